What follows belongs to an exercise in optimizing a design on an open flow for small area and a short achievable clock period; a production flow would make more cautious choices.
Where RTL was checked, it was by simulation tests only, not by an equivalence proof against the original.
Runs are listed by start time; runs that overlapped did not see each other's results, and the first one shown may already differ from the original design.
Not every run is shown, and edits may drop behaviour that the tests do not exercise.
The RTL of runs 1 and 2 was laid out without a check of its function.
No activity file was given, so power comes from the tool's default toggle rates.

<file path="design/flow/run.sh">
#!/bin/bash
# synth_recipe.tcl (not shown) runs the flow's synth.tcl, then flattens the netlist and writes it again
# the make line also repeats each setting of config.mk as NAME=value (left out here)
make -C /OpenROAD-flow-scripts/flow DESIGN_CONFIG=/design/flow/config.mk WORK_HOME=/design/flow/orfs CLKGATE_MAP_FILE= SYNTH_SCRIPT=/design/flow/synth_recipe.tcl finish
</file>
<file path="design/flow/config.mk">
export PLATFORM = sky130hd
export DESIGN_NAME = RV32I
export DESIGN_NICKNAME = RV32I
export VERILOG_FILES = /design/flow/design.v
export SDC_FILE = /design/flow/constraint.sdc
export NUM_CORES = 8
export LEC_CHECK = 0
export CAP_MARGIN = 20
export CORE_MARGIN = 2
export CORE_UTILIZATION = 40
export SLEW_MARGIN = 20
</file>
<file path="design/flow/constraint.sdc">
create_clock -name core_clock -period 22.0 [get_ports {clk}]
set_input_delay 4.4000 -clock core_clock [delete_from_list [all_inputs] [get_ports {clk}]]
set_output_delay 4.4000 -clock core_clock [all_outputs]
set_load 0.01 [all_outputs]
</file>
<file path="design/flow/design.v">
module mux2 #(parameter WIDTH = 8)
                      (output [WIDTH-1:0] y,
                       input [WIDTH-1:0] d0, d1,
                       input              s);
     assign y[WIDTH-1:0] = s ? d1 : d0;
endmodule
module mux3 #(parameter WIDTH = 8)
                     (output [WIDTH-1:0] y,
                         input  [WIDTH-1:0] d0, d1, d2,
                         input  [1:0]       s);
     assign y = s[1] ? d2 : (s[0] ? d1 : d0);
endmodule
module adder(output  [31:0] y,input   [31:0] a, b);
     assign y = a + b;
endmodule
module pc(output reg [31:0] PC, input clk, reset, en, input [31:0] PCNext);
    always @(posedge clk or posedge reset) begin
        if (reset) begin
            PC<=0;
        end
        else if (en) begin
            PC <= PCNext;
        end
    end
endmodule
module instruction_fetch(
		output [6:0] opcode, 
		output [11:7] rd, 
		output [14:12] funct3,
		output [19:15] rs1,
		output [24:20] rs2,
		output [31:25] funct7,
		output [31:7] imm,
		input [31:0] Instr);
	assign opcode=Instr[6:0];
	assign rd=Instr[11:7];
	assign funct3=Instr[14:12];
	assign rs1=Instr[19:15];
	assign rs2=Instr[24:20];
	assign funct7=Instr[31:25];
	assign imm=Instr[31:7];
endmodule
module extend(output reg 	[31:0] immext,
               input  		[31:7] instr,
               input  		[2:0]  immsrc);
    always@(*) begin
        case(immsrc)
            3'b000:     immext = {{20{instr[31]}}, instr[31:20]}; 
            3'b001:     immext = {{20{instr[31]}}, instr[31:25], instr[11:7]}; 
            3'b010:     immext = {{20{instr[31]}}, instr[7], instr[30:25], instr[11:8], 1'b0}; 
            3'b011:     immext = {instr[31:12], 12'b0}; 
            3'b100:     immext = {{12{instr[31]}}, instr[19:12],  instr[20], instr[30:21], 1'b0}; 
            default:   immext = 32'b0;  
        endcase
    end
endmodule
module register_file(output reg [31:0] RD1,RD2, input clk, WE3, rst, input [4:0] A1,A2,A3, input [31:0] WD3);
    reg [31:0] reg_file [31:0];
    integer i;
    always @(posedge clk or posedge rst ) begin  
        if(rst)begin  
            for(i=0;i<32;i=i+1)begin
                reg_file[i]<=32'd0;
            end
        end
        else if(!rst && WE3 && (A3!=0))begin  
            reg_file[A3]<=WD3;
        end
    end
    always @(*) begin
        RD1=reg_file[A1];
        RD2=reg_file[A2];
    end
endmodule
module branch_cond(output reg br_taken, input [0:2] br_type, input [0:31] A, B);
	always @(*) begin	
		case (br_type)
			3'b000: br_taken = (A==B)? 1:0;	 
			3'b001: br_taken = (A!=B)? 1:0;	 
			3'b010: br_taken = 0;	 
			3'b011: br_taken = 1;	 
			3'b100: br_taken = ($signed(A) < $signed(B))?  1:0;	 
			3'b101: br_taken = ($signed(A) >= $signed(B))? 1:0;	 
			3'b110: br_taken = (A<B)?  1:0;	 
			3'b111: br_taken = (A>=B)? 1:0;	 
			default: br_taken = 0;
		endcase
	end
endmodule
module alu(input [31:0] A,B,   
           input [3:0] ALU_Sel, 
           output [31:0] ALU_Out,  
           output reg zero,over_load);
    reg [31:0] ALU_Result;
    wire [32:0] tmp;
    assign ALU_Out = ALU_Result;  
    always @(*)begin
      over_load = 0;
      case(ALU_Sel)
      4'b0000:  
      begin
        ALU_Result = A + B ;
                if ((A[31] == B[31])&&(ALU_Result[31] != B[31])) over_load = 1;
                else over_load =0;
      end
      4'b0001:
      begin  
        ALU_Result = A - B ;
                if ((A[31]!=B[31])&&(ALU_Result[31] == B[31])) over_load = 1;
                else over_load =0;
      end
      4'b0100:  
        ALU_Result = A<<B[4:0]; 
      4'b0101:  
        ALU_Result = A>>B[4:0]; 
      4'b0110:  
        ALU_Result = $signed(A)>>>B[4:0];
      4'b1000:  
        ALU_Result = A & B;
      4'b1001:  
        ALU_Result = A | B;
      4'b1010:  
        ALU_Result = A ^ B;
      4'b1100:  
        ALU_Result = B;
      4'b1101:  
        ALU_Result = (A < B)?32'd1:32'd0 ;
      4'b1110:  
        ALU_Result = ($signed(A) < $signed(B))?32'd1:32'd0 ;
      default: ALU_Result = 32'b0 ;
      endcase
      if (ALU_Result == 0) zero =1;
                else zero = 0;
    end
endmodule
module data_memory(output reg [31:0] ReadData,input clk,rst, input [2:0] ReadControl, WriteControl, input [7:0] Address, input [31:0] WriteData);
    reg [31:0] data_mem_file [63:0];     
    reg [31:0] store_intermediate, load_intermediate1;
    reg signed [31:0] load_intermediate2;
    integer i;
    always @(posedge clk or posedge rst) begin  
        if(rst)
        begin
            for(i=0;i<=63;i=i+1)begin     
                data_mem_file[i]<=32'd0;
            end
        end
        else 
        begin
            case(WriteControl) 
                3'b000:begin
                    data_mem_file[Address>>2] <= ( (data_mem_file[Address>>2]) & ~(32'h000000ff<< ({3'd0,Address[1:0]}<<3) ) ) | ({24'h000000,WriteData[7:0]}<<({3'd0,Address[1:0]}<<3));
                 end             
                3'b001:begin
                    data_mem_file[Address>>2] <= ( (data_mem_file[Address>>2]) & ~(32'h0000ffff<< ({3'd0,(Address[1]),1'd0}<<3) )) | ({16'h0000,WriteData[15:0]}<<({3'd0,(Address[1]),1'd0}<<3)); 
                 end
                3'b010: data_mem_file[Address>>2] <= WriteData; 
                default: ; 
            endcase
        end
    end
    always @(*) begin
        load_intermediate1 = 0;
        load_intermediate2 = 0;
        case (ReadControl) 
            3'b000:begin
                load_intermediate1=((3-{3'd0,Address[1:0]})<<3);
                load_intermediate2=data_mem_file[Address >> 2]<<load_intermediate1;
                ReadData = load_intermediate2>>>24; 
            end
            3'b001:begin
                load_intermediate1=(2-{3'd0,(Address[1]),1'd0})<<3; 
                load_intermediate2=data_mem_file[Address >> 2]<<load_intermediate1;
                ReadData = load_intermediate2>>>16; 
            end
            3'b010: ReadData =  data_mem_file[Address >> 2]; 
            3'b100:begin
                load_intermediate1=((3-{3'd0,(Address[1:0])})<<3);
                load_intermediate2=data_mem_file[Address >> 2]<<load_intermediate1;
                ReadData = load_intermediate2>>24; 
            end
            3'b101:begin
                load_intermediate1=((2-{3'd0,(Address[1]),1'd0})<<3);
                load_intermediate2=data_mem_file[Address >> 2]<<load_intermediate1;
                ReadData = load_intermediate2>>16; 
            end
            default: begin
            ReadData = 0;
            end
        endcase
    end
endmodule
module result2 #(parameter WIDTH = 32)
                      (output [WIDTH-1:0] result2,
                       input clk, rst, en,
                       input [WIDTH-1:0] result,
                       input [1:0] s);
     reg [WIDTH-1:0] temp;
     assign result2 = (s[1]^s[0]) ? result : temp;
     always @(posedge clk or posedge rst)
        begin
          if (rst)
            temp <= 0;
          else if (en && (s[1]^s[0]))
            temp <= result;
        end
endmodule
module datapath(output [6:0] opcode,
                output [14:12] funct3, 
                output [31:25] funct7, 
                output [31:0] Result,output [31:0] Result2,
                input rst,clk, reg_wr,sel_A,sel_B,
                input [1:0] wb_sel,
                input [2:0] ImmSrc,input [3:0] alu_op, input [2:0] br_type, ReadControl, WriteControl,input test,input [7:0]test_addr,
                output zero,over_load,
                input [31:0] Instr, output [31:0] PC);
	wire [31:0] PCNext, PCPlus4, ImmExt, SrcA, RD1, RD2, SrcB, rdata, ALUResult;
	wire [24:20] rs2;
	wire [19:15] rs1;
	wire [11:7] rd;
    wire [31:7] imm;
    wire br_taken;
    wire [31:0] inpaddr_t;
    wire [31:0] Result2_t;
	assign inpaddr_t = test? test_addr:ALUResult[7:0];
	assign Result2 = test?rdata:Result2_t;
	mux2 #(32) pcnext(PCNext,PCPlus4,ALUResult,br_taken);
	pc pc_inst(PC,clk,rst,!test,PCNext);
	adder pc_plus4(PCPlus4,PC,32'd4);
	instruction_fetch ins_fetch(opcode,rd,funct3,rs1,rs2,funct7,imm,Instr);
	extend ext(ImmExt,Instr[31:7],ImmSrc);
	register_file reg_file(RD1,RD2,clk, reg_wr && !test, rst, rs1,rs2,rd, Result);
	branch_cond Br_taken(br_taken,br_type,RD1,RD2);
	mux2 #(32) srcA(SrcA,PC,RD1,sel_A);
	mux2 #(32) srcB(SrcB,RD2,ImmExt,sel_B);
	alu aalu(SrcA,SrcB,alu_op, ALUResult,zero,over_load);
	data_memory data_mem(rdata,clk,rst,ReadControl,test ? 3'b111 : WriteControl,inpaddr_t,RD2);
	mux3 #(32) result(Result,PCPlus4,ALUResult,rdata,wb_sel);
	result2 #(32) r2(Result2_t,clk,rst,!test,Result,wb_sel);
endmodule
module controller(output reg [2:0] ImmSrc, output reg [3:0] alu_op, output reg [2:0] br_type,ReadControl,WriteControl,
                    output reg reg_wr, sel_A, sel_B,
                    output reg [1:0] wb_sel,
                    input[6:0] opcode,     
                    input [14:12] funct3,  
                    input [31:25] funct7,  
                    input rst);
        reg R,Ii,S,L,B,auipc,lui,jal,jalr;
    always@(*)begin    
        if (rst)
        begin
            {R,Ii,S,L,B,auipc,lui,jal,jalr}<=0;
        end    
        else 
        begin  
            case(opcode) 
                3: {R,Ii,S,L,B,auipc,lui,jal,jalr}<= 'b000100000;                          
                19:{R,Ii,S,L,B,auipc,lui,jal,jalr}<= 'b010000000;                          
                23:{R,Ii,S,L,B,auipc,lui,jal,jalr}<= 'b000001000;                          
                35:{R,Ii,S,L,B,auipc,lui,jal,jalr}<= 'b001000000;                          
                51:{R,Ii,S,L,B,auipc,lui,jal,jalr}<= 'b100000000;                          
                55:{R,Ii,S,L,B,auipc,lui,jal,jalr}<= 'b000000100;                          
                99:{R,Ii,S,L,B,auipc,lui,jal,jalr}<= 'b000010000;                          
                103:{R,Ii,S,L,B,auipc,lui,jal,jalr}<='b000000001;                          
                111:{R,Ii,S,L,B,auipc,lui,jal,jalr}<='b000000010;                          
                default:{R,Ii,S,L,B,auipc,lui,jal,jalr}<='b000000000;
            endcase    
        end
    end
    always @(*) begin
        if (R||Ii) begin     
            casex({R,funct7[30] & (R | (funct3 == 3'b101)),funct7[25] & R,funct3}) 
                6'b100000:alu_op<=0; 
                6'b110000:alu_op<=1; 
                6'b000000:alu_op<=0; 
                6'b100001:alu_op<=4; 
                6'b000001:alu_op<=4; 
                6'b100010:alu_op<=14; 
                6'b000010:alu_op<=14; 
                6'b100011:alu_op<=13; 
                6'b000011:alu_op<=13; 
                6'b100100:alu_op<=10; 
                6'b000100:alu_op<=10; 
                6'b100101:alu_op<=5; 
                6'b000101:alu_op<=5; 
                6'b110101:alu_op<=6; 
                6'b010101:alu_op<=6; 
                6'b100110:alu_op<=9; 
                6'b000110:alu_op<=9; 
                6'b100111:alu_op<=8; 
                6'b000111:alu_op<=8; 
                default:alu_op<=0;
            endcase    
        end
        else if(lui)begin
            alu_op<=4'b1100; 
        end
        else begin
            alu_op<=0; 
        end            
    end
    always @(*) begin 
        case ({S})
            1: WriteControl<=funct3;
            default: WriteControl<=7; 
        endcase
    end
    always @(*) begin 
        case ({L})
            1: ReadControl<=funct3;
            default: ReadControl<=7; 
        endcase
    end
    always @(*) begin 
        casex({jal,jalr,B})
            3'b100: br_type <= 3 ;
            3'b010: br_type <= 3 ; 
            3'b001: br_type <= funct3 ;
            default: br_type<= 2;  
        endcase
    end
    always@(*)begin
        case({R,Ii,S,L,B,auipc,lui,jal,jalr}) 
            10'b100000000:{ImmSrc,sel_A, sel_B,wb_sel,reg_wr}<=8'b00010011; 
            10'b010000000:{ImmSrc,sel_A, sel_B,wb_sel,reg_wr}<=8'b00011011; 
            10'b001000000:{ImmSrc,sel_A, sel_B,wb_sel,reg_wr}<=8'b00111000; 
            10'b000100000:{ImmSrc,sel_A, sel_B,wb_sel,reg_wr}<=8'b00011101; 
            10'b000010000:{ImmSrc,sel_A, sel_B,wb_sel,reg_wr}<=8'b01001000; 
            10'b000001000:{ImmSrc,sel_A, sel_B,wb_sel,reg_wr}<=8'b01101011; 
            10'b000000100:{ImmSrc,sel_A, sel_B,wb_sel,reg_wr}<=8'b01111011; 
            10'b000000010:{ImmSrc,sel_A, sel_B,wb_sel,reg_wr}<=8'b10001001; 
            10'b000000001:{ImmSrc,sel_A, sel_B,wb_sel,reg_wr}<=8'b00011001; 
            default: {ImmSrc,sel_A, sel_B,wb_sel,reg_wr}<=0;
        endcase
    end
endmodule
module RV32I(output [31:0] Result,output [31:0] Result2,input clk,rst,input test,input [7:0] test_addr,output zero,overload,
             input [31:0] instr, output [31:0] pc);
wire [6:0] opcode;
wire [14:12] funct3; 
wire [31:25] funct7; 
wire br_taken,ResultSrc,reg_wr,sel_A,sel_B; 
wire [3:0] alu_op;
wire [2:0] ImmSrc, br_type, ReadControl,WriteControl;
wire [1:0] wb_sel;
wire [2:0] ReadControl_t;
assign ReadControl_t = test ? 3'b010:ReadControl;
datapath dp(opcode, funct3, funct7, Result,Result2, rst,clk,reg_wr,sel_A,sel_B, wb_sel, ImmSrc, alu_op,br_type,ReadControl_t,WriteControl,test,test_addr,zero,overload,instr,pc);
controller con(ImmSrc,alu_op,br_type,ReadControl,WriteControl, reg_wr, sel_A, sel_B, wb_sel, opcode, funct3, funct7,rst);
endmodule
</file>
==> results by group, run 1 <==
GRT
  – Largest net degree at the start of global routing: 180
  – Global-route wire length before repair: 1170000 um
  – Grt total ovfl: 0
  – Antenna violations before repair: 78
  – Tot GR Track Use: 41.9%
  – Vias in the first global route: 142000

Timing
  – Final Cycle Share: 98.8%
  – RSZ-0062 raised after global routing: no
  – Final TNS setup: 0 ps
  – Clk_skew: 112 ps
  – Least-Margin Pin Slew: 1300 ps
  – Endpoints failing setup: 0
  – Fmax: 46.0 MHz
  – Final Max Slew Viols: 0
  – Max transition margin: 12.8%
  – Post-route minimum period: 21740 ps
  – Final hold vios: 0

Routing
  – Final WL: 852000 um
  – DRC: 0
  – DR iter-0 viols: approximately 26000
  – Vias/cell: approximately 6.9
  – Routed vias: 154000
  – ANT nets after route: 0
  – Drt first pass iters: 17
  – Wire per inst: 37.9 um

Critical path
  – WS Path Type: in -> out
  – WP data required: 17600 ps
  – Startpoint Class: input port
  – Slowest-stage cell, CP: nor4_1
  – Buf+Inv Stages, Crit Path: 10
  – CP top delay family: compound AO/OA/AOI/OAI gates
  – Crit path arrival time: 17340 ps
  – Critical path fanouts, max: 33
  – Crit-path max cell delay: 1000 ps
  – CP Capture Type: primary output
  – Crit-path most repeated cell: buf_4

Clocking
  – Clock sink count: 3136
  – CTS tree: yes
  – Post-CTS Resized: 0
  – Clock latency (worst-skew pair): between 1000 and 1500 ps
  – # H-tree levels: 5
  – Root Buffer: clkbuf_16
  – Hold-fix buffers, CTS: 0
  – Clock tree buffer depth: 4
  – Worst-path clk slew: 50 ps
  – Post-CTS Setup Bufs: 0
  – Cts bufs inserted: 352

Finish
  – Register Area: 0.0785 sq mm
  – Multi-input gate area: 0.0718 sq mm
  – Fillcell total: about 38000
  – Nets: ~17000
  – Fin util: between 40% and 50%
  – Layout cells sized above 1: a little under an eighth
  – Commonest non-fill, non-tap cell in the layout: nand2_1
  – Commonest cells after routing, fill and taps aside: nand2_1, dfrtp_1, o21ai_0, a22oi_1, nor2_1
  – Synthesis-to-layout area growth: 14.2%

Power
  – P_int: approximately 10000 uW
  – Sequential power share: 40.0%
  – IR drop worst, VDD: around 77 uV
  – P per Cell Area: around 80 mW/mm^2
  – Total power: 14700 uW
  – Switching Share: 31.7%
  – Static Leakage: 0.0774 uW
  – Comb power frac: 16.9%
  – P_sw: approximately 4700 uW
  – Clk pwr share: between 40% and 50%

Die
  – Rows: 229
  – CORE AREA: between 0.3 and 0.4 sq mm
  – Die height: around 630 um
  – Die ar.: 0.395 sq mm
  – Initial Util: roughly two fifths
  – Top Ports: 141
  – Die Wd: around 630 um

Yosys
  – Post-synth EDFFs: 0
  – Mapped Area: 0.156 sq mm
  – Synthesis Warnings: 11
  – Syn avg cell area: 8.98 sq um
  – Async S/R FF share, synth: 100%
  – Register area share after synthesis: 50.3%
  – Synthesized flop and latch total: 3136
  – Dominant synthesized flop cell: dfrtp_1
  – Post-synth top area share: 50.3%
  – Leading area contributor after synthesis: dfrtp_1
  – Post-Synthesis Cells: 17400
  – Number of distinct library cells after synthesis: 111
  – Top cells by area, synth: dfrtp_1, nand2_1, o21ai_0, a22oi_1, clkbuf_1

Run
  – Max cap viols: 0

Placement
  – Port Buffer Count: 140
  – RePlAce Congestion: 1.12
  – Post-DP HPWL: 556000 um

Run status
  – Status: timing/DRC/antenna clean

Min path
  – Hold Crit Class: reg -> reg
path summary, 6_finish.rpt:
| path | cells past startpoint | startpoint | slack [ps] | endpoint |
|---|---|---|---|---|
| min in group asynchronous | 2 | rst | 3980 | dp.pc_inst.PC[30] |
| hold / removal | 0 | dp.reg_file.reg_file[0][15] | 410 | dp.reg_file.reg_file[0][15] |
| max in group asynchronous | 7 | rst | 13650 | dp.data_mem.data_mem_file[51][29] |
| setup / recovery | 36 | instr[24] | 260 | Result[2] |
| setup reg to reg | 33 | dp.reg_file.reg_file[26][1] | 9690 | dp.data_mem.data_mem_file[4][20] |
| hold reg to reg | 0 | dp.reg_file.reg_file[0][15] | 410 | dp.reg_file.reg_file[0][15] |
state kept, by name, indices dropped and copies added (netlist names):
signal / cells
dp.reg_file.reg_file: 1024
dp.data_mem.data_mem_file: 2048
dp.pc_inst.PC: 32
dp.r2.temp: 32
logic make-up after synthesis:
logic type	share of synthesized area (%)
AOI/OAI and AO/OA	22.9
xor gates and xnor gates	0.180
adders and majority gates	1.10
buffers and inverters	4.97
DFF	50.3
muxes	3.04
and+or+nand+nor	17.4
routing by layer:
layer	GRT usage (%)	part of all wire, %	vias up
li1	-	-	61900
met1	53.9	37	75500
met2	56.7	39	13100
met3	16.2	15	3760
met4	30.7	9.3	42
met5	0.0121	0.032	-
Yosys cell counts (22+ instances only):
cell / instances
nor3_2: 22
o2111ai_1: 47
nand4_1: 488
a22oi_1: 1011
o22a_1: 22
clkbuf_1: 1299
a21oi_1: 632
o32ai_1: 31
nor3_1: 179
nand3_1: 407
o21a_1: 25
nor3b_1: 23
and2_1: 25
mux2i_1: 257
inv_1: 226
and4_1: 74
a221oi_1: 144
dfrtp_1: 3136
xnor2_1: 29
ha_1: 134
buf_4: 26
nor4_1: 96
nand2_1: 3249
o221ai_1: 23
a2111oi_0: 99
nor2_1: 827
o21ai_0: 2314
o22ai_1: 84
o211ai_1: 33
a21o_1: 38
o31ai_1: 137
mux2_2: 185
nand2b_1: 28
buf_2: 246
a221o_1: 28
buf_1: 106
and3_1: 375
o21ai_1: 340
a211oi_1: 59
a22o_1: 217
nor2b_1: 39
or4_1: 36
a31oi_1: 98
a222oi_1: 56
or3_1: 38
stage by stage:
step | instance area [sq um] | hold WS, ps | instances | worst slack, ps
floorplan | 156000 | 441 | 17400 | -30730
global placement | 165000 | 388 | 21800 | 1300
detailed placement | 165000 | 393 | 21800 | 1150
CTS | 178000 | 405 | 22400 | 1110
global route | 178000 | 417 | 22400 | 464
finish | 178000 | 407 | 22500 | 260
worst register-to-register path: cells and delay by family, from the launching register on:
family | cells | cell delay [ps]
DFF | 1 | 460
and+or+nand+nor | 9 | 2520
adders and majority gates | 1 | 430
xor gates and xnor gates | 1 | 160
AOI/OAI and AO/OA | 15 | 5840
buffers and inverters | 7 | 2660
power by group through the flow:
stage                     combinational, uW  clock, uW  sequential (uW)
final                                  2470       6330             5860
after global routing                   2470       6550             5860
after CTS                              2320       6310             5850
after detailed placement               2320          0             5960
after global placement                 2320          0             5960
after floorplan                        1110          0             5980
layout make-up:
type                    instances  share of cell area, %
flip-flops and latches       3136                   44.1
repair buffers                923                   4.45
well taps                    5197                   3.65
multi-input cells           12300                   40.4
diodes                         71                 0.0998
clock inverters               138                   1.11
inverters                     231                  0.490
clock buffers                 492                   5.73
==> run 2: changes to the inputs <==
==> design/flow/design.v (replaced) <==
module register_file(output reg [31:0] RD1, RD2,
                     input clk, rst, WE,
                     input [4:0] A1, A2, A3,
                     input [31:0] WD3);
    reg [31*32-1:0] r;    
    reg [31:1] v;
    wire [31:0] wsel = (32'd1 << A3) & {{31{WE}}, 1'b0};
    wire [31:0] s1 = (32'd1 << A1) & {v, 1'b0};
    wire [31:0] s2 = (32'd1 << A2) & {v, 1'b0};
    genvar g;
    generate
        for (g = 1; g < 32; g = g + 1) begin : regs
            always @(posedge clk)
                if (wsel[g])
                    r[(g-1)*32 +: 32] <= WD3;
            always @(posedge clk or posedge rst)
                if (rst)
                    v[g] <= 1'b0;
                else if (wsel[g])
                    v[g] <= 1'b1;
        end
    endgenerate
    integer i;
    always @(*) begin
        RD1 = 32'd0;
        RD2 = 32'd0;
        for (i = 1; i < 32; i = i + 1) begin
            RD1 = RD1 | (r[(i-1)*32 +: 32] & {32{s1[i]}});
            RD2 = RD2 | (r[(i-1)*32 +: 32] & {32{s2[i]}});
        end
    end
endmodule
module alu(input [31:0] A, B,
           input SUB,
           input F_ADD, F_SLL, F_SR, F_ARITH, F_SLT, F_SLTU, F_XOR, F_OR, F_AND, F_COPY,
           output [31:0] Y,
           output [31:0] SUM,
           output zero, over_load);
    wire [31:0] bx = B ^ {32{SUB}};
    wire [32:0] s = {1'b0, A} + {1'b0, bx} + {32'd0, SUB};
    assign SUM = s[31:0];
    wire ltu = ~s[32];
    wire lt  = (A[31] ^ B[31]) ? A[31] : s[31];
    wire [4:0] sh = B[4:0];
    wire [31:0] arev, srev;
    wire [31:0] sin = F_SLL ? arev : A;
    wire [31:0] sr = $signed({F_SR & F_ARITH & A[31], sin}) >>> sh;
    genvar k;
    generate
        for (k = 0; k < 32; k = k + 1) begin : rev
            assign arev[k] = A[31-k];
            assign srev[k] = sr[31-k];
        end
    endgenerate
    assign Y = ({32{F_ADD}}  & s[31:0])
             | ({32{F_SLL}}  & srev)
             | ({32{F_SR}}   & sr)
             | ({32{F_XOR}}  & (A ^ B))
             | ({32{F_OR}}   & (A | B))
             | ({32{F_AND}}  & (A & B))
             | ({32{F_COPY}} & B)
             | {31'd0, (F_SLT & lt) | (F_SLTU & ltu)};
    wire z_add = ~|((A ^ B) ^ {A[30:0] | B[30:0], 1'b0});    
    wire z_eq  = (A == B);                                   
    assign zero = (F_ADD & ~SUB & z_add)
                | ((F_ADD & SUB | F_XOR) & z_eq)
                | (F_SLL & ~|srev)
                | (F_SR & ~|sr)
                | (F_OR & ~|(A | B))
                | (F_AND & ~|(A & B))
                | (F_COPY & ~|B)
                | (F_SLT & ~lt)
                | (F_SLTU & ~ltu);
    assign over_load = F_ADD & (A[31] == bx[31]) & (s[31] != A[31]);
endmodule
module data_memory(output reg [31:0] RD,
                   input clk, rst, WE,
                   input [3:0] LE,
                   input [5:0] WA,
                   input [31:0] WD,
                   input [63:0] RSEL);
    reg [64*32-1:0] m;
    reg [63:0] v;
    wire [63:0] wsel = (64'd1 << WA) & {64{WE}};
    wire [31:0] wd = WD & {{8{LE[3]}}, {8{LE[2]}}, {8{LE[1]}}, {8{LE[0]}}};
    genvar g, l;
    generate
        for (g = 0; g < 64; g = g + 1) begin : words
            for (l = 0; l < 4; l = l + 1) begin : lanes
                always @(posedge clk)
                    if (wsel[g] & (LE[l] | ~v[g]))
                        m[g*32 + l*8 +: 8] <= wd[l*8 +: 8];
            end
            always @(posedge clk or posedge rst)
                if (rst)
                    v[g] <= 1'b0;
                else if (wsel[g])
                    v[g] <= 1'b1;
        end
    endgenerate
    wire [63:0] rs = RSEL & v;
    integer i;
    always @(*) begin
        RD = 32'd0;
        for (i = 0; i < 64; i = i + 1)
            RD = RD | (m[i*32 +: 32] & {32{rs[i]}});
    end
endmodule
module RV32I(output [31:0] Result, output [31:0] Result2, input clk, rst, input test, input [7:0] test_addr,
             output zero, overload,
             input [31:0] instr, output [31:0] pc);
    wire [6:0] op = instr[6:0];
    wire [2:0] f3 = instr[14:12];
    wire f30 = instr[30];
    wire f25 = instr[25];
    wire [4:0] rd  = instr[11:7];
    wire [4:0] ra1 = instr[19:15];
    wire [4:0] ra2 = instr[24:20];
    wire isL   = ~rst & (op == 7'h03);
    wire isI   = ~rst & (op == 7'h13);
    wire isAUI = ~rst & (op == 7'h17);
    wire isS   = ~rst & (op == 7'h23);
    wire isR   = ~rst & (op == 7'h33);
    wire isLUI = ~rst & (op == 7'h37);
    wire isB   = ~rst & (op == 7'h63);
    wire isJR  = ~rst & (op == 7'h67);
    wire isJ   = ~rst & (op == 7'h6f);
    wire wb_alu = isR | isI | isAUI | isLUI;           
    wire wb_pc4 = ~(wb_alu | isL);                     
    wire reg_wr = wb_alu | isL | isJ | isJR;
    reg  [31:0] PC;
    reg  [31:0] hold2;
    assign pc = PC;
    wire [31:0] pc4 = PC + 32'd4;
    wire [31:0] rs1, rs2;
    wire selA_rs1 = isR | isI | isS | isL | isLUI | isJR;
    wire selB_rs2 = ~(isI | isS | isL | isB | isAUI | isLUI | isJ | isJR);
    wire [31:0] immI = {{20{instr[31]}}, instr[31:20]};
    wire [31:0] immS = {{20{instr[31]}}, instr[31:25], instr[11:7]};
    wire [31:0] immB = {{20{instr[31]}}, instr[7], instr[30:25], instr[11:8], 1'b0};
    wire [31:0] immU = {instr[31:12], 12'd0};
    wire [31:0] immJ = {{12{instr[31]}}, instr[19:12], instr[20], instr[30:21], 1'b0};
    wire [31:0] imm = ({32{isI | isL | isJR}} & immI)
                    | ({32{isS}} & immS)
                    | ({32{isB}} & immB)
                    | ({32{isAUI | isLUI}} & immU)
                    | ({32{isJ}} & immJ);
    wire [31:0] A = selA_rs1 ? rs1 : PC;
    wire [31:0] B = selB_rs2 ? rs2 : imm;
    wire f3_000 = (f3 == 3'b000);
    wire f3_101 = (f3 == 3'b101);
    wire use_f3 = isI | (isR & ~f25 & (~f30 | f3_000 | f3_101));
    wire do_sub = isR & ~f25 & f30 & f3_000;
    wire F_SLL  = use_f3 & (f3 == 3'b001);
    wire F_SLT  = use_f3 & (f3 == 3'b010);
    wire F_SLTU = use_f3 & (f3 == 3'b011);
    wire F_XOR  = use_f3 & (f3 == 3'b100);
    wire F_SR   = use_f3 & f3_101;
    wire F_OR   = use_f3 & (f3 == 3'b110);
    wire F_AND  = use_f3 & (f3 == 3'b111);
    wire F_COPY = isLUI;
    wire F_ADD  = ~(F_SLL | F_SLT | F_SLTU | F_XOR | F_SR | F_OR | F_AND | F_COPY);
    wire SUB    = do_sub | F_SLT | F_SLTU;
    wire [31:0] alu_y, sum;
    alu u_alu(.A(A), .B(B), .SUB(SUB),
              .F_ADD(F_ADD), .F_SLL(F_SLL), .F_SR(F_SR), .F_ARITH(f30), .F_SLT(F_SLT), .F_SLTU(F_SLTU),
              .F_XOR(F_XOR), .F_OR(F_OR), .F_AND(F_AND), .F_COPY(F_COPY),
              .Y(alu_y), .SUM(sum), .zero(zero), .over_load(overload));
    wire beq  = (rs1 == rs2);
    wire bltu = (rs1 < rs2);
    wire blt  = ($signed(rs1) < $signed(rs2));
    reg  cond;
    always @(*)
        case (f3)
            3'b000: cond = beq;
            3'b001: cond = ~beq;
            3'b010: cond = 1'b0;
            3'b011: cond = 1'b1;
            3'b100: cond = blt;
            3'b101: cond = ~blt;
            3'b110: cond = bltu;
            default: cond = ~bltu;
        endcase
    wire taken = isJ | isJR | (isB & cond);
    wire [7:0] la = rs1[7:0];
    wire [7:0] lb = instr[27:20];
    wire c2 = (la[1] & lb[1]) | ((la[1] | lb[1]) & la[0] & lb[0]);
    wire [1:0] lsum10 = la[1:0] + lb[1:0];
    function sdec_f(input [7:0] a, input [7:0] b, input c, input [5:0] wa);
        reg [7:0] k;
        reg ok;
        integer i;
        begin
            k = {wa, 2'b00};
            ok = ~(a[2] ^ b[2] ^ k[2] ^ c);
            for (i = 3; i < 8; i = i + 1)
                ok = ok & ~(a[i] ^ b[i] ^ k[i] ^ ((a[i-1] & b[i-1]) | ((a[i-1] | b[i-1]) & ~k[i-1])));
            sdec_f = ok;
        end
    endfunction
    wire [63:0] sdec;
    genvar gw;
    generate
        for (gw = 0; gw < 64; gw = gw + 1) begin : sdecs
            assign sdec[gw] = sdec_f(la, lb, c2, gw);
        end
    endgenerate
    wire [63:0] tdec = 64'd1 << test_addr[7:2];
    wire [63:0] rsel = test ? tdec : sdec;
    wire [31:0] word;
    wire [7:0]  sa = rs1[7:0] + immS[7:0];
    wire st = isS & ~test;
    wire [3:0] le = (f3 == 3'b000) ? (4'b0001 << sa[1:0]) :
                    (f3 == 3'b001) ? (sa[1] ? 4'b1100 : 4'b0011) : 4'b1111;
    wire st_we = st & (f3 == 3'b000 | f3 == 3'b001 | f3 == 3'b010);
    wire [31:0] wdata = (f3[1:0] == 2'b00) ? {4{rs2[7:0]}} :
                        (f3[1:0] == 2'b01) ? {2{rs2[15:0]}} : rs2;
    data_memory u_dmem(.RD(word), .clk(clk), .rst(rst), .WE(st_we), .LE(le), .WA(sa[7:2]), .WD(wdata), .RSEL(rsel));
    wire [7:0]  byte_ = (lsum10 == 2'd0) ? word[7:0] :
                        (lsum10 == 2'd1) ? word[15:8] :
                        (lsum10 == 2'd2) ? word[23:16] : word[31:24];
    wire [15:0] half = lsum10[1] ? word[31:16] : word[15:0];
    reg  [31:0] ld;
    always @(*) begin
        if (test)
            ld = word;
        else
            case (f3)
                3'b000: ld = {{24{byte_[7]}}, byte_};
                3'b001: ld = {{16{half[15]}}, half};
                3'b010: ld = word;
                3'b100: ld = {24'd0, byte_};
                3'b101: ld = {16'd0, half};
                default: ld = 32'd0;
            endcase
    end
    assign Result  = isL ? ld : (wb_alu ? alu_y : pc4);
    assign Result2 = (isL & ~test) ? ld : ((wb_alu & ~test) ? alu_y : (test ? word : hold2));
    register_file u_rf(.RD1(rs1), .RD2(rs2), .clk(clk), .rst(rst), .WE(reg_wr & ~test),
                       .A1(ra1), .A2(ra2), .A3(rd), .WD3(Result));
    always @(posedge clk or posedge rst) begin
        if (rst) begin
            PC <= 32'd0;
            hold2 <= 32'd0;
        end else if (~test) begin
            PC <= taken ? sum : pc4;
            if (wb_alu | isL)
                hold2 <= Result;
        end
    end
endmodule
--- a/design/flow/config.mk
+++ b/design/flow/config.mk
@@ -8,4 +8,5 @@
 export CAP_MARGIN = 20
 export CORE_MARGIN = 2
 export CORE_UTILIZATION = 40
+export SETUP_SLACK_MARGIN = 5
 export SLEW_MARGIN = 20
==> run 2 against run 1 <==
Still clean. Combinational power decreased by 22%. Clock skew is 2.2 ps lower. Sequential power increased by 18%. Clock power decreased by 2%. Area after synthesis fell by 7.2%. Utilization up 2.7 points. Worst setup slack gained 4400 ps. Count of clock-buffer cells in the layout is 65 lower. Wire length increased by 18%. Highest routed layer unchanged.
==> results by group, run 2 <==
Critical path
  – Slowest-stage cell, CP: a222oi_1
  – WS Path Type: in -> out
  – CP Capture Type: primary output
  – Crit-path most repeated cell: buf_4
  – Startpoint Class: input port
  – Crit path arrival time: 12970 ps (-4370 ps)
  – Critical path fanouts, max: 14 (-58%)
  – Crit-path max cell delay: 680 ps (-320 ps)
  – WP data required: 17600 ps (about the same)

Clocking
  – Clock tree buffer depth: 4 (unchanged)
  – CTS tree: yes
  – Clock latency (worst-skew pair): 1050 ps (about the same)
  – # H-tree levels: 5 (unchanged)
  – Clock sink count: 3199 (+2.0%)
  – Root Buffer: clkbuf_16
  – Worst-path clk slew: 60 ps (about the same)
  – Cts bufs inserted: 343 (-2.6%)

GRT
  – Global-route wire length before repair: 1260000 um (+7.4%)
  – Vias in the first global route: 120000 (-15%)
  – Tot GR Track Use: 53.3% (+11 points)
  – Largest net degree at the start of global routing: 68 (-62%)
  – Grt total ovfl: 0 (unchanged)
  – Antenna violations before repair: 150 (+92%)

Yosys
  – Most frequent cells after synthesis: edfxtp_1, nand3_1, nand2_1
  – Async S/R FF share, synth: 4.97% (-95 points)
  – Register area share after synthesis: 65.9% (+16 points)
  – Syn avg cell area: 13.0 sq um (+45%)
  – Synthesized flop and latch total: 3199 (+2.0%)
  – Synthesis Warnings: 3 (-8)
  – Top cells by area, synth: edfxtp_1, nand3_1, a22oi_1, dfrtp_1, nand2_1
  – Mapped Area: 0.145 sq mm (-7.2%)
  – Post-synth top area share: 63.1% (+13 points)
  – Count leader, synth: edfxtp_1
  – Number of distinct library cells after synthesis: 125 (+13%)
  – Leading area contributor after synthesis: edfxtp_1
  – Dominant synthesized flop cell: edfxtp_1
  – Post-Synthesis Cells: 11100 (-36%)
  – Post-synth EDFFs: 3040 (+3040)

Timing
  – Final Max Slew Viols: 0 (unchanged)
  – Final TNS setup: 0 ps (unchanged)
  – Least-Margin Pin Slew: 1390 ps (+96.9 ps)
  – Max transition margin: 6.80% (-6.0 points)
  – RSZ-0062 raised after global routing: no
  – Clk_skew: 110 ps (-2.21 ps)
  – Fmax: 57.6 MHz (+25%)
  – Post-route minimum period: 17370 ps (-4370 ps)
  – Endpoints failing setup: 0 (unchanged)
  – Final hold vios: 0 (unchanged)
  – Final Cycle Share: 78.9% (-20 points)

Power
  – P_int: 10800 uW (+8.1%)
  – IR drop worst, VDD: 99.6 uV (+30%)
  – P_sw: 4230 uW (-9.0%)
  – Clk pwr share: 41.2% (-2.0 points)
  – Switching Share: 28.1% (-3.6 points)
  – Comb power frac: 12.9% (-4.0 points)
  – Sequential power share: 46.0% (+6.0 points)
  – Static Leakage: 0.0593 uW (-23%)
  – P per Cell Area: 86.3 mW/mm^2 (+4.8%)

Finish
  – Layout cells sized above 1: 19.9% (+8.2 points)
  – Top Registers: u_dmem.m x2048, u_rf.r x992, u_dmem.v x64
  – Synthesis-to-layout area growth: 20.5%
  – Nets: 12100 (-29%)
  – Max FFs per register: 2048 (unchanged)
  – Commonest cells after routing, fill and taps aside: edfxtp_1, buf_4, nand3_1, nand2_1, a22oi_1
  – Fin cells: 17100 (-24%)
  – Fin util: 48.5% (+2.7 points)
  – Top reg by flops: u_dmem.m
  – Commonest non-fill, non-tap cell in the layout: edfxtp_1

Die
  – Die height: 605 um (-3.6%)
  – Top Ports: 141 (unchanged)
  – Die ar.: 0.366 sq mm (-7.1%)
  – Rows: 220 (-3.9%)
  – Die Wd: 605 um (-3.6%)
  – CORE AREA: 0.359 sq mm (-7.5%)
  – Initial Util: 40.2% (+0.12 points)

Routing
  – DR iter-0 viols: 33300 (+27%)
  – Routed vias: 135000 (-12%)
  – Wire per inst: 58.7 um (+55%)
  – Final WL: 1000000 um (+18%)
  – Vias/cell: 7.92 (+15%)
  – DRC: 0 (unchanged)
  – ANT nets after route: 0 (unchanged)
  – Drt first pass iters: 17 (unchanged)

Run status
  – Status: timing/DRC/antenna clean

Run
  – Max cap viols: 0 (unchanged)

Placement
  – Post-DP HPWL: 694000 um (+25%)
  – RePlAce Congestion: 1.17 (+3.9%)
  – Port Buffer Count: 138 (-1.4%)
  – Cells after DPL: 16200 (-26%)

Min path
  – Hold Crit Class: reg -> reg
[run 2: cell count changes in the layout (fill, tap and decap cells not counted), sizes merged, moves of 166 or more]
cell,previous run,this run
a22oi,1011,570
and3,375,179
buf,793,1122
dfrtp,3136,159
edfxtp,0,3040
mux2i,260,94
nand2,3249,723
nand3,407,943
nor2,832,404
o21ai,2656,183
[run 2: layer usage]
| metal | up-vias | track usage (%) | wire length, um |
|---|---|---|---|
| met5 | - | 2.22 | 2530 |
| met4 | 80 | 38.5 | 91900 |
| met3 | 4089 | 31.8 | 190000 |
| met2 | 16400 | 66.9 | 369000 |
| met1 | 67800 | 66.1 | 351000 |
| li1 | 47000 | - | - |
[run 2: layout make-up]
class / instances / area, sq um
Sequential cell: 3199 / 95300
Tap cell: 4773 / 5970
Fill cell: 31600 / 185000
Multi-Input combinational cell: 6914 / 49700
Timing Repair Buffer: 1255 / 10600
Clock buffer: 427 / 9060
Antenna cell: 135 / 338
Inverter: 183 / 697
Clock inverter: 210 / 2690
[run 2: logic make-up (layout without fill, tap and decap cells)]
group / after synthesis / count (layout) / share of synthesized area, %
flops: 3199 / 3199 / 65.9
compound gates: 2955 / 2955 / 15.5
fa+ha+maj: 149 / 149 / 1.30
buf+inv: 980 / 2075 / 2.64
simple gates: 3531 / 3533 / 12.8
other cells: 0 / 135 / 0
xor+xnor: 147 / 147 / 0.909
mux: 130 / 130 / 0.954
[run 2: path summary, 6_finish.rpt]
kind                            depth (start not counted)  slack [ps]       from      endpoint
min in group asynchronous                               3        3930        rst      hold2[7]
worst max-delay path                                   35        4630  instr[16]     Result[4]
worst max register to register                         32       12830  u_rf.v[8]   u_rf.r[740]
worst min register to register                          2         490  hold2[28]     hold2[28]
max in group asynchronous                               5       15790        rst  u_dmem.v[23]
worst min-delay path                                    2         490  hold2[28]     hold2[28]
[run 2: power by group through the flow]
stage | clock, uW | combinational, uW | sequential (uW)
3_3_place_gp | 0 | 1760 | 7040
5_1_grt | 6350 | 1910 | 6920
3_5_place_dp | 0 | 1760 | 7040
6_report | 6190 | 1930 | 6920
2_1_floorplan | 0 | 691 | 7020
4_1_cts | 6130 | 1800 | 6910
[run 2: stage by stage]
stage               cell area (sq um)  worst slack [ps]  power [uW]  hold slack [ps]
global route                   174000              4970       15200              521
finish                         174000              4630       15000              487
detailed placement             159000              2030        8800              471
global placement               158000              1390        8800              468
floorplan                      145000              5300        7710              445
CTS                            173000              4970       14800              486
[run 2: timing repair]
| action | in CTS | in global routing |
|---|---|---|
| setup buffers | 106 | 54 |
| gates resized for setup | 295 | 123 |
| setup endpoints to repair | 66 | 61 |
| pin swaps | 51 | 32 |
| cloned | 3 | 1 |
| hold buffers | 0 | 0 |
[run 2: critical path: cells and delay by family]
kind | cells | cell delay, ps
xor gates and xnor gates | 1 | 160
buffers and inverters | 13 | 3050
AOI/OAI and AO/OA | 5 | 1530
muxes | 1 | 340
and+or+nand+nor | 14 | 2920
adders and majority gates | 1 | 440
==> run 3: changes to the inputs <==
--- a/design/flow/design.v
+++ b/design/flow/design.v
@@ -184,29 +184,44 @@
     wire taken = isJ | isJR | (isB & cond);
     wire [7:0] la = rs1[7:0];
     wire [7:0] lb = instr[27:20];
-    wire c2 = (la[1] & lb[1]) | ((la[1] | lb[1]) & la[0] & lb[0]);
-    wire [1:0] lsum10 = la[1:0] + lb[1:0];
-    function sdec_f(input [7:0] a, input [7:0] b, input c, input [5:0] wa);
-        reg [7:0] k;
-        reg ok;
-        integer i;
-        begin
-            k = {wa, 2'b00};
-            ok = ~(a[2] ^ b[2] ^ k[2] ^ c);
-            for (i = 3; i < 8; i = i + 1)
-                ok = ok & ~(a[i] ^ b[i] ^ k[i] ^ ((a[i-1] & b[i-1]) | ((a[i-1] | b[i-1]) & ~k[i-1])));
-            sdec_f = ok;
-        end
+    wire [7:0] le_ = la ^ lb;
+    wire [7:0] lg = la & lb;
+    wire [7:0] lp = la | lb;
+    wire c2 = lg[1] | (lp[1] & lg[0]);
+    wire [1:0] m2 = {~(le_[2] ^ ~c2), ~(le_[2] ^ c2)};
+    function [3:0] mt(input e, input g, input p);
+        mt = {~(e ^ ~g), ~(e ^ ~p), ~(e ^ g), ~(e ^ p)};    
     endfunction
-    wire [63:0] sdec;
-    genvar gw;
-    generate
-        for (gw = 0; gw < 64; gw = gw + 1) begin : sdecs
-            assign sdec[gw] = sdec_f(la, lb, c2, gw);
-        end
-    endgenerate
-    wire [63:0] tdec = 64'd1 << test_addr[7:2];
-    wire [63:0] rsel = test ? tdec : sdec;
+    wire [3:0] m3 = mt(le_[3], lg[2], lp[2]);
+    wire [3:0] m4 = mt(le_[4], lg[3], lp[3]);
+    wire [3:0] m5 = mt(le_[5], lg[4], lp[4]);
+    wire [3:0] m6 = mt(le_[6], lg[5], lp[5]);
+    wire [3:0] m7 = mt(le_[7], lg[6], lp[6]);
+    reg [7:0]  ga;
+    reg [15:0] gb;
+    integer j;
+    always @(*) begin
+        for (j = 0; j < 8; j = j + 1)
+            ga[j] = m2[j & 1] & m3[(j >> 0) & 3] & m4[(j >> 1) & 3];
+        for (j = 0; j < 16; j = j + 1)
+            gb[j] = m5[(j >> 0) & 3] & m6[(j >> 1) & 3] & m7[(j >> 2) & 3];
+    end
+    wire [7:0]  ta = 8'd1 << test_addr[4:2];
+    wire [7:0]  tb8 = 8'd1 << test_addr[7:5];
+    wire [7:0]  sa_ = test ? ta : ga;
+    wire [15:0] sb_;
+    genvar gj;
+    generate
+        for (gj = 0; gj < 16; gj = gj + 1) begin : gbt
+            assign sb_[gj] = test ? tb8[gj >> 1] : gb[gj];
+        end
+    endgenerate
+    wire [63:0] rsel;
+    generate
+        for (gj = 0; gj < 64; gj = gj + 1) begin : wls
+            assign rsel[gj] = sa_[gj & 7] & sb_[gj >> 2];
+        end
+    endgenerate
     wire [31:0] word;
     wire [7:0]  sa = rs1[7:0] + immS[7:0];
     wire st = isS & ~test;
@@ -216,24 +231,27 @@
     wire [31:0] wdata = (f3[1:0] == 2'b00) ? {4{rs2[7:0]}} :
                         (f3[1:0] == 2'b01) ? {2{rs2[15:0]}} : rs2;
     data_memory u_dmem(.RD(word), .clk(clk), .rst(rst), .WE(st_we), .LE(le), .WA(sa[7:2]), .WD(wdata), .RSEL(rsel));
-    wire [7:0]  byte_ = (lsum10 == 2'd0) ? word[7:0] :
-                        (lsum10 == 2'd1) ? word[15:8] :
-                        (lsum10 == 2'd2) ? word[23:16] : word[31:24];
-    wire [15:0] half = lsum10[1] ? word[31:16] : word[15:0];
-    reg  [31:0] ld;
-    always @(*) begin
-        if (test)
-            ld = word;
-        else
-            case (f3)
-                3'b000: ld = {{24{byte_[7]}}, byte_};
-                3'b001: ld = {{16{half[15]}}, half};
-                3'b010: ld = word;
-                3'b100: ld = {24'd0, byte_};
-                3'b101: ld = {16'd0, half};
-                default: ld = 32'd0;
-            endcase
-    end
+    wire a0 = le_[0];
+    wire a1 = le_[1] ^ lg[0];
+    wire isw = test | (f3 == 3'b010);
+    wire ish = ~test & (f3[1:0] == 2'b01);
+    wire isb = ~test & (f3[1:0] == 2'b00);
+    wire sgn = ~f3[2];
+    wire sel0 = isw | (ish & ~a1) | (isb & ~a1 & ~a0);
+    wire sel1 = isb & ~a1 & a0;
+    wire sel2 = (ish & a1) | (isb & a1 & ~a0);
+    wire sel3 = isb & a1 & a0;
+    wire hi1  = isw | (ish & ~a1);                  
+    wire hi3  = ish & a1;                           
+    wire bsign = (sel0 & word[7]) | (sel1 & word[15]) | (sel2 & word[23]) | (sel3 & word[31]);
+    wire hsign = a1 ? word[31] : word[15];
+    wire ext8  = isb & sgn & bsign;                 
+    wire ext16 = ext8 | (ish & sgn & hsign);        
+    wire [31:0] ld;
+    assign ld[7:0]   = ({8{sel0}} & word[7:0]) | ({8{sel1}} & word[15:8])
+                     | ({8{sel2}} & word[23:16]) | ({8{sel3}} & word[31:24]);
+    assign ld[15:8]  = ({8{hi1}} & word[15:8]) | ({8{hi3}} & word[31:24]) | {8{ext8}};
+    assign ld[31:16] = ({16{isw}} & word[31:16]) | {16{ext16}};
     assign Result  = isL ? ld : (wb_alu ? alu_y : pc4);
     assign Result2 = (isL & ~test) ? ld : ((wb_alu & ~test) ? alu_y : (test ? word : hold2));
     register_file u_rf(.RD1(rs1), .RD2(rs2), .clk(clk), .rst(rst), .WE(reg_wr & ~test),
--- a/design/flow/config.mk
+++ b/design/flow/config.mk
@@ -8,5 +8,7 @@
 export CAP_MARGIN = 20
 export CORE_MARGIN = 2
 export CORE_UTILIZATION = 40
+export CTS_CLUSTER_DIAMETER = 100
+export CTS_CLUSTER_SIZE = 25
 export SETUP_SLACK_MARGIN = 5
 export SLEW_MARGIN = 20
==> run 3 against run 2 <==
Utilization shrank 2.1 points. Synthesized cell count down 0.91%. Power shrank 18%. Worst setup slack better by 6.8 ps. Combinational power down about 10%. Critical path type unchanged. Non-clock buffer count down 178. Final cell count is 3.8% lower. Design area decreased by 4.5%. Sequential cell count did not move. Via count shrank 4.2%. Still clean on timing, DRC and antenna. Sequential power is essentially flat. Area after synthesis fell by 0.20%.
==> results by group, run 3 <==
Die
  – CORE AREA: 0.359 sq mm (about the same)
  – Die Wd: 605 um (-0.10%)
  – Top Ports: 141 (unchanged)
  – Initial Util: 40.2% (-0.051 points)
  – Die height: 605 um (-0.10%)
  – Die ar.: 0.366 sq mm (-0.20%)
  – Rows: 220 (unchanged)

Clocking
  – Cts bufs inserted: 166 (-52%)
  – Worst-path clk slew: 90 ps (+30 ps)
  – CTS tree: yes
  – Clock latency (worst-skew pair): 1020 ps (-30 ps)
  – Root Buffer: clkbuf_16
  – # H-tree levels: 4 (-1)
  – Clock sink count: 3199 (unchanged)
  – Clock tree buffer depth: 4 (unchanged)

Timing
  – Clk_skew: 76.1 ps (-33.8 ps)
  – Fmax: 57.6 MHz (about the same)
  – RSZ-0062 raised after global routing: yes
  – Post-route minimum period: 17360 ps (-6.81 ps)
  – Final Cycle Share: 78.9% (about the same)
  – Final hold vios: 0 (unchanged)
  – Endpoints failing setup: 0 (unchanged)
  – Least-Margin Pin Slew: 1330 ps (-68.4 ps)
  – Max transition margin: 11.6% (+4.8 points)
  – Final TNS setup: 0 ps (unchanged)
  – Hold WS: 481 ps (-5.89 ps)
  – Final Max Slew Viols: 0 (unchanged)

Run status
  – Status: timing/DRC/antenna clean

Yosys
  – Dominant synthesized flop cell: edfxtp_1
  – Async S/R FF share, synth: 4.97% (unchanged)
  – Synthesis Warnings: 3 (unchanged)
  – Post-synth top area share: 63.2% (+0.13 points)
  – Register area share after synthesis: 66.0% (+0.13 points)
  – Top cells by area, synth: edfxtp_1, a22oi_1, dfrtp_1, nand2_1, clkbuf_1
  – Post-synth EDFFs: 3040 (unchanged)
  – Post-Synthesis Cells: 11000 (-0.91%)
  – Synthesized flop and latch total: 3199 (unchanged)
  – Most frequent cells after synthesis: edfxtp_1, a22oi_1, nand2_1
  – Number of distinct library cells after synthesis: 110 (-12%)
  – Mapped Area: 0.144 sq mm (-0.20%)
  – Count leader, synth: edfxtp_1
  – Leading area contributor after synthesis: edfxtp_1
  – Syn avg cell area: 13.1 sq um (+0.71%)

GRT
  – Tot GR Track Use: 47.9% (-5.4 points)
  – Grt total ovfl: 0 (unchanged)
  – Vias in the first global route: 115000 (-4.4%)
  – Antenna violations before repair: 129 (-14%)
  – Largest net degree at the start of global routing: 65 (-4.4%)
  – Global-route wire length before repair: 1150000 um (-8.8%)

Placement
  – Post-DP HPWL: 604000 um (-13%)
  – RePlAce Congestion: 1.11 (-5.0%)
  – Port Buffer Count: 138 (unchanged)
  – Cells after DPL: 15900 (-1.8%)

Finish
  – Max FFs per register: 2048 (unchanged)
  – Fillcell total: 31900 (+1.0%)
  – Multi-input gate area: 0.0498 sq mm (+0.32%)
  – Layout cells sized above 1: 17.4% (-2.6 points)
  – Register Area: 0.0953 sq mm (about the same)
  – Fin cells: 16400 (-3.8%)
  – Top reg by flops: u_dmem.m
  – Synthesis-to-layout area growth: 15.3%
  – Nets: 11600 (-3.8%)
  – Top Registers: u_dmem.m x2048, u_rf.r x992, u_dmem.v x64
  – Commonest cells after routing, fill and taps aside: edfxtp_1, a22oi_1, buf_4, nand2_1, nand4_1
  – Commonest non-fill, non-tap cell in the layout: edfxtp_1

Critical path
  – Critical path fanouts, max: 14 (unchanged)
  – CP Capture Type: primary output
  – WS Path Type: in -> out
  – Crit path arrival time: 12960 ps (about the same)
  – WP data required: 17600 ps (about the same)
  – Startpoint Class: input port

Routing
  – DR iter-0 viols: 31000 (-6.9%)
  – Drt first pass iters: 13 (-4)
  – ANT nets after route: 0 (unchanged)
  – Vias/cell: 7.88 (-0.44%)
  – Final WL: 905000 um (-9.8%)
  – DRC: 0 (unchanged)
  – Wire per inst: 55.1 um (-6.3%)
  – Routed vias: 130000 (-4.2%)

Run
  – Max cap viols: 0 (unchanged)

Power
  – Static Leakage: 0.0560 uW (-5.6%)
  – IR drop worst, VDD: 84.0 uV (-16%)
  – P per Cell Area: 73.9 mW/mm^2 (-14%)

Min path
  – Hold Crit Class: reg -> reg
## run 3: cell types whose count changed in the layout (fill, tap and decap cells not counted), moves of 56 or more
cell and change:
a2111oi_0 +114, a22o_1 -86, a22oi_1 +340, a32o_1 -77, a32oi_1 -56, and3_1 +195
and4_1 +97, buf_4 -172, clkbuf_16 -177, nand3_1 -618, nor3_1 +95, o21ai_0 +61
## run 3: through the flow
stage	power [uW]	instance area, sq um	setup WS (ps)	utilization (%)
floorplan	7630	144000	4820	-
global placement	8560	157000	2210	43.7
detailed placement	8560	157000	2260	43.8
CTS	12100	165000	4900	45.9
global route	12400	166000	4870	46.3
finish	12300	166000	4640	46.3
## run 3: what timing repair did
item | in CTS | in global routing
gates cloned | 2 | 5
resized for setup | 322 | 162
pin swaps | 63 | 36
endpoints found under the setup margin | 66 | 64
hold buffers | 0 | 0
buffers inserted | 114 | 55
## run 3: layer usage
metal | share of wire [%] | vias to the layer above | track usage (%)
li1 | - | 45700 | -
met1 | 33 | 64400 | 57.2
met2 | 40 | 15100 | 66.2
met3 | 17 | 4325 | 22.0
met4 | 10 | 95 | 38.0
met5 | 0.14 | - | 1.10
## run 3: worst paths after layout
kind,startpoint,to,slack [ps],cells past startpoint
worst max-delay path,instr[16],Result[0],4640,25
min in group asynchronous,rst,u_dmem.v[20],4380,2
worst min-delay path,hold2[4],hold2[4],480,2
worst max register to register,u_rf.v[14],u_rf.r[735],13050,29
worst min register to register,hold2[4],hold2[4],480,2
max in group asynchronous,rst,u_rf.v[18],15400,4
## run 3: area by class of cell
type                    instances  area share [%]
well taps                    4773            3.59
flip-flops and latches       3199            57.2
multi-input cells            6823            29.9
clock inverters                47           0.410
clock buffers                 209            2.62
repair buffers               1077            5.62
diodes                        151           0.227
inverters                     168           0.382
## run 3: critical path, stage by stage
cell and delay [ps]:
buf_6 270, buf_4 380, nor3b_4 170, buf_4 250
and3_1 200, a2111oi_0 830, and3_1 340, and3_4 260
ha_4 240, nand2_1 120, nand2_1 200, nand4_1 380
buf_4 360, nand3_1 420, a21oi_4 180, buf_4 310
a22oi_1 330, nand4_1 220, or4b_1 690, or4_4 710
nor2_1 280, o2111ai_2 330, a21boi_4 280, buf_12 170
clkdlybuf4s50_1 500
## run 3: power breakdown
group	internal, uW	switching, uW	leakage (uW)	total [uW]
Sequential	6810	79.8	0.0301	6890
Combinational	433	1290	0.0235	1730
Clock	1480	2210	0.00242	3680
## run 3: cells by family after synthesis
| kind of cell | Yosys count | synth area share, % |
|---|---|---|
| AO/OA/AOI/OAI | 3189 | 16.4 |
| XOR/XNOR | 146 | 0.886 |
| adder cells (fa/ha/maj) | 148 | 1.30 |
| buffers and inverters | 970 | 2.55 |
| flip-flops | 3199 | 66.0 |
| multiplexers | 72 | 0.522 |
| AND/OR/NAND/NOR | 3266 | 12.3 |
==> run 4: changes to the inputs <==
--- a/design/flow/design.v
+++ b/design/flow/design.v
@@ -1,13 +1,129 @@
-module register_file(output reg [31:0] RD1, RD2,
+module g_inv(output y, input a);
+    assign y = ~a;
+endmodule
+module g_nand2(output y, input a, b);
+    assign y = ~(a & b);
+endmodule
+module g_nand3(output y, input a, b, c);
+    assign y = ~(a & b & c);
+endmodule
+module g_nand4(output y, input a, b, c, d);
+    assign y = ~(a & b & c & d);
+endmodule
+module g_nor2(output y, input a, b);
+    assign y = ~(a | b);
+endmodule
+module g_nor3(output y, input a, b, c);
+    assign y = ~(a | b | c);
+endmodule
+module g_xor2(output y, input a, b);
+    assign y = a ^ b;
+endmodule
+module g_xnor2(output y, input a, b);
+    assign y = ~(a ^ b);
+endmodule
+module g_mux2i(output y, input a0, a1, s);
+    assign y = ~(s ? a1 : a0);
+endmodule
+module g_a21oi(output y, input a1, a2, b1);
+    assign y = ~((a1 & a2) | b1);
+endmodule
+module g_a22oi(output y, input a1, a2, b1, b2);
+    assign y = ~((a1 & a2) | (b1 & b2));
+endmodule
+module g_aoi222(output y, input a0, b0, a1, b1, a2, b2);
+    assign y = ~((a0 & b0) | (a1 & b1) | (a2 & b2));
+endmodule
+module rd64(output y, input [63:0] s, input [63:0] d);
+    wire [21:0] t;       
+    genvar k;
+    generate
+        for (k = 0; k < 21; k = k + 1) begin : l1
+            g_aoi222 u(t[k], s[3*k], d[3*k], s[3*k+1], d[3*k+1], s[3*k+2], d[3*k+2]);
+        end
+    endgenerate
+    g_nand2 u63(t[21], s[63], d[63]);
+    wire [5:0] u;        
+    g_nand4 n0(u[0], t[0], t[1], t[2], t[3]);
+    g_nand4 n1(u[1], t[4], t[5], t[6], t[7]);
+    g_nand4 n2(u[2], t[8], t[9], t[10], t[11]);
+    g_nand4 n3(u[3], t[12], t[13], t[14], t[15]);
+    g_nand3 n4(u[4], t[16], t[17], t[18]);
+    g_nand3 n5(u[5], t[19], t[20], t[21]);
+    wire [2:0] v;        
+    g_nor2 o0(v[0], u[0], u[1]);
+    g_nor2 o1(v[1], u[2], u[3]);
+    g_nor2 o2(v[2], u[4], u[5]);
+    g_nand3 f(y, v[0], v[1], v[2]);
+endmodule
+module rd31n(output yn, input [31:1] s, input [31:1] d);
+    wire [10:0] t;       
+    genvar k;
+    generate
+        for (k = 0; k < 10; k = k + 1) begin : l1
+            g_aoi222 u(t[k], s[3*k+1], d[3*k+1], s[3*k+2], d[3*k+2], s[3*k+3], d[3*k+3]);
+        end
+    endgenerate
+    g_nand2 u31(t[10], s[31], d[31]);
+    wire [2:0] u;        
+    g_nand4 n0(u[0], t[0], t[1], t[2], t[3]);
+    g_nand4 n1(u[1], t[4], t[5], t[6], t[7]);
+    g_nand3 n2(u[2], t[8], t[9], t[10]);
+    g_nor3 f(yn, u[0], u[1], u[2]);
+endmodule
+module sumdec(output [7:0] SA, output [15:0] SB,
+              input [7:0] an,           
+              input [7:0] b,            
+              input test,
+              input [7:0] tan,          
+              input [7:0] tbn);         
+    wire [7:0] bn = ~b;
+    wire [7:0] e, en, g, p;
+    genvar i, j;
+    generate
+        for (i = 0; i < 8; i = i + 1) begin : pg
+            g_xnor2 ue(e[i], an[i], b[i]);       
+            g_xor2  un(en[i], an[i], b[i]);      
+            g_nor2  ug(g[i], an[i], bn[i]);      
+            g_nand2 up(p[i], an[i], bn[i]);      
+        end
+    endgenerate
+    wire c2n;
+    g_a21oi uc(c2n, p[1], g[0], g[1]);
+    wire [1:0] m2;
+    g_xor2 um20(m2[0], e[2], c2n);
+    g_xor2 um21(m2[1], en[2], c2n);
+    wire [19:0] mm;    
+    generate
+        for (i = 3; i < 8; i = i + 1) begin : mt
+            g_xnor2 u0(mm[(i-3)*4+0], e[i],  p[i-1]);
+            g_xnor2 u1(mm[(i-3)*4+1], e[i],  g[i-1]);
+            g_xnor2 u2(mm[(i-3)*4+2], en[i], p[i-1]);
+            g_xnor2 u3(mm[(i-3)*4+3], en[i], g[i-1]);
+        end
+        for (j = 0; j < 8; j = j + 1) begin : ga
+            wire gn;
+            g_nand3 u(gn, m2[j & 1], mm[0 + (j & 3)], mm[4 + ((j >> 1) & 3)]);
+            g_mux2i t(SA[j], gn, tan[j], test);
+        end
+        for (j = 0; j < 16; j = j + 1) begin : gb
+            wire gn;
+            g_nand3 u(gn, mm[8 + (j & 3)], mm[12 + ((j >> 1) & 3)], mm[16 + ((j >> 2) & 3)]);
+            g_mux2i t(SB[j], gn, tbn[j >> 1], test);
+        end
+    endgenerate
+endmodule
+module register_file(output [31:0] RD1n, RD2n,
                      input clk, rst, WE,
                      input [4:0] A1, A2, A3,
                      input [31:0] WD3);
     reg [31*32-1:0] r;    
     reg [31:1] v;
     wire [31:0] wsel = (32'd1 << A3) & {{31{WE}}, 1'b0};
-    wire [31:0] s1 = (32'd1 << A1) & {v, 1'b0};
-    wire [31:0] s2 = (32'd1 << A2) & {v, 1'b0};
-    genvar g;
+    wire [31:1] s1, s2;
+    rdec d1(s1, A1, v);
+    rdec d2(s2, A2, v);
+    genvar g, b;
     generate
         for (g = 1; g < 32; g = g + 1) begin : regs
             always @(posedge clk)
@@ -19,16 +135,37 @@
                 else if (wsel[g])
                     v[g] <= 1'b1;
         end
+        for (b = 0; b < 32; b = b + 1) begin : bits
+            wire [31:1] col;
+            for (g = 1; g < 32; g = g + 1) begin : c
+                assign col[g] = r[(g-1)*32 + b];
+            end
+            rd31n p1(RD1n[b], s1[31:1], col);
+            rd31n p2(RD2n[b], s2[31:1], col);
+        end
     endgenerate
-    integer i;
-    always @(*) begin
-        RD1 = 32'd0;
-        RD2 = 32'd0;
-        for (i = 1; i < 32; i = i + 1) begin
-            RD1 = RD1 | (r[(i-1)*32 +: 32] & {32{s1[i]}});
-            RD2 = RD2 | (r[(i-1)*32 +: 32] & {32{s2[i]}});
+endmodule
+module rdec(output [31:1] s, input [4:0] A, input [31:1] v);
+    wire [4:0] An;
+    wire [3:0] pa;       
+    wire [7:0] pb;       
+    genvar i;
+    generate
+        for (i = 0; i < 5; i = i + 1) begin : iv
+            g_inv u(An[i], A[i]);
+        end
+        for (i = 0; i < 4; i = i + 1) begin : da
+            g_nor2 u(pa[i], (i & 1) ? An[0] : A[0], (i & 2) ? An[1] : A[1]);
+        end
+        for (i = 0; i < 8; i = i + 1) begin : db
+            g_nor3 u(pb[i], (i & 1) ? An[2] : A[2], (i & 2) ? An[3] : A[3], (i & 4) ? An[4] : A[4]);
+        end
+        for (i = 1; i < 32; i = i + 1) begin : w
+            wire sn;
+            g_nand3 u(sn, pa[i & 3], pb[i >> 2], v[i]);
+            g_inv   d(s[i], sn);
         end
-    end
+    endgenerate
 endmodule
 module alu(input [31:0] A, B,
            input SUB,
@@ -73,17 +210,19 @@
                 | (F_SLTU & ~ltu);
     assign over_load = F_ADD & (A[31] == bx[31]) & (s[31] != A[31]);
 endmodule
-module data_memory(output reg [31:0] RD,
+module data_memory(output [31:0] RD,
                    input clk, rst, WE,
                    input [3:0] LE,
                    input [5:0] WA,
                    input [31:0] WD,
-                   input [63:0] RSEL);
+                   input [7:0] SA,
+                   input [15:0] SB);
     reg [64*32-1:0] m;
     reg [63:0] v;
     wire [63:0] wsel = (64'd1 << WA) & {64{WE}};
     wire [31:0] wd = WD & {{8{LE[3]}}, {8{LE[2]}}, {8{LE[1]}}, {8{LE[0]}}};
-    genvar g, l;
+    wire [63:0] rs;
+    genvar g, l, b;
     generate
         for (g = 0; g < 64; g = g + 1) begin : words
             for (l = 0; l < 4; l = l + 1) begin : lanes
@@ -97,14 +236,53 @@
                 else if (wsel[g])
                     v[g] <= 1'b1;
         end
+        for (g = 0; g < 64; g = g + 1) begin : sel
+            wire rsn;
+            g_nand3 u(rsn, SA[g % 8], SB[g / 4], v[g]);
+            g_inv   d(rs[g], rsn);
+        end
+        for (b = 0; b < 32; b = b + 1) begin : bits
+            wire [63:0] col;
+            for (g = 0; g < 64; g = g + 1) begin : c
+                assign col[g] = m[g*32 + b];
+            end
+            rd64 p(RD[b], rs, col);
+        end
+    endgenerate
+endmodule
+module wbmux(output [31:0] Y,
+             input [31:0] W, ALU, OTH,
+             input L0, L1, L2, L3, H1, H3, LW,
+             input Q7, Q15B, Q15, Q23, Q31B, Q31,
+             input SA, SO);
+    wire x0, x1, x2, x3, ext8, ext16;
+    g_a22oi s0(x0, Q7, W[7], Q15B, W[15]);
+    g_a22oi s1(x1, Q23, W[23], Q31B, W[31]);
+    g_nand2 s2(ext8, x0, x1);
+    g_a22oi s3(x2, Q7, W[7], Q15, W[15]);
+    g_a22oi s4(x3, Q23, W[23], Q31, W[31]);
+    g_nand2 s5(ext16, x2, x3);
+    genvar j;
+    generate
+        for (j = 0; j < 8; j = j + 1) begin : b0
+            wire t0, t1;
+            g_aoi222 u0(t0, L0, W[j], L1, W[j+8], L2, W[j+16]);
+            g_aoi222 u1(t1, L3, W[j+24], SA, ALU[j], SO, OTH[j]);
+            g_nand2  u2(Y[j], t0, t1);
+        end
+        for (j = 8; j < 16; j = j + 1) begin : b1
+            wire t0, t1;
+            g_aoi222 u0(t0, H1, W[j], H3, W[j+16], SA, ALU[j]);
+            g_a21oi  u1(t1, SO, OTH[j], ext8);
+            g_nand2  u2(Y[j], t0, t1);
+        end
+        for (j = 16; j < 32; j = j + 1) begin : b2
+            wire t0, t1;
+            g_a22oi  u0(t0, LW, W[j], SA, ALU[j]);
+            g_a21oi  u1(t1, SO, OTH[j], ext16);
+            g_nand2  u2(Y[j], t0, t1);
+        end
     endgenerate
-    wire [63:0] rs = RSEL & v;
-    integer i;
-    always @(*) begin
-        RD = 32'd0;
-        for (i = 0; i < 64; i = i + 1)
-            RD = RD | (m[i*32 +: 32] & {32{rs[i]}});
-    end
 endmodule
 module RV32I(output [31:0] Result, output [31:0] Result2, input clk, rst, input test, input [7:0] test_addr,
              output zero, overload,
@@ -132,7 +310,9 @@
     reg  [31:0] hold2;
     assign pc = PC;
     wire [31:0] pc4 = PC + 32'd4;
-    wire [31:0] rs1, rs2;
+    wire [31:0] rs1n, rs2n;
+    wire [31:0] rs1 = ~rs1n;
+    wire [31:0] rs2 = ~rs2n;
     wire selA_rs1 = isR | isI | isS | isL | isLUI | isJR;
     wire selB_rs2 = ~(isI | isS | isL | isB | isAUI | isLUI | isJ | isJR);
     wire [31:0] immI = {{20{instr[31]}}, instr[31:20]};
@@ -182,46 +362,12 @@
             default: cond = ~bltu;
         endcase
     wire taken = isJ | isJR | (isB & cond);
-    wire [7:0] la = rs1[7:0];
     wire [7:0] lb = instr[27:20];
-    wire [7:0] le_ = la ^ lb;
-    wire [7:0] lg = la & lb;
-    wire [7:0] lp = la | lb;
-    wire c2 = lg[1] | (lp[1] & lg[0]);
-    wire [1:0] m2 = {~(le_[2] ^ ~c2), ~(le_[2] ^ c2)};
-    function [3:0] mt(input e, input g, input p);
-        mt = {~(e ^ ~g), ~(e ^ ~p), ~(e ^ g), ~(e ^ p)};    
-    endfunction
-    wire [3:0] m3 = mt(le_[3], lg[2], lp[2]);
-    wire [3:0] m4 = mt(le_[4], lg[3], lp[3]);
-    wire [3:0] m5 = mt(le_[5], lg[4], lp[4]);
-    wire [3:0] m6 = mt(le_[6], lg[5], lp[5]);
-    wire [3:0] m7 = mt(le_[7], lg[6], lp[6]);
-    reg [7:0]  ga;
-    reg [15:0] gb;
-    integer j;
-    always @(*) begin
-        for (j = 0; j < 8; j = j + 1)
-            ga[j] = m2[j & 1] & m3[(j >> 0) & 3] & m4[(j >> 1) & 3];
-        for (j = 0; j < 16; j = j + 1)
-            gb[j] = m5[(j >> 0) & 3] & m6[(j >> 1) & 3] & m7[(j >> 2) & 3];
-    end
-    wire [7:0]  ta = 8'd1 << test_addr[4:2];
-    wire [7:0]  tb8 = 8'd1 << test_addr[7:5];
-    wire [7:0]  sa_ = test ? ta : ga;
+    wire [7:0] tan = ~(8'd1 << test_addr[4:2]);
+    wire [7:0] tbn = ~(8'd1 << test_addr[7:5]);
+    wire [7:0]  sa_;
     wire [15:0] sb_;
-    genvar gj;
-    generate
-        for (gj = 0; gj < 16; gj = gj + 1) begin : gbt
-            assign sb_[gj] = test ? tb8[gj >> 1] : gb[gj];
-        end
-    endgenerate
-    wire [63:0] rsel;
-    generate
-        for (gj = 0; gj < 64; gj = gj + 1) begin : wls
-            assign rsel[gj] = sa_[gj & 7] & sb_[gj >> 2];
-        end
-    endgenerate
+    sumdec u_sd(.SA(sa_), .SB(sb_), .an(rs1n[7:0]), .b(lb), .test(test), .tan(tan), .tbn(tbn));
     wire [31:0] word;
     wire [7:0]  sa = rs1[7:0] + immS[7:0];
     wire st = isS & ~test;
@@ -230,9 +376,9 @@
     wire st_we = st & (f3 == 3'b000 | f3 == 3'b001 | f3 == 3'b010);
     wire [31:0] wdata = (f3[1:0] == 2'b00) ? {4{rs2[7:0]}} :
                         (f3[1:0] == 2'b01) ? {2{rs2[15:0]}} : rs2;
-    data_memory u_dmem(.RD(word), .clk(clk), .rst(rst), .WE(st_we), .LE(le), .WA(sa[7:2]), .WD(wdata), .RSEL(rsel));
-    wire a0 = le_[0];
-    wire a1 = le_[1] ^ lg[0];
+    data_memory u_dmem(.RD(word), .clk(clk), .rst(rst), .WE(st_we), .LE(le), .WA(sa[7:2]), .WD(wdata), .SA(sa_), .SB(sb_));
+    wire a0 = rs1[0] ^ lb[0];
+    wire a1 = rs1[1] ^ lb[1] ^ (rs1[0] & lb[0]);
     wire isw = test | (f3 == 3'b010);
     wire ish = ~test & (f3[1:0] == 2'b01);
     wire isb = ~test & (f3[1:0] == 2'b00);
@@ -241,20 +387,30 @@
     wire sel1 = isb & ~a1 & a0;
     wire sel2 = (ish & a1) | (isb & a1 & ~a0);
     wire sel3 = isb & a1 & a0;
-    wire hi1  = isw | (ish & ~a1);                  
-    wire hi3  = ish & a1;                           
-    wire bsign = (sel0 & word[7]) | (sel1 & word[15]) | (sel2 & word[23]) | (sel3 & word[31]);
-    wire hsign = a1 ? word[31] : word[15];
-    wire ext8  = isb & sgn & bsign;                 
-    wire ext16 = ext8 | (ish & sgn & hsign);        
-    wire [31:0] ld;
-    assign ld[7:0]   = ({8{sel0}} & word[7:0]) | ({8{sel1}} & word[15:8])
-                     | ({8{sel2}} & word[23:16]) | ({8{sel3}} & word[31:24]);
-    assign ld[15:8]  = ({8{hi1}} & word[15:8]) | ({8{hi3}} & word[31:24]) | {8{ext8}};
-    assign ld[31:16] = ({16{isw}} & word[31:16]) | {16{ext16}};
-    assign Result  = isL ? ld : (wb_alu ? alu_y : pc4);
-    assign Result2 = (isL & ~test) ? ld : ((wb_alu & ~test) ? alu_y : (test ? word : hold2));
-    register_file u_rf(.RD1(rs1), .RD2(rs2), .clk(clk), .rst(rst), .WE(reg_wr & ~test),
+    wire hi1  = isw | (ish & ~a1);
+    wire hi3  = ish & a1;
+    wire q7   = isb & sgn & ~a1 & ~a0;
+    wire q15b = isb & sgn & ~a1 & a0;
+    wire q23  = isb & sgn & a1 & ~a0;
+    wire q31b = isb & sgn & a1 & a0;
+    wire q15  = q15b | (ish & sgn & ~a1);
+    wire q31  = q31b | (ish & sgn & a1);
+    wire r2_ld  = test | isL;
+    wire r2_alu = ~test & wb_alu;
+    wire r2_hld = ~test & ~isL & ~wb_alu;
+    wbmux u_wb1(.Y(Result), .W(word), .ALU(alu_y), .OTH(pc4),
+                .L0(isL & sel0), .L1(isL & sel1), .L2(isL & sel2), .L3(isL & sel3),
+                .H1(isL & hi1), .H3(isL & hi3), .LW(isL & isw),
+                .Q7(isL & q7), .Q15B(isL & q15b), .Q15(isL & q15), .Q23(isL & q23),
+                .Q31B(isL & q31b), .Q31(isL & q31),
+                .SA(wb_alu), .SO(wb_pc4));
+    wbmux u_wb2(.Y(Result2), .W(word), .ALU(alu_y), .OTH(hold2),
+                .L0(r2_ld & sel0), .L1(r2_ld & sel1), .L2(r2_ld & sel2), .L3(r2_ld & sel3),
+                .H1(r2_ld & hi1), .H3(r2_ld & hi3), .LW(r2_ld & isw),
+                .Q7(r2_ld & q7), .Q15B(r2_ld & q15b), .Q15(r2_ld & q15), .Q23(r2_ld & q23),
+                .Q31B(r2_ld & q31b), .Q31(r2_ld & q31),
+                .SA(r2_alu), .SO(r2_hld));
+    register_file u_rf(.RD1n(rs1n), .RD2n(rs2n), .clk(clk), .rst(rst), .WE(reg_wr & ~test),
                        .A1(ra1), .A2(ra2), .A3(rd), .WD3(Result));
     always @(posedge clk or posedge rst) begin
         if (rst) begin
==> design/flow/flow/run.sh (new file) <==
#!/bin/bash
# Own layout flow: the standard layout (standard.sh, standard synthesis) with
#  - timing repair aiming at 10 ns of setup slack instead of 0 (the clock period and
#    the constraints are unchanged; this only makes repair_timing work harder),
#  - buf_4 port buffers and cell resizing across footprints,
#  - a clock tree without dummy loads.
# Each tool's full output stays in orfs/logs (per step); make's own output goes to make.log.
set -euo pipefail
bash standard.sh \
  SETUP_SLACK_MARGIN=10 \
  MATCH_CELL_FOOTPRINT=0 \
  "BUFFER_PORTS_ARGS=-buffer_cell sky130_fd_sc_hd__buf_4" \
  "CTS_ARGS=-sink_clustering_enable -repair_clock_nets -dont_use_dummy_load -sink_clustering_size 25 -sink_clustering_max_diameter 100" \
  finish > make.log 2>&1
==> design/flow/standard.sh (new file) <==
#!/bin/bash
# synth_recipe.tcl (not shown) runs the flow's synth.tcl, then flattens the netlist and writes it again
# the make line also repeats each setting of config.mk as NAME=value (left out here)
make -C /OpenROAD-flow-scripts/flow DESIGN_CONFIG=/design/flow/config.mk WORK_HOME=/design/flow/orfs CLKGATE_MAP_FILE= SYNTH_SCRIPT=/design/flow/synth_recipe.tcl "${@:-finish}"
--- a/design/flow/config.mk
+++ b/design/flow/config.mk
@@ -10,5 +10,5 @@
 export CORE_UTILIZATION = 40
 export CTS_CLUSTER_DIAMETER = 100
 export CTS_CLUSTER_SIZE = 25
-export SETUP_SLACK_MARGIN = 5
 export SLEW_MARGIN = 20
+export SYNTH_HIERARCHICAL = 1
removed: design/flow/run.sh
==> run 4 against run 3 <==
Count of clock-buffer cells in the layout down 54. Clock power decreased by 15%. Power shrank 9.1%. Area after synthesis down 7.6%. Utilization grew 2.3 points. Die area is 7.5% lower. Clock skew is 93 ps higher. First-iteration DRC count fell by 29%. Largest cell class unchanged.
==> results by group, run 4 <==
Run status
  – Status: timing/DRC/antenna clean

Timing
  – Fmax: 64.6 MHz (+12%)
  – Final hold vios: 0 (unchanged)
  – Final Max Slew Viols: 0 (unchanged)
  – RSZ-0062 raised after global routing: yes
  – Post-route minimum period: 15480 ps (-1880 ps)
  – Max transition margin: 21.3% (+9.7 points)
  – Final worst setup slack: 6520 ps (+1880 ps)
  – Least-Margin Pin Slew: 1170 ps (-152 ps)
  – Final TNS setup: 0 ps (unchanged)
  – Clk_skew: 169 ps (+92.8 ps)
  – Final Cycle Share: 70.4% (-8.5 points)
  – Endpoints failing setup: 0 (unchanged)

Yosys
  – Post-Synthesis Cells: 8332 (-24%)
  – Post-synth top area share: 68.4% (+5.2 points)
  – Number of distinct library cells after synthesis: 97 (-12%)
  – Register area share after synthesis: 71.4% (+5.4 points)
  – Leading area contributor after synthesis: edfxtp_1
  – Dominant synthesized flop cell: edfxtp_1
  – Async S/R FF share, synth: 4.97% (unchanged)
  – Count leader, synth: edfxtp_1
  – Synthesis Warnings: 9 (+6)
  – Most frequent cells after synthesis: edfxtp_1, a222oi_1, nand2_1
  – Top cells by area, synth: edfxtp_1, a222oi_1, dfrtp_1, nand4_1, nand3_1
  – Post-synth EDFFs: 3040 (unchanged)
  – Synthesized flop and latch total: 3199 (unchanged)
  – Mapped Area: 0.133 sq mm (-7.6%)
  – Syn avg cell area: 16.0 sq um (+22%)

Finish
  – Layout cells sized above 1: 27.7% (+10 points)
  – Commonest cells after routing, fill and taps aside: edfxtp_1, a222oi_1, buf_4, nand2_1, nand4_1
  – Top reg by flops: u_dmem.m
  – Fillcell total: 27900 (-12%)
  – Synthesis-to-layout area growth: 21.3%
  – Commonest non-fill, non-tap cell in the layout: edfxtp_1
  – Top Registers: u_dmem.m x2048, u_rf.r x992, u_dmem.v x64
  – Nets: 9952 (-14%)
  – Max FFs per register: 2048 (unchanged)
  – Final non-filler cell area: 0.162 sq mm (-2.8%)

GRT
  – Vias in the first global route: 92300 (-20%)
  – Largest net degree at the start of global routing: 78 (+20%)
  – Antenna violations before repair: 36 (-72%)
  – Tot GR Track Use: 32.0% (-16 points)
  – Grt total ovfl: 0 (unchanged)
  – Global-route wire length before repair: 753000 um (-35%)

Placement
  – RePlAce Congestion: 0.961 (-13%)
  – Post-DP HPWL: 316000 um (-48%)
  – Port Buffer Count: 138 (unchanged)
  – Cell Area, Placed: 0.144 sq mm (-8.8%)
  – Worst slack at placement: 4160 ps (+1900 ps)

Critical path
  – Crit-path most repeated cell: buf_12
  – Crit-path max cell delay: 800 ps (-30 ps)
  – WS Path Type: in -> out
  – CP Capture Type: primary output
  – CP top delay family: simple AND/OR/NAND/NOR gates
  – WP data required: 17600 ps (about the same)
  – Critical path fanouts, max: 7 (-7)
  – Buf+Inv Stages, Crit Path: 12 (+5)
  – Crit path arrival time: 11080 ps (-1880 ps)
  – Startpoint Class: input port
  – Setup slack, reg-to-reg: 14600 ps (+1550 ps)
  – Slowest-stage cell, CP: a222oi_1

Die
  – Die height: 582 um (-3.8%)
  – Die ar.: 0.338 sq mm (-7.5%)
  – Rows: 212 (-3.6%)
  – Initial Util: 40.1% (-0.085 points)
  – Top Ports: 141 (unchanged)
  – CORE AREA: 0.333 sq mm (-7.4%)
  – Die Wd: 582 um (-3.8%)

Clocking
  – Worst-path clk slew: 70 ps (-20 ps)
  – Root Buffer: clkbuf_16
  – Hold-fix buffers, CTS: 0 (unchanged)
  – Clock sink count: 3199 (unchanged)
  – Clock latency (worst-skew pair): 950 ps (-70 ps)
  – # H-tree levels: 4 (unchanged)
  – CTS tree: yes
  – Cts bufs inserted: 155 (-6.6%)
  – Clock tree buffer depth: 4 (unchanged)

Routing
  – Final WL: 567000 um (-37%)
  – ANT nets after route: 0 (unchanged)
  – DR iter-0 viols: 22000 (-29%)
  – Drt first pass iters: 12 (-1)
  – Wire per inst: 39.9 um (-27%)
  – DRC: 0 (unchanged)
  – Routed vias: 100000 (-23%)
  – Vias/cell: 7.05 (-11%)

Power
  – P per Cell Area: 69.1 mW/mm^2 (-6.5%)
  – Static Leakage: 0.0564 uW (+0.87%)
  – IR drop worst, VDD: 69.6 uV (-17%)

Run
  – Max cap viols: 0 (unchanged)

Min path
  – Hold Crit Class: reg -> reg
run 4: changes by cell type in the layout (fill, tap and decap cells not counted), sizes merged, moves of 244 or more:
cell	change
nand2	-319
nor2b	+244
a222oi	+1226
a22oi	-853
and3	-365
a21oi	-374
buf	+444
run 4: worst paths after layout:
check	from	to	cells past startpoint
worst max-delay path	instr[16]	Result2[8]	29
worst min-delay path	hold2[3]	hold2[3]	1
worst max register to register	u_rf.v[13]	hold2[30]	31
worst min register to register	hold2[3]	hold2[3]	1
max in group asynchronous	rst	PC[23]	3
min in group asynchronous	rst	u_dmem.v[11]	2
run 4: modules after synthesis (local to each module, per instance), excerpt:
module,area (sq um),times used,cells inside
RV32I,6350,1,806
g_aoi222,10.0,1360,1
g_nor3,10.0,80,1
sumdec,26.3,1,7
alu,7740,1,991
g_a21oi,8.76,49,1
data_memory,67600,1,2848
g_nand3,5.00,310,1
g_xnor2,8.76,26,1
g_nand4,6.26,256,1
g_nor2,3.75,111,1
g_mux2i,10.0,24,1
g_nand2,3.75,170,1
g_xor2,8.76,8,1
run 4: worst register-to-register path, delay by kind of cell (launching register included):
kind	cells	cell delay, ps
AND/OR/NAND/NOR	10	2740
flip-flops	1	480
multiplexers	2	490
buffers and inverters	13	1990
AO/OA/AOI/OAI	4	1140
XOR/XNOR	2	350
run 4: power by group:
part           total (uW)  leakage (uW)  switching (uW)  internal, uW
Clock                3120       0.00191            1850          1270
Combinational        1290        0.0213             894           397
Sequential           6780        0.0332            27.6          6750
run 4: cells by family (layout without fill, tap and decap cells):
family	count (synthesis)	in the layout	synth area share (%)
compound gates	2018	2018	13.9
xor+xnor	162	162	1.07
fa+ha+maj	138	138	1.31
buf+inv	524	1942	1.64
flops	3199	3199	71.4
mux	206	206	2.10
other cells	0	32	0
simple gates	2085	2104	8.57
run 4: stage by stage:
stage / util, % / hold slack, ps / instances / total power, uW
5_1_grt: 48.6 / 512 / 14200 / 11400
3_5_place_dp: 43.1 / 479 / 13000 / 7890
6_report: 48.7 / 498 / 14200 / 11200
3_3_place_gp: 43.1 / 473 / 13000 / 7870
4_1_cts: 48.0 / 496 / 14000 / 11100
2_1_floorplan: - / 458 / 8332 / 7370
run 4: final cells by class:
| cell class | count | area [sq um] | area share (%) |
|---|---|---|---|
| antenna | 32 | 80.1 | 0.0495 |
| inverter | 290 | 1530 | 0.945 |
| timing repair inverter | 79 | 594 | 0.367 |
| tap | 4387 | 5490 | 3.39 |
| sequential | 3199 | 95300 | 58.9 |
| timing repair buffer | 1418 | 14300 | 8.86 |
| multi-input combinational | 4628 | 40700 | 25.1 |
| clock buffer | 155 | 3880 | 2.40 |
run 4: layer usage:
layer | GRT usage (%) | up-vias | wire, um
li1 | - | 39100 | -
met1 | 40.4 | 50700 | 190000
met2 | 47.9 | 8618 | 246000
met3 | 8.31 | 1618 | 80400
met4 | 22.4 | 5 | 50500
met5 | 0.184 | - | 106
run 4: repair_timing:
item,CTS,global route
pin swaps,434,224
resized for setup,809,141
setup buffers,770,105
setup endpoints to repair,1059,66
gates cloned,113,16
==> run 5: changes to the inputs <==
--- a/design/flow/design.v
+++ b/design/flow/design.v
@@ -34,6 +34,12 @@
 module g_aoi222(output y, input a0, b0, a1, b1, a2, b2);
     assign y = ~((a0 & b0) | (a1 & b1) | (a2 & b2));
 endmodule
+module g_o21ai(output y, input a1, a2, b1);
+    assign y = ~((a1 | a2) & b1);
+endmodule
+module g_and2(output y, input a, b);
+    assign y = a & b;
+endmodule
 module rd64(output y, input [63:0] s, input [63:0] d);
     wire [21:0] t;       
     genvar k;
@@ -120,9 +126,11 @@
     reg [31*32-1:0] r;    
     reg [31:1] v;
     wire [31:0] wsel = (32'd1 << A3) & {{31{WE}}, 1'b0};
-    wire [31:1] s1, s2;
+    wire [31:1] s1, s2, s1h, s2h;
     rdec d1(s1, A1, v);
     rdec d2(s2, A2, v);
+    rdec d1h(s1h, A1, v);
+    rdec d2h(s2h, A2, v);
     genvar g, b;
     generate
         for (g = 1; g < 32; g = g + 1) begin : regs
@@ -140,8 +148,8 @@
             for (g = 1; g < 32; g = g + 1) begin : c
                 assign col[g] = r[(g-1)*32 + b];
             end
-            rd31n p1(RD1n[b], s1[31:1], col);
-            rd31n p2(RD2n[b], s2[31:1], col);
+            rd31n p1(RD1n[b], (b < 16) ? s1 : s1h, col);
+            rd31n p2(RD2n[b], (b < 16) ? s2 : s2h, col);
         end
     endgenerate
 endmodule
@@ -167,48 +175,148 @@
         end
     endgenerate
 endmodule
-module alu(input [31:0] A, B,
+module alu(input [31:0] RS1N, RS2N, PC, IMM,    
+           input SELA, SELB,                    
            input SUB,
            input F_ADD, F_SLL, F_SR, F_ARITH, F_SLT, F_SLTU, F_XOR, F_OR, F_AND, F_COPY,
            output [31:0] Y,
            output [31:0] SUM,
            output zero, over_load);
-    wire [31:0] bx = B ^ {32{SUB}};
-    wire [32:0] s = {1'b0, A} + {1'b0, bx} + {32'd0, SUB};
-    assign SUM = s[31:0];
-    wire ltu = ~s[32];
-    wire lt  = (A[31] ^ B[31]) ? A[31] : s[31];
-    wire [4:0] sh = B[4:0];
+    wire [31:0] A, bx, xr;
+    wire [31:0] pcn = ~PC;
+    wire [31:0] immxn = ~(IMM ^ {32{SUB}});
+    genvar k;
+    generate
+        for (k = 0; k < 32; k = k + 1) begin : op
+            g_mux2i ua(A[k], pcn[k], RS1N[k], SELA);
+            g_xor2  ux(xr[k], RS2N[k], SUB);
+            g_mux2i ub(bx[k], immxn[k], xr[k], SELB);
+        end
+    endgenerate
+    wire [31:0] p, tn, gn;        
+    wire c31, c32;
+    ksadd u_add(.S(SUM), .P(p), .TN(tn), .GN(gn), .C31(c31), .C32(c32), .A(A), .B(bx), .CIN(SUB));
+    wire ovf = c31 ^ c32;
+    wire lt  = SUM[31] ^ ovf;
+    wire ltu = ~c32;
+    wire [4:0] sh = bx[4:0];
     wire [31:0] arev, srev;
     wire [31:0] sin = F_SLL ? arev : A;
     wire [31:0] sr = $signed({F_SR & F_ARITH & A[31], sin}) >>> sh;
-    genvar k;
     generate
         for (k = 0; k < 32; k = k + 1) begin : rev
             assign arev[k] = A[31-k];
             assign srev[k] = sr[31-k];
         end
     endgenerate
-    assign Y = ({32{F_ADD}}  & s[31:0])
+    assign Y = ({32{F_ADD}}  & SUM)
              | ({32{F_SLL}}  & srev)
              | ({32{F_SR}}   & sr)
-             | ({32{F_XOR}}  & (A ^ B))
-             | ({32{F_OR}}   & (A | B))
-             | ({32{F_AND}}  & (A & B))
-             | ({32{F_COPY}} & B)
+             | ({32{F_XOR}}  & p)
+             | ({32{F_OR}}   & ~tn)
+             | ({32{F_AND}}  & ~gn)
+             | ({32{F_COPY}} & bx)
              | {31'd0, (F_SLT & lt) | (F_SLTU & ltu)};
-    wire z_add = ~|((A ^ B) ^ {A[30:0] | B[30:0], 1'b0});    
-    wire z_eq  = (A == B);                                   
-    assign zero = (F_ADD & ~SUB & z_add)
-                | ((F_ADD & SUB | F_XOR) & z_eq)
-                | (F_SLL & ~|srev)
-                | (F_SR & ~|sr)
-                | (F_OR & ~|(A | B))
-                | (F_AND & ~|(A & B))
-                | (F_COPY & ~|B)
+    wire z_as = ~|(p ^ {~tn[30:0], SUB});
+    reg [31:0] keep;
+    integer i;
+    always @(*)
+        for (i = 0; i < 32; i = i + 1)
+            keep[i] = F_SLL ? (i + sh <= 31) : (i >= sh);
+    wire z_sh = ~|(A & keep);
+    assign zero = (F_ADD & z_as)
+                | (F_XOR & ~|p)
+                | (F_OR & &tn)
+                | (F_AND & &gn)
+                | (F_COPY & ~|bx)
+                | ((F_SLL | F_SR) & z_sh)
                 | (F_SLT & ~lt)
                 | (F_SLTU & ~ltu);
-    assign over_load = F_ADD & (A[31] == bx[31]) & (s[31] != A[31]);
+    assign over_load = F_ADD & ovf;
+endmodule
+module ksadd(output [31:0] S, P, TN, GN, output C31, C32,
+             input [31:0] A, B, input CIN);
+    genvar i;
+    wire cinn;
+    g_inv uci(cinn, CIN);
+    generate
+        for (i = 0; i < 32; i = i + 1) begin : l0
+            g_xor2  up(P[i], A[i], B[i]);
+            g_nor2  ut(TN[i], A[i], B[i]);
+            g_nand2 ug(GN[i], A[i], B[i]);
+        end
+    endgenerate
+    wire [31:0] g1, t1;
+    wire g0cn;      
+    generate
+        for (i = 0; i < 32; i = i + 1) begin : l1
+            if (i == 0) begin : b
+                g_o21ai ug(g1[0], TN[0], cinn, GN[0]);      
+                g_inv   un(g0cn, g1[0]);
+                assign t1[0] = 1'b0;
+            end else if (i == 1) begin : b
+                g_o21ai ug(g1[1], TN[1], g0cn, GN[1]);
+                g_nor2  ut(t1[1], TN[1], TN[0]);
+            end else begin : b
+                g_o21ai ug(g1[i], TN[i], GN[i-1], GN[i]);
+                g_nor2  ut(t1[i], TN[i], TN[i-1]);
+            end
+        end
+    endgenerate
+    wire [31:0] g2n, t2n;
+    generate
+        for (i = 0; i < 32; i = i + 1) begin : l2
+            if (i < 2) begin : b
+                g_inv ug(g2n[i], g1[i]);
+                assign t2n[i] = 1'b1;
+            end else begin : b
+                g_a21oi ug(g2n[i], t1[i], g1[i-2], g1[i]);
+                g_nand2 ut(t2n[i], t1[i], t1[i-2]);
+            end
+        end
+    endgenerate
+    wire [31:0] g3, t3;
+    generate
+        for (i = 0; i < 32; i = i + 1) begin : l3
+            if (i < 4) begin : b
+                g_inv ug(g3[i], g2n[i]);
+                assign t3[i] = 1'b0;
+            end else begin : b
+                g_o21ai ug(g3[i], t2n[i], g2n[i-4], g2n[i]);
+                g_nor2  ut(t3[i], t2n[i], t2n[i-4]);
+            end
+        end
+    endgenerate
+    wire [31:0] g4n, t4n;
+    generate
+        for (i = 0; i < 32; i = i + 1) begin : l4
+            if (i < 8) begin : b
+                g_inv ug(g4n[i], g3[i]);
+                assign t4n[i] = 1'b1;
+            end else begin : b
+                g_a21oi ug(g4n[i], t3[i], g3[i-8], g3[i]);
+                g_nand2 ut(t4n[i], t3[i], t3[i-8]);
+            end
+        end
+    endgenerate
+    wire [31:0] g5;
+    generate
+        for (i = 0; i < 32; i = i + 1) begin : l5
+            if (i < 16) begin : b
+                g_inv ug(g5[i], g4n[i]);
+            end else begin : b
+                g_o21ai ug(g5[i], t4n[i], g4n[i-16], g4n[i]);
+            end
+        end
+    endgenerate
+    wire [31:0] c = {g5[30:0], CIN};
+    generate
+        for (i = 0; i < 32; i = i + 1) begin : sm
+            g_xor2 us(S[i], P[i], c[i]);
+        end
+    endgenerate
+    assign C31 = g5[30];
+    assign C32 = g5[31];
 endmodule
 module data_memory(output [31:0] RD,
                    input clk, rst, WE,
@@ -221,7 +329,7 @@
     reg [63:0] v;
     wire [63:0] wsel = (64'd1 << WA) & {64{WE}};
     wire [31:0] wd = WD & {{8{LE[3]}}, {8{LE[2]}}, {8{LE[1]}}, {8{LE[0]}}};
-    wire [63:0] rs;
+    wire [63:0] rs, rs1;
     genvar g, l, b;
     generate
         for (g = 0; g < 64; g = g + 1) begin : words
@@ -237,16 +345,18 @@
                     v[g] <= 1'b1;
         end
         for (g = 0; g < 64; g = g + 1) begin : sel
-            wire rsn;
-            g_nand3 u(rsn, SA[g % 8], SB[g / 4], v[g]);
-            g_inv   d(rs[g], rsn);
+            wire rsn0, rsn1;
+            g_nand3 u0(rsn0, SA[g % 8], SB[g / 4], v[g]);
+            g_inv   d0(rs[g], rsn0);
+            g_nand3 u1(rsn1, SA[g % 8], SB[g / 4], v[g]);
+            g_inv   d1(rs1[g], rsn1);
         end
         for (b = 0; b < 32; b = b + 1) begin : bits
             wire [63:0] col;
             for (g = 0; g < 64; g = g + 1) begin : c
                 assign col[g] = m[g*32 + b];
             end
-            rd64 p(RD[b], rs, col);
+            rd64 p(RD[b], (b < 16) ? rs : rs1, col);
         end
     endgenerate
 endmodule
@@ -255,32 +365,35 @@
              input L0, L1, L2, L3, H1, H3, LW,
              input Q7, Q15B, Q15, Q23, Q31B, Q31,
              input SA, SO);
-    wire x0, x1, x2, x3, ext8, ext16;
+    wire x0, x1, x2, x3, ext8n, ext16n;
     g_a22oi s0(x0, Q7, W[7], Q15B, W[15]);
     g_a22oi s1(x1, Q23, W[23], Q31B, W[31]);
-    g_nand2 s2(ext8, x0, x1);
+    g_and2  s2(ext8n, x0, x1);
     g_a22oi s3(x2, Q7, W[7], Q15, W[15]);
     g_a22oi s4(x3, Q23, W[23], Q31, W[31]);
-    g_nand2 s5(ext16, x2, x3);
+    g_and2  s5(ext16n, x2, x3);
+    wire [31:0] ta, to;
     genvar j;
     generate
+        for (j = 0; j < 32; j = j + 1) begin : bt
+            g_nand2 ua(ta[j], SA, ALU[j]);         
+            g_nand2 uo(to[j], SO, OTH[j]);
+        end
         for (j = 0; j < 8; j = j + 1) begin : b0
             wire t0, t1;
-            g_aoi222 u0(t0, L0, W[j], L1, W[j+8], L2, W[j+16]);
-            g_aoi222 u1(t1, L3, W[j+24], SA, ALU[j], SO, OTH[j]);
-            g_nand2  u2(Y[j], t0, t1);
+            g_a22oi  u0(t0, L0, W[j], L1, W[j+8]);
+            g_a22oi  u1(t1, L2, W[j+16], L3, W[j+24]);
+            g_nand4  u2(Y[j], t0, t1, to[j], ta[j]);
         end
         for (j = 8; j < 16; j = j + 1) begin : b1
-            wire t0, t1;
-            g_aoi222 u0(t0, H1, W[j], H3, W[j+16], SA, ALU[j]);
-            g_a21oi  u1(t1, SO, OTH[j], ext8);
-            g_nand2  u2(Y[j], t0, t1);
+            wire t0;
+            g_a22oi  u0(t0, H1, W[j], H3, W[j+16]);
+            g_nand4  u2(Y[j], t0, ext8n, to[j], ta[j]);
         end
         for (j = 16; j < 32; j = j + 1) begin : b2
-            wire t0, t1;
-            g_a22oi  u0(t0, LW, W[j], SA, ALU[j]);
-            g_a21oi  u1(t1, SO, OTH[j], ext16);
-            g_nand2  u2(Y[j], t0, t1);
+            wire t0;
+            g_nand2  u0(t0, LW, W[j]);
+            g_nand4  u2(Y[j], t0, ext16n, to[j], ta[j]);
         end
     endgenerate
 endmodule
@@ -325,8 +438,6 @@
                     | ({32{isB}} & immB)
                     | ({32{isAUI | isLUI}} & immU)
                     | ({32{isJ}} & immJ);
-    wire [31:0] A = selA_rs1 ? rs1 : PC;
-    wire [31:0] B = selB_rs2 ? rs2 : imm;
     wire f3_000 = (f3 == 3'b000);
     wire f3_101 = (f3 == 3'b101);
     wire use_f3 = isI | (isR & ~f25 & (~f30 | f3_000 | f3_101));
@@ -342,7 +453,7 @@
     wire F_ADD  = ~(F_SLL | F_SLT | F_SLTU | F_XOR | F_SR | F_OR | F_AND | F_COPY);
     wire SUB    = do_sub | F_SLT | F_SLTU;
     wire [31:0] alu_y, sum;
-    alu u_alu(.A(A), .B(B), .SUB(SUB),
+    alu u_alu(.RS1N(rs1n), .RS2N(rs2n), .PC(PC), .IMM(imm), .SELA(selA_rs1), .SELB(selB_rs2), .SUB(SUB),
               .F_ADD(F_ADD), .F_SLL(F_SLL), .F_SR(F_SR), .F_ARITH(f30), .F_SLT(F_SLT), .F_SLTU(F_SLTU),
               .F_XOR(F_XOR), .F_OR(F_OR), .F_AND(F_AND), .F_COPY(F_COPY),
               .Y(alu_y), .SUM(sum), .zero(zero), .over_load(overload));
==> run 5 against run 4 <==
Sequential power about the same. Utilization shrank 0.32 points. Wire length fell by 4.5%. Largest power group unchanged. Critical path type unchanged. Area after synthesis grew 2.0%. Synthesized cell count up 7.5%. Via count up 0.80%. Count of clock-buffer cells in the layout up 2. Non-clock buffer count increased by 9. Critical endpoint is now Result2[1]. Die area increased by 2.0%. Power rose by 1.6%. Sequential cell count is the same. Register-to-register slack lost 3600 ps.
==> results by group, run 5 <==
Clocking
  – Root Buffer: clkbuf_16
  – CTS tree: yes
  – # H-tree levels: 4 (unchanged)
  – Clock tree buffer depth: 4 (unchanged)
  – Clock latency (worst-skew pair): 920 ps (-30 ps)
  – Clock sink count: 3199 (unchanged)
  – Cts bufs inserted: 157 (+1.3%)
  – Hold-fix buffers, CTS: 0 (unchanged)
  – Worst-path clk slew: 30 ps (-40 ps)

Critical path
  – Crit path arrival time: 10390 ps (-690 ps)
  – CP Capture Type: primary output
  – Setup slack, reg-to-reg: 10970 ps (-3630 ps)
  – Startpoint Class: input port
  – WS Path Type: in -> out
  – WP data required: 17600 ps (about the same)
  – Critical path fanouts, max: 6 (-1)
  – Slowest-stage cell, CP: a222oi_1
  – Crit-path max cell delay: 780 ps (-20 ps)

Yosys
  – Top cells by area, synth: edfxtp_1, a222oi_1, dfrtp_1, nand3_1, nand4_1
  – Synthesized flop and latch total: 3199 (unchanged)
  – Most frequent cells after synthesis: edfxtp_1, a222oi_1, nand2_1
  – Post-synth top area share: 67.1% (-1.3 points)
  – Mapped Area: 0.136 sq mm (+2.0%)
  – Dominant synthesized flop cell: edfxtp_1
  – Post-Synthesis Cells: 8959 (+7.5%)
  – Synthesis Warnings: 10 (+1)
  – Number of distinct library cells after synthesis: 93 (-4.1%)
  – Async S/R FF share, synth: 4.97% (unchanged)
  – Syn avg cell area: 15.2 sq um (-5.2%)
  – Count leader, synth: edfxtp_1
  – Post-synth EDFFs: 3040 (unchanged)
  – Leading area contributor after synthesis: edfxtp_1
  – Register area share after synthesis: 70.0% (-1.4 points)

Routing
  – Wire per inst: 36.4 um (-8.9%)
  – Routed vias: 101000 (+0.80%)
  – DRC: 0 (unchanged)
  – Vias/cell: 6.78 (-3.8%)
  – Drt first pass iters: 14 (+2)
  – Final WL: 541000 um (-4.5%)
  – DR iter-0 viols: 19800 (-9.9%)
  – ANT nets after route: 0 (unchanged)

Placement
  – Cell Area, Placed: 0.146 sq mm (+1.9%)
  – Post-DP HPWL: 342000 um (+8.4%)
  – RePlAce Congestion: 0.986 (+2.6%)
  – Port Buffer Count: 138 (unchanged)

Finish
  – Synthesis-to-layout area growth: 20.5%
  – Fillcell total: 28900 (+3.4%)
  – Max FFs per register: 2048 (unchanged)
  – Top Registers: u_dmem.m x2048, u_rf.r x992, u_dmem.v x64
  – Layout cells sized above 1: 26.3% (-1.4 points)
  – Nets: 10400 (+4.6%)
  – Top reg by flops: u_dmem.m
  – Final non-filler cell area: 0.164 sq mm (+1.3%)
  – Commonest cells after routing, fill and taps aside: edfxtp_1, a222oi_1, buf_4, nand2_1, nand3_1
  – Commonest non-fill, non-tap cell in the layout: edfxtp_1

Timing
  – RSZ-0062 raised after global routing: yes
  – Least-Margin Pin Slew: 1170 ps (-5.72 ps)
  – Post-route minimum period: 14790 ps (-690 ps)
  – Final Max Slew Viols: 0 (unchanged)
  – Endpoints failing setup: 0 (unchanged)
  – Fmax: 67.6 MHz (+4.7%)
  – Final Cycle Share: 67.2% (-3.1 points)
  – Max transition margin: 22.0% (+0.71 points)
  – Final TNS setup: 0 ps (unchanged)
  – Final hold vios: 0 (unchanged)
  – Clk_skew: 128 ps (-40.9 ps)

GRT
  – Antenna violations before repair: 48 (+33%)
  – Grt total ovfl: 0 (unchanged)
  – Global-route wire length before repair: 733000 um (-2.6%)
  – Tot GR Track Use: 29.9% (-2.1 points)
  – Vias in the first global route: 95100 (+3.0%)
  – Largest net degree at the start of global routing: 65 (-17%)

Power
  – Static Leakage: 0.0570 uW (+0.97%)
  – IR drop worst, VDD: 73.0 uV (+4.9%)
  – Total power: 11400 uW (+1.6%)
  – P per Cell Area: 69.3 mW/mm^2 (+0.32%)

Die
  – Die height: 587 um (+0.98%)
  – Die Wd: 587 um (+0.98%)
  – CORE AREA: 0.339 sq mm (+2.0%)
  – Rows: 214 (+0.94%)
  – Top Ports: 141 (unchanged)
  – Die ar.: 0.345 sq mm (+2.0%)
  – Initial Util: 40.1% (about the same)

Run status
  – Status: timing/DRC/antenna clean

Run
  – Max cap viols: 0 (unchanged)

Min path
  – Hold Crit Class: reg -> reg
[run 5: changes by cell type in the layout (fill, tap and decap cells not counted), moves of 49 or more]
cell and delta:
mux2i_1 +54, nand3_1 +204, nand4_1 +69, clkinvlp_4 -59, nand3_2 -49, buf_6 +112
buf_4 -83, ha_1 -84, inv_1 +136, nand2_1 +120
[run 5: path summary, 6_finish.rpt]
kind	from	end	cells past startpoint
max	instr[19]	Result2[1]	27
min	hold2[9]	hold2[9]	1
max reg2reg	u_rf.v[19]	u_rf.r[893]	71
min reg2reg	hold2[9]	hold2[9]	1
max in group asynchronous	rst	u_dmem.v[45]	3
min in group asynchronous	rst	u_dmem.v[48]	2
[run 5: worst max-delay path, delay by kind of cell]
family          cells  cell delay (ps)
compound gates      3             1310
xor+xnor            1              220
buf+inv            11             1600
mux                 1               80
simple gates       11             2740
[run 5: Yosys stat by module, one instance, submodules excluded, excerpt]
module       flip-flops and latches  cells inside
g_nor2                            0             1
g_and2                            0             1
data_memory                    2112          2848
g_xor2                            0             1
alu                               0           864
RV32I                            64           710
g_a22oi                           0             1
sumdec                            0             7
g_mux2i                           0             1
g_nand4                           0             1
g_inv                             0             1
g_o21ai                           0             1
[run 5: layout make-up]
class | instances | area, sq um | share of cell area (%)
multi-input cells | 5070 | 42000 | 25.6
diodes | 24 | 60.1 | 0.0366
clock buffers | 157 | 3930 | 2.40
repair buffers | 1427 | 14700 | 8.97
flip-flops and latches | 3199 | 95300 | 58.1
inverters | 458 | 2280 | 1.39
well taps | 4536 | 5680 | 3.46
repair inverters | 3 | 17.5 | 0.0107
[run 5: cells by family (layout without fill, tap and decap cells)]
logic type | Yosys count | count (layout) | synth area share (%)
other | 0 | 24 | 0
muxes | 283 | 283 | 2.62
AOI/OAI and AO/OA | 1988 | 1988 | 13.4
and+or+nand+nor | 2515 | 2515 | 9.95
buffers and inverters | 690 | 2045 | 2.06
adders and majority gates | 48 | 48 | 0.447
xor gates and xnor gates | 236 | 236 | 1.52
DFF | 3199 | 3199 | 70.0
[run 5: routing by layer]
layer / track usage [%] / vias up / share of wire (%)
met3: 9.58 / 1398 / 14
met1: 38.2 / 51400 / 36
met4: 13.0 / 32 / 5.4
met2: 46.6 / 7355 / 45
li1: - / 40700 / -
met5: 0 / - / 0.038
[run 5: through the flow]
stage	utilization (%)	std cells	worst slack, ps	hold slack [ps]
2_1_floorplan	-	8959	6830	481
3_3_place_gp	43.0	13900	5060	490
3_5_place_dp	43.1	13900	5010	495
4_1_cts	47.4	14700	7660	502
5_1_grt	48.3	14900	7290	518
6_report	48.3	14900	7210	505
[run 5: where the power goes]
group / internal, uW / total [uW] / switching (uW) / leakage (uW)
clock: 1280 / 3120 / 1840 / 0.00193
sequential: 6750 / 6800 / 44.9 / 0.0323
combinational: 467 / 1440 / 976 / 0.0227
[run 5: timing repair]
item	in CTS	in global routing
gates resized for setup	988	288
gates cloned	45	8
pin swaps	348	215
endpoints found under the setup margin	133	98
buffers inserted	584	175
==> run 6: changes to the inputs <==
--- a/design/flow/design.v
+++ b/design/flow/design.v
@@ -360,18 +360,19 @@
         end
     endgenerate
 endmodule
-module wbmux(output [31:0] Y,
+module wbmux(output [31:0] Y, YI,       
              input [31:0] W, ALU, OTH,
              input L0, L1, L2, L3, H1, H3, LW,
              input Q7, Q15B, Q15, Q23, Q31B, Q31,
              input SA, SO);
-    wire x0, x1, x2, x3, ext8n, ext16n;
+    wire x0, x1, x2, x3, ext8n, ext16n, ext16m;
     g_a22oi s0(x0, Q7, W[7], Q15B, W[15]);
     g_a22oi s1(x1, Q23, W[23], Q31B, W[31]);
     g_and2  s2(ext8n, x0, x1);
     g_a22oi s3(x2, Q7, W[7], Q15, W[15]);
     g_a22oi s4(x3, Q23, W[23], Q31, W[31]);
-    g_and2  s5(ext16n, x2, x3);
+    g_and2  s5(ext16n, x2, x3);           
+    g_and2  s6(ext16m, x2, x3);           
     wire [31:0] ta, to;
     genvar j;
     generate
@@ -384,16 +385,19 @@
             g_a22oi  u0(t0, L0, W[j], L1, W[j+8]);
             g_a22oi  u1(t1, L2, W[j+16], L3, W[j+24]);
             g_nand4  u2(Y[j], t0, t1, to[j], ta[j]);
+            g_nand4  u3(YI[j], t0, t1, to[j], ta[j]);
         end
         for (j = 8; j < 16; j = j + 1) begin : b1
             wire t0;
             g_a22oi  u0(t0, H1, W[j], H3, W[j+16]);
             g_nand4  u2(Y[j], t0, ext8n, to[j], ta[j]);
+            g_nand4  u3(YI[j], t0, ext8n, to[j], ta[j]);
         end
         for (j = 16; j < 32; j = j + 1) begin : b2
             wire t0;
             g_nand2  u0(t0, LW, W[j]);
-            g_nand4  u2(Y[j], t0, ext16n, to[j], ta[j]);
+            g_nand4  u2(Y[j], t0, (j < 24) ? ext16n : ext16m, to[j], ta[j]);
+            g_nand4  u3(YI[j], t0, (j < 24) ? ext16n : ext16m, to[j], ta[j]);
         end
     endgenerate
 endmodule
@@ -509,20 +513,22 @@
     wire r2_ld  = test | isL;
     wire r2_alu = ~test & wb_alu;
     wire r2_hld = ~test & ~isL & ~wb_alu;
-    wbmux u_wb1(.Y(Result), .W(word), .ALU(alu_y), .OTH(pc4),
+    wire [31:0] wb;      
+    wbmux u_wb1(.Y(Result), .YI(wb), .W(word), .ALU(alu_y), .OTH(pc4),
                 .L0(isL & sel0), .L1(isL & sel1), .L2(isL & sel2), .L3(isL & sel3),
                 .H1(isL & hi1), .H3(isL & hi3), .LW(isL & isw),
                 .Q7(isL & q7), .Q15B(isL & q15b), .Q15(isL & q15), .Q23(isL & q23),
                 .Q31B(isL & q31b), .Q31(isL & q31),
                 .SA(wb_alu), .SO(wb_pc4));
-    wbmux u_wb2(.Y(Result2), .W(word), .ALU(alu_y), .OTH(hold2),
+    wire [31:0] r2_unused;
+    wbmux u_wb2(.Y(Result2), .YI(r2_unused), .W(word), .ALU(alu_y), .OTH(hold2),
                 .L0(r2_ld & sel0), .L1(r2_ld & sel1), .L2(r2_ld & sel2), .L3(r2_ld & sel3),
                 .H1(r2_ld & hi1), .H3(r2_ld & hi3), .LW(r2_ld & isw),
                 .Q7(r2_ld & q7), .Q15B(r2_ld & q15b), .Q15(r2_ld & q15), .Q23(r2_ld & q23),
                 .Q31B(r2_ld & q31b), .Q31(r2_ld & q31),
                 .SA(r2_alu), .SO(r2_hld));
     register_file u_rf(.RD1n(rs1n), .RD2n(rs2n), .clk(clk), .rst(rst), .WE(reg_wr & ~test),
-                       .A1(ra1), .A2(ra2), .A3(rd), .WD3(Result));
+                       .A1(ra1), .A2(ra2), .A3(rd), .WD3(wb));
     always @(posedge clk or posedge rst) begin
         if (rst) begin
             PC <= 32'd0;
@@ -530,7 +536,7 @@
         end else if (~test) begin
             PC <= taken ? sum : pc4;
             if (wb_alu | isL)
-                hold2 <= Result;
+                hold2 <= wb;
         end
     end
 endmodule
==> design/flow/flow/run.sh (replaced) <==
#!/bin/bash
# Own layout flow: the standard layout (standard.sh, standard synthesis) with
#  - timing repair aiming at 10 ns of setup slack instead of 0, on the worst path only (the clock period and
#    the constraints are unchanged; this only makes repair_timing work harder),
#  - buf_4 port buffers and cell resizing across footprints,
#  - a clock tree without dummy loads.
# Each tool's full output stays in orfs/logs (per step); make's own output goes to make.log.
set -euo pipefail
bash standard.sh \
  SETUP_SLACK_MARGIN=10 TNS_END_PERCENT=0 \
  MATCH_CELL_FOOTPRINT=0 \
  "BUFFER_PORTS_ARGS=-buffer_cell sky130_fd_sc_hd__buf_4" \
  "CTS_ARGS=-sink_clustering_enable -repair_clock_nets -dont_use_dummy_load -sink_clustering_size 25 -sink_clustering_max_diameter 100" \
  finish > make.log 2>&1
==> run 6 against run 5 <==
Still clean on timing, DRC and antenna. Sequential power about the same. Combinational power down 24%. Via count down 2.2%. Clock power about the same. Final cell count down 2.1%. Power down 3.1%. Non-clock buffer count down 338. First-iteration DRC count down 2.1%. Worst setup slack worse by 320 ps. Largest cell class unchanged.
==> results by group, run 6 <==
Run status
  – Status: timing/DRC/antenna clean

Min path
  – Hold Path End: hold2[21]
  – Hold Crit Class: reg -> reg
  – Hold Path Origin: hold2[21]
  – Hold Crit Depth: 1 (unchanged)

Routing
  – Routed vias: 98600 (-2.2%)
  – DRC: 0 (unchanged)
  – Drt first pass iters: 13 (-1)
  – Final WL: 519000 um (-4.2%)
  – Wire per inst: 35.6 um (-2.1%)
  – Vias/cell: 6.77 (about the same)
  – DR iter-0 viols: 19400 (-2.1%)
  – ANT nets after route: 0 (unchanged)

GRT
  – Largest net degree at the start of global routing: 68 (+4.6%)
  – Global-route wire length before repair: 711000 um (-3.0%)
  – Tot GR Track Use: 28.7% (-1.2 points)
  – Vias in the first global route: 93600 (-1.6%)
  – Grt total ovfl: 0 (unchanged)
  – Antenna violations before repair: 31 (-35%)

Finish
  – Layout cells sized above 1: 22.7% (-3.6 points)
  – Multi-input gate area: 0.0414 sq mm (-1.6%)
  – Top Registers: u_dmem.m x2048, u_rf.r x992, u_dmem.v x64
  – Commonest non-fill, non-tap cell in the layout: edfxtp_1
  – Register Area: 0.0953 sq mm (unchanged)
  – Top reg by flops: u_dmem.m
  – Nets: 10100 (-2.9%)
  – Max FFs per register: 2048 (unchanged)
  – Synthesis-to-layout area growth: 16.6%
  – Commonest cells after routing, fill and taps aside: edfxtp_1, a222oi_1, buf_4, nand2_1, nand3_1
  – Fillcell total: 29500 (+2.0%)

Clocking
  – Root Buffer: clkbuf_16
  – Cts bufs inserted: 158 (+0.64%)
  – Clock sink count: 3199 (unchanged)
  – Clock tree buffer depth: 4 (unchanged)
  – Worst-path clk slew: 30 ps (about the same)
  – # H-tree levels: 4 (unchanged)
  – CTS tree: yes
  – Clock latency (worst-skew pair): 910 ps (about the same)

Die
  – CORE AREA: 0.340 sq mm (about the same)
  – Die ar.: 0.345 sq mm (+0.16%)
  – Die Wd: 588 um (about the same)
  – Initial Util: 40.1% (about the same)
  – Top Ports: 141 (unchanged)
  – Rows: 214 (unchanged)
  – Die height: 588 um (about the same)

Critical path
  – Crit-path max cell delay: 670 ps (-110 ps)
  – Critical path fanouts, max: 16 (+10)
  – Startpoint Class: input port
  – CP Capture Type: primary output
  – R2R depth: 25 (-65%)
  – Crit path arrival time: 10710 ps (+320 ps)
  – R2R Path End: hold2[30]
  – WP data required: 17600 ps (about the same)
  – Crit Reg-Reg Startpoint: u_rf.v[6]
  – Crit-path most repeated cell: buf_12
  – Setup slack, reg-to-reg: 15230 ps (+4260 ps)
  – WS Path Type: in -> out
  – Slowest-stage cell, CP: nand4_1

Power
  – P per Cell Area: 69.4 mW/mm^2 (about the same)
  – IR drop worst, VDD: 77.5 uV (+6.2%)
  – Total power: 11000 uW (-3.1%)
  – Static Leakage: 0.0544 uW (-4.6%)

Yosys
  – Post-Synthesis Cells: 8993 (+0.38%)
  – Mapped Area: 0.136 sq mm (+0.16%)
  – Syn avg cell area: 15.2 sq um (-0.22%)
  – Synthesis Warnings: 10 (unchanged)

Timing
  – Final hold vios: 0 (unchanged)
  – Least-Margin Pin Slew: 1100 ps (-64.8 ps)
  – Final Cycle Share: 68.7% (+1.5 points)
  – Fmax: 66.2 MHz (-2.1%)
  – Final TNS setup: 0 ps (unchanged)
  – Clk_skew: 147 ps (+19.1 ps)
  – Max transition margin: 25.9% (+3.9 points)
  – Post-route minimum period: 15110 ps (+322 ps)
  – Endpoints failing setup: 0 (unchanged)
  – Final Max Slew Viols: 0 (unchanged)
  – RSZ-0062 raised after global routing: yes

Placement
  – Port Buffer Count: 138 (unchanged)
  – RePlAce Congestion: 1.03 (+4.9%)
  – Post-DP HPWL: 344000 um (+0.46%)

Run
  – Max cap viols: 0 (unchanged)
run 6: worst max-delay path by stage:
stage | to | slack, ps | from | cells after the start
floorplan | Result[31] | 7270 | rst | 16
global placement | Result[9] | 4690 | instr[17] | 24
detailed placement | Result[9] | 4530 | instr[17] | 24
CTS | Result[0] | 7290 | instr[16] | 24
global route | Result[9] | 7040 | instr[16] | 25
finish | Result[9] | 6890 | instr[15] | 28
run 6: critical path: cells and delay by family:
family,cells,cell delay [ps]
AND/OR/NAND/NOR,11,2880
buffers and inverters,11,1960
AO/OA/AOI/OAI,3,850
XOR/XNOR,2,370
multiplexers,1,170
run 6: cell type report:
| type | instances | area share (%) |
|---|---|---|
| Tap cell | 4536 | 3.57 |
| Clock buffer | 158 | 2.49 |
| Sequential cell | 3199 | 60.0 |
| Antenna cell | 10 | 0.0158 |
| Multi-Input combinational cell | 5104 | 26.1 |
| Timing Repair inverter | 4 | 0.0173 |
| Inverter | 458 | 1.44 |
| Timing Repair Buffer | 1089 | 6.41 |
run 6: metal layers:
| layer | track usage [%] | vias up | share of wire [%] |
|---|---|---|---|
| li1 | - | 40200 | - |
| met1 | 36.8 | 50200 | 36 |
| met2 | 45.2 | 6946 | 45 |
| met3 | 7.30 | 1236 | 12 |
| met4 | 14.5 | 30 | 6.1 |
| met5 | 0.123 | - | 0.068 |
run 6: timing repair:
item,4_1_cts,5_1_grt
hold buffers,0,0
gates cloned,16,2
setup endpoints to repair,107,66
buffers inserted,458,60
pin swaps,202,84
gates resized for setup,638,80
run 6: report_power, final:
part / internal, uW / switching (uW) / leakage [uW]
clock: 1290 / 1820 / 0.00195
sequential: 6760 / 48.7 / 0.0323
combinational: 288 / 813 / 0.0201
total: 8330 / 2680 / 0.0544
run 6: per-stage QoR:
stage | instances | area [sq um] | setup slack, ps | util [%] | hold WS, ps
3_5_place_dp | 13900 | 146000 | 4530 | 42.9 | 495
4_1_cts | 14500 | 158000 | 7290 | 46.4 | 505
3_3_place_gp | 13800 | 146000 | 4690 | 42.9 | 489
5_1_grt | 14600 | 159000 | 7040 | 46.8 | 523
2_1_floorplan | 8993 | 136000 | 7270 | - | 481
6_report | 14600 | 159000 | 6890 | 46.8 | 513
==> run 7: changes to the inputs <==
--- a/design/flow/design.v
+++ b/design/flow/design.v
@@ -360,19 +360,18 @@
         end
     endgenerate
 endmodule
-module wbmux(output [31:0] Y, YI,       
+module wbmux(output [31:0] Y,
              input [31:0] W, ALU, OTH,
              input L0, L1, L2, L3, H1, H3, LW,
              input Q7, Q15B, Q15, Q23, Q31B, Q31,
              input SA, SO);
-    wire x0, x1, x2, x3, ext8n, ext16n, ext16m;
+    wire x0, x1, x2, x3, ext8n, ext16n;
     g_a22oi s0(x0, Q7, W[7], Q15B, W[15]);
     g_a22oi s1(x1, Q23, W[23], Q31B, W[31]);
     g_and2  s2(ext8n, x0, x1);
     g_a22oi s3(x2, Q7, W[7], Q15, W[15]);
     g_a22oi s4(x3, Q23, W[23], Q31, W[31]);
-    g_and2  s5(ext16n, x2, x3);           
-    g_and2  s6(ext16m, x2, x3);           
+    g_and2  s5(ext16n, x2, x3);
     wire [31:0] ta, to;
     genvar j;
     generate
@@ -385,19 +384,16 @@
             g_a22oi  u0(t0, L0, W[j], L1, W[j+8]);
             g_a22oi  u1(t1, L2, W[j+16], L3, W[j+24]);
             g_nand4  u2(Y[j], t0, t1, to[j], ta[j]);
-            g_nand4  u3(YI[j], t0, t1, to[j], ta[j]);
         end
         for (j = 8; j < 16; j = j + 1) begin : b1
             wire t0;
             g_a22oi  u0(t0, H1, W[j], H3, W[j+16]);
             g_nand4  u2(Y[j], t0, ext8n, to[j], ta[j]);
-            g_nand4  u3(YI[j], t0, ext8n, to[j], ta[j]);
         end
         for (j = 16; j < 32; j = j + 1) begin : b2
             wire t0;
             g_nand2  u0(t0, LW, W[j]);
-            g_nand4  u2(Y[j], t0, (j < 24) ? ext16n : ext16m, to[j], ta[j]);
-            g_nand4  u3(YI[j], t0, (j < 24) ? ext16n : ext16m, to[j], ta[j]);
+            g_nand4  u2(Y[j], t0, ext16n, to[j], ta[j]);
         end
     endgenerate
 endmodule
@@ -513,15 +509,20 @@
     wire r2_ld  = test | isL;
     wire r2_alu = ~test & wb_alu;
     wire r2_hld = ~test & ~isL & ~wb_alu;
-    wire [31:0] wb;      
-    wbmux u_wb1(.Y(Result), .YI(wb), .W(word), .ALU(alu_y), .OTH(pc4),
+    wbmux u_wb1(.Y(Result), .W(word), .ALU(alu_y), .OTH(pc4),
                 .L0(isL & sel0), .L1(isL & sel1), .L2(isL & sel2), .L3(isL & sel3),
                 .H1(isL & hi1), .H3(isL & hi3), .LW(isL & isw),
                 .Q7(isL & q7), .Q15B(isL & q15b), .Q15(isL & q15), .Q23(isL & q23),
                 .Q31B(isL & q31b), .Q31(isL & q31),
                 .SA(wb_alu), .SO(wb_pc4));
-    wire [31:0] r2_unused;
-    wbmux u_wb2(.Y(Result2), .YI(r2_unused), .W(word), .ALU(alu_y), .OTH(hold2),
+    wire [31:0] wb;
+    wbmux u_wb3(.Y(wb), .W(word), .ALU(alu_y), .OTH(pc4),
+                .L0(isL & sel0), .L1(isL & sel1), .L2(isL & sel2), .L3(isL & sel3),
+                .H1(isL & hi1), .H3(isL & hi3), .LW(isL & isw),
+                .Q7(isL & q7), .Q15B(isL & q15b), .Q15(isL & q15), .Q23(isL & q23),
+                .Q31B(isL & q31b), .Q31(isL & q31),
+                .SA(wb_alu), .SO(wb_pc4));
+    wbmux u_wb2(.Y(Result2), .W(word), .ALU(alu_y), .OTH(hold2),
                 .L0(r2_ld & sel0), .L1(r2_ld & sel1), .L2(r2_ld & sel2), .L3(r2_ld & sel3),
                 .H1(r2_ld & hi1), .H3(r2_ld & hi3), .LW(r2_ld & isw),
                 .Q7(r2_ld & q7), .Q15B(r2_ld & q15b), .Q15(r2_ld & q15), .Q23(r2_ld & q23),
==> run 7 against run 6 <==
Synthesized cell count up 0.75%. Count of clock-buffer cells in the layout grew 2. Global-route usage rose by 0.82 points.
==> results by group, run 7 <==
Timing
  – Final worst setup slack: 6730 ps (-159 ps)
  – Clk_skew: 127 ps (-19.7 ps)
  – Fmax: 65.5 MHz (-1.0%)
  – Least-Margin Pin Slew: 1180 ps (+74.5 ps)
  – RSZ-0062 raised after global routing: yes
  – Final hold vios: 0 (unchanged)
  – Max transition margin: 21.4% (-4.4 points)
  – Post-route minimum period: 15270 ps (+159 ps)
  – Final TNS setup: 0 ps (unchanged)
  – Endpoints failing setup: 0 (unchanged)
  – Final Cycle Share: 69.4% (+0.72 points)
  – Final Max Slew Viols: 0 (unchanged)

Yosys
  – Post-Synthesis Cells: 9060 (+0.75%)
  – Mapped Area: 0.137 sq mm (+0.40%)
  – Top cells by area, synth: edfxtp_1, a222oi_1, dfrtp_1, nand4_1, nand3_1
  – Post-synth top area share: 66.7%
  – Register area share after synthesis: 69.6%
  – Synthesized flop and latch total: 3199
  – Synthesis Warnings: 10 (unchanged)
  – Number of distinct library cells after synthesis: 92
  – Dominant synthesized flop cell: edfxtp_1
  – Syn avg cell area: 15.1 sq um (-0.35%)
  – Leading area contributor after synthesis: edfxtp_1
  – Most frequent cells after synthesis: edfxtp_1, a222oi_1, nand2_1
  – Count leader, synth: edfxtp_1
  – Post-synth EDFFs: 3040
  – Async S/R FF share, synth: roughly 5.0%

Die
  – Die Wd: 589 um (+0.20%)
  – CORE AREA: 0.340 sq mm (+0.16%)
  – Initial Util: 40.2% (+0.095 points)
  – Die ar.: 0.347 sq mm (+0.39%)
  – Die height: 589 um (+0.20%)
  – Top Ports: 141 (unchanged)
  – Rows: 214 (unchanged)

Critical path
  – Crit-path max cell delay: 550 ps (-120 ps)
  – CP Capture Type: primary output
  – Buf+Inv Stages, Crit Path: 9 (-2)
  – Critical Path Source: instr[15]
  – Crit Reg-Reg Startpoint: u_rf.v[13]
  – R2R depth: 25 (unchanged)
  – Startpoint Class: input port
  – WS Path Type: in -> out
  – R2R Path End: u_rf.r[793]
  – Slowest-stage cell, CP: nand3_2
  – Crit path arrival time: 10870 ps (+160 ps)
  – Critical path fanouts, max: 9 (-7)
  – WP data required: 17600 ps (about the same)
  – Setup slack, reg-to-reg: 14540 ps (-690 ps)
  – CP top delay family: simple AND/OR/NAND/NOR gates

Finish
  – Commonest non-fill, non-tap cell in the layout: edfxtp_1
  – Final non-filler cell area: 0.158 sq mm (-0.44%)
  – Top reg by flops: u_dmem.m
  – Max FFs per register: 2048 (unchanged)
  – Synthesis-to-layout area growth: 15.6%
  – Nets: 10100 (-0.18%)
  – Commonest cells after routing, fill and taps aside: edfxtp_1, a222oi_1, buf_4, nand2_1, nand3_1
  – Top Registers: u_dmem.m x2048, u_rf.r x992, u_dmem.v x64
  – Fin util: 46.5% (-0.28 points)
  – Layout cells sized above 1: 21.8% (-0.93 points)

Clocking
  – Clock sink count: 3199 (unchanged)
  – Clock tree buffer depth: 4 (unchanged)
  – Worst-path clk slew: 60 ps (+30 ps)
  – # H-tree levels: 4 (unchanged)
  – Clock latency (worst-skew pair): 910 ps (about the same)
  – Hold-fix buffers, CTS: 0 (unchanged)
  – Cts bufs inserted: 160 (+1.3%)
  – CTS tree: yes
  – Root Buffer: clkbuf_16

Power
  – P per Cell Area: 70.2 mW/mm^2 (+1.3%)
  – Total power: 11100 uW (+0.80%)
  – IR drop worst, VDD: 76.9 uV (-0.82%)
  – Static Leakage: 0.0538 uW (-1.1%)

GRT
  – Tot GR Track Use: 29.5% (+0.82 points)
  – Grt total ovfl: 0 (unchanged)
  – Global-route wire length before repair: 725000 um (+2.1%)
  – Antenna violations before repair: 38 (+23%)
  – Largest net degree at the start of global routing: 68 (unchanged)
  – Vias in the first global route: 94100 (+0.57%)

Routing
  – Vias/cell: 6.84 (+0.97%)
  – Routed vias: 99500 (+0.88%)
  – DRC: 0 (unchanged)
  – Final WL: 532000 um (+2.6%)
  – Wire per inst: 36.6 um (+2.7%)
  – ANT nets after route: 0 (unchanged)
  – DR iter-0 viols: 19600 (+1.1%)
  – Drt first pass iters: 12 (-1)

Min path
  – Hold Crit Depth: 1 (unchanged)
  – Hold Path Origin: hold2[0]
  – Hold Crit Class: reg -> reg
  – Hold Path End: hold2[0]

Placement
  – Cell Area, Placed: 0.146 sq mm (+0.41%)
  – Post-DP HPWL: 349000 um (+1.7%)
  – RePlAce Congestion: 0.993 (-4.0%)
  – Worst slack at placement: 4820 ps (+289 ps)
  – Port Buffer Count: 138 (unchanged)

Run status
  – Status: timing/DRC/antenna clean

Run
  – Max cap viols: 0 (unchanged)
[run 7: area by class of cell]
cell class,count,area (sq um)
antenna,15,37.5
clock buffer,160,4000
fill,29400,182000
inverter,422,2090
multi-input combinational,5212,41900
sequential,3199,95300
tap,4536,5680
timing repair buffer,995,9100
timing repair inverter,6,37.5
[run 7: Yosys stat by module, one instance, submodules excluded, excerpt]
module	copies in the design	flip-flops and latches
g_and2	6	0
register_file	1	1023
g_xnor2	26	0
g_aoi222	1312	0
data_memory	1	2112
g_nand2	418	0
g_inv	304	0
g_nor3	96	0
g_a22oi	84	0
g_nand4	352	0
g_o21ai	76	0
g_nor2	205	0
g_mux2i	88	0
g_nand3	436	0
[run 7: metal layers]
metal / vias to the layer above / track usage, % / routed length [um]
met4: 18 / 14.3 / 30800
met3: 1233 / 7.91 / 67900
li1: 40300 / - / -
met2: 7318 / 45.4 / 237000
met5: - / 0 / 133
met1: 50600 / 38.8 / 196000
[run 7: worst reg2reg max path, delay by kind of cell (launching register included)]
kind	cells	cell delay, ps
buf+inv	8	1720
flops	1	510
compound gates	4	1210
mux	1	90
simple gates	11	3390
xor+xnor	1	90
[run 7: cell families (layout without fill, tap and decap cells)]
| family | after synthesis | count (layout) | synth area share, % |
|---|---|---|---|
| flip-flops | 3199 | 3199 | 69.6 |
| AND/OR/NAND/NOR | 2612 | 2612 | 10.2 |
| AO/OA/AOI/OAI | 2025 | 2025 | 13.6 |
| buffers and inverters | 649 | 1583 | 1.95 |
| multiplexers | 289 | 289 | 2.70 |
| XOR/XNOR | 238 | 238 | 1.53 |
| adder cells (fa/ha/maj) | 48 | 48 | 0.445 |
| other | 0 | 15 | 0 |
[run 7: worst max-delay path by stage]
| stage | slack [ps] | endpoint | cells after the start |
|---|---|---|---|
| after global placement | 4760 | Result2[9] | 23 |
| final | 6730 | Result2[11] | 25 |
| after detailed placement | 4820 | Result2[13] | 24 |
| after CTS | 7260 | Result2[13] | 27 |
| after global routing | 6800 | Result[15] | 28 |
| after floorplan | 7180 | Result2[31] | 21 |
[run 7: repair_timing]
item,in CTS,in global routing
setup buffers,399,46
setup endpoints to repair,168,66
endpoints found under the hold margin,0,0
cloned,15,1
pin swaps,181,39
gates resized for setup,597,32
[run 7: power breakdown]
group	switching [uW]	internal (uW)	total, uW
sequential	32.7	6760	6790
combinational	868	309	1180
clock	1830	1300	3140
[run 7: stage by stage]
stage                     hold slack, ps  std cells
after floorplan                      481       9060
after global placement               490      13900
after detailed placement             495      13900
after CTS                            507      14500
after global routing                 524      14500
final                                510      14500
==> run 8: changes to the inputs <==
==> design/flow/design.v: back to that of run 6 <==
--- a/design/flow/config.mk
+++ b/design/flow/config.mk
@@ -7,7 +7,7 @@
 export LEC_CHECK = 0
 export CAP_MARGIN = 20
 export CORE_MARGIN = 2
-export CORE_UTILIZATION = 40
+export CORE_UTILIZATION = 70
 export CTS_CLUSTER_DIAMETER = 100
 export CTS_CLUSTER_SIZE = 25
 export SLEW_MARGIN = 20
==> run 8 against run 7 <==
Die area is 43% lower. Final cell count is 15% lower. Sequential share of layout area is 1.3 points higher. Sequential power hardly changed. Area after synthesis is 0.39% lower.
==> results by group, run 8 <==
Power
  – IR drop worst, VDD: 82.3 uV (+7.0%)
  – Sequential power share: 62.6% (+1.5 points)
  – Clk pwr share: 27.5% (-0.8 points)
  – P_sw: 2610 uW (-4.4%)
  – P per Cell Area: 70.1 mW/mm^2 (-0.12%)
  – P_int: 8240 uW (-1.6%)
  – Switching Share: 24.1% (-0.53 points)
  – Static Leakage: 0.0531 uW (-1.2%)
  – Comb power frac: 9.8% (-0.8 points)

GRT
  – Vias in the first global route: 95200 (+1.2%)
  – Tot GR Track Use: 47.9% (+18 points)
  – Global-route wire length before repair: 675000 um (-6.9%)
  – Grt total ovfl: 0 (unchanged)
  – Largest net degree at the start of global routing: 82 (+21%)
  – Antenna violations before repair: 27 (-29%)

Finish
  – Final non-filler cell area: 0.155 sq mm (-2.2%)
  – Commonest cells after routing, fill and taps aside: edfxtp_1, a222oi_1, buf_4, nand2_1, nand3_1
  – Synthesis-to-layout area growth: 13.5%
  – Top reg by flops: u_dmem.m
  – Max FFs per register: 2048 (unchanged)
  – Commonest non-fill, non-tap cell in the layout: edfxtp_1
  – Multi-input gate area: 0.0415 sq mm (-1.0%)
  – Fillcell total: 9959 (-66%)
  – Nets: 9942 (-1.4%)
  – Layout cells sized above 1: 21.6% (-0.18 points)
  – Top Registers: u_dmem.m x2048, u_rf.r x992, u_dmem.v x64
  – Register Area: 0.0953 sq mm (unchanged)

Routing
  – ANT nets after route: 0 (unchanged)
  – Final WL: 499000 um (-6.1%)
  – Drt first pass iters: 17 (+5)
  – DRC: 0 (unchanged)
  – Routed vias: 104000 (+4.2%)
  – Wire per inst: 40.3 um (+10%)
  – Vias/cell: 8.36 (+22%)
  – DR iter-0 viols: 27800 (+41%)

Timing
  – RSZ-0062 raised after global routing: yes
  – Final TNS setup: 0 ps (unchanged)
  – Hold WS: 507 ps (-3.06 ps)
  – Final Cycle Share: 69.6% (+0.15 points)
  – Max transition margin: 16.3% (-5.2 points)
  – Final hold vios: 0 (unchanged)
  – Post-route minimum period: 15310 ps (+33.7 ps)
  – Fmax: 65.3 MHz (-0.22%)
  – Least-Margin Pin Slew: 1250 ps (+68.2 ps)
  – Endpoints failing setup: 0 (unchanged)
  – Clk_skew: 137 ps (+9.91 ps)
  – Final Max Slew Viols: 0 (unchanged)

Clocking
  – CTS tree: yes
  – Clock tree buffer depth: 3 (-1)
  – Cts bufs inserted: 148 (-7.5%)
  – Worst-path clk slew: 50 ps (about the same)
  – Root Buffer: clkbuf_16
  – Clock latency (worst-skew pair): 880 ps (-30 ps)
  – # H-tree levels: 4 (unchanged)
  – Clock sink count: 3199 (unchanged)

Critical path
  – Setup slack, reg-to-reg: 14850 ps (+310 ps)
  – Startpoint Class: input port
  – WS Path Type: in -> out
  – Critical path fanouts, max: 9 (unchanged)
  – CP Capture Type: primary output
  – R2R depth: 24 (-4.0%)
  – WP data required: 17600 ps (about the same)
  – Crit path arrival time: 10910 ps (+40 ps)

Die
  – CORE AREA: 0.193 sq mm (-43%)
  – Rows: 161 (-25%)
  – Die ar.: 0.198 sq mm (-43%)
  – Die height: 445 um (-24%)
  – Top Ports: 141 (unchanged)
  – Initial Util: 70.6% (+30 points)
  – Die Wd: 445 um (-24%)

Min path
  – Hold Crit Class: reg -> reg
  – Hold Crit Depth: 1 (unchanged)

Yosys
  – Post-Synthesis Cells: 8993 (-0.74%)
  – Synthesis Warnings: 10 (unchanged)
  – Syn avg cell area: 15.2 sq um (+0.35%)
  – Mapped Area: 0.136 sq mm (-0.39%)

Run status
  – Status: timing/DRC/antenna clean

Placement
  – Post-DP HPWL: 311000 um (-11%)
  – Port Buffer Count: 138 (unchanged)
  – RePlAce Congestion: 1.03 (+4.0%)
  – Cell Area, Placed: 0.142 sq mm (-2.7%)

Run
  – Max cap viols: 0 (unchanged)
[run 8: path summary, 6_finish.rpt]
path,from,end
setup / recovery,instr[17],Result[13]
hold / removal,hold2[29],hold2[29]
setup reg to reg,u_rf.v[20],u_rf.r[598]
hold reg to reg,hold2[29],hold2[29]
max in group asynchronous,rst,u_dmem.v[61]
min in group asynchronous,rst,u_rf.v[12]
[run 8: metrics by stage]
| stage | setup slack, ps | power (uW) | std cells | utilization, % |
|---|---|---|---|---|
| floorplan | 7270 | 7370 | 8993 | - |
| global placement | 5710 | 7830 | 11700 | 73.7 |
| detailed placement | 5600 | 7850 | 11700 | 73.8 |
| CTS | 7580 | 10700 | 12200 | 78.3 |
| global route | 7030 | 11000 | 12400 | 80.1 |
| finish | 6690 | 10900 | 12400 | 80.2 |
[run 8: metal layers]
layer,vias up,global-route usage (%),share of wire (%)
met4,18,36.2,10
met1,49600,59.6,30
met2,11500,70.4,43
met5,-,0.0244,0.023
met3,2682,15.5,17
li1,39900,-,-
[run 8: layout make-up]
class	instances	area share, %
repair buffers	935	5.63
inverters	458	1.49
flip-flops and latches	3199	61.6
multi-input cells	5105	26.8
diodes	25	0.0404
clock buffers	148	2.39
repair inverters	4	0.0162
well taps	2526	2.04
[run 8: repair_timing]
action / CTS / global route
setup endpoints to repair: 66 / 66
hold endpoints to repair: 0 / 0
gates cloned: 6 / 3
hold buffers: 0 / 0
resized for setup: 436 / 211
pin swaps: 100 / 151
setup buffers: 281 / 200
[run 8: critical path, cell delays in order]
cell and delay (ps):
buf_16 130, clkinvlp_4 160, nor3_4 100, nand3_1 140
clkinvlp_4 230, buf_12 200, a222oi_1 390, nand4_1 500
nor3_2 380, buf_6 220, xor2_4 200, xnor2_2 130
nand3_2 130, mux2i_4 240, nand3_1 260, clkinvlp_4 200
buf_4 200, a222oi_1 450, nand4_1 560, nor2_2 460
nand3_2 380, a22oi_2 290, nand4_1 270, buf_4 240
[run 8: power groups by stage]
stage / clock network, uW / registers (uW) / logic [uW]
3_3_place_gp: 0 / 6930 / 898
2_1_floorplan: 0 / 6920 / 448
4_1_cts: 2920 / 6790 / 945
3_5_place_dp: 0 / 6930 / 918
6_report: 2990 / 6800 / 1070
5_1_grt: 3130 / 6800 / 1070
==> run 9: changes to the inputs <==
--- a/design/flow/design.v
+++ b/design/flow/design.v
@@ -126,11 +126,9 @@
     reg [31*32-1:0] r;    
     reg [31:1] v;
     wire [31:0] wsel = (32'd1 << A3) & {{31{WE}}, 1'b0};
-    wire [31:1] s1, s2, s1h, s2h;
+    wire [31:1] s1, s2;
     rdec d1(s1, A1, v);
     rdec d2(s2, A2, v);
-    rdec d1h(s1h, A1, v);
-    rdec d2h(s2h, A2, v);
     genvar g, b;
     generate
         for (g = 1; g < 32; g = g + 1) begin : regs
@@ -148,8 +146,8 @@
             for (g = 1; g < 32; g = g + 1) begin : c
                 assign col[g] = r[(g-1)*32 + b];
             end
-            rd31n p1(RD1n[b], (b < 16) ? s1 : s1h, col);
-            rd31n p2(RD2n[b], (b < 16) ? s2 : s2h, col);
+            rd31n p1(RD1n[b], s1, col);
+            rd31n p2(RD2n[b], s2, col);
         end
     endgenerate
 endmodule
@@ -197,7 +195,7 @@
     wire c31, c32;
     ksadd u_add(.S(SUM), .P(p), .TN(tn), .GN(gn), .C31(c31), .C32(c32), .A(A), .B(bx), .CIN(SUB));
     wire ovf = c31 ^ c32;
-    wire lt  = SUM[31] ^ ovf;
+    wire lt  = p[31] ^ c32;
     wire ltu = ~c32;
     wire [4:0] sh = bx[4:0];
     wire [31:0] arev, srev;
@@ -329,7 +327,7 @@
     reg [63:0] v;
     wire [63:0] wsel = (64'd1 << WA) & {64{WE}};
     wire [31:0] wd = WD & {{8{LE[3]}}, {8{LE[2]}}, {8{LE[1]}}, {8{LE[0]}}};
-    wire [63:0] rs, rs1;
+    wire [63:0] rs;
     genvar g, l, b;
     generate
         for (g = 0; g < 64; g = g + 1) begin : words
@@ -345,18 +343,16 @@
                     v[g] <= 1'b1;
         end
         for (g = 0; g < 64; g = g + 1) begin : sel
-            wire rsn0, rsn1;
+            wire rsn0;
             g_nand3 u0(rsn0, SA[g % 8], SB[g / 4], v[g]);
             g_inv   d0(rs[g], rsn0);
-            g_nand3 u1(rsn1, SA[g % 8], SB[g / 4], v[g]);
-            g_inv   d1(rs1[g], rsn1);
         end
         for (b = 0; b < 32; b = b + 1) begin : bits
             wire [63:0] col;
             for (g = 0; g < 64; g = g + 1) begin : c
                 assign col[g] = m[g*32 + b];
             end
-            rd64 p(RD[b], (b < 16) ? rs : rs1, col);
+            rd64 p(RD[b], rs, col);
         end
     endgenerate
 endmodule
==> design/flow/flow/run.sh (replaced) <==
#!/bin/bash
# Own layout flow: the standard layout (standard.sh, standard synthesis) with
#  - timing repair aiming at 10 ns of setup slack instead of 0, on the worst path only
#    (the clock period and the constraints are unchanged; this only makes
#    repair_timing work harder),
#  - buf_4 port buffers and cell resizing across footprints,
#  - a clock tree without dummy loads.
# Each tool's full output stays in orfs/logs (per step); make's own output goes to make.log.
set -euo pipefail
bash standard.sh \
  SETUP_SLACK_MARGIN=10 TNS_END_PERCENT=0 \
  MATCH_CELL_FOOTPRINT=0 \
  "BUFFER_PORTS_ARGS=-buffer_cell sky130_fd_sc_hd__buf_4" \
  "CTS_ARGS=-sink_clustering_enable -repair_clock_nets -dont_use_dummy_load -sink_clustering_size 20 -sink_clustering_max_diameter 80" \
  finish > make.log 2>&1
--- a/design/flow/config.mk
+++ b/design/flow/config.mk
@@ -7,8 +7,8 @@
 export LEC_CHECK = 0
 export CAP_MARGIN = 20
 export CORE_MARGIN = 2
-export CORE_UTILIZATION = 70
-export CTS_CLUSTER_DIAMETER = 100
-export CTS_CLUSTER_SIZE = 25
+export CORE_UTILIZATION = 40
+export CTS_CLUSTER_DIAMETER = 80
+export CTS_CLUSTER_SIZE = 20
 export SLEW_MARGIN = 20
 export SYNTH_HIERARCHICAL = 1
==> run 9 against run 8 <==
Still clean. Sequential share of layout area increased by 0.65 points. First-iteration DRC count decreased by 29%. Final cell count increased by 12%. Clock power increased by 15%. Synthesized cell count decreased by 3.3%. Hold slack got worse by 0.74 ps. Count of clock-buffer cells in the layout increased by 42. Largest cell class unchanged. Highest routed layer unchanged.
==> results by group, run 9 <==
Timing
  – Max transition margin: 20.9% (+4.7 points)
  – Endpoints failing setup: 0 (unchanged)
  – Hold WS: 507 ps (-0.739 ps)
  – RSZ-0062 raised after global routing: yes
  – Least-Margin Pin Slew: 1180 ps (-63.5 ps)
  – Final Cycle Share: 68.1% (-1.5 points)
  – Final Max Slew Viols: 0 (unchanged)
  – Final hold vios: 0 (unchanged)
  – Fmax: 66.8 MHz (+2.2%)
  – Post-route minimum period: 14980 ps (-332 ps)
  – Final worst setup slack: 7020 ps (+332 ps)
  – Clk_skew: 113 ps (-24.1 ps)
  – Final TNS setup: 0 ps (unchanged)

GRT
  – Grt total ovfl: 0 (unchanged)
  – Antenna violations before repair: 32 (+19%)
  – Largest net degree at the start of global routing: 73 (-11%)
  – Tot GR Track Use: 28.7% (-19 points)
  – Vias in the first global route: 89900 (-5.5%)
  – Global-route wire length before repair: 695000 um (+3.0%)

Finish
  – Nets: 9495 (-4.5%)
  – Top reg by flops: u_dmem.m
  – Max FFs per register: 2048 (unchanged)
  – Layout cells sized above 1: 18.3% (-3.2 points)
  – Commonest non-fill, non-tap cell in the layout: edfxtp_1
  – Final non-filler cell area: 0.153 sq mm (-1.0%)
  – Top Registers: u_dmem.m x2048, u_rf.r x992, u_dmem.v x64
  – Commonest cells after routing, fill and taps aside: edfxtp_1, a222oi_1, buf_4, nand2_1, nand4_1
  – Synthesis-to-layout area growth: 13.6% (about the same)

Placement
  – RePlAce Congestion: 0.981 (-4.9%)
  – Cell Area, Placed: 0.145 sq mm (+1.5%)
  – Port Buffer Count: 138 (unchanged)
  – Post-DP HPWL: 327000 um (+5.2%)
  – Worst slack at placement: 4190 ps (-1420 ps)

Die
  – CORE AREA: 0.336 sq mm (+74%)
  – Die height: 584 um (+31%)
  – Die ar.: 0.342 sq mm (+72%)
  – Top Ports: 141 (unchanged)
  – Die Wd: 584 um (+31%)
  – Rows: 213 (+32%)
  – Initial Util: 40.1% (-31 points)

Critical path
  – Startpoint Class: input port
  – Crit path arrival time: 10580 ps (-330 ps)
  – Worst-path cell chain: buf_4 > inv_1 > nor3_2 > nand3_1 > inv_1 > buf_6 > a222oi_1 > nand4_1 > nor3_4 > buf_4 > xor2_1 > mux2i_4 > buf_12 > buf_8 > inv_2 > mux2i_1 > a221oi_2 > mux4_2 > nand2_1 > a221o_1 > nand2_1 > nand4_1 > buf_4
  – Crit-path max cell delay: 600 ps (+40 ps)
  – Critical path fanouts, max: 63 (+54)
  – Crit-path most repeated cell: buf_4
  – CP Capture Type: primary output
  – WP data required: 17600 ps (about the same)
  – CP top delay family: buffers and inverters
  – Buf+Inv Stages, Crit Path: 9 (+1)
  – WS Path Type: in -> out
  – Slowest-stage cell, CP: a221oi_2

Clocking
  – CTS tree: yes
  – Clock latency (worst-skew pair): 940 ps (+60 ps)
  – Root Buffer: clkbuf_16
  – # H-tree levels: 4 (unchanged)
  – Clock sink count: 3199 (unchanged)
  – Cts bufs inserted: 190 (+28%)
  – Hold-fix buffers, CTS: 0 (unchanged)
  – Worst-path clk slew: 50 ps (about the same)
  – Clock tree buffer depth: 4 (+1)

Run status
  – Status: timing/DRC/antenna clean

Power
  – P per Cell Area: 73.2 mW/mm^2 (+4.3%)
  – IR drop worst, VDD: 64.5 uV (-22%)
  – Static Leakage: 0.0519 uW (-2.4%)

Run
  – Max cap viols: 0 (unchanged)

Yosys
  – Synthesis Warnings: 10 (unchanged)
  – Syn avg cell area: 15.5 sq um (+2.3%)
  – Post-Synthesis Cells: 8697 (-3.3%)
  – Mapped Area: 0.135 sq mm (-1.1%)

Routing
  – Vias/cell: 6.87 (-18%)
  – Drt first pass iters: 11 (-6)
  – Wire per inst: 36.5 um (-9.4%)
  – Final WL: 508000 um (+1.8%)
  – ANT nets after route: 0 (unchanged)
  – DR iter-0 viols: 19800 (-29%)
  – DRC: 0 (unchanged)
  – Routed vias: 95800 (-7.6%)

Min path
  – Hold Crit Class: reg -> reg
-- run 9: repair_timing --
item | 4_1_cts | 5_1_grt
endpoints found under the setup margin | 998 | 66
cloned | 4 | 3
pin swaps | 116 | 48
setup buffers | 107 | 26
endpoints found under the hold margin | 0 | 0
gates resized for setup | 424 | 48
-- run 9: final cells by class --
cell class	instances	area [sq um]
fillers	29300	183000
flip-flops and latches	3199	95300
multi-input cells	4989	39900
repair buffers	743	6320
well taps	4515	5650
clock buffers	190	4750
inverters	280	1170
diodes	19	47.5
repair inverters	1	5.00
-- run 9: worst paths after layout --
path                                start  slack [ps]              to  depth (start not counted)
worst max-delay path            instr[23]        7020     Result2[10]                         23
worst min-delay path            hold2[10]         510       hold2[10]                          1
worst max register to register  u_rf.v[7]       15230  u_dmem.m[1326]                         20
worst min register to register  hold2[10]         510       hold2[10]                          1
max in group asynchronous             rst       17220          PC[26]                          3
min in group asynchronous             rst        3720      u_rf.v[15]                          2
-- run 9: routing by layer --
metal / routed length [um] / global-route usage, % / vias up / share of wire (%)
li1: - / - / 38700 / -
met3: 61300 / 5.90 / 1115 / 12
met1: 187000 / 38.3 / 49000 / 37
met2: 227000 / 44.0 / 6948 / 45
met5: 12 / 0 / - / 0.0024
met4: 32200 / 15.6 / 2 / 6.3
-- run 9: worst register-to-register path, stage by stage, from the launching register on --
cell and delay (ps):
dfrtp_1 420, nand3_2 110, clkinvlp_4 190, buf_12 200, a222oi_1 340, nand4_1 410
nor3_2 270, buf_6 150, buf_4 190, inv_1 130, ha_1 290, a21o_1 180
a21oi_1 220, o21bai_1 100, a21oi_1 260, o21bai_1 100, a21oi_1 200, xnor2_1 390
nand3_2 810, buf_4 560, nor3_2 880
-- run 9: stage by stage --
| step | utilization [%] | instances | power (uW) |
|---|---|---|---|
| finish | 45.6 | 13900 | 11200 |
| global route | 45.5 | 13900 | 11500 |
| CTS | 45.3 | 13900 | 11200 |
| detailed placement | 43.0 | 13600 | 7860 |
| global placement | 42.9 | 13600 | 7840 |
| floorplan | - | 8697 | 7370 |
-- run 9: power breakdown --
group / leakage [uW] / switching, uW / internal [uW]
Sequential: 0.0323 / 30.7 / 6760
Combinational: 0.0172 / 727 / 262
Clock: 0.00234 / 1900 / 1530
Total: 0.0519 / 2660 / 8550
==> run 10: changes to the inputs <==
--- a/design/flow/flow/run.sh
+++ b/design/flow/flow/run.sh
@@ -4,11 +4,13 @@
 #    (the clock period and the constraints are unchanged; this only makes
 #    repair_timing work harder),
 #  - buf_4 port buffers and cell resizing across footprints,
+#  - synthesis mapping for a smaller assumed load (smaller cells; timing repair sizes up
+#    the critical ones),
 #  - a clock tree without dummy loads.
 # Each tool's full output stays in orfs/logs (per step); make's own output goes to make.log.
 set -euo pipefail
 bash standard.sh \
-  SETUP_SLACK_MARGIN=10 TNS_END_PERCENT=0 \
+  SETUP_SLACK_MARGIN=10 TNS_END_PERCENT=0 ABC_LOAD_IN_FF=1 \
   MATCH_CELL_FOOTPRINT=0 \
   "BUFFER_PORTS_ARGS=-buffer_cell sky130_fd_sc_hd__buf_4" \
   "CTS_ARGS=-sink_clustering_enable -repair_clock_nets -dont_use_dummy_load -sink_clustering_size 20 -sink_clustering_max_diameter 80" \
==> run 10 against run 9 <==
Utilization rose by 0.44 points. Still clean. Highest routed layer unchanged. Clock power barely moved. Wire length rose by 1.7%. Critical path type unchanged.
==> results by group, run 10 <==
Placement
  – Cell Area, Placed: 0.144 sq mm (-0.54%)
  – Worst slack at placement: 4520 ps (+338 ps)
  – Post-DP HPWL: 328000 um (+0.45%)
  – RePlAce Congestion: 1.01 (+3.2%)
  – Port Buffer Count: 138 (unchanged)

Clocking
  – Hold-fix buffers, CTS: 0 (unchanged)
  – Worst-path clk slew: 60 ps (about the same)
  – Root Buffer: clkbuf_16
  – Clock latency (worst-skew pair): 950 ps (about the same)
  – CTS tree: yes
  – Clock tree buffer depth: 4 (unchanged)
  – Cts bufs inserted: 193 (+1.6%)
  – Clock sink count: 3199 (unchanged)
  – # H-tree levels: 4 (unchanged)

Critical path
  – CP Capture Type: primary output
  – WS Path Type: in -> out
  – Startpoint Class: input port
  – Crit path arrival time: 10660 ps (+80 ps)
  – Critical path fanouts, max: 32 (-49%)
  – WP data required: 17600 ps (about the same)

Finish
  – Synthesis-to-layout area growth: 14.5%
  – Layout cells sized above 1: 17.6% (-0.78 points)
  – Multi-input gate area: 0.0393 sq mm (-1.3%)
  – Max FFs per register: 2048 (unchanged)
  – Final non-filler cell area: 0.153 sq mm (about the same)
  – Fillcell total: 28800 (-1.8%)
  – Top reg by flops: u_dmem.m
  – Top Registers: u_dmem.m x2048, u_rf.r x992, u_dmem.v x64
  – Nets: 9572 (+0.81%)
  – Register Area: 0.0953 sq mm (unchanged)
  – Commonest non-fill, non-tap cell in the layout: edfxtp_1
  – Commonest cells after routing, fill and taps aside: edfxtp_1, a222oi_1, buf_4, nand2_1, nand4_1

Yosys
  – Syn avg cell area: 15.4 sq um (-0.73%)
  – Synthesis Warnings: 10 (unchanged)
  – Post-Synthesis Cells: 8697 (unchanged)
  – Mapped Area: 0.134 sq mm (-0.73%)

Timing
  – Final hold vios: 0 (unchanged)
  – Max transition margin: 17.6% (-3.3 points)
  – Final worst setup slack: 6940 ps (-87.1 ps)
  – Final Max Slew Viols: 0 (unchanged)
  – Final TNS setup: 0 ps (unchanged)
  – Post-route minimum period: 15060 ps (+87.1 ps)
  – Hold WS: 505 ps (-1.52 ps)
  – Endpoints failing setup: 0 (unchanged)
  – Least-Margin Pin Slew: 1230 ps (+49.7 ps)
  – RSZ-0062 raised after global routing: yes
  – Clk_skew: 170 ps (+56.9 ps)
  – Final Cycle Share: 68.5% (+0.40 points)
  – Fmax: 66.4 MHz (-0.58%)

Min path
  – Hold Crit Class: reg -> reg

GRT
  – Grt total ovfl: 0 (unchanged)
  – Antenna violations before repair: 31 (-3.1%)
  – Global-route wire length before repair: 705000 um (+1.5%)
  – Tot GR Track Use: 29.3% (+0.64 points)
  – Vias in the first global route: 91000 (+1.2%)
  – Largest net degree at the start of global routing: 74 (+1.4%)

Routing
  – ANT nets after route: 0 (unchanged)
  – Final WL: 517000 um (+1.7%)
  – DRC: 0 (unchanged)
  – Vias/cell: 6.95 (+1.2%)
  – Wire per inst: 37.2 um (+2.0%)
  – Drt first pass iters: 11 (unchanged)
  – Routed vias: 96600 (+0.85%)
  – DR iter-0 viols: 21000 (+6.3%)

Die
  – Die height: 582 um (-0.36%)
  – Die Wd: 582 um (-0.36%)
  – CORE AREA: 0.333 sq mm (-0.86%)
  – Die ar.: 0.339 sq mm (-0.72%)
  – Initial Util: 40.2% (+0.055 points)
  – Rows: 212 (-0.47%)
  – Top Ports: 141 (unchanged)

Power
  – P per Cell Area: 73.4 mW/mm^2 (+0.30%)
  – Static Leakage: 0.0522 uW (+0.66%)
  – Total power: 11200 uW (+0.39%)
  – IR drop worst, VDD: 67.7 uV (+5.0%)

Run
  – Max cap viols: 0 (unchanged)

Run status
  – Status: timing/DRC/antenna clean
==> run 10: cell count changes in the layout (fill, tap and decap cells not counted), moves of 45 or more <==
cell / previous run / this run
nor3_2: 212 / 167
buf_4: 624 / 677
nor3_1: 123 / 177
a22oi_2: 56 / 11
a21oi_2: 55 / 5
a22oi_1: 15 / 60
a21oi_1: 71 / 123
==> run 10: path summary, 6_finish.rpt <==
path	start	to	slack, ps	cells after the start
min in group asynchronous	rst	u_rf.v[21]	3570	2
min	u_rf.v[12]	u_rf.v[12]	510	1
max in group asynchronous	rst	PC[15]	17170	3
max	instr[18]	Result[27]	6940	28
max reg2reg	u_rf.v[21]	hold2[30]	15000	27
min reg2reg	u_rf.v[12]	u_rf.v[12]	510	1
==> run 10: critical path, cell delays in order <==
cell,delay (ps)
buf_6,190
inv_4,80
nor3_2,430
nand3_1,120
inv_1,130
buf_12,250
a222oi_1,160
nand4_1,290
nor3_2,90
buf_6,160
nor2_1,190
a21oi_4,90
buf_6,130
xor2_2,180
nand3_1,110
mux2i_1,90
buf_6,250
nand3_1,160
clkinvlp_4,170
buf_4,180
a222oi_1,440
nand4_1,450
nor2_4,350
nand3_4,240
a22oi_2,420
and2_4,330
nand4_1,240
buf_4,220
==> run 10: layout make-up <==
type	count	share of cell area, %
flip-flops and latches	3199	62.2
multi-input cells	4992	25.7
repair buffers	815	4.60
well taps	4387	3.58
clock buffers	193	3.15
inverters	280	0.778
diodes	24	0.0392
==> run 10: power by group <==
group	switching, uW	total [uW]	internal, uW
Clock	1900	3450	1550
Sequential	35.0	6790	6760
Combinational	736	1000	267
Total	2670	11200	8570
==> run 10: layer usage <==
metal / wire, um / GRT usage [%] / up-vias
li1: - / - / 38900
met1: 187000 / 38.6 / 49100
met2: 230000 / 44.8 / 7419
met3: 67000 / 6.97 / 1212
met4: 32300 / 15.9 / 2
met5: 14 / 0 / -
==> run 10: through the flow <==
step / cells / utilization (%)
after floorplan: 8697 / -
after global placement: 13500 / 43.1
after detailed placement: 13500 / 43.2
after CTS: 13800 / 45.8
after global routing: 13900 / 46.0
final: 13900 / 46.0
==> run 10: repair_timing <==
action / in CTS / in global routing
setup endpoints to repair: 807 / 66
gates resized for setup: 566 / 32
pin swaps: 154 / 34
buffers inserted: 140 / 16
gates cloned: 6 / 0
==> run 11: changes to the inputs <==
==> design/flow/flow/run.sh (replaced) <==
#!/bin/bash
# Own layout flow: the standard layout (standard.sh, standard synthesis) with
#  - timing repair aiming at 10 ns of setup slack instead of 0, on the worst path only
#    (the clock period and the constraints are unchanged; this only makes
#    repair_timing work harder),
#  - buf_4 port buffers and cell resizing across footprints,
#  - all ports placed on the left edge of the die (flow/io.tcl), so that the input to
#    output logic sits near its pins,
#  - a clock tree without dummy loads.
# Each tool's full output stays in orfs/logs (per step); make's own output goes to make.log.
set -euo pipefail
bash standard.sh \
  SETUP_SLACK_MARGIN=10 TNS_END_PERCENT=0 \
  MATCH_CELL_FOOTPRINT=0 \
  "BUFFER_PORTS_ARGS=-buffer_cell sky130_fd_sc_hd__buf_4" \
  "IO_CONSTRAINTS=$(pwd)/flow/io.tcl" \
  "CTS_ARGS=-sink_clustering_enable -repair_clock_nets -dont_use_dummy_load -sink_clustering_size 20 -sink_clustering_max_diameter 80" \
  finish > make.log 2>&1
==> design/flow/flow/io.tcl (new file) <==
# all ports on the left edge of the die
set_io_pin_constraint -region left:* -pin_names [concat [all_inputs] [all_outputs]]
==> run 11 against run 10 <==
Via count grew 0.20%. Sequential share of layout area shrank 0.92 points. Synthesized cell count is the same. Worst setup slack gained 3.1 ps.
==> results by group, run 11 <==
Run status
  – Status: timing/DRC/antenna clean

Critical path
  – CP Capture Type: primary output
  – Crit-path max cell delay: 690 ps (+240 ps)
  – Critical path fanouts, max: 32 (unchanged)
  – Crit Reg-Reg Startpoint: u_rf.v[23]
  – WS Path Type: in -> out
  – R2R Path End: hold2[20]
  – Startpoint Class: input port
  – Slowest-stage cell, CP: a222oi_1
  – Crit path arrival time: 10660 ps (about the same)
  – R2R depth: 28 (+3.7%)
  – Setup slack, reg-to-reg: 15020 ps (+20 ps)
  – WP data required: 17600 ps (about the same)

Power
  – Total power: 11300 uW (+0.42%)
  – P per Cell Area: 72.6 mW/mm^2 (-1.1%)
  – Static Leakage: 0.0528 uW (+1.1%)
  – IR drop worst, VDD: 75.3 uV (+11%)

Finish
  – Nets: 9593 (+0.22%)
  – Top reg by flops: u_dmem.m
  – Fin util: 46.3% (+0.29 points)
  – Commonest non-fill, non-tap cell in the layout: edfxtp_1
  – Commonest cells after routing, fill and taps aside: edfxtp_1, a222oi_1, buf_4, nand2_1, nand4_1
  – Top Registers: u_dmem.m x2048, u_rf.r x992, u_dmem.v x64
  – Max FFs per register: 2048 (unchanged)
  – Synthesis-to-layout area growth: 15.4%
  – Layout cells sized above 1: 20.1% (+2.6 points)

Timing
  – Least-Margin Pin Slew: 1160 ps (-72.2 ps)
  – Final Cycle Share: 68.5% (about the same)
  – Endpoints failing setup: 0 (unchanged)
  – Hold WS: 505 ps (+0.0650 ps)
  – Final TNS setup: 0 ps (unchanged)
  – Final worst setup slack: 6940 ps (+3.10 ps)
  – Post-route minimum period: 15060 ps (-3.10 ps)
  – Fmax: 66.4 MHz (about the same)
  – Max transition margin: 22.1% (+4.5 points)
  – RSZ-0062 raised after global routing: yes
  – Clk_skew: 153 ps (-17.0 ps)
  – Final hold vios: 0 (unchanged)
  – Final Max Slew Viols: 0 (unchanged)

Die
  – Die height: 584 um (+0.36%)
  – Die Wd: 584 um (+0.36%)
  – Die ar.: 0.342 sq mm (+0.73%)
  – Top Ports: 141 (unchanged)
  – Initial Util: 40.1% (-0.055 points)
  – Rows: 213 (+0.47%)
  – CORE AREA: 0.336 sq mm (+0.87%)

Clocking
  – CTS tree: yes
  – Clock latency (worst-skew pair): 950 ps (about the same)
  – # H-tree levels: 4 (unchanged)
  – Hold-fix buffers, CTS: 0 (unchanged)
  – Clock sink count: 3199 (unchanged)
  – Clock tree buffer depth: 4 (unchanged)
  – Worst-path clk slew: 80 ps (+20 ps)
  – Root Buffer: clkbuf_16
  – Cts bufs inserted: 193 (unchanged)

Routing
  – Wire per inst: 37.7 um (+1.4%)
  – Final WL: 529000 um (+2.5%)
  – DR iter-0 viols: 20700 (-1.5%)
  – DRC: 0 (unchanged)
  – Routed vias: 96800 (+0.20%)
  – Vias/cell: 6.90 (-0.84%)
  – Drt first pass iters: 14 (+3)
  – ANT nets after route: 0 (unchanged)

Placement
  – Port Buffer Count: 138 (unchanged)
  – Worst slack at placement: 4740 ps (+217 ps)
  – Post-DP HPWL: 337000 um (+2.5%)
  – RePlAce Congestion: 0.977 (-3.6%)

Yosys
  – Syn avg cell area: 15.5 sq um (+0.73%)
  – Mapped Area: 0.135 sq mm (+0.73%)
  – Synthesis Warnings: 10 (unchanged)
  – Post-Synthesis Cells: 8697 (unchanged)

Run
  – Max cap viols: 0 (unchanged)

Min path
  – Hold Path End: u_rf.v[9]
  – Hold Crit Depth: 1 (unchanged)
  – Hold Crit Class: reg -> reg
  – Hold Path Origin: u_rf.v[9]

GRT
  – Global-route wire length before repair: 712000 um (+0.89%)
  – Vias in the first global route: 90000 (-1.2%)
  – Antenna violations before repair: 27 (-13%)
  – Largest net degree at the start of global routing: 73 (-1.4%)
  – Tot GR Track Use: 29.6% (+0.33 points)
  – Grt total ovfl: 0 (unchanged)
## run 11: cell count changes in the layout (fill, tap and decap cells not counted), sizes merged
cell,before,now
and2,60,59
and2b,1,0
buf,798,810
clkbuf,210,219
clkinvlp,32,37
diode,24,22
inv,247,243
nor2b,274,275
## run 11: critical path, delay by kind of cell
family | cells | cell delay (ps)
simple gates | 11 | 2870
buf+inv | 9 | 1380
mux | 1 | 170
compound gates | 4 | 1620
xor+xnor | 1 | 90
## run 11: timing repair
item                                    4_1_cts  5_1_grt
setup buffers                               155       43
cloned                                       14       10
resized for setup                           684       85
pin swaps                                   164      121
endpoints found under the setup margin      834       66
## run 11: how the worst max path moves through the flow
| stage | start | end | slack, ps |
|---|---|---|---|
| 5_1_grt | instr[19] | Result2[2] | 7140 |
| 6_report | instr[19] | Result[0] | 6940 |
| 3_3_place_gp | instr[16] | Result[29] | 4810 |
| 4_1_cts | instr[18] | Result2[2] | 7490 |
| 2_1_floorplan | rst | zero | 7360 |
| 3_5_place_dp | instr[16] | Result[29] | 4740 |
## run 11: power by group
part / internal (uW) / leakage, uW / switching [uW] / total, uW
clock network: 1550 / 0.00238 / 1900 / 3450
logic: 275 / 0.0181 / 779 / 1050
registers: 6760 / 0.0323 / 36.1 / 6790
## run 11: stage by stage
stage                     cells  instance area [sq um]
after global placement    13600                 144000
after CTS                 14000                 154000
after floorplan            8697                 135000
final                     14000                 156000
after detailed placement  13600                 145000
after global routing      14000                 155000
## run 11: routing by layer
| metal | share of wire (%) | routed length (um) | vias up | GRT usage, % |
|---|---|---|---|---|
| li1 | - | - | 38900 | - |
| met1 | 37 | 198000 | 49600 | 40.2 |
| met2 | 44 | 231000 | 7173 | 44.7 |
| met3 | 14 | 71800 | 1083 | 8.02 |
| met4 | 5.3 | 28000 | 16 | 12.8 |
| met5 | 0.019 | 102 | - | 0.518 |
## run 11: layout make-up
cell class                 count  area [sq um]
antenna                       22          55.1
fill                       29100        181000
tap                         4515          5650
clock buffer                 193          4830
timing repair buffer         836          8030
multi-input combinational   4991         40500
inverter                     280          1210
timing repair inverter         1          5.00
sequential                  3199         95300
==> run 12: changes to the inputs <==
--- a/design/flow/design.v
+++ b/design/flow/design.v
@@ -153,23 +153,21 @@
 endmodule
 module rdec(output [31:1] s, input [4:0] A, input [31:1] v);
     wire [4:0] An;
-    wire [3:0] pa;       
-    wire [7:0] pb;       
+    wire [3:0] pan;      
+    wire [7:0] pbn;      
     genvar i;
     generate
         for (i = 0; i < 5; i = i + 1) begin : iv
             g_inv u(An[i], A[i]);
         end
         for (i = 0; i < 4; i = i + 1) begin : da
-            g_nor2 u(pa[i], (i & 1) ? An[0] : A[0], (i & 2) ? An[1] : A[1]);
+            g_nand2 u(pan[i], (i & 1) ? A[0] : An[0], (i & 2) ? A[1] : An[1]);
         end
         for (i = 0; i < 8; i = i + 1) begin : db
-            g_nor3 u(pb[i], (i & 1) ? An[2] : A[2], (i & 2) ? An[3] : A[3], (i & 4) ? An[4] : A[4]);
+            g_nand3 u(pbn[i], (i & 1) ? A[2] : An[2], (i & 2) ? A[3] : An[3], (i & 4) ? A[4] : An[4]);
         end
         for (i = 1; i < 32; i = i + 1) begin : w
-            wire sn;
-            g_nand3 u(sn, pa[i & 3], pb[i >> 2], v[i]);
-            g_inv   d(s[i], sn);
+            g_nor3 u(s[i], pan[i & 3], pbn[i >> 2], ~v[i]);
         end
     endgenerate
 endmodule
@@ -177,7 +175,7 @@
            input SELA, SELB,                    
            input SUB,
            input F_ADD, F_SLL, F_SR, F_ARITH, F_SLT, F_SLTU, F_XOR, F_OR, F_AND, F_COPY,
-           output [31:0] Y,
+           output [31:0] REST,                  
            output [31:0] SUM,
            output zero, over_load);
     wire [31:0] A, bx, xr;
@@ -207,14 +205,13 @@
             assign srev[k] = sr[31-k];
         end
     endgenerate
-    assign Y = ({32{F_ADD}}  & SUM)
-             | ({32{F_SLL}}  & srev)
-             | ({32{F_SR}}   & sr)
-             | ({32{F_XOR}}  & p)
-             | ({32{F_OR}}   & ~tn)
-             | ({32{F_AND}}  & ~gn)
-             | ({32{F_COPY}} & bx)
-             | {31'd0, (F_SLT & lt) | (F_SLTU & ltu)};
+    assign REST = ({32{F_SLL}}  & srev)
+                | ({32{F_SR}}   & sr)
+                | ({32{F_XOR}}  & p)
+                | ({32{F_OR}}   & ~tn)
+                | ({32{F_AND}}  & ~gn)
+                | ({32{F_COPY}} & bx)
+                | {31'd0, (F_SLT & lt) | (F_SLTU & ltu)};
     wire z_as = ~|(p ^ {~tn[30:0], SUB});
     reg [31:0] keep;
     integer i;
@@ -357,10 +354,10 @@
     endgenerate
 endmodule
 module wbmux(output [31:0] Y, YI,       
-             input [31:0] W, ALU, OTH,
+             input [31:0] W, SUM, REST, OTH,
              input L0, L1, L2, L3, H1, H3, LW,
              input Q7, Q15B, Q15, Q23, Q31B, Q31,
-             input SA, SO);
+             input SA, SAA, SO);
     wire x0, x1, x2, x3, ext8n, ext16n, ext16m;
     g_a22oi s0(x0, Q7, W[7], Q15B, W[15]);
     g_a22oi s1(x1, Q23, W[23], Q31B, W[31]);
@@ -373,7 +370,7 @@
     genvar j;
     generate
         for (j = 0; j < 32; j = j + 1) begin : bt
-            g_nand2 ua(ta[j], SA, ALU[j]);         
+            g_a22oi ua(ta[j], SAA, SUM[j], SA, REST[j]);    
             g_nand2 uo(to[j], SO, OTH[j]);
         end
         for (j = 0; j < 8; j = j + 1) begin : b0
@@ -452,11 +449,11 @@
     wire F_COPY = isLUI;
     wire F_ADD  = ~(F_SLL | F_SLT | F_SLTU | F_XOR | F_SR | F_OR | F_AND | F_COPY);
     wire SUB    = do_sub | F_SLT | F_SLTU;
-    wire [31:0] alu_y, sum;
+    wire [31:0] sum, alu_rest;
     alu u_alu(.RS1N(rs1n), .RS2N(rs2n), .PC(PC), .IMM(imm), .SELA(selA_rs1), .SELB(selB_rs2), .SUB(SUB),
               .F_ADD(F_ADD), .F_SLL(F_SLL), .F_SR(F_SR), .F_ARITH(f30), .F_SLT(F_SLT), .F_SLTU(F_SLTU),
               .F_XOR(F_XOR), .F_OR(F_OR), .F_AND(F_AND), .F_COPY(F_COPY),
-              .Y(alu_y), .SUM(sum), .zero(zero), .over_load(overload));
+              .REST(alu_rest), .SUM(sum), .zero(zero), .over_load(overload));
     wire beq  = (rs1 == rs2);
     wire bltu = (rs1 < rs2);
     wire blt  = ($signed(rs1) < $signed(rs2));
@@ -510,19 +507,19 @@
     wire r2_alu = ~test & wb_alu;
     wire r2_hld = ~test & ~isL & ~wb_alu;
     wire [31:0] wb;      
-    wbmux u_wb1(.Y(Result), .YI(wb), .W(word), .ALU(alu_y), .OTH(pc4),
+    wbmux u_wb1(.Y(Result), .YI(wb), .W(word), .SUM(sum), .REST(alu_rest), .OTH(pc4),
                 .L0(isL & sel0), .L1(isL & sel1), .L2(isL & sel2), .L3(isL & sel3),
                 .H1(isL & hi1), .H3(isL & hi3), .LW(isL & isw),
                 .Q7(isL & q7), .Q15B(isL & q15b), .Q15(isL & q15), .Q23(isL & q23),
                 .Q31B(isL & q31b), .Q31(isL & q31),
-                .SA(wb_alu), .SO(wb_pc4));
+                .SA(wb_alu), .SAA(wb_alu & F_ADD), .SO(wb_pc4));
     wire [31:0] r2_unused;
-    wbmux u_wb2(.Y(Result2), .YI(r2_unused), .W(word), .ALU(alu_y), .OTH(hold2),
+    wbmux u_wb2(.Y(Result2), .YI(r2_unused), .W(word), .SUM(sum), .REST(alu_rest), .OTH(hold2),
                 .L0(r2_ld & sel0), .L1(r2_ld & sel1), .L2(r2_ld & sel2), .L3(r2_ld & sel3),
                 .H1(r2_ld & hi1), .H3(r2_ld & hi3), .LW(r2_ld & isw),
                 .Q7(r2_ld & q7), .Q15B(r2_ld & q15b), .Q15(r2_ld & q15), .Q23(r2_ld & q23),
                 .Q31B(r2_ld & q31b), .Q31(r2_ld & q31),
-                .SA(r2_alu), .SO(r2_hld));
+                .SA(r2_alu), .SAA(r2_alu & F_ADD), .SO(r2_hld));
     register_file u_rf(.RD1n(rs1n), .RD2n(rs2n), .clk(clk), .rst(rst), .WE(reg_wr & ~test),
                        .A1(ra1), .A2(ra2), .A3(rd), .WD3(wb));
     always @(posedge clk or posedge rst) begin
==> design/flow/flow/run.sh (replaced) <==
#!/bin/bash
# Own layout flow: the standard layout (standard.sh, standard synthesis) with
#  - timing repair aiming at 10 ns of setup slack instead of 0, on the worst path only
#    (the clock period and the constraints are unchanged; this only makes
#    repair_timing work harder),
#  - buf_4 port buffers and cell resizing across footprints,
#  - a clock tree without dummy loads.
# Each tool's full output stays in orfs/logs (per step); make's own output goes to make.log.
set -euo pipefail
bash standard.sh \
  SETUP_SLACK_MARGIN=10 TNS_END_PERCENT=0 \
  MATCH_CELL_FOOTPRINT=0 \
  "BUFFER_PORTS_ARGS=-buffer_cell sky130_fd_sc_hd__buf_4" \
  "CTS_ARGS=-sink_clustering_enable -repair_clock_nets -dont_use_dummy_load -sink_clustering_size 20 -sink_clustering_max_diameter 80" \
  finish > make.log 2>&1
removed: design/flow/flow/io.tcl
==> run 12 against run 11 <==
Sequential cell count unchanged. Count of clock-buffer cells in the layout decreased by 3. Fmax decreased by 1.1%. Power increased by 0.27%. Critical path depth unchanged. Highest routed layer unchanged. Largest cell class unchanged. Clock skew decreased by 25 ps. Via count decreased by 0.80%. Area after synthesis increased by 0.60%. Clock power decreased by 1%. First-iteration DRC count decreased by 0.88%. Non-clock buffer count decreased by 43.
==> results by group, run 12 <==
Timing
  – Clk_skew: 128 ps (-24.8 ps)
  – Final hold vios: 0 (unchanged)
  – Final Max Slew Viols: 0 (unchanged)
  – Least-Margin Pin Slew: 1300 ps (+145 ps)
  – Post-route minimum period: 15230 ps (+169 ps)
  – Hold WS: 510 ps (+4.90 ps)
  – Fmax: 65.7 MHz (-1.1%)
  – Max transition margin: 12.2% (-9.9 points)
  – Final TNS setup: 0 ps (unchanged)
  – Endpoints failing setup: 0 (unchanged)
  – RSZ-0062 raised after global routing: yes
  – Final Cycle Share: 69.2% (+0.77 points)

Clocking
  – CTS tree: yes
  – Root Buffer: clkbuf_16
  – Cts bufs inserted: 190 (-1.6%)
  – Worst-path clk slew: 80 ps (about the same)
  – Clock sink count: 3199 (unchanged)
  – Clock latency (worst-skew pair): 940 ps (about the same)
  – Clock tree buffer depth: 4 (unchanged)
  – # H-tree levels: 4 (unchanged)
  – Hold-fix buffers, CTS: 0 (unchanged)

Routing
  – Vias/cell: 6.87 (-0.38%)
  – Routed vias: 96000 (-0.80%)
  – DR iter-0 viols: 20500 (-0.88%)
  – Wire per inst: 36.8 um (-2.3%)
  – ANT nets after route: 0 (unchanged)
  – DRC: 0 (unchanged)
  – Final WL: 515000 um (-2.7%)
  – Drt first pass iters: 13 (-1)

Critical path
  – Crit path arrival time: 10830 ps (+170 ps)
  – R2R depth: 17 (-39%)
  – Slowest-stage cell, CP: nand4_1
  – Setup slack, reg-to-reg: 14990 ps (-30 ps)
  – Crit-path max cell delay: 610 ps (-80 ps)
  – WS Path Type: in -> out
  – R2R Path End: u_dmem.m[631]
  – Critical path fanouts, max: 8 (-75%)
  – Buf+Inv Stages, Crit Path: 8 (-1)
  – Crit Reg-Reg Startpoint: u_rf.v[12]
  – CP top delay family: simple AND/OR/NAND/NOR gates
  – CP Capture Type: primary output
  – WP data required: 17600 ps (about the same)
  – Startpoint Class: input port

Yosys
  – Synthesis Warnings: 10 (unchanged)
  – Post-Synthesis Cells: 8704 (+0.080%)
  – Syn avg cell area: 15.6 sq um (+0.52%)
  – Mapped Area: 0.136 sq mm (+0.60%)

GRT
  – Grt total ovfl: 0 (unchanged)
  – Vias in the first global route: 91100 (+1.3%)
  – Largest net degree at the start of global routing: 73 (unchanged)
  – Met2 global-route usage: 44.5% (-0.18 points)
  – Routing usage on met3: 5.73% (-2.3 points)
  – Met1 Use GR: 38.9% (-1.4 points)
  – Antenna violations before repair: 20 (-26%)
  – Tot GR Track Use: 29.0% (-0.62 points)
  – Global-route wire length before repair: 706000 um (-0.87%)
  – GRT Max-Usage Layer: met2

Power
  – Switching Share: 24.0% (+0.025 points)
  – Comb power frac: 9.7% (+0.4 points)
  – P per Cell Area: 73.1 mW/mm^2 (+0.68%)
  – Clk pwr share: 30.1% (-0.4 points)
  – Static Leakage: 0.0514 uW (-2.5%)
  – P_sw: 2720 uW (+0.38%)
  – Sequential power share: 60.2% (about the same)
  – P_int: 8600 uW (+0.24%)
  – IR drop worst, VDD: 79.0 uV (+4.9%)

Run
  – Max cap viols: 0 (unchanged)

Finish
  – Synthesis-to-layout area growth: 14.2%
  – Commonest non-fill, non-tap cell in the layout: edfxtp_1
  – Max FFs per register: 2048 (unchanged)
  – Layout cells sized above 1: 19.6% (-0.52 points)
  – Top reg by flops: u_dmem.m
  – Nets: 9540 (-0.55%)
  – Fillcell total: 29200 (+0.29%)
  – Top Registers: u_dmem.m x2048, u_rf.r x992, u_dmem.v x64
  – Fin util: 45.9% (-0.33 points)
  – Commonest cells after routing, fill and taps aside: edfxtp_1, a222oi_1, buf_4, nand2_1, nand4_1

Die
  – Die height: 586 um (+0.30%)
  – Rows: 213 (unchanged)
  – Top Ports: 141 (unchanged)
  – Die Wd: 586 um (+0.30%)
  – CORE AREA: 0.337 sq mm (+0.32%)
  – Initial Util: 40.2% (+0.11 points)
  – Die ar.: 0.344 sq mm (+0.60%)

Placement
  – RePlAce Congestion: 0.981 (+0.42%)
  – Post-DP HPWL: 329000 um (-2.4%)
  – Port Buffer Count: 138 (unchanged)

Min path
  – Hold Path End: u_rf.v[28]
  – Hold Path Origin: u_rf.v[28]
  – Hold Crit Class: reg -> reg
  – Hold Crit Depth: 1 (unchanged)

Run status
  – Status: timing/DRC/antenna clean
-- run 12: power by group through the flow --
stage,Sequential (uW),Combinational (uW),Clock (uW)
CTS,6820,1070,3440
finish,6820,1100,3410
global placement,6950,1020,0
global route,6820,1140,3630
detailed placement,6950,1050,0
floorplan,6950,520,0
-- run 12: per-layer routing --
layer | wire (um) | part of all wire, %
met1 | 189000 | 37
met2 | 230000 | 45
met3 | 61900 | 12
met4 | 33400 | 6.5
met5 | 19 | 0.0037
-- run 12: area by class of cell --
cell class                 count  area, sq um  share of cell area, %
sequential                  3199        95300                   61.5
multi-input combinational   4965        40900                   26.4
timing repair buffer         793         7100                   4.58
tap                         4515         5650                   3.65
clock buffer                 190         4750                   3.07
inverter                     299         1200                  0.777
antenna                       17         42.5                 0.0275
timing repair inverter         1         7.51                0.00485
-- run 12: how the worst max path moves through the flow --
| stage | slack (ps) | depth (start not counted) | end | start |
|---|---|---|---|---|
| finish | 6770 | 26 | Result2[19] | instr[19] |
| global route | 6840 | 25 | Result[8] | instr[19] |
| floorplan | 7520 | 20 | zero | rst |
| global placement | 4460 | 25 | Result[27] | instr[15] |
| detailed placement | 4320 | 25 | Result[19] | instr[16] |
| CTS | 7320 | 25 | Result[8] | instr[17] |
-- run 12: what timing repair did --
action / 4_1_cts / 5_1_grt
cloned: 20 / 0
hold endpoints to repair: 0 / 0
setup buffers: 149 / 4
pin swaps: 158 / 10
gates resized for setup: 460 / 2
endpoints found under the setup margin: 836 / 66
-- run 12: metrics by stage --
stage | setup WS [ps] | power, uW | cells | instance area [sq um]
detailed placement | 4320 | 8000 | 13600 | 146000
CTS | 7320 | 11300 | 14000 | 155000
global route | 6840 | 11600 | 14000 | 155000
global placement | 4460 | 7980 | 13600 | 146000
floorplan | 7520 | 7470 | 8704 | 136000
finish | 6770 | 11300 | 14000 | 155000
==> run 13: changes to the inputs <==
==> design/flow/design.v: back to that of run 9 <==
--- a/design/flow/config.mk
+++ b/design/flow/config.mk
@@ -7,7 +7,7 @@
 export LEC_CHECK = 0
 export CAP_MARGIN = 20
 export CORE_MARGIN = 2
-export CORE_UTILIZATION = 40
+export CORE_UTILIZATION = 50
 export CTS_CLUSTER_DIAMETER = 80
 export CTS_CLUSTER_SIZE = 20
 export SLEW_MARGIN = 20
==> run 13 against run 12 <==
Clock skew grew 5.3 ps. Critical path depth shrank 1. Area after synthesis shrank 0.60%. Via count grew 0.93%. Global-route usage grew 8.0 points. Register-to-register slack gained 120 ps. Sequential power is essentially flat. Combinational power shrank 7%. Sequential cell count is the same. Wire length grew 0.88%. Clock power grew 1%.
==> results by group, run 13 <==
Min path
  – Hold Crit Class: reg -> reg

Run status
  – Status: timing/DRC/antenna clean

Critical path
  – WS Path Type: in -> out
  – CP Capture Type: primary output
  – Crit path arrival time: 10580 ps (-250 ps)
  – Critical path fanouts, max: 14 (+6)
  – Startpoint Class: input port
  – WP data required: 17600 ps (about the same)

Clocking
  – Clock sink count: 3199 (unchanged)
  – CTS tree: yes
  – # H-tree levels: 4 (unchanged)
  – Hold-fix buffers, CTS: 0 (unchanged)
  – Cts bufs inserted: 195 (+2.6%)
  – Clock latency (worst-skew pair): 920 ps (-20 ps)
  – Worst-path clk slew: 40 ps (-40 ps)
  – Clock tree buffer depth: 4 (unchanged)
  – Root Buffer: clkbuf_16

GRT
  – Vias in the first global route: 90400 (-0.70%)
  – Antenna violations before repair: 44 (+120%)
  – Largest net degree at the start of global routing: 66 (-9.6%)
  – Grt total ovfl: 0 (unchanged)
  – Tot GR Track Use: 37.0% (+8.0 points)
  – Global-route wire length before repair: 708000 um (+0.39%)

Timing
  – Final Max Slew Viols: 0 (unchanged)
  – Final Cycle Share: 68.1% (-1.1 points)
  – Post-route minimum period: 14980 ps (-249 ps)
  – Least-Margin Pin Slew: 1110 ps (-192 ps)
  – Endpoints failing setup: 0 (unchanged)
  – RSZ-0062 raised after global routing: yes
  – Final TNS setup: 0 ps (unchanged)
  – Final hold vios: 0 (unchanged)
  – Fmax: 66.8 MHz (+1.7%)
  – Max transition margin: 25.3% (+13 points)
  – Clk_skew: 134 ps (+5.26 ps)

Placement
  – RePlAce Congestion: 0.980 (about the same)
  – Cell Area, Placed: 0.144 sq mm (-1.6%)
  – Cells after DPL: 12600 (-7.0%)
  – Post-DP HPWL: 330000 um (+0.55%)
  – Port Buffer Count: 138 (unchanged)

Routing
  – Final WL: 519000 um (+0.88%)
  – Vias/cell: 7.43 (+8.1%)
  – DRC: 0 (unchanged)
  – ANT nets after route: 0 (unchanged)
  – Wire per inst: 39.8 um (+8.1%)
  – Routed vias: 96900 (+0.93%)
  – DR iter-0 viols: 21500 (+4.9%)
  – Drt first pass iters: 14 (+1)

Power
  – IR drop worst, VDD: 72.9 uV (-7.7%)
  – Static Leakage: 0.0525 uW (+2.1%)
  – P per Cell Area: 73.4 mW/mm^2 (+0.39%)

Finish
  – Fillcell total: 20900 (-28%)
  – Register Area: 0.0953 sq mm (unchanged)
  – Nets: 9574 (+0.36%)
  – Top reg by flops: u_dmem.m
  – Fin cells: 13100 (-6.6%)
  – Layout cells sized above 1: 19.8% (+0.21 points)
  – Commonest non-fill, non-tap cell in the layout: edfxtp_1
  – Top Registers: u_dmem.m x2048, u_rf.r x992, u_dmem.v x64
  – Multi-input gate area: 0.0403 sq mm (-1.5%)
  – Commonest cells after routing, fill and taps aside: edfxtp_1, a222oi_1, buf_4, nand2_1, nand4_1
  – Synthesis-to-layout area growth: 14.0%
  – Final non-filler cell area: 0.154 sq mm (-0.79%)
  – Max FFs per register: 2048 (unchanged)

Die
  – Die ar.: 0.274 sq mm (-20%)
  – Initial Util: 50.3% (+10 points)
  – CORE AREA: 0.268 sq mm (-21%)
  – Die Wd: 523 um (-11%)
  – Rows: 190 (-11%)
  – Die height: 523 um (-11%)
  – Top Ports: 141 (unchanged)

Yosys
  – Post-Synthesis Cells: 8697 (-0.080%)
  – Syn avg cell area: 15.5 sq um (-0.52%)
  – Synthesis Warnings: 10 (unchanged)
  – Mapped Area: 0.135 sq mm (-0.60%)

Run
  – Max cap viols: 0 (unchanged)
[run 13: final timing paths]
path	endpoint	slack [ps]	start	depth (start not counted)
max	Result2[16]	7020	instr[19]	25
min	hold2[27]	510	hold2[27]	1
max reg2reg	hold2[9]	15110	u_rf.v[16]	26
min reg2reg	hold2[27]	510	hold2[27]	1
max in group asynchronous	u_rf.v[24]	17530	rst	3
min in group asynchronous	u_rf.v[2]	3730	rst	2
[run 13: critical path, stage by stage]
cell and delay (ps):
buf_12 130, inv_8 70, nor3_4 50, nand3_2 110, clkinvlp_4 170, buf_4 220, a222oi_1 390, nand4_1 550
nor3_4 300, buf_4 200, xor2_2 210, xnor2_1 170, nand3_1 160, mux2i_2 230, nand3_2 160, inv_2 90
buf_12 160, a222oi_1 500, nand4_1 480, nor2_4 340, nand3_4 270, a22oi_2 470, and2_4 300, nand4_1 190
buf_4 210
[run 13: what timing repair did]
| item | 4_1_cts | 5_1_grt |
|---|---|---|
| endpoints found under the hold margin | 0 | 0 |
| endpoints found under the setup margin | 822 | 66 |
| pin swaps | 134 | 40 |
| setup buffers | 169 | 9 |
| gates cloned | 21 | 0 |
| resized for setup | 591 | 40 |
[run 13: through the flow]
stage               setup slack (ps)  power, uW  utilization (%)  hold slack [ps]
floorplan                       7360       7370                -              467
global placement                4520       7850             53.5              482
detailed placement              4670       7870             53.6              488
CTS                             7440      11300             57.2              507
global route                    7130      11500             57.4              523
finish                          7020      11300             57.4              508
[run 13: power breakdown]
part | internal (uW) | switching [uW] | leakage (uW)
registers | 6760 | 45.1 | 0.0323
logic | 269 | 753 | 0.0178
clock network | 1570 | 1890 | 0.00240
total | 8590 | 2690 | 0.0525
[run 13: final cells by class]
| type | count | area share [%] |
|---|---|---|
| well taps | 3552 | 2.89 |
| repair buffers | 816 | 4.91 |
| diodes | 17 | 0.0277 |
| clock buffers | 195 | 3.18 |
| inverters | 280 | 0.796 |
| multi-input cells | 4990 | 26.2 |
| flip-flops and latches | 3199 | 62.0 |
| repair inverters | 1 | 0.00326 |
[run 13: per-layer routing]
layer	vias to the layer above	wire length [um]	GRT usage, %
met5	-	203	0
met4	30	33800	19.7
met3	1155	63900	7.51
met2	7363	231000	56.1
met1	49500	190000	50.5
li1	38900	-	-
==> run 14: changes to the inputs <==
--- a/design/flow/config.mk
+++ b/design/flow/config.mk
@@ -7,8 +7,9 @@
 export LEC_CHECK = 0
 export CAP_MARGIN = 20
 export CORE_MARGIN = 2
-export CORE_UTILIZATION = 50
+export CORE_UTILIZATION = 40
 export CTS_CLUSTER_DIAMETER = 80
 export CTS_CLUSTER_SIZE = 20
+export PLACE_DENSITY = 0.7
 export SLEW_MARGIN = 20
 export SYNTH_HIERARCHICAL = 1
==> run 14 against run 13 <==
Final cell count is 7.3% higher. Via count is 0.54% higher. Highest routed layer unchanged. Wire length is 3.9% lower. Sequential power hardly changed. Sequential cell count stayed put. Design area is 0.46% higher. Non-clock buffer count is 26 lower.
==> results by group, run 14 <==
GRT
  – Vias in the first global route: 91400 (+1.1%)
  – Largest net degree at the start of global routing: 73 (+11%)
  – Routing usage on met3: 8.11% (+0.60 points)
  – Met1 Use GR: 35.9% (-15 points)
  – Tot GR Track Use: 28.0% (-8.9 points)
  – Antenna violations before repair: 44 (unchanged)
  – Global-route wire length before repair: 685000 um (-3.3%)
  – GRT Max-Usage Layer: met2
  – Met2 global-route usage: 41.9% (-14 points)
  – Grt total ovfl: 0 (unchanged)

Finish
  – Nets: 9543 (-0.32%)
  – Top Registers: u_dmem.m x2048, u_rf.r x992, u_dmem.v x64
  – Multi-input gate area: 0.0403 sq mm (+0.11%)
  – Synthesis-to-layout area growth: 14.6%
  – Layout cells sized above 1: 19.8% (-0.062 points)
  – Top reg by flops: u_dmem.m
  – Commonest cells after routing, fill and taps aside: edfxtp_1, a222oi_1, buf_4, nand2_1, nand4_1
  – Fillcell total: 28700 (+37%)
  – Final non-filler cell area: 0.154 sq mm (+0.46%)
  – Max FFs per register: 2048 (unchanged)
  – Commonest non-fill, non-tap cell in the layout: edfxtp_1
  – Register Area: 0.0953 sq mm (unchanged)

Power
  – IR drop worst, VDD: 70.8 uV (-2.8%)
  – Total power: 11200 uW (-0.68%)
  – P per Cell Area: 72.6 mW/mm^2 (-1.1%)
  – Static Leakage: 0.0520 uW (-0.90%)

Min path
  – Hold Crit Depth: 1 (unchanged)
  – Hold Crit Class: reg -> reg
  – Hold Path End: hold2[31]
  – Hold Path Origin: hold2[31]

Routing
  – Vias/cell: 6.96 (-6.3%)
  – Final WL: 499000 um (-3.9%)
  – DR iter-0 viols: 22200 (+3.0%)
  – Routed vias: 97400 (+0.54%)
  – Drt first pass iters: 14 (unchanged)
  – DRC: 0 (unchanged)
  – Wire per inst: 35.7 um (-10%)
  – ANT nets after route: 0 (unchanged)

Timing
  – Final hold vios: 0 (unchanged)
  – Max transition margin: 15.4% (-9.9 points)
  – Clk_skew: 102 ps (-31.7 ps)
  – Final Cycle Share: 68.7% (+0.57 points)
  – Fmax: 66.2 MHz (-0.83%)
  – RSZ-0062 raised after global routing: yes
  – Post-route minimum period: 15110 ps (+126 ps)
  – Least-Margin Pin Slew: 1270 ps (+153 ps)
  – Endpoints failing setup: 0 (unchanged)
  – Final TNS setup: 0 ps (unchanged)
  – Final Max Slew Viols: 0 (unchanged)

Yosys
  – Post-Synthesis Cells: 8697 (unchanged)
  – Synthesis Warnings: 10 (unchanged)
  – Syn avg cell area: 15.5 sq um (unchanged)
  – Mapped Area: 0.135 sq mm (unchanged)

Clocking
  – Worst-path clk slew: 60 ps (+20 ps)
  – CTS tree: yes
  – Root Buffer: clkbuf_16
  – # H-tree levels: 4 (unchanged)
  – Clock sink count: 3199 (unchanged)
  – Clock latency (worst-skew pair): 930 ps (about the same)
  – Clock tree buffer depth: 4 (unchanged)
  – Cts bufs inserted: 191 (-2.1%)
  – Hold-fix buffers, CTS: 0 (unchanged)

Die
  – Die Wd: 584 um (+12%)
  – Top Ports: 141 (unchanged)
  – CORE AREA: 0.336 sq mm (+25%)
  – Die ar.: 0.342 sq mm (+25%)
  – Initial Util: 40.1% (-10 points)
  – Rows: 213 (+12%)
  – Die height: 584 um (+12%)

Critical path
  – Crit path arrival time: 10710 ps (+130 ps)
  – Startpoint Class: input port
  – R2R depth: 22 (-15%)
  – Critical path fanouts, max: 12 (-2)
  – Crit Reg-Reg Startpoint: u_rf.v[19]
  – R2R Path End: u_dmem.m[629]
  – WS Path Type: in -> out
  – Setup slack, reg-to-reg: 14640 ps (-470 ps)
  – Crit-path max cell delay: 670 ps (+120 ps)
  – Slowest-stage cell, CP: nor3_2
  – Critical path depth: 26 (+4.0%)
  – WP data required: 17600 ps (about the same)
  – Buf+Inv Stages, Crit Path: 7 (-1)
  – Crit-path most repeated cell: buf_4
  – CP Capture Type: primary output
  – CP top delay family: compound AO/OA/AOI/OAI gates

Run
  – Max cap viols: 0 (unchanged)

Placement
  – Port Buffer Count: 138 (unchanged)
  – Cell Area, Placed: 0.144 sq mm (+0.35%)
  – Post-DP HPWL: 323000 um (-2.1%)
  – RePlAce Congestion: 1.01 (+3.4%)

Run status
  – Status: timing/DRC/antenna clean
run 14: worst max-delay path by stage:
stage	from	to	slack, ps
3_5_place_dp	instr[16]	Result[18]	4430
4_1_cts	instr[15]	Result[24]	7330
6_report	instr[17]	Result[24]	6890
5_1_grt	instr[17]	Result[28]	7000
2_1_floorplan	rst	zero	7360
3_3_place_gp	instr[16]	Result[18]	4550
run 14: area by class of cell:
type | instances | share of cell area, %
clock buffers | 191 | 3.10
diodes | 33 | 0.0535
repair buffers | 790 | 4.55
well taps | 4515 | 3.66
inverters | 280 | 0.820
flip-flops and latches | 3199 | 61.7
multi-input cells | 4990 | 26.1
run 14: per-layer routing:
metal  vias up  share of wire (%)  wire length [um]
li1      38800                  -                 -
met1     48800                 34            170000
met2      8399                 44            217000
met3      1415                 15             74700
met4        20                7.5             37500
met5         -              0.027               133
run 14: stage by stage:
| step | hold slack (ps) | setup WS, ps | util (%) | std cells |
|---|---|---|---|---|
| 2_1_floorplan | 467 | 7360 | - | 8697 |
| 3_3_place_gp | 483 | 4550 | 42.8 | 13500 |
| 3_5_place_dp | 486 | 4430 | 42.9 | 13500 |
| 4_1_cts | 508 | 7330 | 45.4 | 13900 |
| 5_1_grt | 519 | 7000 | 45.9 | 14000 |
| 6_report | 512 | 6890 | 45.9 | 14000 |
run 14: what timing repair did:
| item | 4_1_cts | 5_1_grt |
|---|---|---|
| setup buffers | 165 | 50 |
| pin swaps | 124 | 75 |
| resized for setup | 479 | 105 |
| gates cloned | 10 | 4 |
| endpoints found under the hold margin | 0 | 0 |
| endpoints found under the setup margin | 834 | 66 |
run 14: worst register-to-register path: stages (launching register included):
cell and delay (ps):
dfrtp_1 400, nand3_2 110, clkinvlp_4 120, buf_12 150, buf_12 140, buf_8 130, a222oi_1 330, nand4_1 500
nor3_4 410, buf_12 180, buf_4 140, buf_4 150, inv_1 60, ha_1 320, a21oi_1 280, o21bai_1 110
a21oi_1 240, o21bai_1 100, a21oi_1 200, xnor2_1 260, nand3b_1 1040, buf_4 690, nor3_1 920
run 14: power by group:
part | internal, uW | switching [uW] | leakage [uW]
Clock | 1540 | 1850 | 0.00235
Sequential | 6760 | 32.9 | 0.0323
Combinational | 268 | 759 | 0.0173
Total | 8560 | 2640 | 0.0520
==> run 15: changes to the inputs <==
--- a/design/flow/design.v
+++ b/design/flow/design.v
@@ -177,7 +177,7 @@
            input SELA, SELB,                    
            input SUB,
            input F_ADD, F_SLL, F_SR, F_ARITH, F_SLT, F_SLTU, F_XOR, F_OR, F_AND, F_COPY,
-           output [31:0] Y,
+           output [31:0] REST,                  
            output [31:0] SUM,
            output zero, over_load);
     wire [31:0] A, bx, xr;
@@ -207,14 +207,13 @@
             assign srev[k] = sr[31-k];
         end
     endgenerate
-    assign Y = ({32{F_ADD}}  & SUM)
-             | ({32{F_SLL}}  & srev)
-             | ({32{F_SR}}   & sr)
-             | ({32{F_XOR}}  & p)
-             | ({32{F_OR}}   & ~tn)
-             | ({32{F_AND}}  & ~gn)
-             | ({32{F_COPY}} & bx)
-             | {31'd0, (F_SLT & lt) | (F_SLTU & ltu)};
+    assign REST = ({32{F_SLL}}  & srev)
+                | ({32{F_SR}}   & sr)
+                | ({32{F_XOR}}  & p)
+                | ({32{F_OR}}   & ~tn)
+                | ({32{F_AND}}  & ~gn)
+                | ({32{F_COPY}} & bx)
+                | {31'd0, (F_SLT & lt) | (F_SLTU & ltu)};
     wire z_as = ~|(p ^ {~tn[30:0], SUB});
     reg [31:0] keep;
     integer i;
@@ -357,10 +356,10 @@
     endgenerate
 endmodule
 module wbmux(output [31:0] Y, YI,       
-             input [31:0] W, ALU, OTH,
+             input [31:0] W, SUM, REST, OTH,
              input L0, L1, L2, L3, H1, H3, LW,
              input Q7, Q15B, Q15, Q23, Q31B, Q31,
-             input SA, SO);
+             input SA, SAA, SO);
     wire x0, x1, x2, x3, ext8n, ext16n, ext16m;
     g_a22oi s0(x0, Q7, W[7], Q15B, W[15]);
     g_a22oi s1(x1, Q23, W[23], Q31B, W[31]);
@@ -373,7 +372,7 @@
     genvar j;
     generate
         for (j = 0; j < 32; j = j + 1) begin : bt
-            g_nand2 ua(ta[j], SA, ALU[j]);         
+            g_a22oi ua(ta[j], SAA, SUM[j], SA, REST[j]);    
             g_nand2 uo(to[j], SO, OTH[j]);
         end
         for (j = 0; j < 8; j = j + 1) begin : b0
@@ -452,11 +451,11 @@
     wire F_COPY = isLUI;
     wire F_ADD  = ~(F_SLL | F_SLT | F_SLTU | F_XOR | F_SR | F_OR | F_AND | F_COPY);
     wire SUB    = do_sub | F_SLT | F_SLTU;
-    wire [31:0] alu_y, sum;
+    wire [31:0] sum, alu_rest;
     alu u_alu(.RS1N(rs1n), .RS2N(rs2n), .PC(PC), .IMM(imm), .SELA(selA_rs1), .SELB(selB_rs2), .SUB(SUB),
               .F_ADD(F_ADD), .F_SLL(F_SLL), .F_SR(F_SR), .F_ARITH(f30), .F_SLT(F_SLT), .F_SLTU(F_SLTU),
               .F_XOR(F_XOR), .F_OR(F_OR), .F_AND(F_AND), .F_COPY(F_COPY),
-              .Y(alu_y), .SUM(sum), .zero(zero), .over_load(overload));
+              .REST(alu_rest), .SUM(sum), .zero(zero), .over_load(overload));
     wire beq  = (rs1 == rs2);
     wire bltu = (rs1 < rs2);
     wire blt  = ($signed(rs1) < $signed(rs2));
@@ -510,19 +509,19 @@
     wire r2_alu = ~test & wb_alu;
     wire r2_hld = ~test & ~isL & ~wb_alu;
     wire [31:0] wb;      
-    wbmux u_wb1(.Y(Result), .YI(wb), .W(word), .ALU(alu_y), .OTH(pc4),
+    wbmux u_wb1(.Y(Result), .YI(wb), .W(word), .SUM(sum), .REST(alu_rest), .OTH(pc4),
                 .L0(isL & sel0), .L1(isL & sel1), .L2(isL & sel2), .L3(isL & sel3),
                 .H1(isL & hi1), .H3(isL & hi3), .LW(isL & isw),
                 .Q7(isL & q7), .Q15B(isL & q15b), .Q15(isL & q15), .Q23(isL & q23),
                 .Q31B(isL & q31b), .Q31(isL & q31),
-                .SA(wb_alu), .SO(wb_pc4));
+                .SA(wb_alu), .SAA(wb_alu & F_ADD), .SO(wb_pc4));
     wire [31:0] r2_unused;
-    wbmux u_wb2(.Y(Result2), .YI(r2_unused), .W(word), .ALU(alu_y), .OTH(hold2),
+    wbmux u_wb2(.Y(Result2), .YI(r2_unused), .W(word), .SUM(sum), .REST(alu_rest), .OTH(hold2),
                 .L0(r2_ld & sel0), .L1(r2_ld & sel1), .L2(r2_ld & sel2), .L3(r2_ld & sel3),
                 .H1(r2_ld & hi1), .H3(r2_ld & hi3), .LW(r2_ld & isw),
                 .Q7(r2_ld & q7), .Q15B(r2_ld & q15b), .Q15(r2_ld & q15), .Q23(r2_ld & q23),
                 .Q31B(r2_ld & q31b), .Q31(r2_ld & q31),
-                .SA(r2_alu), .SO(r2_hld));
+                .SA(r2_alu), .SAA(r2_alu & F_ADD), .SO(r2_hld));
     register_file u_rf(.RD1n(rs1n), .RD2n(rs2n), .clk(clk), .rst(rst), .WE(reg_wr & ~test),
                        .A1(ra1), .A2(ra2), .A3(rd), .WD3(wb));
     always @(posedge clk or posedge rst) begin
--- a/design/flow/config.mk
+++ b/design/flow/config.mk
@@ -10,6 +10,5 @@
 export CORE_UTILIZATION = 40
 export CTS_CLUSTER_DIAMETER = 80
 export CTS_CLUSTER_SIZE = 20
-export PLACE_DENSITY = 0.7
 export SLEW_MARGIN = 20
 export SYNTH_HIERARCHICAL = 1
==> run 15 against run 14 <==
Critical path depth rose by 1. Global-route usage rose by 1.0 points. Hold slack got worse by 3.9 ps. Count of clock-buffer cells in the layout did not move. Die area rose by 0.43%. Sequential share of layout area rose by 0.46 points. Design area fell by 0.73%. Critical path type unchanged. Critical endpoint is now Result2[5].
==> results by group, run 15 <==
Finish
  – Top Registers: u_dmem.m x2048, u_rf.r x992, u_dmem.v x64
  – Max FFs per register: 2048 (unchanged)
  – Layout cells sized above 1: 18.6% (-1.1 points)
  – Nets: 9476 (-0.70%)
  – Commonest non-fill, non-tap cell in the layout: edfxtp_1
  – Commonest cells after routing, fill and taps aside: edfxtp_1, a222oi_1, buf_4, nand2_1, nand4_1
  – Synthesis-to-layout area growth: 13.2%
  – Top reg by flops: u_dmem.m

Timing
  – Final Max Slew Viols: 0 (unchanged)
  – RSZ-0062 raised after global routing: yes
  – Post-route minimum period: 15090 ps (-11.0 ps)
  – Final Cycle Share: 68.6% (about the same)
  – Final hold vios: 0 (unchanged)
  – Clk_skew: 142 ps (+40.2 ps)
  – Endpoints failing setup: 0 (unchanged)
  – Hold WS: 508 ps (-3.85 ps)
  – Fmax: 66.2 MHz (about the same)
  – Least-Margin Pin Slew: 1180 ps (-83.8 ps)
  – Final worst setup slack: 6910 ps (+11.0 ps)
  – Max transition margin: 21.0% (+5.7 points)
  – Final TNS setup: 0 ps (unchanged)

Clocking
  – Clock latency (worst-skew pair): 940 ps (about the same)
  – CTS tree: yes
  – # H-tree levels: 4 (unchanged)
  – Cts bufs inserted: 191 (unchanged)
  – Clock sink count: 3199 (unchanged)
  – Root Buffer: clkbuf_16
  – Worst-path clk slew: 50 ps (about the same)
  – Clock tree buffer depth: 4 (unchanged)

Run
  – Max cap viols: 0 (unchanged)

Power
  – IR drop worst, VDD: 66.0 uV (-6.8%)
  – Static Leakage: 0.0509 uW (-2.2%)
  – P per Cell Area: 74.0 mW/mm^2 (+2.0%)

Routing
  – Drt first pass iters: 10 (-4)
  – ANT nets after route: 0 (unchanged)
  – DRC: 0 (unchanged)
  – Final WL: 516000 um (+3.4%)
  – Routed vias: 96500 (-0.97%)
  – Wire per inst: 37.1 um (+4.0%)
  – DR iter-0 viols: 20100 (-9.6%)
  – Vias/cell: 6.94 (-0.37%)

Placement
  – Post-DP HPWL: 326000 um (+0.90%)
  – Port Buffer Count: 138 (unchanged)
  – Worst slack at placement: 5130 ps (+707 ps)
  – RePlAce Congestion: 0.967 (-4.6%)

Die
  – CORE AREA: 0.337 sq mm (+0.16%)
  – Top Ports: 141 (unchanged)
  – Die Wd: 586 um (+0.21%)
  – Die ar.: 0.343 sq mm (+0.43%)
  – Die height: 586 um (+0.21%)
  – Rows: 213 (unchanged)
  – Initial Util: 40.2% (+0.11 points)

Run status
  – Status: timing/DRC/antenna clean

Critical path
  – WP data required: 17600 ps (about the same)
  – Critical path fanouts, max: 7 (-5)
  – CP Capture Type: primary output
  – WS Path Type: in -> out
  – Startpoint Class: input port
  – Crit path arrival time: 10690 ps (-20 ps)

GRT
  – Tot GR Track Use: 29.0% (+1.0 points)
  – Grt total ovfl: 0 (unchanged)
  – Largest net degree at the start of global routing: 73 (unchanged)
  – Vias in the first global route: 90900 (-0.57%)
  – Antenna violations before repair: 30 (-32%)
  – Global-route wire length before repair: 703000 um (+2.6%)

Min path
  – Hold Crit Class: reg -> reg

Yosys
  – Mapped Area: 0.135 sq mm (+0.43%)
  – Syn avg cell area: 15.6 sq um (+0.35%)
  – Post-Synthesis Cells: 8704 (+0.080%)
  – Synthesis Warnings: 10 (unchanged)
==> run 15: layout make-up <==
cell class,count,area [sq um]
Antenna cell,15,37.5
Clock buffer,191,4780
Fill cell,29300,183000
Inverter,299,1230
Multi-Input combinational cell,4964,39900
Sequential cell,3199,95300
Tap cell,4515,5650
Timing Repair Buffer,730,6360
==> run 15: stage by stage <==
step           std cells  power, uW  util [%]  area [sq um]
2_1_floorplan       8704       7460         -        136000
3_3_place_gp       13600       7980      43.1        145000
3_5_place_dp       13600       8000      43.2        145000
4_1_cts            13900      11300      45.3        153000
5_1_grt            13900      11600      45.5        153000
6_report           13900      11300      45.5        153000
==> run 15: where the power goes <==
part	total, uW	internal, uW	switching [uW]
sequential	6820	6770	47.2
clock	3430	1540	1890
combinational	1100	295	803
==> run 15: timing repair <==
item | in CTS | in global routing
setup buffers | 58 | 26
hold buffers | 0 | 0
gates cloned | 12 | 3
resized for setup | 391 | 33
pin swaps | 71 | 34
endpoints found under the setup margin | 66 | 66
==> run 15: critical path: stages <==
cell and delay [ps]:
buf_16 130, clkinv_8 50, nor2_4 60, nand3_2 110
clkinv_4 70, buf_12 130, a222oi_1 400, nand4_1 550
nor3_2 340, buf_6 160, nand2_4 50, a21oi_4 280
xor2_4 130, nand3_2 90, mux2i_1 80, clkbuf_8 260
nand3_4 120, clkinvlp_4 220, buf_4 210, buf_4 130
a222oi_1 540, nand4_1 280, nor2_2 400, nand3_2 450
a22oi_2 350, nand4_1 360, buf_4 290
==> run 15: layer usage <==
layer / routed length (um) / share of wire [%] / vias to the layer above / track usage (%)
li1: - / - / 38800 / -
met4: 34900 / 6.8 / 13 / 16.6
met5: 121 / 0.023 / - / 0.224
met3: 64900 / 13 / 1267 / 6.67
met1: 188000 / 36 / 49100 / 38.4
met2: 228000 / 44 / 7275 / 43.9
==> run 15: final timing paths <==
| path | start | endpoint | slack [ps] | depth (start not counted) |
|---|---|---|---|---|
| max in group asynchronous | rst | hold2[21] | 17190 | 3 |
| hold reg to reg | hold2[2] | hold2[2] | 510 | 1 |
| min in group asynchronous | rst | u_dmem.v[2] | 3490 | 2 |
| setup reg to reg | u_rf.v[1] | u_dmem.m[1589] | 14760 | 21 |
| hold / removal | hold2[2] | hold2[2] | 510 | 1 |
| setup / recovery | instr[16] | Result2[5] | 6910 | 27 |
==> run 16: changes to the inputs <==
==> design/flow/design.v: back to that of run 9 <==
==> design/flow/flow/run.sh (replaced) <==
#!/bin/bash
# Own layout flow: the standard layout (standard.sh, standard synthesis) with
#  - timing repair aiming at 10 ns of setup slack instead of 0, on the worst path only
#    (the clock period and the constraints are unchanged; this only makes
#    repair_timing work harder),
#  - buf_4 port buffers and cell resizing across footprints,
#  - a clock tree of clkbuf_8 cells without dummy loads.
# Each tool's full output stays in orfs/logs (per step); make's own output goes to make.log.
set -euo pipefail
bash standard.sh \
  SETUP_SLACK_MARGIN=10 TNS_END_PERCENT=0 \
  MATCH_CELL_FOOTPRINT=0 \
  "BUFFER_PORTS_ARGS=-buffer_cell sky130_fd_sc_hd__buf_4" \
  "CTS_ARGS=-sink_clustering_enable -repair_clock_nets -dont_use_dummy_load -sink_clustering_size 16 -sink_clustering_max_diameter 60 -buf_list sky130_fd_sc_hd__clkbuf_8" \
  finish > make.log 2>&1
--- a/design/flow/config.mk
+++ b/design/flow/config.mk
@@ -8,7 +8,8 @@
 export CAP_MARGIN = 20
 export CORE_MARGIN = 2
 export CORE_UTILIZATION = 40
-export CTS_CLUSTER_DIAMETER = 80
-export CTS_CLUSTER_SIZE = 20
+export CTS_BUF_LIST = sky130_fd_sc_hd__clkbuf_8
+export CTS_CLUSTER_DIAMETER = 60
+export CTS_CLUSTER_SIZE = 16
 export SLEW_MARGIN = 20
 export SYNTH_HIERARCHICAL = 1
==> run 16 against run 15 <==
Count of clock-buffer cells in the layout rose by 54. Critical path type unchanged. Non-clock buffer count increased by 15. Still clean on timing, DRC and antenna. Critical path depth unchanged. Fmax grew 0.44%. Largest cell class unchanged. Final cell count up 0.65%. Hold slack better by 1.5 ps. Critical endpoint is now Result2[15]. Largest power group unchanged. Worst setup slack gained 66 ps. Design area is 1.1% lower.
==> results by group, run 16 <==
Power
  – Switching Share: 24.5% (+0.36 points)
  – P per Cell Area: 69.9 mW/mm^2 (-5.5%)
  – Sequential power share: 64.0% (+3.9 points)
  – P_int: 8010 uW (-7.0%)
  – IR drop worst, VDD: 65.8 uV (-0.25%)
  – Comb power frac: 9.3% (-0.4 points)
  – P_sw: 2600 uW (-5.2%)
  – Static Leakage: 0.0512 uW (+0.69%)
  – Clk pwr share: 26.7% (-3.5 points)

Placement
  – RePlAce Congestion: 0.981 (+1.5%)
  – Cell Area, Placed: 0.145 sq mm (-0.54%)
  – Post-DP HPWL: 327000 um (+0.21%)
  – Port Buffer Count: 138 (unchanged)

GRT
  – Grt total ovfl: 0 (unchanged)
  – Largest net degree at the start of global routing: 73 (unchanged)
  – Tot GR Track Use: 28.8% (-0.28 points)
  – Antenna violations before repair: 29 (-3.3%)
  – Global-route wire length before repair: 697000 um (-0.90%)
  – Vias in the first global route: 90500 (-0.40%)

Critical path
  – Crit path arrival time: 10630 ps (-60 ps)
  – Slowest-stage cell, CP: nand4_1
  – WP data required: 17600 ps (about the same)
  – CP Capture Type: primary output
  – WS Path Type: in -> out
  – R2R depth: 20 (-4.8%)
  – Critical path fanouts, max: 32 (+25)
  – Crit-path max cell delay: 530 ps (-20 ps)
  – Startpoint Class: input port

Die
  – Die ar.: 0.342 sq mm (-0.43%)
  – Rows: 213 (unchanged)
  – CORE AREA: 0.336 sq mm (-0.16%)
  – Die Wd: 584 um (-0.21%)
  – Initial Util: 40.1% (-0.11 points)
  – Top Ports: 141 (unchanged)
  – Die height: 584 um (-0.21%)

Routing
  – ANT nets after route: 0 (unchanged)
  – DR iter-0 viols: 19600 (-2.1%)
  – DRC: 0 (unchanged)
  – Wire per inst: 36.4 um (-1.9%)
  – Final WL: 510000 um (-1.2%)
  – Vias/cell: 6.84 (-1.3%)
  – Routed vias: 95800 (-0.69%)
  – Drt first pass iters: 13 (+3)

Finish
  – Nets: 9551 (+0.79%)
  – Final non-filler cell area: 0.152 sq mm (-1.1%)
  – Max FFs per register: 2048 (unchanged)
  – Commonest cells after routing, fill and taps aside: edfxtp_1, a222oi_1, buf_4, nand2_1, nand4_1
  – Fillcell total: 29500 (+0.88%)
  – Top reg by flops: u_dmem.m
  – Commonest non-fill, non-tap cell in the layout: edfxtp_1
  – Layout cells sized above 1: 18.7% (+0.085 points)
  – Top Registers: u_dmem.m x2048, u_rf.r x992, u_dmem.v x64
  – Synthesis-to-layout area growth: 12.5%

Run
  – Max cap viols: 0 (unchanged)

Timing
  – Max transition margin: 24.3% (+3.3 points)
  – Least-Margin Pin Slew: 1130 ps (-55.0 ps)
  – RSZ-0062 raised after global routing: yes
  – Final TNS setup: 0 ps (unchanged)
  – Clk_skew: 173 ps (+31.3 ps)
  – Final Cycle Share: 68.3% (-0.30 points)
  – Post-route minimum period: 15030 ps (-65.5 ps)
  – Endpoints failing setup: 0 (unchanged)
  – Final hold vios: 0 (unchanged)
  – Final Max Slew Viols: 0 (unchanged)
  – Fmax: 66.5 MHz (+0.44%)

Clocking
  – Cts bufs inserted: 245 (+28%)
  – Clock sink count: 3199 (unchanged)
  – Worst-path clk slew: 70 ps (+20 ps)
  – CTS tree: yes
  – Clock latency (worst-skew pair): 1150 ps (+210 ps)
  – # H-tree levels: 4 (unchanged)
  – Root Buffer: clkbuf_8
  – Clock tree buffer depth: 4 (unchanged)

Yosys
  – Synthesis Warnings: 10 (unchanged)
  – Syn avg cell area: 15.5 sq um (-0.35%)
  – Mapped Area: 0.135 sq mm (-0.43%)
  – Post-Synthesis Cells: 8697 (-0.080%)

Min path
  – Hold Crit Class: reg -> reg
  – Hold Crit Depth: 1 (unchanged)

Run status
  – Status: timing/DRC/antenna clean
==> run 16: power by group through the flow <==
stage          Combinational, uW  Sequential, uW  Clock, uW
3_3_place_gp                 915            6920          0
2_1_floorplan                443            6920          0
3_5_place_dp                 934            6920          0
6_report                     987            6790       2830
5_1_grt                     1010            6790       3060
4_1_cts                      957            6790       2860
==> run 16: through the flow <==
stage	std cells	total power, uW	hold WS (ps)	worst slack, ps	util, %
floorplan	8697	7370	467	7360	-
global placement	13600	7840	482	4260	42.9
detailed placement	13600	7860	491	4190	43.0
CTS	13900	10600	512	7340	44.9
global route	14000	10900	522	7040	45.1
finish	14000	10600	509	6970	45.1
==> run 16: worst max-delay path, delay by kind of cell <==
kind            cells  cell delay (ps)
buf+inv             8             1570
simple gates        8             1930
mux                 1              120
compound gates      8             2070
xor+xnor            2              490
==> run 16: timing repair <==
| action | CTS | global route |
|---|---|---|
| resized for setup | 407 | 43 |
| pin swaps | 109 | 40 |
| gates cloned | 4 | 2 |
| setup buffers | 108 | 27 |
| hold buffers | 0 | 0 |
| setup endpoints to repair | 837 | 66 |
==> run 16: final timing paths <==
kind                            from             end  slack [ps]
max in group asynchronous        rst          PC[27]       17370
min reg2reg                 hold2[5]        hold2[5]         510
min in group asynchronous        rst      u_rf.v[23]        3510
max                        instr[21]     Result2[15]        6970
min                         hold2[5]        hold2[5]         510
max reg2reg                u_rf.v[7]  u_dmem.m[1325]       15230
==> run 16: layout make-up <==
type / instances / area [sq um] / area share (%)
diodes: 30 / 75.1 / 0.0495
clock buffers: 245 / 3370 / 2.22
inverters: 280 / 1170 / 0.773
multi-input cells: 4989 / 39800 / 26.3
flip-flops and latches: 3199 / 95300 / 62.8
well taps: 4515 / 5650 / 3.73
repair buffers: 745 / 6260 / 4.13
==> run 16: per-layer routing <==
metal	wire (um)	part of all wire, %	vias to the layer above	GRT usage [%]
met5	79	0.015	-	0.140
li1	-	-	38800	-
met1	188000	37	48900	38.1
met3	61400	12	1207	6.22
met4	33000	6.5	4	16.1
met2	227000	45	6955	43.9
==> run 17: changes to the inputs <==
--- a/design/flow/design.v
+++ b/design/flow/design.v
@@ -40,6 +40,9 @@
 module g_and2(output y, input a, b);
     assign y = a & b;
 endmodule
+module g_a22o(output y, input a1, a2, b1, b2);
+    assign y = (a1 & a2) | (b1 & b2);
+endmodule
 module rd64(output y, input [63:0] s, input [63:0] d);
     wire [21:0] t;       
     genvar k;
@@ -132,9 +135,13 @@
     genvar g, b;
     generate
         for (g = 1; g < 32; g = g + 1) begin : regs
+            wire h = v[g] & ~wsel[g];
+            wire [31:0] d;
+            for (b = 0; b < 32; b = b + 1) begin : bb
+                g_a22o u(d[b], r[(g-1)*32 + b], h, WD3[b], wsel[g]);
+            end
             always @(posedge clk)
-                if (wsel[g])
-                    r[(g-1)*32 +: 32] <= WD3;
+                r[(g-1)*32 +: 32] <= d;
             always @(posedge clk or posedge rst)
                 if (rst)
                     v[g] <= 1'b0;
@@ -332,9 +339,14 @@
     generate
         for (g = 0; g < 64; g = g + 1) begin : words
             for (l = 0; l < 4; l = l + 1) begin : lanes
+                wire e = wsel[g] & (LE[l] | ~v[g]);
+                wire h = v[g] & ~e;
+                wire [7:0] d;
+                for (b = 0; b < 8; b = b + 1) begin : bb
+                    g_a22o u(d[b], m[g*32 + l*8 + b], h, wd[l*8 + b], e);
+                end
                 always @(posedge clk)
-                    if (wsel[g] & (LE[l] | ~v[g]))
-                        m[g*32 + l*8 +: 8] <= wd[l*8 +: 8];
+                    m[g*32 + l*8 +: 8] <= d;
             end
             always @(posedge clk or posedge rst)
                 if (rst)
==> run 17 against run 16 <==
Combinational power is 1% higher. Sequential cell count stayed put. Non-clock buffer count is 36 lower. Area after synthesis is 0.53% lower. Clock power is 4% higher. Sequential power is 14% lower. Power is 7.9% lower. Die area is 0.53% lower. Design area is 0.66% lower. Sequential share of layout area is 20 points lower. Largest power group unchanged. Wire length is 27% higher.
==> results by group, run 17 <==
Routing
  – Wire per inst: 37.7 um (+3.5%)
  – Drt first pass iters: 13 (unchanged)
  – DR iter-0 viols: 25200 (+28%)
  – Final WL: 650000 um (+27%)
  – DRC: 0 (unchanged)
  – ANT nets after route: 0 (unchanged)
  – Routed vias: 128000 (+34%)
  – Vias/cell: 7.45 (+8.9%)

Yosys
  – Mapped Area: 0.134 sq mm (-0.53%)
  – Syn avg cell area: 11.0 sq um (-29%)
  – Synthesis Warnings: 10 (unchanged)
  – Post-Synthesis Cells: 12200 (+40%)

Finish
  – Layout cells sized above 1: 13.6% (-5.1 points)
  – Nets: 12900 (+35%)
  – Max FFs per register: 2048 (unchanged)
  – Synthesis-to-layout area growth: 12.3%
  – Commonest non-fill, non-tap cell in the layout: a22o_1
  – Top reg by flops: u_dmem.m
  – Commonest cells after routing, fill and taps aside: a22o_1, dfxtp_1, a222oi_1, buf_4, nand2_1
  – Top Registers: u_dmem.m x2048, u_rf.r x992, u_dmem.v x64

Timing
  – Fmax: 66.1 MHz (-0.64%)
  – Post-route minimum period: 15130 ps (+96.8 ps)
  – Hold WS: 486 ps (-23.3 ps)
  – Final hold vios: 0 (unchanged)
  – Final Cycle Share: 68.8% (+0.44 points)
  – Final TNS setup: 0 ps (unchanged)
  – RSZ-0062 raised after global routing: yes
  – Final Max Slew Viols: 0 (unchanged)
  – Endpoints failing setup: 0 (unchanged)
  – Clk_skew: 171 ps (-2.23 ps)
  – Least-Margin Pin Slew: 1320 ps (+192 ps)
  – Max transition margin: 11.4% (-13 points)

Die
  – Initial Util: 40.2% (+0.10 points)
  – Top Ports: 141 (unchanged)
  – Rows: 212 (-0.47%)
  – Die height: 583 um (-0.27%)
  – Die ar.: 0.340 sq mm (-0.53%)
  – Die Wd: 583 um (-0.27%)
  – CORE AREA: 0.333 sq mm (-0.79%)

Clocking
  – Clock sink count: 3199 (unchanged)
  – Clock tree buffer depth: 4 (unchanged)
  – Worst-path clk slew: 50 ps (-20 ps)
  – Hold-fix buffers, CTS: 0 (unchanged)
  – Cts bufs inserted: 243 (-0.82%)
  – CTS tree: yes
  – Clock latency (worst-skew pair): 1180 ps (+30 ps)
  – Root Buffer: clkbuf_8
  – # H-tree levels: 4 (unchanged)

GRT
  – Antenna violations before repair: 41 (+41%)
  – Vias in the first global route: 121000 (+33%)
  – Grt total ovfl: 0 (unchanged)
  – Tot GR Track Use: 36.2% (+7.5 points)
  – Global-route wire length before repair: 907000 um (+30%)
  – Largest net degree at the start of global routing: 68 (-6.8%)

Min path
  – Hold Crit Class: reg -> reg
  – Hold Path Origin: u_dmem.m[616]

Critical path
  – Crit-path max cell delay: 530 ps (about the same)
  – Crit Reg-Reg Startpoint: u_rf.v[22]
  – Buf+Inv Stages, Crit Path: 8 (unchanged)
  – Critical path fanouts, max: 32 (unchanged)
  – CP top delay family: simple AND/OR/NAND/NOR gates
  – Startpoint Class: input port
  – Critical Path Source: instr[15]
  – Crit path arrival time: 10730 ps (+100 ps)
  – CP Capture Type: primary output
  – WP data required: 17600 ps (about the same)
  – WS Path Type: in -> out
  – Slowest-stage cell, CP: nand4_1

Placement
  – RePlAce Congestion: 1.03 (+4.6%)
  – Post-DP HPWL: 414000 um (+27%)
  – Port Buffer Count: 138 (unchanged)

Run status
  – Status: timing/DRC/antenna clean

Power
  – Static Leakage: 0.0549 uW (+7.1%)
  – P per Cell Area: 64.8 mW/mm^2 (-7.3%)
  – IR drop worst, VDD: 63.7 uV (-3.2%)

Run
  – Max cap viols: 0 (unchanged)
==> run 17: cell type report <==
class	instances	area, sq um
inverter	287	1190
fill	30900	183000
timing repair buffer	709	6670
multi-input combinational	8386	69000
clock buffer	243	3340
timing repair inverter	2	10.0
sequential	3199	64800
antenna	27	67.6
tap	4387	5490
==> run 17: repair_timing <==
action,CTS,global route
resized for setup,530,41
setup buffers,145,18
pin swaps,184,62
gates cloned,13,0
endpoints found under the setup margin,393,66
==> run 17: routing by layer <==
layer / routed length, um / share of wire (%) / up-vias / global-route usage [%]
li1: - / - / 52500 / -
met1: 240000 / 37 / 63900 / 45.3
met2: 273000 / 42 / 10100 / 53.4
met3: 81600 / 13 / 1971 / 10.0
met4: 55200 / 8.5 / 16 / 26.2
met5: 102 / 0.016 / - / 0
==> run 17: stage by stage <==
step	instance area [sq um]	setup WS [ps]	std cells	util, %	power [uW]
5_1_grt	151000	6990	17200	45.2	9990
6_report	151000	6870	17200	45.2	9770
2_1_floorplan	134000	7540	12200	-	6390
3_3_place_gp	142000	4610	16800	42.7	6870
4_1_cts	150000	7400	17200	44.9	9720
3_5_place_dp	143000	4590	16800	42.8	6890
==> run 17: power breakdown <==
group          internal, uW  total (uW)  leakage (uW)  switching [uW]
sequential             5810        5840        0.0266            27.7
combinational           243         998        0.0265             755
clock                   981        2930       0.00175            1950
==> run 17: worst paths after layout <==
| path | cells after the start | endpoint | slack, ps |
|---|---|---|---|
| worst max-delay path | 25 | Result[29] | 6870 |
| worst min-delay path | 1 | u_dmem.m[616] | 490 |
| worst max register to register | 21 | u_dmem.m[1453] | 14550 |
| worst min register to register | 1 | u_dmem.m[616] | 490 |
| max in group asynchronous | 3 | u_dmem.v[57] | 17330 |
| min in group asynchronous | 2 | u_dmem.v[9] | 3360 |
==> run 18: changes to the inputs <==
--- a/design/flow/design.v
+++ b/design/flow/design.v
@@ -40,9 +40,6 @@
 module g_and2(output y, input a, b);
     assign y = a & b;
 endmodule
-module g_a22o(output y, input a1, a2, b1, b2);
-    assign y = (a1 & a2) | (b1 & b2);
-endmodule
 module rd64(output y, input [63:0] s, input [63:0] d);
     wire [21:0] t;       
     genvar k;
@@ -135,13 +132,9 @@
     genvar g, b;
     generate
         for (g = 1; g < 32; g = g + 1) begin : regs
-            wire h = v[g] & ~wsel[g];
-            wire [31:0] d;
-            for (b = 0; b < 32; b = b + 1) begin : bb
-                g_a22o u(d[b], r[(g-1)*32 + b], h, WD3[b], wsel[g]);
-            end
             always @(posedge clk)
-                r[(g-1)*32 +: 32] <= d;
+                if (wsel[g])
+                    r[(g-1)*32 +: 32] <= WD3;
             always @(posedge clk or posedge rst)
                 if (rst)
                     v[g] <= 1'b0;
@@ -339,14 +332,9 @@
     generate
         for (g = 0; g < 64; g = g + 1) begin : words
             for (l = 0; l < 4; l = l + 1) begin : lanes
-                wire e = wsel[g] & (LE[l] | ~v[g]);
-                wire h = v[g] & ~e;
-                wire [7:0] d;
-                for (b = 0; b < 8; b = b + 1) begin : bb
-                    g_a22o u(d[b], m[g*32 + l*8 + b], h, wd[l*8 + b], e);
-                end
                 always @(posedge clk)
-                    m[g*32 + l*8 +: 8] <= d;
+                    if (wsel[g] & (LE[l] | ~v[g]))
+                        m[g*32 + l*8 +: 8] <= wd[l*8 +: 8];
             end
             always @(posedge clk or posedge rst)
                 if (rst)
==> design/flow/flow/run.sh (replaced) <==
#!/bin/bash
# Own layout flow: the standard layout (standard.sh, standard synthesis) with
#  - timing repair aiming at 10 ns of setup slack instead of 0, on the worst path only
#    (the clock period and the constraints are unchanged; this only makes
#    repair_timing work harder),
#  - buf_2 port buffers and cell resizing across footprints,
#  - a clock tree of clkbuf_8 cells without dummy loads.
# Each tool's full output stays in orfs/logs (per step); make's own output goes to make.log.
set -euo pipefail
bash standard.sh \
  SETUP_SLACK_MARGIN=10 TNS_END_PERCENT=0 \
  MATCH_CELL_FOOTPRINT=0 \
  "BUFFER_PORTS_ARGS=-buffer_cell sky130_fd_sc_hd__buf_2" \
  "CTS_ARGS=-sink_clustering_enable -repair_clock_nets -dont_use_dummy_load -sink_clustering_size 16 -sink_clustering_max_diameter 60 -buf_list sky130_fd_sc_hd__clkbuf_8" \
  finish > make.log 2>&1
==> run 18 against run 17 <==
Design area is 1.3% higher. Largest power group unchanged. Critical path depth did not move. Synthesized cell count down 29%. Still clean on timing, DRC and antenna. Fmax up 0.64%. Largest cell class is now registers. Sequential power rose by 16%.
==> results by group, run 18 <==
Critical path
  – WP data required: 17600 ps (about the same)
  – Critical path fanouts, max: 32 (unchanged)
  – CP Capture Type: primary output
  – Crit Reg-Reg Startpoint: u_rf.v[20]
  – Crit path arrival time: 10630 ps (-100 ps)
  – Setup slack, reg-to-reg: 15040 ps (+490 ps)
  – WS Path Type: in -> out
  – R2R Path End: u_dmem.m[1451]
  – Crit-path max cell delay: 510 ps (-20 ps)
  – R2R depth: 20 (-4.8%)
  – Startpoint Class: input port
  – Slowest-stage cell, CP: nand4_1

Power
  – Sequential power share: 63.8% (+4.0 points)
  – P_int: 8000 uW (+14%)
  – Static Leakage: 0.0515 uW (-6.1%)
  – IR drop worst, VDD: 65.9 uV (+3.4%)
  – Comb power frac: 9.6% (-0.6 points)
  – P per Cell Area: 69.7 mW/mm^2 (+7.5%)
  – Total power: 10600 uW (+8.9%)
  – Switching Share: 24.8% (-3.2 points)
  – Clk pwr share: 26.6% (-3.4 points)
  – P_sw: 2640 uW (-3.4%)

Routing
  – Vias/cell: 6.81 (-8.6%)
  – Met2 WL post-DR: 230000 um (-16%)
  – DR iter-0 viols: 19900 (-21%)
  – Drt first pass iters: 14 (+1)
  – Routed vias: 95700 (-25%)
  – DRC: 0 (unchanged)
  – ANT nets after route: 0 (unchanged)
  – Final WL: 510000 um (-22%)
  – Max layer used: met5
  – Wire per inst: 36.3 um (-3.8%)
  – Met1 wire length: 188000 um (-22%)
  – Metal3 WL: 61700 um (-24%)

Min path
  – Hold Path End: hold2[28]
  – Hold Crit Depth: 1 (unchanged)
  – Hold Crit Class: reg -> reg
  – Hold Path Origin: hold2[28]

Clocking
  – Cts bufs inserted: 245 (+0.82%)
  – Worst-path clk slew: 60 ps (about the same)
  – CTS tree: yes
  – Clock sink count: 3199 (unchanged)
  – Clock tree buffer depth: 4 (unchanged)
  – Root Buffer: clkbuf_8
  – # H-tree levels: 4 (unchanged)
  – Clock latency (worst-skew pair): 1150 ps (-30 ps)

Placement
  – Port Buffer Count: 138 (unchanged)
  – Post-DP HPWL: 333000 um (-20%)
  – RePlAce Congestion: 0.964 (-6.0%)

Timing
  – Final TNS setup: 0 ps (unchanged)
  – Hold WS: 507 ps (+20.9 ps)
  – Clk_skew: 183 ps (+12.0 ps)
  – RSZ-0062 raised after global routing: yes
  – Final Max Slew Viols: 0 (unchanged)
  – Final Cycle Share: 68.3% (-0.44 points)
  – Least-Margin Pin Slew: 1200 ps (-116 ps)
  – Endpoints failing setup: 0 (unchanged)
  – Fmax: 66.5 MHz (+0.64%)
  – Final hold vios: 0 (unchanged)
  – Post-route minimum period: 15030 ps (-96.0 ps)
  – Max transition margin: 19.2% (+7.8 points)

Finish
  – Synthesis-to-layout area growth: 13.2%
  – Top reg by flops: u_dmem.m
  – Fin util: 45.4% (+0.23 points)
  – Top Registers: u_dmem.m x2048, u_rf.r x992, u_dmem.v x64
  – Commonest non-fill, non-tap cell in the layout: edfxtp_1
  – Max FFs per register: 2048 (unchanged)
  – Register Area: 0.0953 sq mm (+47%)
  – Layout cells sized above 1: 19.6% (+6.0 points)
  – Commonest cells after routing, fill and taps aside: edfxtp_1, a222oi_1, buf_4, nand2_1, nand4_1
  – Nets: 9581 (-26%)
  – Fillcell total: 29300 (-5.2%)
  – Multi-input gate area: 0.0403 sq mm (-42%)

Yosys
  – Synthesis Warnings: 10 (unchanged)
  – Syn avg cell area: 15.5 sq um (+41%)
  – Mapped Area: 0.135 sq mm (+0.54%)
  – Post-Synthesis Cells: 8697 (-29%)

Die
  – CORE AREA: 0.336 sq mm (+0.79%)
  – Initial Util: 40.1% (-0.10 points)
  – Die height: 584 um (+0.27%)
  – Die Wd: 584 um (+0.27%)
  – Die ar.: 0.342 sq mm (+0.53%)
  – Rows: 213 (+0.47%)
  – Top Ports: 141 (unchanged)

GRT
  – Tot GR Track Use: 28.5% (-7.7 points)
  – Global-route wire length before repair: 692000 um (-24%)
  – Largest net degree at the start of global routing: 68 (unchanged)
  – Grt total ovfl: 0 (unchanged)
  – Vias in the first global route: 89600 (-26%)
  – Antenna violations before repair: 42 (+2.4%)

Run status
  – Status: timing/DRC/antenna clean

Run
  – Max cap viols: 0 (unchanged)
run 18: worst max path at each step:
stage                    from          end  slack [ps]  cells after the start
floorplan                 rst         zero        7360                     17
global placement    instr[17]   Result[31]        4330                     24
detailed placement  instr[17]   Result[31]        4210                     24
CTS                 instr[17]  Result2[15]        7310                     27
global route        instr[15]  Result2[13]        7090                     26
finish              instr[15]    Result[5]        6970                     25
run 18: worst max-delay path, delay by kind of cell:
kind / cells / cell delay [ps]
XOR/XNOR: 2 / 320
buffers and inverters: 9 / 1560
multiplexers: 1 / 180
AO/OA/AOI/OAI: 3 / 1260
AND/OR/NAND/NOR: 10 / 2830
run 18: power by group through the flow:
| stage | logic (uW) | registers (uW) | clock network (uW) |
|---|---|---|---|
| after floorplan | 443 | 6920 | 0 |
| after CTS | 970 | 6780 | 2850 |
| after global placement | 918 | 6920 | 0 |
| after detailed placement | 942 | 6920 | 0 |
| after global routing | 1040 | 6790 | 3060 |
| final | 1020 | 6790 | 2830 |
run 18: repair_timing:
action / in CTS / in global routing
hold buffers: 0 / 0
resized for setup: 457 / 220
setup buffers: 89 / 74
setup endpoints to repair: 616 / 66
pin swaps: 130 / 88
gates cloned: 0 / 10
run 18: stage by stage:
step	cells	instance area, sq um	setup WS [ps]
2_1_floorplan	8697	135000	7360
3_3_place_gp	13600	144000	4330
3_5_place_dp	13600	144000	4210
4_1_cts	13900	150000	7310
5_1_grt	14000	153000	7090
6_report	14100	153000	6970
run 18: area by class of cell:
cell class                      count  share of cell area, %
Clock buffer                      245                   2.21
Timing Repair Buffer              775                   4.37
Sequential cell                  3199                   62.4
Multi-Input combinational cell   4989                   26.4
Inverter                          280                  0.792
Antenna cell                       48                 0.0787
Tap cell                         4515                   3.70
run 18: per-layer routing:
metal | vias up | GRT usage, %
li1 | 38900 | -
met1 | 48900 | 38.2
met2 | 6952 | 44.0
met3 | 1035 | 5.96
met4 | 14 | 14.5
met5 | - | 0
==> run 19: changes to the inputs <==
==> design/flow/flow/run.sh (replaced) <==
#!/bin/bash
# Own layout flow: the standard layout (standard.sh, standard synthesis) with
#  - timing repair aiming at 10 ns of setup slack instead of 0, on the worst path only
#    (the clock period and the constraints are unchanged; this only makes
#    repair_timing work harder),
#  - buffers from synthesis removed at floorplan (instead of a first timing repair),
#  - buf_4 port buffers and cell resizing across footprints,
#  - a clock tree of clkbuf_8 cells without dummy loads.
# Each tool's full output stays in orfs/logs (per step); make's own output goes to make.log.
set -euo pipefail
bash standard.sh \
  SETUP_SLACK_MARGIN=10 TNS_END_PERCENT=0 REMOVE_ABC_BUFFERS=1 \
  MATCH_CELL_FOOTPRINT=0 \
  "BUFFER_PORTS_ARGS=-buffer_cell sky130_fd_sc_hd__buf_4" \
  "CTS_ARGS=-sink_clustering_enable -repair_clock_nets -dont_use_dummy_load -sink_clustering_size 16 -sink_clustering_max_diameter 60 -buf_list sky130_fd_sc_hd__clkbuf_8" \
  finish > make.log 2>&1
==> run 19 against run 18 <==
Via count rose by 0.86%. Non-clock buffer count fell by 18. Clock skew fell by 31 ps. First-iteration DRC count fell by 3.5%. Die area did not move. Sequential share of layout area rose by 0.066 points. Synthesized cell count did not move.
==> results by group, run 19 <==
Finish
  – Commonest non-fill, non-tap cell in the layout: edfxtp_1
  – Top reg by flops: u_dmem.m
  – Fillcell total: 29400 (+0.17%)
  – Commonest cells after routing, fill and taps aside: edfxtp_1, a222oi_1, buf_4, nand2_1, nand4_1
  – Synthesis-to-layout area growth: 13.1%
  – Fin cells: 14000 (-0.40%)
  – Max FFs per register: 2048 (unchanged)
  – Fin util: 45.4% (-0.048 points)
  – Top Registers: u_dmem.m x2048, u_rf.r x992, u_dmem.v x64
  – Layout cells sized above 1: 20.1% (+0.48 points)
  – Nets: 9557 (-0.25%)

Die
  – Die height: 584 um (unchanged)
  – Top Ports: 141 (unchanged)
  – CORE AREA: 0.336 sq mm (unchanged)
  – Initial Util: 40.1% (unchanged)
  – Die ar.: 0.342 sq mm (unchanged)
  – Die Wd: 584 um (unchanged)
  – Rows: 213 (unchanged)

Timing
  – Clk_skew: 152 ps (-30.9 ps)
  – Post-route minimum period: 14950 ps (-82.8 ps)
  – Final Max Slew Viols: 0 (unchanged)
  – Final hold vios: 0 (unchanged)
  – Fmax: 66.9 MHz (+0.55%)
  – RSZ-0062 raised after global routing: yes
  – Final Cycle Share: 67.9% (-0.38 points)
  – Max transition margin: 19.7% (+0.55 points)
  – Hold WS: 508 ps (+0.986 ps)
  – Endpoints failing setup: 0 (unchanged)
  – Least-Margin Pin Slew: 1200 ps (-1.83 ps)

Routing
  – Drt first pass iters: 14 (unchanged)
  – Wire per inst: 36.5 um (+0.62%)
  – DRC: 0 (unchanged)
  – DR iter-0 viols: 19200 (-3.5%)
  – Final WL: 511000 um (+0.22%)
  – Vias/cell: 6.90 (+1.3%)
  – ANT nets after route: 0 (unchanged)
  – Routed vias: 96500 (+0.86%)

Yosys
  – Mapped Area: 0.135 sq mm (unchanged)
  – Syn avg cell area: 15.5 sq um (unchanged)
  – Post-Synthesis Cells: 8697 (unchanged)
  – Synthesis Warnings: 10 (unchanged)

GRT
  – Global-route wire length before repair: 695000 um (+0.58%)
  – Vias in the first global route: 91300 (+1.9%)
  – Largest net degree at the start of global routing: 73 (+7.4%)
  – Grt total ovfl: 0 (unchanged)
  – Antenna violations before repair: 22 (-48%)
  – Tot GR Track Use: 28.6% (+0.091 points)

Clocking
  – Worst-path clk slew: 60 ps (about the same)
  – Clock sink count: 3199 (unchanged)
  – # H-tree levels: 4 (unchanged)
  – Clock tree buffer depth: 4 (unchanged)
  – CTS tree: yes
  – Root Buffer: clkbuf_8
  – Cts bufs inserted: 238 (-2.9%)
  – Clock latency (worst-skew pair): 1130 ps (-20 ps)

Critical path
  – WS Path Type: in -> out
  – Startpoint Class: input port
  – Buf+Inv Stages, Crit Path: 9 (unchanged)
  – Critical path fanouts, max: 24 (-25%)
  – Crit path arrival time: 10550 ps (-80 ps)
  – CP Capture Type: primary output
  – WP data required: 17600 ps (about the same)
  – CP top delay family: simple AND/OR/NAND/NOR gates
  – Crit-path max cell delay: 660 ps (+150 ps)
  – Slowest-stage cell, CP: nor2_1

Power
  – Total power: 10600 uW (-0.47%)
  – P per Cell Area: 69.4 mW/mm^2 (-0.37%)
  – IR drop worst, VDD: 57.8 uV (-12%)
  – Static Leakage: 0.0511 uW (-0.92%)

Placement
  – Post-DP HPWL: 329000 um (-0.98%)
  – Port Buffer Count: 138 (unchanged)
  – Cells after DPL: 13600 (-0.18%)
  – RePlAce Congestion: 0.993 (+2.9%)

Run
  – Max cap viols: 0 (unchanged)

Min path
  – Hold Crit Class: reg -> reg

Run status
  – Status: timing/DRC/antenna clean
-- run 19: final cells by class --
| type | count | area, sq um | share of cell area (%) |
|---|---|---|---|
| flip-flops and latches | 3199 | 95300 | 62.5 |
| inverters | 280 | 1250 | 0.823 |
| repair buffers | 757 | 6710 | 4.40 |
| multi-input cells | 4990 | 40200 | 26.4 |
| diodes | 16 | 40.0 | 0.0263 |
| well taps | 4515 | 5650 | 3.71 |
| clock buffers | 238 | 3280 | 2.15 |
-- run 19: worst paths after layout --
kind	to	start	depth (start not counted)	slack, ps
worst max-delay path	Result2[5]	instr[17]	26	7050
worst max register to register	u_dmem.m[1099]	u_rf.v[7]	19	15100
max in group asynchronous	u_dmem.v[1]	rst	3	17350
worst min register to register	hold2[19]	hold2[19]	1	510
min in group asynchronous	u_dmem.v[55]	rst	2	3420
worst min-delay path	hold2[19]	hold2[19]	1	510
-- run 19: layer usage --
layer,vias to the layer above,track usage (%),part of all wire (%)
met5,-,0,0.010
met4,8,16.2,6.8
met3,1251,6.20,12
met2,7212,43.8,44
met1,49300,37.9,37
li1,38800,-,-
-- run 19: repair_timing --
action / in CTS / in global routing
gates resized for setup: 525 / 102
setup endpoints to repair: 71 / 66
gates cloned: 3 / 6
hold buffers: 0 / 0
pin swaps: 117 / 67
buffers inserted: 117 / 57
-- run 19: stage by stage --
step | cell area [sq um] | setup TNS (ps) | worst slack [ps]
floorplan | 134000 | -57650 | -1190
global placement | 144000 | 0 | 4690
detailed placement | 144000 | 0 | 4650
CTS | 151000 | 0 | 7480
global route | 152000 | 0 | 7150
finish | 152000 | 0 | 7050
-- run 19: worst register-to-register path: stages, from the launching register on --
cell        delay (ps)
dfrtp_1            430
nand3_2            120
clkinvlp_4         190
buf_4              180
a222oi_1           400
nand4_1            390
nor3_4             340
buf_4              230
inv_1              110
ha_1               280
a21o_1             180
a21oi_1            270
o21bai_1           110
a21oi_1            250
o21bai_1            90
a21oi_1            210
xnor2_1            400
nand3b_1           930
buf_4              670
nor3_2             810
-- run 19: power by group --
group	switching (uW)	internal, uW
clock	1840	962
combinational	731	265
sequential	30.6	6760
==> run 20: changes to the inputs <==
--- a/design/flow/design.v
+++ b/design/flow/design.v
@@ -40,6 +40,9 @@
 module g_and2(output y, input a, b);
     assign y = a & b;
 endmodule
+module g_a22o(output y, input a1, a2, b1, b2);
+    assign y = (a1 & a2) | (b1 & b2);
+endmodule
 module rd64(output y, input [63:0] s, input [63:0] d);
     wire [21:0] t;       
     genvar k;
@@ -132,9 +135,13 @@
     genvar g, b;
     generate
         for (g = 1; g < 32; g = g + 1) begin : regs
+            wire h = v[g] & ~wsel[g];
+            wire [31:0] d;
+            for (b = 0; b < 32; b = b + 1) begin : bb
+                g_a22o u(d[b], r[(g-1)*32 + b], h, WD3[b], wsel[g]);
+            end
             always @(posedge clk)
-                if (wsel[g])
-                    r[(g-1)*32 +: 32] <= WD3;
+                r[(g-1)*32 +: 32] <= d;
             always @(posedge clk or posedge rst)
                 if (rst)
                     v[g] <= 1'b0;
@@ -332,9 +339,14 @@
     generate
         for (g = 0; g < 64; g = g + 1) begin : words
             for (l = 0; l < 4; l = l + 1) begin : lanes
+                wire e = wsel[g] & (LE[l] | ~v[g]);
+                wire h = v[g] & ~e;
+                wire [7:0] d;
+                for (b = 0; b < 8; b = b + 1) begin : bb
+                    g_a22o u(d[b], m[g*32 + l*8 + b], h, wd[l*8 + b], e);
+                end
                 always @(posedge clk)
-                    if (wsel[g] & (LE[l] | ~v[g]))
-                        m[g*32 + l*8 +: 8] <= wd[l*8 +: 8];
+                    m[g*32 + l*8 +: 8] <= d;
             end
             always @(posedge clk or posedge rst)
                 if (rst)
==> run 20 against run 19 <==
Critical endpoint unchanged. Highest routed layer unchanged. Clock skew up 8.5 ps. Sequential cell count unchanged. Still clean on timing, DRC and antenna. Clock power up 5%. Worst setup slack worse by 170 ps. Largest power group unchanged. Global-route usage up 7.4 points. Combinational power about the same. Design area down 1.4%. Synthesized cell count up 40%. Sequential power down 14%. Wire length up 27%. Utilization down 0.30 points. Die area down 0.53%.
==> results by group, run 20 <==
Finish
  – Top reg by flops: u_dmem.m
  – Nets: 12900 (+35%)
  – Top Registers: u_dmem.m x2048, u_rf.r x992, u_dmem.v x64
  – Final non-filler cell area: 0.150 sq mm (-1.4%)
  – Layout cells sized above 1: 13.4% (-6.8 points)
  – Commonest cells after routing, fill and taps aside: a22o_1, dfxtp_1, a222oi_1, buf_4, nand2_1
  – Fin util: 45.1% (-0.30 points)
  – Fin cells: 17200 (+23%)
  – Max FFs per register: 2048 (unchanged)
  – Synthesis-to-layout area growth: 12.1%
  – Commonest non-fill, non-tap cell in the layout: a22o_1
  – Fillcell total: 30800 (+4.8%)

Clocking
  – # H-tree levels: 4 (unchanged)
  – CTS tree: yes
  – Root Buffer: clkbuf_8
  – Clock tree buffer depth: 4 (unchanged)
  – Worst-path clk slew: 50 ps (about the same)
  – Cts bufs inserted: 243 (+2.1%)
  – Clock latency (worst-skew pair): 1150 ps (+20 ps)
  – Clock sink count: 3199 (unchanged)

Critical path
  – Crit-path max cell delay: 600 ps (-60 ps)
  – WP data required: 17600 ps (about the same)
  – Startpoint Class: input port
  – Slowest-stage cell, CP: a222oi_1
  – End of the critical path: Result2[5]
  – CP top delay family: simple AND/OR/NAND/NOR gates
  – R2R Path End: u_dmem.m[1747]
  – Setup slack, reg-to-reg: 14510 ps (-590 ps)
  – WS Path Type: in -> out
  – CP Capture Type: primary output
  – Crit path arrival time: 10720 ps (+170 ps)
  – Buf+Inv Stages, Crit Path: 11 (+2)
  – Critical path depth: 27 (+3.8%)
  – Crit Reg-Reg Startpoint: u_rf.v[22]
  – R2R depth: 21 (+2)
  – Critical path fanouts, max: 19 (-21%)
  – Critical Path Source: instr[19]

Routing
  – Drt first pass iters: 14 (unchanged)
  – ANT nets after route: 0 (unchanged)
  – DR iter-0 viols: 26300 (+37%)
  – Routed vias: 128000 (+33%)
  – Wire per inst: 37.8 um (+3.5%)
  – Final WL: 650000 um (+27%)
  – Vias/cell: 7.46 (+8.2%)
  – DRC: 0 (unchanged)

Die
  – Initial Util: 40.2% (+0.10 points)
  – Die ar.: 0.340 sq mm (-0.53%)
  – Die Wd: 583 um (-0.27%)
  – Die height: 583 um (-0.27%)
  – Rows: 212 (-0.47%)
  – Top Ports: 141 (unchanged)
  – CORE AREA: 0.333 sq mm (-0.79%)

Timing
  – Final hold vios: 0 (unchanged)
  – Final TNS setup: 0 ps (unchanged)
  – Final Max Slew Viols: 0 (unchanged)
  – Post-route minimum period: 15120 ps (+170 ps)
  – Clk_skew: 161 ps (+8.51 ps)
  – Max transition margin: 10.8% (-9.0 points)
  – Endpoints failing setup: 0 (unchanged)
  – Least-Margin Pin Slew: 1340 ps (+134 ps)
  – RSZ-0062 raised after global routing: yes
  – Fmax: 66.1 MHz (-1.1%)
  – Final Cycle Share: 68.7% (+0.77 points)

Min path
  – Hold Path Origin: u_dmem.m[426]
  – Hold Crit Class: reg -> reg

GRT
  – Global-route wire length before repair: 905000 um (+30%)
  – Vias in the first global route: 121000 (+32%)
  – Antenna violations before repair: 43 (+95%)
  – Grt total ovfl: 0 (unchanged)
  – Largest net degree at the start of global routing: 68 (-6.8%)
  – Tot GR Track Use: 36.1% (+7.4 points)

Yosys
  – Synthesis Warnings: 10 (unchanged)
  – Post-Synthesis Cells: 12200 (+40%)
  – Mapped Area: 0.134 sq mm (-0.53%)
  – Syn avg cell area: 11.0 sq um (-29%)

Power
  – Static Leakage: 0.0546 uW (+6.8%)
  – P per Cell Area: 65.2 mW/mm^2 (-6.1%)
  – IR drop worst, VDD: 73.7 uV (+27%)

Run status
  – Status: timing/DRC/antenna clean

Placement
  – Port Buffer Count: 138 (unchanged)
  – Cell Area, Placed: 0.143 sq mm (-1.3%)
  – Cells after DPL: 16800 (+24%)
  – RePlAce Congestion: 1.02 (+2.5%)
  – Post-DP HPWL: 415000 um (+26%)

Run
  – Max cap viols: 0 (unchanged)
-- run 20: where the power goes --
part	internal (uW)	switching [uW]	total, uW	leakage [uW]
registers	5810	36.2	5850	0.0266
clock network	982	1940	2930	0.00175
logic	244	780	1020	0.0262
-- run 20: metrics by stage --
stage / worst slack [ps] / total power (uW) / hold WS [ps]
floorplan: -2890 / 6380 / 455
global placement: 4330 / 6890 / 464
detailed placement: 4650 / 6910 / 469
CTS: 7350 / 9740 / 484
global route: 7070 / 10000 / 496
finish: 6880 / 9800 / 486
-- run 20: metal layers --
metal	part of all wire, %	global-route usage (%)	wire length (um)	vias up
li1	-	-	-	52400
met1	37	45.0	239000	63800
met2	42	52.8	272000	10100
met3	12	9.93	80800	2048
met4	8.8	27.5	57500	12
met5	0.033	0	217	-
-- run 20: what timing repair did --
item,4_1_cts,5_1_grt
hold buffers,0,0
cloned,15,1
pin swaps,156,59
buffers inserted,113,13
resized for setup,522,63
endpoints found under the setup margin,825,66
-- run 20: layout make-up --
cell class | instances | area (sq um) | area share [%]
Clock buffer | 243 | 3340 | 2.23
Antenna cell | 31 | 77.6 | 0.0516
Timing Repair inverter | 1 | 7.51 | 0.00500
Tap cell | 4387 | 5490 | 3.65
Multi-Input combinational cell | 8387 | 69100 | 46.0
Sequential cell | 3199 | 64800 | 43.2
Timing Repair Buffer | 666 | 6160 | 4.10
Inverter | 287 | 1220 | 0.814
-- run 20: worst min path at each step --
stage	end	depth (start not counted)
2_1_floorplan	u_dmem.m[0]	1
3_3_place_gp	u_dmem.m[893]	1
3_5_place_dp	u_dmem.m[300]	1
4_1_cts	u_dmem.m[426]	1
5_1_grt	u_dmem.m[426]	1
6_report	u_dmem.m[426]	1
==> run 21: changes to the inputs <==
--- a/design/flow/design.v
+++ b/design/flow/design.v
@@ -184,7 +184,7 @@
            input SELA, SELB,                    
            input SUB,
            input F_ADD, F_SLL, F_SR, F_ARITH, F_SLT, F_SLTU, F_XOR, F_OR, F_AND, F_COPY,
-           output [31:0] Y,
+           output [31:0] REST,                  
            output [31:0] SUM,
            output zero, over_load);
     wire [31:0] A, bx, xr;
@@ -214,14 +214,13 @@
             assign srev[k] = sr[31-k];
         end
     endgenerate
-    assign Y = ({32{F_ADD}}  & SUM)
-             | ({32{F_SLL}}  & srev)
-             | ({32{F_SR}}   & sr)
-             | ({32{F_XOR}}  & p)
-             | ({32{F_OR}}   & ~tn)
-             | ({32{F_AND}}  & ~gn)
-             | ({32{F_COPY}} & bx)
-             | {31'd0, (F_SLT & lt) | (F_SLTU & ltu)};
+    assign REST = ({32{F_SLL}}  & srev)
+                | ({32{F_SR}}   & sr)
+                | ({32{F_XOR}}  & p)
+                | ({32{F_OR}}   & ~tn)
+                | ({32{F_AND}}  & ~gn)
+                | ({32{F_COPY}} & bx)
+                | {31'd0, (F_SLT & lt) | (F_SLTU & ltu)};
     wire z_as = ~|(p ^ {~tn[30:0], SUB});
     reg [31:0] keep;
     integer i;
@@ -369,10 +368,10 @@
     endgenerate
 endmodule
 module wbmux(output [31:0] Y, YI,       
-             input [31:0] W, ALU, OTH,
+             input [31:0] W, SUM, REST, OTH,
              input L0, L1, L2, L3, H1, H3, LW,
              input Q7, Q15B, Q15, Q23, Q31B, Q31,
-             input SA, SO);
+             input SA, SAA, SO);
     wire x0, x1, x2, x3, ext8n, ext16n, ext16m;
     g_a22oi s0(x0, Q7, W[7], Q15B, W[15]);
     g_a22oi s1(x1, Q23, W[23], Q31B, W[31]);
@@ -385,7 +384,7 @@
     genvar j;
     generate
         for (j = 0; j < 32; j = j + 1) begin : bt
-            g_nand2 ua(ta[j], SA, ALU[j]);         
+            g_a22oi ua(ta[j], SAA, SUM[j], SA, REST[j]);    
             g_nand2 uo(to[j], SO, OTH[j]);
         end
         for (j = 0; j < 8; j = j + 1) begin : b0
@@ -464,11 +463,11 @@
     wire F_COPY = isLUI;
     wire F_ADD  = ~(F_SLL | F_SLT | F_SLTU | F_XOR | F_SR | F_OR | F_AND | F_COPY);
     wire SUB    = do_sub | F_SLT | F_SLTU;
-    wire [31:0] alu_y, sum;
+    wire [31:0] sum, alu_rest;
     alu u_alu(.RS1N(rs1n), .RS2N(rs2n), .PC(PC), .IMM(imm), .SELA(selA_rs1), .SELB(selB_rs2), .SUB(SUB),
               .F_ADD(F_ADD), .F_SLL(F_SLL), .F_SR(F_SR), .F_ARITH(f30), .F_SLT(F_SLT), .F_SLTU(F_SLTU),
               .F_XOR(F_XOR), .F_OR(F_OR), .F_AND(F_AND), .F_COPY(F_COPY),
-              .Y(alu_y), .SUM(sum), .zero(zero), .over_load(overload));
+              .REST(alu_rest), .SUM(sum), .zero(zero), .over_load(overload));
     wire beq  = (rs1 == rs2);
     wire bltu = (rs1 < rs2);
     wire blt  = ($signed(rs1) < $signed(rs2));
@@ -522,19 +521,19 @@
     wire r2_alu = ~test & wb_alu;
     wire r2_hld = ~test & ~isL & ~wb_alu;
     wire [31:0] wb;      
-    wbmux u_wb1(.Y(Result), .YI(wb), .W(word), .ALU(alu_y), .OTH(pc4),
+    wbmux u_wb1(.Y(Result), .YI(wb), .W(word), .SUM(sum), .REST(alu_rest), .OTH(pc4),
                 .L0(isL & sel0), .L1(isL & sel1), .L2(isL & sel2), .L3(isL & sel3),
                 .H1(isL & hi1), .H3(isL & hi3), .LW(isL & isw),
                 .Q7(isL & q7), .Q15B(isL & q15b), .Q15(isL & q15), .Q23(isL & q23),
                 .Q31B(isL & q31b), .Q31(isL & q31),
-                .SA(wb_alu), .SO(wb_pc4));
+                .SA(wb_alu), .SAA(wb_alu & F_ADD), .SO(wb_pc4));
     wire [31:0] r2_unused;
-    wbmux u_wb2(.Y(Result2), .YI(r2_unused), .W(word), .ALU(alu_y), .OTH(hold2),
+    wbmux u_wb2(.Y(Result2), .YI(r2_unused), .W(word), .SUM(sum), .REST(alu_rest), .OTH(hold2),
                 .L0(r2_ld & sel0), .L1(r2_ld & sel1), .L2(r2_ld & sel2), .L3(r2_ld & sel3),
                 .H1(r2_ld & hi1), .H3(r2_ld & hi3), .LW(r2_ld & isw),
                 .Q7(r2_ld & q7), .Q15B(r2_ld & q15b), .Q15(r2_ld & q15), .Q23(r2_ld & q23),
                 .Q31B(r2_ld & q31b), .Q31(r2_ld & q31),
-                .SA(r2_alu), .SO(r2_hld));
+                .SA(r2_alu), .SAA(r2_alu & F_ADD), .SO(r2_hld));
     register_file u_rf(.RD1n(rs1n), .RD2n(rs2n), .clk(clk), .rst(rst), .WE(reg_wr & ~test),
                        .A1(ra1), .A2(ra2), .A3(rd), .WD3(wb));
     always @(posedge clk or posedge rst) begin
==> run 21 against run 20 <==
Final cell count rose by 1.0%. Critical path depth rose by 2. Highest routed layer unchanged. Hold slack improved by 2.5 ps. Register-to-register slack improved by 40 ps. Combinational power barely moved. Die area rose by 0.68%. Non-clock buffer count rose by 37. Fmax rose by 0.83%. Wire length fell by 0.59%. Sequential power barely moved. Worst setup slack improved by 120 ps.
==> results by group, run 21 <==
Placement
  – Port Buffer Count: 138 (unchanged)
  – Worst slack at placement: 4440 ps (-208 ps)
  – RePlAce Congestion: 1.02 (+0.21%)
  – Post-DP HPWL: 419000 um (+0.91%)
  – Cell Area, Placed: 0.144 sq mm (+1.1%)

Power
  – IR drop worst, VDD: 61.2 uV (-17%)
  – P per Cell Area: 65.0 mW/mm^2 (-0.39%)
  – Static Leakage: 0.0550 uW (+0.74%)

Critical path
  – Crit-path max cell delay: 410 ps (-190 ps)
  – CP Capture Type: primary output
  – WP data required: 17600 ps (about the same)
  – Crit-path most repeated cell: buf_12
  – Crit path arrival time: 10590 ps (-130 ps)
  – Critical path fanouts, max: 26 (+7)
  – Startpoint Class: input port
  – WS Path Type: in -> out
  – Slowest-stage cell, CP: nor3_2

Timing
  – Final TNS setup: 0 ps (unchanged)
  – Post-route minimum period: 14990 ps (-125 ps)
  – Endpoints failing setup: 0 (unchanged)
  – Final Cycle Share: 68.1% (-0.57 points)
  – Final hold vios: 0 (unchanged)
  – Least-Margin Pin Slew: 1340 ps (+6.99 ps)
  – Hold WS: 489 ps (+2.48 ps)
  – Max transition margin: 10.3% (-0.47 points)
  – Fmax: 66.7 MHz (+0.83%)
  – Final worst setup slack: 7010 ps (+125 ps)
  – Clk_skew: 155 ps (-5.52 ps)
  – Final Max Slew Viols: 0 (unchanged)
  – RSZ-0062 raised after global routing: yes

GRT
  – Met1 Use GR: 46.0% (+1.0 points)
  – GRT Max-Usage Layer: met2
  – Vias in the first global route: 122000 (+0.77%)
  – Global-route wire length before repair: 903000 um (-0.18%)
  – Tot GR Track Use: 35.7% (-0.37 points)
  – Routing usage on met3: 9.61% (-0.32 points)
  – Met2 global-route usage: 51.2% (-1.6 points)
  – Antenna violations before repair: 28 (-35%)
  – Grt total ovfl: 0 (unchanged)
  – Largest net degree at the start of global routing: 66 (-2.9%)

Yosys
  – Mapped Area: 0.135 sq mm (+0.68%)
  – Post-Synthesis Cells: 12200 (+0.17%)
  – Syn avg cell area: 11.0 sq um (+0.51%)
  – Synthesis Warnings: 10 (unchanged)

Routing
  – Routed vias: 129000 (+0.65%)
  – Final WL: 646000 um (-0.59%)
  – ANT nets after route: 0 (unchanged)
  – DR iter-0 viols: 26100 (-0.96%)
  – DRC: 0 (unchanged)
  – Vias/cell: 7.44 (-0.37%)
  – Wire per inst: 37.2 um (-1.6%)
  – Drt first pass iters: 13 (-1)

Clocking
  – Clock sink count: 3199 (unchanged)
  – Clock tree buffer depth: 4 (unchanged)
  – Root Buffer: clkbuf_8
  – Cts bufs inserted: 243 (unchanged)
  – # H-tree levels: 4 (unchanged)
  – CTS tree: yes
  – Clock latency (worst-skew pair): 1200 ps (+50 ps)
  – Worst-path clk slew: 70 ps (+20 ps)
  – Hold-fix buffers, CTS: 0 (unchanged)

Finish
  – Final non-filler cell area: 0.151 sq mm (+0.76%)
  – Fillcell total: 31200 (+1.5%)
  – Synthesis-to-layout area growth: 12.2% (about the same)
  – Commonest cells after routing, fill and taps aside: a22o_1, dfxtp_1, a222oi_1, buf_4, nand2_1
  – Commonest non-fill, non-tap cell in the layout: a22o_1
  – Max FFs per register: 2048 (unchanged)
  – Top reg by flops: u_dmem.m
  – Nets: 12900 (+0.37%)
  – Top Registers: u_dmem.m x2048, u_rf.r x992, u_dmem.v x64
  – Layout cells sized above 1: 13.7% (+0.33 points)

Die
  – Die Wd: 585 um (+0.34%)
  – Top Ports: 141 (unchanged)
  – Die height: 585 um (+0.34%)
  – Rows: 213 (+0.47%)
  – Die ar.: 0.342 sq mm (+0.68%)
  – CORE AREA: 0.336 sq mm (+0.87%)
  – Initial Util: 40.1% (-0.076 points)

Run
  – Max cap viols: 0 (unchanged)

Run status
  – Status: timing/DRC/antenna clean

Min path
  – Hold Crit Class: reg -> reg
-- run 21: critical path, delay by kind of cell --
| kind | cells | cell delay (ps) |
|---|---|---|
| mux | 1 | 100 |
| xor+xnor | 1 | 180 |
| compound gates | 4 | 790 |
| simple gates | 12 | 2750 |
| buf+inv | 11 | 2310 |
-- run 21: timing repair --
item                                    4_1_cts  5_1_grt
resized for setup                           500       12
buffers inserted                            110        7
endpoints found under the setup margin      619       66
cloned                                       13        0
pin swaps                                   119       31
-- run 21: metal layers --
layer  vias up  wire [um]
met5         -        112
met1     64500     243000
met3      1871      80600
met2     10100     268000
met4        16      53900
li1      52700          -
-- run 21: cell type report --
class / instances / area, sq um / share of cell area, %
Clock buffer: 243 / 3340 / 2.21
Sequential cell: 3199 / 64800 / 42.8
Tap cell: 4515 / 5650 / 3.73
Timing Repair Buffer: 703 / 6650 / 4.39
Multi-Input combinational cell: 8384 / 69600 / 46.0
Antenna cell: 32 / 80.1 / 0.0529
Inverter: 301 / 1210 / 0.801
-- run 21: final timing paths --
check | from | slack, ps | depth (start not counted) | endpoint
worst max-delay path | instr[18] | 7010 | 29 | Result[24]
worst min-delay path | u_dmem.m[632] | 490 | 1 | u_dmem.m[632]
worst min register to register | u_dmem.m[632] | 490 | 1 | u_dmem.m[632]
min in group asynchronous | rst | 3300 | 2 | u_dmem.v[19]
worst max register to register | u_rf.v[2] | 14550 | 23 | u_dmem.m[377]
max in group asynchronous | rst | 17410 | 3 | u_dmem.v[57]
-- run 21: power by group --
| part | internal, uW | switching, uW | total (uW) | leakage, uW |
|---|---|---|---|---|
| registers | 5810 | 41.2 | 5860 | 0.0266 |
| clock network | 980 | 1960 | 2940 | 0.00175 |
| logic | 260 | 774 | 1030 | 0.0266 |
-- run 21: metrics by stage --
step	total power, uW	cells	utilization [%]
after detailed placement	6960	17000	42.8
after global placement	6950	17000	42.8
after floorplan	6440	11900	-
after CTS	9790	17300	44.9
after global routing	10100	17400	45.0
final	9830	17400	45.0
==> run 22: changes to the inputs <==
==> design/flow/flow/run.sh (replaced) <==
#!/bin/bash
# Own layout flow: the standard layout (standard.sh, standard synthesis) with
#  - timing repair aiming at 10 ns of setup slack instead of 0, on the worst path only
#    (the clock period and the constraints are unchanged; this only makes
#    repair_timing work harder),
#  - buffers from synthesis removed at floorplan (instead of a first timing repair),
#  - buf_4 port buffers and cell resizing across footprints,
#  - a clock tree without dummy loads.
# Each tool's full output stays in orfs/logs (per step); make's own output goes to make.log.
set -euo pipefail
bash standard.sh \
  SETUP_SLACK_MARGIN=10 TNS_END_PERCENT=0 REMOVE_ABC_BUFFERS=1 \
  MATCH_CELL_FOOTPRINT=0 \
  "BUFFER_PORTS_ARGS=-buffer_cell sky130_fd_sc_hd__buf_4" \
  "CTS_ARGS=-sink_clustering_enable -repair_clock_nets -dont_use_dummy_load -sink_clustering_size 20 -sink_clustering_max_diameter 80" \
  finish > make.log 2>&1
--- a/design/flow/config.mk
+++ b/design/flow/config.mk
@@ -8,8 +8,7 @@
 export CAP_MARGIN = 20
 export CORE_MARGIN = 2
 export CORE_UTILIZATION = 40
-export CTS_BUF_LIST = sky130_fd_sc_hd__clkbuf_8
-export CTS_CLUSTER_DIAMETER = 60
-export CTS_CLUSTER_SIZE = 16
+export CTS_CLUSTER_DIAMETER = 80
+export CTS_CLUSTER_SIZE = 20
 export SLEW_MARGIN = 20
 export SYNTH_HIERARCHICAL = 1
==> run 22 against run 21 <==
Still clean on timing, DRC and antenna. Register-to-register slack improved by 50 ps. Die area did not move. Non-clock buffer count is 2 higher. Utilization rose by 0.40 points. Hold slack worse by 2.2 ps. Via count is 0.52% lower. Power increased by 5.7%. Critical path depth decreased by 2. Critical path type unchanged. Highest routed layer unchanged.
==> results by group, run 22 <==
Timing
  – Least-Margin Pin Slew: 1330 ps (-13.6 ps)
  – Final hold vios: 0 (unchanged)
  – Fmax: 67.0 MHz (+0.44%)
  – RSZ-0062 raised after global routing: yes
  – Final Cycle Share: 67.9% (-0.30 points)
  – Final Max Slew Viols: 0 (unchanged)
  – Final TNS setup: 0 ps (unchanged)
  – Clk_skew: 139 ps (-16.5 ps)
  – Endpoints failing setup: 0 (unchanged)
  – Max transition margin: 11.2% (+0.91 points)
  – Post-route minimum period: 14930 ps (-65.0 ps)

GRT
  – Met1 Use GR: 46.1% (about the same)
  – Vias in the first global route: 121000 (-0.54%)
  – Met2 global-route usage: 51.5% (+0.29 points)
  – GRT Max-Usage Layer: met2
  – Largest net degree at the start of global routing: 66 (unchanged)
  – Antenna violations before repair: 28 (unchanged)
  – Global-route wire length before repair: 902000 um (-0.16%)
  – Routing usage on met3: 9.28% (-0.33 points)
  – Tot GR Track Use: 35.6% (-0.065 points)
  – Grt total ovfl: 0 (unchanged)

Clocking
  – Clock sink count: 3199 (unchanged)
  – CTS tree: yes
  – Root Buffer: clkbuf_16
  – Clock latency (worst-skew pair): 950 ps (-250 ps)
  – Clock tree buffer depth: 4 (unchanged)
  – # H-tree levels: 4 (unchanged)
  – Cts bufs inserted: 189 (-22%)
  – Hold-fix buffers, CTS: 0 (unchanged)
  – Worst-path clk slew: 70 ps (about the same)

Power
  – Clk pwr share: 33.8% (+3.9 points)
  – Static Leakage: 0.0556 uW (+1.1%)
  – P_int: 7600 uW (+7.7%)
  – P per Cell Area: 68.1 mW/mm^2 (+4.8%)
  – Sequential power share: 56.3% (-3.3 points)
  – Switching Share: 26.9% (-1.3 points)
  – Comb power frac: 9.9% (-0.6 points)
  – Total power: 10400 uW (+5.7%)
  – IR drop worst, VDD: 77.5 uV (+27%)
  – P_sw: 2800 uW (+0.73%)

Critical path
  – Crit-path max cell delay: 420 ps (about the same)
  – CP top delay family: simple AND/OR/NAND/NOR gates
  – WP data required: 17600 ps (about the same)
  – R2R depth: 23 (unchanged)
  – Setup slack, reg-to-reg: 14600 ps (+50 ps)
  – Crit path arrival time: 10530 ps (-60 ps)
  – WS Path Type: in -> out
  – CP Capture Type: primary output
  – Crit Reg-Reg Startpoint: u_rf.v[2]
  – R2R Path End: u_dmem.m[364]
  – Critical path fanouts, max: 16 (-38%)
  – Slowest-stage cell, CP: nand4_1
  – Buf+Inv Stages, Crit Path: 10 (-1)
  – Startpoint Class: input port

Placement
  – Port Buffer Count: 138 (unchanged)
  – RePlAce Congestion: 1.02 (unchanged)
  – Post-DP HPWL: 419000 um (unchanged)

Die
  – Die ar.: 0.342 sq mm (unchanged)
  – CORE AREA: 0.336 sq mm (unchanged)
  – Die Wd: 585 um (unchanged)
  – Top Ports: 141 (unchanged)
  – Initial Util: 40.1% (unchanged)
  – Rows: 213 (unchanged)
  – Die height: 585 um (unchanged)

Routing
  – DR iter-0 viols: 25900 (-0.68%)
  – ANT nets after route: 0 (unchanged)
  – Routed vias: 129000 (-0.52%)
  – Drt first pass iters: 14 (+1)
  – Final WL: 645000 um (-0.22%)
  – DRC: 0 (unchanged)
  – Vias/cell: 7.42 (-0.15%)
  – Wire per inst: 37.2 um (+0.15%)

Finish
  – Synthesis-to-layout area growth: 13.1%
  – Commonest cells after routing, fill and taps aside: a22o_1, dfxtp_1, a222oi_1, buf_4, nand2_1
  – Top reg by flops: u_dmem.m
  – Top Registers: u_dmem.m x2048, u_rf.r x992, u_dmem.v x64
  – Fin util: 45.4% (+0.40 points)
  – Layout cells sized above 1: 13.3% (-0.35 points)
  – Commonest non-fill, non-tap cell in the layout: a22o_1
  – Nets: 12900 (-0.40%)
  – Max FFs per register: 2048 (unchanged)

Yosys
  – Post-Synthesis Cells: 12200 (unchanged)
  – Syn avg cell area: 11.0 sq um (unchanged)
  – Mapped Area: 0.135 sq mm (unchanged)
  – Synthesis Warnings: 10 (unchanged)

Min path
  – Hold Crit Class: reg -> reg
  – Hold Path End: u_dmem.m[668]
  – Hold Crit Depth: 1 (unchanged)
  – Hold Path Origin: u_dmem.m[668]

Run status
  – Status: timing/DRC/antenna clean

Run
  – Max cap viols: 0 (unchanged)
==> run 22: worst max path at each step <==
stage	from	endpoint	slack, ps	cells past startpoint
after floorplan	instr[12]	zero	-2660	20
after global placement	instr[17]	Result[31]	4510	26
after detailed placement	instr[17]	Result[30]	4440	26
after CTS	instr[17]	Result[30]	7470	29
after global routing	instr[18]	Result[30]	7070	29
final	instr[18]	Result[13]	7070	27
==> run 22: what timing repair did <==
item                                    CTS  global route
gates cloned                             13             0
endpoints found under the setup margin  834            66
resized for setup                       501             5
hold endpoints to repair                  0             0
pin swaps                               119            15
buffers inserted                        109             8
==> run 22: area by class of cell <==
class                      count  area, sq um
tap                         4515         5650
inverter                     301         1220
timing repair buffer         705         6650
clock buffer                 189         4730
sequential                  3199        64800
antenna                       19         47.5
fill                       31000       184000
multi-input combinational   8384        69600
==> run 22: per-layer routing <==
layer / vias to the layer above / wire, um
met2: 9974 / 267000
met5: - / 166
met3: 1857 / 79300
li1: 52600 / -
met1: 64100 / 244000
met4: 18 / 54100
==> run 22: power by group through the flow <==
stage	clock network [uW]	logic (uW)	registers [uW]
3_5_place_dp	0	974	5990
5_1_grt	3720	1050	5860
2_1_floorplan	0	459	5980
3_3_place_gp	0	959	5990
4_1_cts	3520	994	5850
6_report	3510	1030	5850
==> run 22: per-stage QoR <==
| stage | setup WS, ps | hold WS [ps] | std cells | area [sq um] |
|---|---|---|---|---|
| after CTS | 7470 | 489 | 17300 | 152000 |
| after global routing | 7070 | 497 | 17300 | 153000 |
| final | 7070 | 487 | 17300 | 153000 |
| after floorplan | -2660 | 455 | 11900 | 133000 |
| after global placement | 4510 | 464 | 17000 | 144000 |
| after detailed placement | 4440 | 469 | 17000 | 144000 |

==> port drivers added, routing unchanged <==
The flow's constraints put no driver on any port. The routed layouts listed below were extracted and timed again, unchanged, in two steps.
Step 1 (the two cells are an assumption about what drives the block):
set clk [get_ports {clk}]
set_driving_cell -lib_cell sky130_fd_sc_hd__clkbuf_16 $clk
set_driving_cell -lib_cell sky130_fd_sc_hd__buf_2 [delete_from_list [all_inputs] $clk]
Step 2, shift: input delay + t, output delay - t, t = (earliest + latest rising clock arrival at the registers) / 2. This alone moves slack from input paths to output paths.
Three values: ideal ports, drivers, drivers and shift; two values: the first two.
| run | t, ns | slack for setup (ns) | clock arrival spread, ns | cell pins on the clock port's net |
|---|---|---|---|---|
| run 1 | 1.106 | 0.260 / 0.229 / 0.229 | 0.112 / 0.112 | 1 |
| run 2 | 1.121 | 4.634 / 4.496 / 4.496 | 0.113 / 0.113 | 1 |
| run 3 | 1.098 | 4.641 / 4.589 / 4.589 | 0.076 / 0.076 | 1 |
| run 4 | 0.984 | 6.518 / 6.340 / 6.340 | 0.180 / 0.180 | 1 |
| run 5 | 0.967 | 7.208 / 7.077 / 6.802 | 0.139 / 0.139 | 1 |
| run 6 | 0.942 | 6.885 / 6.797 / 6.797 | 0.147 / 0.148 | 1 |
| run 7 | 0.952 | 6.726 / 6.662 / 6.662 | 0.133 / 0.133 | 1 |
| run 8 | 0.912 | 6.693 / 6.537 / 6.537 | 0.149 / 0.148 | 1 |
| run 9 | 0.999 | 7.024 / 6.893 / 6.893 | 0.114 / 0.114 | 1 |
| run 10 | 0.977 | 6.937 / 6.868 / 6.868 | 0.171 / 0.171 | 1 |
| run 11 | 0.974 | 6.940 / 6.821 / 6.821 | 0.154 / 0.154 | 1 |
| run 12 | 0.990 | 6.771 / 6.597 / 6.597 | 0.129 / 0.128 | 1 |
| run 13 | 0.960 | 7.020 / 6.902 / 6.902 | 0.133 / 0.134 | 1 |
| run 14 | 0.976 | 6.894 / 6.734 / 6.734 | 0.120 / 0.120 | 1 |
| run 15 | 0.990 | 6.905 / 6.777 / 6.777 | 0.142 / 0.143 | 1 |
| run 16 | 1.161 | 6.971 / 6.872 / 6.872 | 0.180 / 0.179 | 1 |
| run 17 | 1.205 | 6.874 / 6.754 / 6.754 | 0.175 / 0.176 | 1 |
| run 18 | 1.151 | 6.970 / 6.827 / 6.827 | 0.184 / 0.183 | 1 |
| run 19 | 1.139 | 7.052 / 6.903 / 6.903 | 0.152 / 0.153 | 1 |
| run 20 | 1.183 | 6.883 / 6.769 / 6.769 | 0.162 / 0.162 | 1 |
| run 21 | 1.207 | 7.007 / 6.908 / 6.908 | 0.155 / 0.156 | 1 |
| run 22 | 0.999 | 7.072 / 6.951 / 6.951 | 0.139 / 0.139 | 1 |
After both steps setup and hold are still met in every run listed. For run 5, which loses most, drivers alone change the setup slack by -0.131 ns; drivers and shift together by -0.406 ns.
